Source: an optimization exercise on an open RTL-to-GDS flow (aim: small area and a short achievable clock period). Production flows keep margins and buffers that such runs may drop.
Where RTL was checked, it was by simulation tests only, not by an equivalence proof against the original.
Order is by start time. A run may have started before the one above it ended, and the first run may already hold edits.
Not every run is shown, and edits may drop behaviour that the tests do not exercise.
Function not checked in runs 2 to 7, 10 and 21: the RTL went through the layout flow alone.
Power and IR drop assume default switching activity.

[flow/config.mk]
export PLATFORM = sky130hd
export DESIGN_NAME = timer
export DESIGN_NICKNAME = timer
export VERILOG_FILES = /design/flow/design.v
export SDC_FILE = /design/flow/constraint.sdc
export NUM_CORES = 4
export LEC_CHECK = 0
export CAP_MARGIN = 20
export CORE_MARGIN = 2
export CORE_UTILIZATION = 40
export SLEW_MARGIN = 20
[flow/design.v]
module timer
#(
    parameter ADDR_WIDTH    = 32   ,
    parameter DATA_WIDTH    = 32   
)
(
    input                    clk               ,
    input                    rstn              ,
    output logic             slave_rdy         ,
    output logic  [3:0]      timer_int         ,
    input [ADDR_WIDTH-1:0]   raddr             ,
    input                    re                ,
    output logic  [DATA_WIDTH-1:0]   rdata             ,
    input [DATA_WIDTH/8-1:0] rsel              ,
    input [ADDR_WIDTH-1:0]   waddr             ,
    input                    we                ,
    input [DATA_WIDTH-1:0]   wdata             ,
    input [DATA_WIDTH/8-1:0] wsel   
);
logic    [2 :0]  timer_1_control_reg;   
logic    [31:0]  timer_1_load_count;    
logic            timer_1_raw_int_status; 
logic    [2 :0]  timer_2_control_reg;   
logic    [31:0]  timer_2_load_count;    
logic            timer_2_raw_int_status; 
logic    [2 :0]  timer_3_control_reg;   
logic    [31:0]  timer_3_load_count;    
logic            timer_3_raw_int_status; 
logic    [2 :0]  timer_4_control_reg;   
logic    [31:0]  timer_4_load_count;    
logic            timer_4_raw_int_status; 
logic    [31:0]  timer_1_current_value; 
logic            timer_1_int_clear;     
logic            timer_1_int_status;    
logic            timer_1_interrupt;     
logic    [31:0]  timer_2_current_value; 
logic            timer_2_int_clear;     
logic            timer_2_int_status;    
logic            timer_2_interrupt;     
logic    [31:0]  timer_3_current_value; 
logic            timer_3_int_clear;     
logic            timer_3_int_status;    
logic            timer_3_interrupt;     
logic    [31:0]  timer_4_current_value; 
logic            timer_4_int_clear;     
logic            timer_4_int_status;    
logic            timer_4_interrupt;     
logic            timers_int_clear;  
logic first_trans;
logic re_d1;
logic we_d1;
logic re_pos;
logic we_pos;
counter  timer_1 (
  .interrupt              (timer_1_interrupt     ),
  .clk                    (clk                   ),
  .rstn                   (rstn                  ),
  .timer_current_value    (timer_1_current_value ),
  .timer_enable           (timer_1_control_reg[0]),
  .timer_load_count       (timer_1_load_count    ),
  .timer_mode             (timer_1_control_reg[1])
);
counter  timer_2 (
  .interrupt              (timer_2_interrupt     ),
  .clk                    (clk                   ),
  .rstn                   (rstn                  ),
  .timer_current_value    (timer_2_current_value ),
  .timer_enable           (timer_2_control_reg[0]),
  .timer_load_count       (timer_2_load_count    ),
  .timer_mode             (timer_2_control_reg[1])
);
counter  timer_3 (
  .interrupt              (timer_3_interrupt     ),
  .clk                    (clk                   ),
  .rstn                   (rstn                  ),
  .timer_current_value    (timer_3_current_value ),
  .timer_enable           (timer_3_control_reg[0]),
  .timer_load_count       (timer_3_load_count    ),
  .timer_mode             (timer_3_control_reg[1])
);
counter  timer_4 (
  .interrupt              (timer_4_interrupt     ),
  .clk                    (clk                   ),
  .rstn                   (rstn                  ),
  .timer_current_value    (timer_4_current_value ),
  .timer_enable           (timer_4_control_reg[0]),
  .timer_load_count       (timer_4_load_count    ),
  .timer_mode             (timer_4_control_reg[1])
);
always @(posedge clk or negedge rstn)
begin
  if(!rstn)
  begin
    timer_1_load_count <= 32'b0;
    timer_1_control_reg <= 3'b0;
    timer_2_load_count <= 32'b0;
    timer_2_control_reg <= 3'b0;
    timer_3_load_count <= 32'b0;
    timer_3_control_reg <= 3'b0;
    timer_4_load_count <= 32'b0;
    timer_4_control_reg <= 3'b0;
  end
  else
  begin  
    if(we)
    begin
      case(waddr[7:2])
        6'b000000:
        begin
          timer_1_load_count <= wdata;
        end
        6'b000010:
        begin
          timer_1_control_reg <= wdata[2:0];
        end
        6'b000101:
        begin
          timer_2_load_count <= wdata;
        end
        6'b000111:
        begin
          timer_2_control_reg <= wdata[2:0];
        end
        6'b001010:
        begin
          timer_3_load_count <= wdata;
        end
        6'b001100:
        begin
          timer_3_control_reg <= wdata[2:0];
        end
        6'b001111:
        begin
          timer_4_load_count <= wdata;
        end
        6'b010001:
        begin
          timer_4_control_reg <= wdata[2:0];
        end
      endcase
    end
  end
end
always @(posedge clk)
begin
  if(re)  begin
    case(raddr[7:2])
    6'b000000:
    begin
      rdata <= timer_1_load_count;
    end
    6'b000001:
    begin
      rdata <= timer_1_current_value;
    end
    6'b000010:
    begin
      rdata <= {29'b0, timer_1_control_reg};
    end
    6'b000011:
    begin
      rdata <= 32'b0;
    end
    6'b000100:
    begin
      rdata <= {31'b0, timer_1_int_status};
    end
    6'b000101:
    begin
      rdata <= timer_2_load_count;
    end
    6'b000110:
    begin
      rdata <= timer_2_current_value;
    end
    6'b000111:
    begin
      rdata <= {29'b0, timer_2_control_reg};
    end
    6'b001000:
    begin
      rdata <= 32'b0;
    end
    6'b001001:
    begin
      rdata <= {31'b0, timer_2_int_status};
    end
    6'b001010:
    begin
      rdata <= timer_3_load_count;
    end
    6'b001011:
    begin
      rdata <= timer_3_current_value;
    end
    6'b001100:
    begin
      rdata <= {29'b0, timer_3_control_reg};
    end
    6'b001101:
    begin
      rdata <= 32'b0;
    end
    6'b001110:
    begin
      rdata <= {31'b0, timer_3_int_status};
    end
    6'b001111:
    begin
      rdata <= timer_4_load_count;
    end
    6'b010000:
    begin
      rdata <= timer_4_current_value;
    end
    6'b010001:
    begin
      rdata <= {29'b0, timer_4_control_reg};
    end
    6'b010010:
    begin
      rdata <= 32'b0;
    end
    6'b010011:
    begin
      rdata <= {31'b0, timer_4_int_status};
    end
    6'b101000:
    begin
      rdata <= {28'b0, timer_int};
    end
    6'b101001:
    begin
      rdata <= 32'b0;
    end
    6'b101010:
    begin
      rdata <= {28'b0, timer_4_raw_int_status, timer_3_raw_int_status, timer_2_raw_int_status, timer_1_raw_int_status};
    end
    default:
    begin
      rdata <= 32'bx;
    end
    endcase
  end
  else
	begin
	  rdata <= 32'bx;
	end
end
assign timer_int = {timer_4_int_status, timer_3_int_status, timer_2_int_status, timer_1_int_status};
assign first_trans = re_pos || we_pos;
assign re_pos = re && ~re_d1;
assign we_pos = we && ~we_d1;
always @(posedge clk or negedge rstn) begin
    if(!rstn)
        re_d1 <= 1'b0;
    else
        re_d1 <= re;
end
always @(posedge clk or negedge rstn) begin
    if(!rstn)
        we_d1 <= 1'b0;
    else
        we_d1 <= we;
end
assign slave_rdy = ~first_trans;
assign timer_1_int_clear = (raddr[7:2] == 6'b000011) && re;
assign timer_2_int_clear = (raddr[7:2] == 6'b001000) && re;
assign timer_3_int_clear = (raddr[7:2] == 6'b001101) && re;
assign timer_4_int_clear = (raddr[7:2] == 6'b010010) && re;
assign timers_int_clear =  (raddr[7:2] == 6'b101001) && re;
assign timer_1_int_status = timer_1_raw_int_status && !timer_1_control_reg[2];
always @(posedge clk or negedge rstn)
begin
  if(!rstn)
  begin
    timer_1_raw_int_status <= 1'b0;
  end
  else
  begin
    if(timer_1_control_reg[0])
    begin
      if(timer_1_interrupt)
      begin
        timer_1_raw_int_status <= 1'b1;
      end
      else
      begin
        if(timer_1_int_clear || timers_int_clear)
        begin
          timer_1_raw_int_status <= 1'b0;
        end
      end
    end
    else
    begin
      timer_1_raw_int_status <= 1'b0;
    end
  end
end
assign timer_2_int_status = timer_2_raw_int_status && !timer_2_control_reg[2];
always @(posedge clk or negedge rstn)
begin
  if(!rstn)
  begin
    timer_2_raw_int_status <= 1'b0;
  end
  else
  begin
    if(timer_2_control_reg[0])
    begin
      if(timer_2_interrupt)
      begin
        timer_2_raw_int_status <= 1'b1;
      end
      else
      begin
        if(timer_2_int_clear || timers_int_clear)
        begin
          timer_2_raw_int_status <= 1'b0;
        end
      end
    end
    else
    begin
      timer_2_raw_int_status <= 1'b0;
    end
  end
end
assign timer_3_int_status = timer_3_raw_int_status && !timer_3_control_reg[2];
always @(posedge clk or negedge rstn)
begin
  if(!rstn)
  begin
    timer_3_raw_int_status <= 1'b0;
  end
  else
  begin
    if(timer_3_control_reg[0])
    begin
      if(timer_3_interrupt)
      begin
        timer_3_raw_int_status <= 1'b1;
      end
      else
      begin
        if(timer_3_int_clear || timers_int_clear)
        begin
          timer_3_raw_int_status <= 1'b0;
        end
      end
    end
    else
    begin
      timer_3_raw_int_status <= 1'b0;
    end
  end
end
assign timer_4_int_status = timer_4_raw_int_status && !timer_4_control_reg[2];
always @(posedge clk or negedge rstn)
begin
  if(!rstn)
  begin
    timer_4_raw_int_status <= 1'b0;
  end
  else
  begin
    if(timer_4_control_reg[0])
    begin
      if(timer_4_interrupt)
      begin
        timer_4_raw_int_status <= 1'b1;
      end
      else
      begin
        if(timer_4_int_clear || timers_int_clear)
        begin
          timer_4_raw_int_status <= 1'b0;
        end
      end
    end
    else
    begin
      timer_4_raw_int_status <= 1'b0;
    end
  end
end
endmodule
module counter(
  input                 clk                 ,
  input                 rstn                ,
  input                 timer_enable        ,
  input                 timer_mode          ,
  input        [31:0]   timer_load_count    ,
  output logic [31:0]   timer_current_value ,
  output logic          interrupt           
);
logic     [31:0]  counter;            
logic             timer_enable_flop;  
logic            load_cnt_en;        
always @(posedge clk or negedge rstn)
begin
  if(!rstn)
  begin
      timer_enable_flop <=0;
  end
  else
  begin
      timer_enable_flop <=timer_enable ;
  end
end
assign load_cnt_en= (timer_enable && !timer_enable_flop)
                    || !(|counter[31:0]);
always @(posedge clk or negedge rstn)
begin
  if(!rstn)
  begin
      counter[31:0] <=32'hffffffff;
  end
  else if(load_cnt_en)
  begin
    if(timer_mode)
    begin
      counter[31:0]<=timer_load_count[31:0];
    end
    else 
    begin
      counter[31:0]<=32'hffffffff;
    end
  end
  else if (timer_enable)
  begin
    counter[31:0]<=counter[31:0]-1'b1;
  end
  else
  begin
    counter[31:0]<=counter[31:0];
  end
end
assign timer_current_value[31:0]=counter[31:0];
always @(posedge clk or negedge rstn)
begin
  if(!rstn)
  begin
    interrupt <=1'b0;
  end
  else if(!{|counter[31:0]})
  begin
    interrupt <=1'b1;
  end
  else
  begin
    interrupt<=1'b0 ;
  end
end
endmodule
[flow/run.sh]
#!/bin/bash
# synth_recipe.tcl (not shown) runs the flow's synth.tcl, then flattens the netlist and writes it again
# the make line also repeats each setting of config.mk as NAME=value (left out here)
make -C /OpenROAD-flow-scripts/flow DESIGN_CONFIG=/design/flow/config.mk WORK_HOME=/design/flow/orfs CLKGATE_MAP_FILE= SYNTH_SCRIPT=/design/flow/synth_recipe.tcl finish
[flow/constraint.sdc]
create_clock -name core_clock -period 4.0 [get_ports {clk}]
set_input_delay 0.8000 -clock core_clock [delete_from_list [all_inputs] [get_ports {clk}]]
set_output_delay 0.8000 -clock core_clock [all_outputs]
set_load 0.01 [all_outputs]
==> results.txt, run 1 <==
Setup Viol. Count Final 0; clock period minus worst slack 3220 ps; Async SR Flop Fraction 89.8%; Reg power frac 48.2%; cell leakage power 7.89 nW; multi-input logic area 0.00904 mm^2; global-route wire length before repair 102000 um; yosys warns 2; P&R area growth vs syn 16.6%; register bit total from synthesis 314; top cell type's share of synthesized area 21.8%; dpl ws 640 ps; share of the clock period used by the worst path 80.4%; num rows 77; Setup TNS Final 0 ps; die height 214 um; Post-synth EDFFs 0; share of post-route cells with drive strength above 1 23.6%; initial antenna violation count 0; Via Count 16300; Critical Path Start Type flop; CP cell instances nor4_1 > nand4_1 > or3_4 > inv_2 > nor4_1 > or3_1; ranking of synthesized cells by area dfrtp_1 (22%), dfstp_2 (19%), mux2_2 (9.1%); vias in the first global route 15700; Routed WL 67800 um; CTS sink cnt 314; Net Count, Synth 1923; I/O Buffers 84; Post-CTS Setup Inserts 0; FILL cells 4204; Fin. Hold Viols 0; Synth Cell Area 0.0177 mm^2; Finished Layout Cells 2486; slowest CP cell nor4_1; area leader, netlist dfrtp_1; placed cells 2415; Crit Path Category reg2reg; crit-path most repeated cell nor4_1; DRC 0; CTS clk-pin slew, worst paths 60 ps; initial core utilization 40.2%; total congestion overflow 0; run status complete, no violations; clk root buf clkbuf_16; Slew headroom 23.3%; Int Power 7.65 mW; CTS H-tree depth 2; Fmax 311 MHz; combinational fraction of design power 19.9%; Final Worst Setup Slack 784 ps; Die W 214 um; Vias/cell 6.55; IO Pins 145; clk_skew 20.0 ps; Inserted Clock Buffers 38; Pwr per Cell Area 560 mW/mm^2; WP buf/inv 1; CP delay by family, top simple AND/OR/NAND/NOR gates; drt initial violations 1845; Worst Path Max Fanout 20; Arr. time, crit path 3690 ps; Skew-Pair Late Insertion Delay 560 ps; fin nets 1979; max-slew violations 0; GPL Wtd Cong 0.982; wire per inst 27.3 um; pin count of the biggest net entering global routing 97; CTS tree yes; Final ANT Viol Nets 0; Finished Cell Area 0.0206 mm^2; Synth Instances 1807; sequential cell area 0.00786 mm^2; Initial DRT Pass Iterations 6; Core Area 0.0439 mm^2; hold_buf cts 0; switching part of the total 33.8%; Synth Flop Type dfrtp_1; Crit. End Element flop; unrepaired setup endpoints after global routing no; max incr delay on CP 680 ps; synthesized area per cell 9.78 um^2; hold crit path type in2async; full die area 0.0459 mm^2; max_cap viols 0; WHS 221 ps; hpwl dp 49300 um; CTS resizes 0; CTS Buffer Depth 3; power share of the clock group 31.9%; Seq/Total Area, Yosys 44.5%; IR drop worst, VDD 0.000319 V; All-Layer GR Usage 29.2%; worst-margin pin slew 1150 ps; DP Area 0.0193 mm^2; P_sw 3.90 mW; CP required 4480 ps; Netlist cell types 90
-- cell usage after synthesis, drive strengths merged, types with 27 or more instances --
cell / number
a21oi: 76
a222oi: 28
a22o: 27
a22oi: 33
a31oi: 31
buf: 36
clkbuf: 106
dfrtp: 154
dfstp: 128
dfxtp: 32
inv: 48
mux2: 143
nand2: 110
nand3: 70
nor2: 117
nor3: 69
nor4: 53
o21ai: 65
or3: 27
or4: 38
-- routing by layer --
layer / vias up / routed length (um) / global-route usage [%]
li1: 7145 / - / -
met1: 8172 / 28700 / 40.3
met2: 819 / 30700 / 45.9
met3: 142 / 5970 / 5.46
met4: 0 / 2400 / 10.5
met5: - / 0 / 0
-- cell families after synthesis --
family	Yosys count	share of synthesized area, %
buffers and inverters	192	4.55
and+or+nand+nor	605	18.2
DFF	314	44.5
AOI/OAI and AO/OA	532	22.4
muxes	147	9.34
adders and majority gates	8	0.566
xor gates and xnor gates	9	0.446
-- cells in the final DEF (no fill, tap or decap), types with 24 or more instances in the layout --
cell / count
a21oi_1: 76
dfrtp_1: 154
a222oi_1: 28
nand3_1: 69
buf_4: 69
nor2_1: 113
o31ai_1: 24
o21ai_0: 62
nor3_1: 68
a31oi_1: 31
nand2_1: 110
clkbuf_16: 39
dfstp_2: 128
or4_1: 33
inv_1: 46
mux2_2: 143
a22oi_1: 33
or3_1: 26
clkdlybuf4s50_1: 83
dfxtp_1: 32
a22o_1: 27
nand4_1: 26
nor4_1: 50
-- power groups by stage --
stage | logic, mW | registers, mW | clock network, mW
final | 2.30 | 5.56 | 3.68
after global routing | 2.54 | 5.66 | 3.85
after CTS | 2.28 | 5.48 | 3.73
after detailed placement | 2.27 | 5.53 | 0
after global placement | 2.22 | 5.51 | 0
after floorplan | 1.70 | 4.92 | 0
-- worst reg2reg max path: cells and delay by family, from the launching register on --
family | cells | cell delay [ps]
buffers and inverters | 1 | 390
and+or+nand+nor | 5 | 2320
DFF | 1 | 440
-- metrics by stage --
stage	util [%]	total power, mW
after floorplan	-	6.62
after global placement	43.9	7.73
after detailed placement	43.9	7.80
after CTS	46.9	11.5
after global routing	46.9	12.0
final	46.9	11.5
-- path summary, 6_finish.rpt --
path                                                 start  slack [ps]  cells past startpoint                                  end
setup / recovery           timer_3.counter[20]$_DFFE_PN1P_         780                      6      timer_3.counter[28]$_DFFE_PN1P_
hold / removal                                        rstn         220                      1  timer_3.timer_enable_flop$_DFF_PN0_
setup reg to reg           timer_3.counter[20]$_DFFE_PN1P_         780                      6      timer_3.counter[28]$_DFFE_PN1P_
hold reg to reg                timer_2.interrupt$_DFF_PN0_         470                      2   timer_2_raw_int_status$_DFFE_PN0P_
max in group asynchronous                             rstn        2760                      2      timer_1.counter[27]$_DFFE_PN1P_
min in group core_clock        timer_2.interrupt$_DFF_PN0_         470                      2   timer_2_raw_int_status$_DFFE_PN0P_
-- cell type report --
type	instances	share of cell area [%]
Antenna cell	2	0.0243
Clock buffer	55	5.32
Clock inverter	14	0.984
Inverter	50	0.935
Multi-Input combinational cell	1301	43.9
Sequential cell	314	38.1
Tap cell	592	3.60
Timing Repair Buffer	158	7.11
==> run 2: changes to the inputs <==
==> flow/design.v (replaced) <==
module timer
#(
    parameter ADDR_WIDTH    = 32   ,
    parameter DATA_WIDTH    = 32
)
(
    input                    clk               ,
    input                    rstn              ,
    output logic             slave_rdy         ,
    output logic  [3:0]      timer_int         ,
    input [ADDR_WIDTH-1:0]   raddr             ,
    input                    re                ,
    output logic  [DATA_WIDTH-1:0]   rdata             ,
    input [DATA_WIDTH/8-1:0] rsel              ,
    input [ADDR_WIDTH-1:0]   waddr             ,
    input                    we                ,
    input [DATA_WIDTH-1:0]   wdata             ,
    input [DATA_WIDTH/8-1:0] wsel
);
logic [3:0][31:0] lc;
logic [3:0][31:0] cnt;
logic [3:0]       lcv;
logic [3:0]       cv;
logic [3:0][2:0]  ctrl;
logic [3:0]       en_d;
logic [3:0]       expf;
logic [3:0]       raw;
logic             re_d1;
logic             we_d1;
wire [5:0] widx = waddr[7:2];
wire [5:0] ridx = raddr[7:2];
logic [3:0] wr_lc, wr_ctrl;
assign wr_lc[0]   = we & (widx == 6'd0);
assign wr_ctrl[0] = we & (widx == 6'd2);
assign wr_lc[1]   = we & (widx == 6'd5);
assign wr_ctrl[1] = we & (widx == 6'd7);
assign wr_lc[2]   = we & (widx == 6'd10);
assign wr_ctrl[2] = we & (widx == 6'd12);
assign wr_lc[3]   = we & (widx == 6'd15);
assign wr_ctrl[3] = we & (widx == 6'd17);
logic [3:0] clr;
wire clr_all = re & (ridx == 6'd41);
assign clr[0] = re & (ridx == 6'd3);
assign clr[1] = re & (ridx == 6'd8);
assign clr[2] = re & (ridx == 6'd13);
assign clr[3] = re & (ridx == 6'd18);
logic [3:0] ist;
assign ist[0] = raw[0] & ~ctrl[0][2];
assign ist[1] = raw[1] & ~ctrl[1][2];
assign ist[2] = raw[2] & ~ctrl[2][2];
assign ist[3] = raw[3] & ~ctrl[3][2];
assign timer_int = ist;
genvar n;
generate
for (n = 0; n < 4; n = n + 1) begin : tm
  wire en   = ctrl[n][0];
  wire mode = ctrl[n][1];
  wire zero = cv[n] & (cnt[n] == 32'd0);
  wire load = (en & ~en_d[n]) | zero;
  wire [31:0] lval = mode ? (lc[n] & {32{lcv[n]}}) : 32'hffffffff;
  always @(posedge clk) begin
    if (wr_lc[n]) lc[n] <= wdata;
    cnt[n] <= load ? lval : cnt[n] - {31'd0, en};
    en_d[n] <= en;
    expf[n] <= zero;
  end
  always @(posedge clk or negedge rstn) begin
    if (!rstn) begin
      lcv[n]  <= 1'b0;
      cv[n]   <= 1'b0;
      ctrl[n] <= 3'b0;
      raw[n]  <= 1'b0;
    end else begin
      if (wr_lc[n]) lcv[n] <= 1'b1;
      if (load) cv[n] <= 1'b1;
      if (wr_ctrl[n]) ctrl[n] <= wdata[2:0];
      if (!en) raw[n] <= 1'b0;
      else if (expf[n]) raw[n] <= 1'b1;
      else if (clr[n] | clr_all) raw[n] <= 1'b0;
    end
  end
end
endgenerate
logic [31:0] rd_next;
always @(*) begin
  case (ridx)
    6'd0:  rd_next = lc[0] & {32{lcv[0]}};
    6'd1:  rd_next = cnt[0] | {32{~cv[0]}};
    6'd2:  rd_next = {29'b0, ctrl[0]};
    6'd4:  rd_next = {31'b0, ist[0]};
    6'd5:  rd_next = lc[1] & {32{lcv[1]}};
    6'd6:  rd_next = cnt[1] | {32{~cv[1]}};
    6'd7:  rd_next = {29'b0, ctrl[1]};
    6'd9:  rd_next = {31'b0, ist[1]};
    6'd10: rd_next = lc[2] & {32{lcv[2]}};
    6'd11: rd_next = cnt[2] | {32{~cv[2]}};
    6'd12: rd_next = {29'b0, ctrl[2]};
    6'd14: rd_next = {31'b0, ist[2]};
    6'd15: rd_next = lc[3] & {32{lcv[3]}};
    6'd16: rd_next = cnt[3] | {32{~cv[3]}};
    6'd17: rd_next = {29'b0, ctrl[3]};
    6'd19: rd_next = {31'b0, ist[3]};
    6'd40: rd_next = {28'b0, ist};
    6'd42: rd_next = {28'b0, raw};
    default: rd_next = 32'b0;
  endcase
end
always @(posedge clk) rdata <= rd_next;
always @(posedge clk or negedge rstn) begin
  if (!rstn) begin
    re_d1 <= 1'b0;
    we_d1 <= 1'b0;
  end else begin
    re_d1 <= re;
    we_d1 <= we;
  end
end
assign slave_rdy = ~((re & ~re_d1) | (we & ~we_d1));
endmodule
==> results.txt, run 2 <==
run status complete, no violations; CTS H-tree depth 2; Post-CTS Setup Inserts 0; hpwl dp 37900 um; Crit. End Element flop; Commonest cells post-synth dfxtp_1 (168), nand2_1 (129), edfxtp_1 (128), a21oi_1 (104), nand3_1 (96); Critical Path Start Type flop; Fin. Hold Viols 0; WP buf/inv 1; DRC 0; yosys warns 1; CP required 4440 ps; Slew headroom 23.8%; CTS tree yes; max incr delay on CP 680 ps; CTS sink cnt 322; top layer in use met4; IR drop worst, VDD 0.000247 V; initial antenna violation count 0; num rows 72; All-Layer GR Usage 26.9%; share of post-route cells with drive strength above 1 10.1%; Pwr per Cell Area 545 mW/mm^2; max_cap viols 0; Final ANT Viol Nets 0; Synth Cell Area 0.0158 mm^2; clk_skew 29.4 ps; Finished Cell Area 0.0188 mm^2; Synth Instances 1639; area leader, netlist edfxtp_1; top-count cell post-synth dfxtp_1; Via Count 13600; Net Count, Synth 1755; CP delay by family, top simple AND/OR/NAND/NOR gates; CTS clk-pin slew, worst paths 60 ps; Arr. time, crit path 3720 ps; Initial DRT Pass Iterations 6; Seq/Total Area, Yosys 49.7%; Fmax 304 MHz; Routed WL 55800 um; full die area 0.0411 mm^2; unrepaired setup endpoints after global routing no; vias in the first global route 12900; Worst Path Max Fanout 15; total congestion overflow 0; FILL cells 3537; die height 203 um; met2 wire length 23900 um; worst-margin pin slew 1140 ps; Setup Viol. Count Final 0; multi-input logic area 0.00722 mm^2; DP Area 0.0175 mm^2; IO Pins 145; top cell type's share of synthesized area 24.3%; clk root buf clkbuf_16; n_diodes 0; Vias/cell 6.00; Crit Path Category reg2reg; met3 WL 6160 um; clock period minus worst slack 3280 ps; CP cell instances nor4_1 > nand2_1 > nor4_1 > a31oi_4 > buf_4 > mux2_2; global-route wire length before repair 82500 um; synthesized area per cell 9.64 um^2; crit-path most repeated cell nor4_1; Die W 203 um; P&R area growth vs syn 18.7%; wire per inst 24.6 um; I/O Buffers 84; pin count of the biggest net entering global routing 49; Inserted Clock Buffers 36; hold_buf cts 0; Synth Flop Type dfxtp_1; Async SR Flop Fraction 8.07%; Core Area 0.0388 mm^2; most common cell after layout, fill and taps aside dfxtp_1; fin nets 1833; CTS Buffer Depth 3; initial core utilization 40.7%; cell leakage power 7.21 nW; Skew-Pair Late Insertion Delay 560 ps; Setup TNS Final 0 ps; max-slew violations 0; Post-synth EDFFs 128; sequential cell area 0.00786 mm^2; CTS resizes 0; Netlist cell types 64; M1 wire length 23900 um; register bit total from synthesis 322; biggest regs cnt (128), lc (128), rdata (32); WHS 231 ps; hold crit path type in2async; most frequent cells in the layout dfxtp_1 (168), nand2_1 (129), edfxtp_1 (128); drt initial violations 1728; share of the clock period used by the worst path 82.1%; slowest CP cell nor4_1; GPL Wtd Cong 0.936; ranking of synthesized cells by area edfxtp_1 (24%), dfxtp_1 (21%), xnor2_1 (5.1%)
run 2: cell types whose count changed after synthesis, sizes merged, moves of 85 or more:
cell,change
dfxtp,+136
dfrtp,-128
dfstp,-128
edfxtp,+128
mux2,-118
xnor2,+85
run 2: final timing paths:
kind / start / to / slack, ps / cells after the start
max: cnt[8]$_DFF_P_ / cnt[20]$_DFF_P_ / 720 / 6
min: rstn / ctrl[0]$_DFFE_PN0P_ / 230 / 1
min in group core_clock: expf[1]$_DFF_P_ / raw[1]$_DFFE_PN0P_ / 490 / 2
max in group asynchronous: rstn / raw[1]$_DFFE_PN0P_ / 3240 / 2
max reg2reg: cnt[8]$_DFF_P_ / cnt[20]$_DFF_P_ / 720 / 6
min reg2reg: expf[1]$_DFF_P_ / raw[1]$_DFFE_PN0P_ / 490 / 2
run 2: kinds of logic after synthesis:
family                     share of synthesized area [%]
AOI/OAI and AO/OA                                   12.9
xor gates and xnor gates                            6.04
adders and majority gates                          0.634
buffers and inverters                               4.97
DFF                                                 49.7
muxes                                               4.95
and+or+nand+nor                                     20.8
run 2: power breakdown:
group	leakage, nW	internal [mW]	switching, mW	total [mW]
registers	2.85	3.95	0.727	4.67
logic	3.72	0.849	1.03	1.88
clock network	0.636	2.27	1.40	3.67
total	7.21	7.07	3.15	10.2
run 2: worst register-to-register path: stages (launching register included):
cell and delay [ps]:
dfxtp_1 330, nor4_1 680, nand2_1 380, nor4_1 660
a31oi_4 460, buf_4 360, mux2_2 300
run 2: layout make-up:
class	count	area share, %
Tap cell	518	3.46
Sequential cell	322	41.9
Inverter	90	1.80
Multi-Input combinational cell	1119	38.5
Timing Repair Buffer	148	7.42
Clock inverter	21	1.67
Clock buffer	45	5.26
run 2: routing by layer:
layer / vias to the layer above / GRT usage (%)
li1: 6102 / -
met1: 6609 / 38.1
met2: 763 / 40.3
met3: 113 / 6.57
met4: 0 / 8.65
met5: - / 0
run 2: stage by stage:
| stage | utilization [%] | cells | total power [mW] | worst slack [ps] |
|---|---|---|---|---|
| floorplan | - | 1639 | 5.81 | 779 |
| global placement | 45.0 | 2197 | 6.49 | 571 |
| detailed placement | 45.0 | 2197 | 6.54 | 536 |
| CTS | 48.3 | 2263 | 10.2 | 827 |
| global route | 48.3 | 2263 | 10.6 | 666 |
| finish | 48.3 | 2263 | 10.2 | 716 |
==> run 3: changes to the inputs <==
--- a/flow/config.mk
+++ b/flow/config.mk
@@ -5,7 +5,9 @@
 export SDC_FILE = /design/flow/constraint.sdc
 export NUM_CORES = 4
 export LEC_CHECK = 0
+export ABC_CLOCK_PERIOD_IN_PS = 2000
 export CAP_MARGIN = 20
 export CORE_MARGIN = 2
-export CORE_UTILIZATION = 40
+export CORE_UTILIZATION = 55
+export SETUP_SLACK_MARGIN = 1.6
 export SLEW_MARGIN = 20
==> results.txt, run 3 <==
run status complete, no violations; fin util 67.5%; All-Layer GR Usage 37.2%; Routed WL 57900 um; Post-Synth Simple-Gate Area 20.8%; worst-margin pin slew 1070 ps; hold_buf cts 0; WP buf/inv 2; I/O Buffers 84; Synth Cell Area 0.0158 mm^2; Fin. Hold Viols 0; Pwr per Cell Area 520 mW/mm^2; Setup crit start raddr[2]; total congestion overflow 0; wire per inst 26.8 um; Post-synth EDFFs 128; Fmax 415 MHz; Via Count 14000; Commonest cells post-synth dfxtp_1 (168), nand2_1 (129), edfxtp_1 (128), a21oi_1 (104), nand3_1 (96); drt initial violations 1723; Synth Flop Type dfxtp_1; share of the clock period used by the worst path 60.2%; share of post-route cells with drive strength above 1 14.7%; hpwl dp 37000 um; Setup TNS Final 0 ps; Initial DRT Pass Iterations 6; vias in the first global route 13100; most common cell after layout, fill and taps aside dfxtp_1; P_sw 3.20 mW; register-to-register setup slack 1640 ps; Int Power 6.79 mW; initial antenna violation count 0; CTS Buffer Depth 3; synthesized area per cell 9.64 um^2; die height 173 um; DRC 0; CP delay by family, top simple AND/OR/NAND/NOR gates; GPL Wtd Cong 0.955; Arr. time, crit path 2670 ps; max_cap viols 0; fin nets 1866; CP required 4260 ps; IR drop worst, VDD 0.000536 V; power share of the clock group 33.1%; CTS clk-pin slew, worst paths 60 ps; clock period minus worst slack 2410 ps; main combinational cell family by area after synthesis simple AND/OR/NAND/NOR gates; xor/xnor share of the synthesized area 6.04%; Async SR Flop Fraction 8.07%; max incr delay on CP 460 ps; Inserted Clock Buffers 36; Skew-Pair Late Insertion Delay 520 ps; CTS H-tree depth 2; initial core utilization 55.5%; Critical Path Start Type primary input; IO Pins 145; Slew headroom 28.8%; full die area 0.0301 mm^2; complex-gate fraction of the synthesized area 12.9%; Net Count, Synth 1755; top cell type's share of synthesized area 24.3%; Netlist cell types 64; Final ANT Viol Nets 0; Worst Path Max Fanout 31; switching part of the total 32.0%; unrepaired setup endpoints after global routing no; CTS sink cnt 322; CP cell instances clkdlybuf4s50_1 > nor2b_2 > nand2_1 > buf_12 > o22ai_1 > a311oi_2 > nand4_1; combinational fraction of design power 19.2%; Crit. End Element flop; Crit Path Category in2reg; cell leakage power 7.56 nW; Crit Reg-Reg Startpoint cnt[15]$_DFF_P_; register bit total from synthesis 322; multiplexer share of the synthesized area 4.95%; pin count of the biggest net entering global routing 49; Die W 173 um; clk_skew 17.5 ps; Synth Instances 1639; max-slew violations 0; Seq/Total Area, Yosys 49.7%; Reg power frac 47.7%; Core Area 0.0285 mm^2; top-count cell post-synth dfxtp_1; P&R area growth vs syn 21.7%; Vias/cell 6.48; num rows 62; clk root buf clkbuf_16; adder-cell area share of the yosys netlist 0.634%; Setup Viol. Count Final 0; FILL cells 2316; hold crit path type in2async; global-route wire length before repair 82800 um; most frequent cells in the layout dfxtp_1 (168), edfxtp_1 (128), nand2_1 (126); Power, Total 9.99 mW; biggest regs cnt (128), lc (128), rdata (32); area leader, netlist edfxtp_1; ranking of synthesized cells by area edfxtp_1 (24%), dfxtp_1 (21%), xnor2_1 (5.1%); slowest CP cell clkdlybuf4s50_1; CTS tree yes; yosys warns 1
[run 3: cell counts after synthesis]
No cell type changed its count.
[run 3: per-stage QoR]
step / instances / instance area [um^2] / setup slack (ps) / hold slack [ps]
after floorplan: 1639 / 15900 / 1350 / 417
after global placement: 2056 / 17300 / 581 / 467
after detailed placement: 2056 / 17300 / 525 / 470
after CTS: 2142 / 18900 / 1590 / 473
after global routing: 2160 / 19200 / 1590 / 293
final: 2162 / 19200 / 1590 / 263
[run 3: power by group through the flow]
| stage | registers [mW] | logic [mW] | clock network, mW |
|---|---|---|---|
| 6_report | 4.77 | 1.92 | 3.31 |
| 5_1_grt | 4.82 | 2.08 | 3.45 |
| 4_1_cts | 4.70 | 1.82 | 3.31 |
| 3_5_place_dp | 4.72 | 1.78 | 0 |
| 3_3_place_gp | 4.70 | 1.75 | 0 |
| 2_1_floorplan | 4.43 | 1.38 | 0 |
[run 3: per-layer routing]
metal | up-vias | global-route usage [%] | wire length [um]
li1 | 6180 | - | -
met1 | 6720 | 53.5 | 24200
met2 | 925 | 52.7 | 23700
met4 | 0 | 16.2 | 2760
met5 | - | 0 | 0
met3 | 183 | 10.3 | 7280
[run 3: what timing repair did]
action | in CTS | in global routing
setup buffers | 21 | 16
gates cloned | 1 | 2
setup endpoints to repair | 226 | 122
pin swaps | 12 | 9
resized for setup | 73 | 33
[run 3: layout make-up]
class | instances | area [um^2] | share of cell area [%]
Multi-Input combinational cell | 1119 | 7580 | 39.4
Timing Repair Buffer | 181 | 1790 | 9.31
Inverter | 90 | 338 | 1.76
Clock buffer | 52 | 1020 | 5.32
Tap cell | 384 | 480 | 2.50
Antenna cell | 2 | 5.00 | 0.0260
Sequential cell | 322 | 7870 | 40.9
Clock inverter | 12 | 136 | 0.709
[run 3: worst paths after layout]
| check | end | cells after the start |
|---|---|---|
| setup / recovery | rdata[7]$_DFF_P_ | 7 |
| hold / removal | ctrl[7]$_DFFE_PN0P_ | 1 |
| setup reg to reg | cnt[31]$_DFF_P_ | 7 |
| hold reg to reg | en_d[2]$_DFF_P_ | 0 |
| max in group asynchronous | ctrl[0]$_DFFE_PN0P_ | 2 |
| min in group core_clock | en_d[2]$_DFF_P_ | 0 |
[run 3: logic make-up (layout without fill, tap and decap cells)]
group                    count (synthesis)  count (layout)
AND/OR/NAND/NOR                        612             612
flip-flops                             322             322
AO/OA/AOI/OAI                          315             315
buffers and inverters                  198             335
XOR/XNOR                               109             109
multiplexers                            75              75
adder cells (fa/ha/maj)                  8               8
other                                    0               2
==> run 4: changes to the inputs <==
==> flow/config.mk (replaced) <==
export PLATFORM = sky130hd
export DESIGN_NAME = timer
export DESIGN_NICKNAME = timer
export VERILOG_FILES = /design/flow/design.v
export SDC_FILE = /design/flow/constraint.sdc
export NUM_CORES = 4
export LEC_CHECK = 0
export ABC_CLOCK_PERIOD_IN_PS = 1800
export CAP_MARGIN = 20
export CORE_MARGIN = 2
export CORE_UTILIZATION = 55
export SETUP_SLACK_MARGIN = 2.0
export SLEW_MARGIN = 20
==> results.txt, run 4 <==
run status complete, no violations; slowest CP cell or4_4; Critical Path Start Type flop; CTS clk-pin slew, worst paths 60 ps; power share of the clock group 31.6%; CP cell instances or3_4 > or4_4 > o31ai_4 > buf_12 > buf_16 > nand3_1 > o21a_1; Final ANT Viol Nets 0; Worst Path Max Fanout 8; Vias/cell 6.69; Skew-Pair Late Insertion Delay 530 ps; full die area 0.0301 mm^2; Commonest cells post-synth dfxtp_1 (168), nand2_1 (129), edfxtp_1 (128), a21oi_1 (104), nand3_1 (96); Synth Flop Type dfxtp_1; drt initial violations 2088; Post-synth EDFFs 128; Via Count 15100; combinational fraction of design power 23.7%; Arr. time, crit path 2800 ps; Setup crit start cnt[85]$_DFF_P_; P_sw 3.58 mW; top-count cell post-synth dfxtp_1; Fin. Hold Viols 0; top cell type's share of synthesized area 24.3%; CP required 4420 ps; P&R area growth vs syn 37.1%; switching part of the total 33.4%; DRC 0; hold crit path type in2async; Int Power 7.15 mW; hold_buf cts 0; Inserted Clock Buffers 36; Fmax 420 MHz; worst-margin pin slew 1000 ps; CTS sink cnt 322; yosys warns 1; Net Count, Synth 1755; CTS Buffer Depth 3; Crit. End Element flop; clk root buf clkbuf_16; clock period minus worst slack 2380 ps; Die W 173 um; Reg power frac 44.7%; total congestion overflow 0; Power, Total 10.7 mW; synthesized area per cell 9.64 um^2; IO Pins 145; share of post-route cells with drive strength above 1 28.1%; share of the clock period used by the worst path 59.5%; Initial DRT Pass Iterations 6; IR drop worst, VDD 0.000472 V; vias in the first global route 14700; Setup Viol. Count Final 0; clk_skew 14.2 ps; Pwr per Cell Area 496 mW/mm^2; num rows 62; Crit Path Category reg2reg; Routed WL 67100 um; global-route wire length before repair 93900 um; Seq/Total Area, Yosys 49.7%; Core Area 0.0285 mm^2; All-Layer GR Usage 42.6%; Crit Reg-Reg Startpoint cnt[85]$_DFF_P_; wire per inst 29.8 um; biggest regs cnt (128), lc (128), rdata (32); CTS H-tree depth 2; initial antenna violation count 1; unrepaired setup endpoints after global routing yes; area leader, netlist edfxtp_1; initial core utilization 55.5%; Slew headroom 33.4%; most common cell after layout, fill and taps aside dfxtp_1; GPL Wtd Cong 0.918; CTS tree yes; max-slew violations 0; most frequent cells in the layout dfxtp_1 (149), edfxtp_1 (128), nand2_1 (124); Synth Cell Area 0.0158 mm^2; max incr delay on CP 600 ps; Synth Instances 1639; register bit total from synthesis 322; die height 173 um; pin count of the biggest net entering global routing 52; Netlist cell types 64; Async SR Flop Fraction 8.07%; max_cap viols 0; fin nets 1957; I/O Buffers 84; Setup TNS Final 0 ps; cell leakage power 8.65 nW; ranking of synthesized cells by area edfxtp_1 (24%), dfxtp_1 (21%), xnor2_1 (5.1%); hpwl dp 37300 um
## run 4: cell counts after synthesis
No cell type changed its count.
## run 4: what timing repair did
action	4_1_cts	5_1_grt
setup buffers	82	23
resized for setup	274	139
endpoints found under the hold margin	0	0
cloned	22	6
pin swaps	40	38
setup endpoints to repair	339	274
## run 4: critical path, delay by kind of cell, from the launching register on
kind	cells	cell delay (ps)
AO/OA/AOI/OAI	2	460
buffers and inverters	2	360
flip-flops	1	340
AND/OR/NAND/NOR	3	1100
## run 4: worst paths after layout
check                                           end  slack [ps]  cells past startpoint
worst max-delay path                cnt[94]$_DFF_P_        1620                      7
worst min-delay path                re_d1$_DFF_PN0_         260                      1
worst max register to register      cnt[94]$_DFF_P_        1620                      7
worst min register to register   raw[3]$_DFFE_PN0P_         450                      1
max in group asynchronous       ctrl[8]$_DFFE_PN0P_        3200                      2
min in group core_clock             we_d1$_DFF_PN0_         410                      1
## run 4: per-layer routing
layer / global-route usage, % / share of wire, % / up-vias
li1: - / - / 6382
met1: 52.2 / 35 / 7169
met2: 65.4 / 43 / 1154
met3: 11.8 / 13 / 368
met4: 29.5 / 8.4 / 2
met5: 0 / 0.019 / -
## run 4: layout make-up
cell class                 count  area (um^2)
multi-input combinational   1122         8550
sequential                   322         7900
fill                        1959         6810
timing repair buffer         269         3190
clock buffer                  44          982
tap                          384          480
inverter                      90          340
clock inverter                20          200
antenna                        1         2.50
## run 4: power groups by stage
stage	registers, mW	logic, mW	clock network (mW)
floorplan	4.46	1.45	0
global placement	4.71	1.80	0
detailed placement	4.74	1.83	0
CTS	4.72	2.22	3.38
global route	4.87	2.69	3.52
finish	4.80	2.54	3.39
## run 4: cell families (layout without fill, tap and decap cells)
group                    count (synthesis)  in the layout  share of synthesized area (%)
XOR/XNOR                               109            109                           6.04
flip-flops                             322            322                           49.7
multiplexers                            75             75                           4.95
buffers and inverters                  198            423                           4.97
AND/OR/NAND/NOR                        612            615                           20.8
other                                    0              1                              0
AO/OA/AOI/OAI                          315            315                           12.9
adder cells (fa/ha/maj)                  8              8                          0.634
## run 4: through the flow
stage | util (%) | area (um^2) | hold slack (ps) | cells | setup WS (ps)
5_1_grt | 76.1 | 21700 | 290 | 2251 | 1580
3_3_place_gp | 61.7 | 17600 | 430 | 2054 | 731
3_5_place_dp | 61.7 | 17600 | 439 | 2054 | 728
2_1_floorplan | - | 16400 | 417 | 1639 | 1350
4_1_cts | 72.7 | 20700 | 407 | 2222 | 1680
6_report | 76.1 | 21700 | 259 | 2252 | 1620
==> run 5: changes to the inputs <==
==> flow/config.mk (replaced) <==
export PLATFORM = sky130hd
export DESIGN_NAME = timer
export DESIGN_NICKNAME = timer
export VERILOG_FILES = /design/flow/design.v
export SDC_FILE = /design/flow/constraint.sdc
export NUM_CORES = 4
export LEC_CHECK = 0
export ABC_CLOCK_PERIOD_IN_PS = 2000
export CAP_MARGIN = 20
export CORE_MARGIN = 2
export CORE_UTILIZATION = 65
export SETUP_SLACK_MARGIN = 1.8
export SLEW_MARGIN = 20
==> results.txt, run 5 <==
CTS clk-pin slew, worst paths 60 ps; num rows 57; Async SR Flop Fraction 8.07%; most frequent cells in the layout dfxtp_1 (160), edfxtp_1 (128), nand2_1 (126); Int Power 6.88 mW; CTS sink cnt 322; DRC 0; ranking of synthesized cells by area edfxtp_1 (24%), dfxtp_1 (21%), xnor2_1 (5.1%); Routed WL 59800 um; global-route wire length before repair 85200 um; Arr. time, crit path 2730 ps; Setup Viol. Count Final 0; grt peak-use layer met2; Setup TNS Final 0 ps; Fin. Hold Viols 0; yosys warns 1; CTS Buffer Depth 3; Critical Path Start Type flop; Synth Instances 1639; Crit Reg-Reg Startpoint cnt[92]$_DFF_P_; wire per inst 28.2 um; top cell type's share of synthesized area 24.3%; worst-margin pin slew 1140 ps; Final Worst Setup Slack 1590 ps; unrepaired setup endpoints after global routing yes; P_sw 3.28 mW; power share of the clock group 32.6%; drt initial violations 2255; biggest regs cnt (128), lc (128), rdata (32); Post-synth EDFFs 128; clk_skew 21.0 ps; I/O Buffers 84; CTS H-tree depth 2; Inserted Clock Buffers 34; run status complete, no violations; die height 160 um; IR drop worst, VDD 0.000401 V; register bit total from synthesis 322; clk root buf clkbuf_16; Slew headroom 23.9%; Vias/cell 6.94; fin nets 1882; GPL Wtd Cong 0.984; share of post-route cells with drive strength above 1 18.9%; Critical Path Sink cnt[68]$_DFF_P_; CP required 4320 ps; Core Area 0.0241 mm^2; Crit. End Element flop; initial core utilization 65.5%; P&R area growth vs syn 25.2%; cell leakage power 7.97 nW; share of the clock period used by the worst path 60.3%; Register-to-Register Path Depth 7; Reg2Reg Capture Point cnt[68]$_DFF_P_; Seq/Total Area, Yosys 49.7%; Fmax 414 MHz; vias in the first global route 14300; max-slew violations 0; hold crit path type in2reg; top-count cell post-synth dfxtp_1; global routing usage on met1 54.0%; Net Count, Synth 1755; Synth Cell Area 0.0158 mm^2; initial antenna violation count 2; All-Layer GR Usage 44.9%; clock period minus worst slack 2410 ps; total congestion overflow 0; synthesized area per cell 9.64 um^2; hpwl dp 35900 um; WHS 467 ps; Initial DRT Pass Iterations 6; Die W 160 um; GR met3 Demand/Resource 12.3%; Pwr per Cell Area 514 mW/mm^2; Synth Flop Type dfxtp_1; Commonest cells post-synth dfxtp_1 (168), nand2_1 (129), edfxtp_1 (128), a21oi_1 (104), nand3_1 (96); full die area 0.0256 mm^2; max_cap viols 0; Power, Total 10.2 mW; Crit Path Category reg2reg; switching part of the total 32.3%; pin count of the biggest net entering global routing 52; register-to-register setup slack 1590 ps; Reg power frac 47.3%; dpl ws 627 ps; IO Pins 145; most common cell after layout, fill and taps aside dfxtp_1; combinational fraction of design power 20.1%; area leader, netlist edfxtp_1; CTS tree yes; Setup crit start cnt[92]$_DFF_P_; fin util 82.0%; met2 usage 69.3%; Final ANT Viol Nets 0; Skew-Pair Late Insertion Delay 520 ps; Worst Path Max Fanout 8; Via Count 14700; Netlist cell types 64
==> run 5: cell counts after synthesis <==
No cell type changed its count.
==> run 5: power by group through the flow <==
stage	logic (mW)	registers, mW	clock network [mW]
final	2.05	4.80	3.31
after detailed placement	1.80	4.73	0
after global placement	1.75	4.70	0
after floorplan	1.42	4.44	0
after CTS	1.87	4.69	3.29
after global routing	2.19	4.85	3.41
==> run 5: worst max-delay path: stages, from the launching register on <==
cell,delay (ps)
dfxtp_2,330
or4_4,540
or4_4,510
o31ai_4,260
buf_12,180
buf_8,130
clkbuf_16,150
a31oi_1,100
==> run 5: area by class of cell <==
cell class	instances	area [um^2]
clock buffers	47	951
clock inverters	14	198
diodes	3	7.51
inverters	90	339
flip-flops and latches	322	7880
repair buffers	196	2110
multi-input cells	1122	7880
well taps	324	405
fillers	1526	4330
==> run 5: logic make-up after synthesis <==
kind of cell               share of synthesized area (%)
DFF                                                 49.7
adders and majority gates                          0.634
muxes                                               4.95
buffers and inverters                               4.97
AOI/OAI and AO/OA                                   12.9
xor gates and xnor gates                            6.04
and+or+nand+nor                                     20.8
==> run 5: how the worst min path moves through the flow <==
stage,startpoint,to,slack (ps),cells after the start
floorplan,ctrl[9]$_DFFE_PN0P_,en_d[3]$_DFF_P_,420,0
global placement,expf[3]$_DFF_P_,raw[3]$_DFFE_PN0P_,430,1
detailed placement,expf[3]$_DFF_P_,raw[3]$_DFFE_PN0P_,450,1
CTS,expf[3]$_DFF_P_,raw[3]$_DFFE_PN0P_,460,1
global route,re,re_d1$_DFF_PN0_,470,1
finish,re,re_d1$_DFF_PN0_,470,1
==> run 5: repair_timing <==
| action | in CTS | in global routing |
|---|---|---|
| pin swaps | 18 | 16 |
| setup endpoints to repair | 316 | 207 |
| resized for setup | 116 | 92 |
| setup buffers | 26 | 18 |
| gates cloned | 8 | 4 |
| hold buffers | 0 | 0 |
==> run 5: metal layers <==
layer / part of all wire [%] / routed length, um / up-vias
met2: 44 / 26400 / 1192
li1: - / - / 6227
met3: 14 / 8170 / 335
met5: 0.022 / 13 / -
met4: 7.9 / 4750 / 2
met1: 34 / 20500 / 6949
==> run 5: per-stage QoR <==
| step | area, um^2 | cells |
|---|---|---|
| floorplan | 16100 | 1639 |
| global placement | 17400 | 1998 |
| detailed placement | 17400 | 1998 |
| CTS | 19100 | 2093 |
| global route | 19800 | 2115 |
| finish | 19800 | 2118 |
==> run 6: changes to the inputs <==
--- a/flow/design.v
+++ b/flow/design.v
@@ -24,6 +24,8 @@
 logic [3:0][2:0]  ctrl;
 logic [3:0]       en_d;
 logic [3:0]       expf;
+logic [3:0]       zq;     
+logic [3:0]       lcz;    
 logic [3:0]       raw;
 logic             re_d1;
 logic             we_d1;
@@ -50,19 +52,50 @@
 assign ist[2] = raw[2] & ~ctrl[2][2];
 assign ist[3] = raw[3] & ~ctrl[3][2];
 assign timer_int = ist;
+wire wz = (wdata == 32'd0);
 genvar n;
 generate
 for (n = 0; n < 4; n = n + 1) begin : tm
   wire en   = ctrl[n][0];
   wire mode = ctrl[n][1];
-  wire zero = cv[n] & (cnt[n] == 32'd0);
-  wire load = (en & ~en_d[n]) | zero;
-  wire [31:0] lval = mode ? (lc[n] & {32{lcv[n]}}) : 32'hffffffff;
+  wire load = (en & ~en_d[n]) | zq[n];
+  wire zq_next = load ? (mode & (~lcv[n] | lcz[n]))
+                      : (en & cv[n] & (cnt[n] == 32'd1));
+  wire [31:0] c = cnt[n];
+  wire [7:0] g;
+  for (genvar j = 0; j < 8; j = j + 1) begin : grp
+    assign g[j] = ~|c[4*j+3:4*j];
+  end
+  wire [7:0] ge;
+  assign ge[0] = en;
+  assign ge[1] = en & g[0];
+  assign ge[2] = en & g[0] & g[1];
+  assign ge[3] = ge[2] & g[2];
+  assign ge[4] = ge[2] & g[2] & g[3];
+  assign ge[5] = ge[4] & g[4];
+  assign ge[6] = ge[4] & g[4] & g[5];
+  assign ge[7] = ge[6] & g[6];
+  wire [31:0] b;
+  for (genvar j = 0; j < 8; j = j + 1) begin : bor
+    assign b[4*j]   = ge[j];
+    assign b[4*j+1] = ge[j] & ~c[4*j];
+    assign b[4*j+2] = ge[j] & ~c[4*j] & ~c[4*j+1];
+    assign b[4*j+3] = ge[j] & ~c[4*j] & ~c[4*j+1] & ~c[4*j+2];
+  end
+  wire sel_lc = load & mode & lcv[n];
+  wire one    = load & ~mode;
   always @(posedge clk) begin
-    if (wr_lc[n]) lc[n] <= wdata;
-    cnt[n] <= load ? lval : cnt[n] - {31'd0, en};
+    if (wr_lc[n]) begin
+      lc[n]  <= wdata;
+      lcz[n] <= wz;
+    end
+    cnt[n] <= (lc[n] & {32{sel_lc}}) | {32{one}} | ({32{~load}} & (c ^ b));
     en_d[n] <= en;
-    expf[n] <= zero;
+    expf[n] <= zq[n];
+  end
+  always @(posedge clk or negedge rstn) begin
+    if (!rstn) zq[n] <= 1'b0;
+    else       zq[n] <= zq_next;
   end
   always @(posedge clk or negedge rstn) begin
     if (!rstn) begin
@@ -81,29 +114,36 @@
   end
 end
 endgenerate
+wire [5:0] i = ridx;
+wire [3:0] s_lc, s_cnt, s_ctrl, s_is;
+assign s_lc[0]   = ~i[4] & ~i[3] & ~i[2] & ~i[1] & ~i[0];    
+assign s_cnt[0]  = ~i[4] & ~i[3] & ~i[2] & ~i[1] &  i[0];    
+assign s_ctrl[0] = ~i[4] & ~i[3] & ~i[2] &  i[1] & ~i[0];    
+assign s_is[0]   = ~i[3] &  i[2] & ~i[1] & ~i[0];            
+assign s_lc[1]   = ~i[3] &  i[2] & ~i[1] &  i[0];            
+assign s_cnt[1]  = ~i[3] &  i[2] &  i[1] & ~i[0];            
+assign s_ctrl[1] = ~i[3] &  i[2] &  i[1] &  i[0];            
+assign s_is[1]   = ~i[5] &  i[3] & ~i[2] & ~i[1] &  i[0];    
+assign s_lc[2]   = ~i[5] &  i[3] & ~i[2] &  i[1] & ~i[0];    
+assign s_cnt[2]  =  i[3] & ~i[2] &  i[1] &  i[0];            
+assign s_ctrl[2] =  i[3] &  i[2] & ~i[1] & ~i[0];            
+assign s_is[2]   =  i[3] &  i[2] &  i[1] & ~i[0];            
+assign s_lc[3]   =  i[3] &  i[2] &  i[1] &  i[0];            
+assign s_cnt[3]  =  i[4] & ~i[1] & ~i[0];                    
+assign s_ctrl[3] =  i[4] & ~i[1] &  i[0];                    
+assign s_is[3]   =  i[4] &  i[1] &  i[0];                    
+wire   s_ti      =  i[5] & ~i[1] & ~i[0];                    
+wire   s_raw     =  i[5] &  i[1];                            
+wire [3:0] g_lc  = s_lc & lcv;
+wire [3:0] g_cnt = s_cnt & cv;
+wire       ones  = |(s_cnt & ~cv);
 logic [31:0] rd_next;
 always @(*) begin
-  case (ridx)
-    6'd0:  rd_next = lc[0] & {32{lcv[0]}};
-    6'd1:  rd_next = cnt[0] | {32{~cv[0]}};
-    6'd2:  rd_next = {29'b0, ctrl[0]};
-    6'd4:  rd_next = {31'b0, ist[0]};
-    6'd5:  rd_next = lc[1] & {32{lcv[1]}};
-    6'd6:  rd_next = cnt[1] | {32{~cv[1]}};
-    6'd7:  rd_next = {29'b0, ctrl[1]};
-    6'd9:  rd_next = {31'b0, ist[1]};
-    6'd10: rd_next = lc[2] & {32{lcv[2]}};
-    6'd11: rd_next = cnt[2] | {32{~cv[2]}};
-    6'd12: rd_next = {29'b0, ctrl[2]};
-    6'd14: rd_next = {31'b0, ist[2]};
-    6'd15: rd_next = lc[3] & {32{lcv[3]}};
-    6'd16: rd_next = cnt[3] | {32{~cv[3]}};
-    6'd17: rd_next = {29'b0, ctrl[3]};
-    6'd19: rd_next = {31'b0, ist[3]};
-    6'd40: rd_next = {28'b0, ist};
-    6'd42: rd_next = {28'b0, raw};
-    default: rd_next = 32'b0;
-  endcase
+  rd_next = {32{ones}};
+  for (int k = 0; k < 4; k = k + 1)
+    rd_next = rd_next | (lc[k] & {32{g_lc[k]}}) | (cnt[k] & {32{g_cnt[k]}})
+            | {29'b0, ctrl[k] & {3{s_ctrl[k]}}} | {31'b0, ist[k] & s_is[k]};
+  rd_next[3:0] = rd_next[3:0] | (ist & {4{s_ti}}) | (raw & {4{s_raw}});
 end
 always @(posedge clk) rdata <= rd_next;
 always @(posedge clk or negedge rstn) begin
--- a/flow/config.mk
+++ b/flow/config.mk
@@ -8,6 +8,6 @@
 export ABC_CLOCK_PERIOD_IN_PS = 2000
 export CAP_MARGIN = 20
 export CORE_MARGIN = 2
-export CORE_UTILIZATION = 65
-export SETUP_SLACK_MARGIN = 1.8
+export CORE_UTILIZATION = 55
+export SETUP_SLACK_MARGIN = 1.7
 export SLEW_MARGIN = 20
==> results.txt, run 6 <==
IR drop worst, VDD 0.000366 V; Seq/Total Area, Yosys 53.8%; Synth Cell Area 0.0150 mm^2; yosys warns 1; CTS sink cnt 330; All-Layer GR Usage 33.7%; drt initial violations 1662; placed cells 1807; most frequent cells in the layout dfxtp_1 (156), nand2_1 (144), edfxtp_1 (132); clk_skew 14.1 ps; max_cap viols 0; P&R area growth vs syn 24.5%; die height 169 um; share of the clock period used by the worst path 61.7%; Critical Path Start Type flop; synthesized area per cell 10.5 um^2; clock period minus worst slack 2470 ps; Core Area 0.0269 mm^2; wire per inst 25.8 um; GPL Wtd Cong 0.897; num rows 60; Routed WL 49400 um; CP required 4450 ps; register bit total from synthesis 330; IO Pins 145; Fin. Hold Viols 0; Initial DRT Pass Iterations 9; Via Count 12300; initial antenna violation count 1; total congestion overflow 0; hold_buf cts 0; initial core utilization 55.9%; Arr. time, crit path 2920 ps; global-route wire length before repair 72000 um; worst-margin pin slew 1050 ps; ranking of synthesized cells by area edfxtp_1 (26%), dfxtp_1 (22%), ha_1 (8.0%); Setup Viol. Count Final 0; Worst Path Max Fanout 3; top cell type's share of synthesized area 26.4%; full die area 0.0286 mm^2; CTS H-tree depth 2; share of post-route cells with drive strength above 1 18.1%; cell leakage power 8.31 nW; Pwr per Cell Area 539 mW/mm^2; Inserted Clock Buffers 37; Slew headroom 30.2%; unrepaired setup endpoints after global routing yes; Net Count, Synth 1636; clk root buf clkbuf_16; I/O Buffers 84; Die W 169 um; Fmax 405 MHz; CTS tree yes; Finished Layout Cells 1914; hold crit path type in2async; Commonest cells post-synth dfxtp_1 (168), nand2_1 (149), edfxtp_1 (132), inv_1 (112); Skew-Pair Late Insertion Delay 520 ps; pin count of the biggest net entering global routing 43; Post-synth EDFFs 132; FILL cells 2072; biggest regs cnt (128), lc (128), rdata (32); DRC 0; Crit Path Category reg2reg; vias in the first global route 11700; run status complete, no violations; Final ANT Viol Nets 0; CTS clk-pin slew, worst paths 60 ps; Vias/cell 6.44; most common cell after layout, fill and taps aside dfxtp_1; Synth Flop Type dfxtp_1; hpwl dp 31600 um; CTS Buffer Depth 3; area leader, netlist edfxtp_1; Crit. End Element flop; Netlist cell types 62; max-slew violations 0; Synth Instances 1432; Power, Total 10.1 mW; Async SR Flop Fraction 9.09%; top-count cell post-synth dfxtp_1; fin nets 1746; Setup TNS Final 0 ps
## run 6: cell types whose count changed in the layout (fill, tap and decap cells not counted), sizes merged, moves of 26 or more
cell,delta
a21boi,-51
a222oi,+31
a22oi,+26
a32o,+31
and3,+80
buf,-29
ha,+88
mux2i,-49
nand3,-86
nor2b,-44
nor3,-58
nor4,-27
o22ai,-38
xnor2,-91
## run 6: worst paths after layout
kind                            startpoint                  end  slack (ps)  cells after the start
max                        cnt[67]$_DFF_P_      cnt[91]$_DFF_P_        1530                     11
min                                   rstn   lcv[0]$_DFFE_PN0P_         360                      1
max reg2reg                cnt[67]$_DFF_P_      cnt[91]$_DFF_P_        1530                     11
min reg2reg                zq[0]$_DFF_PN0_      expf[0]$_DFF_P_         430                      0
max in group asynchronous             rstn  ctrl[9]$_DFFE_PN0P_        3050                      1
min in group core_clock    zq[0]$_DFF_PN0_      expf[0]$_DFF_P_         430                      0
## run 6: layer usage
layer	vias to the layer above	global-route usage [%]	routed length [um]
met5	-	0	0
met4	0	10.3	1530
met3	85	7.79	5620
met2	686	51.9	22000
met1	6028	47.7	20200
li1	5526	-	-
## run 6: timing repair
item	in CTS	in global routing
pin swaps	16	33
endpoints found under the setup margin	193	180
resized for setup	90	100
gates cloned	2	1
buffers inserted	18	16
## run 6: cells by family (layout without fill, tap and decap cells)
| kind of cell | Yosys count | in the layout | synth area share [%] |
|---|---|---|---|
| simple gates | 466 | 468 | 16.6 |
| xor+xnor | 33 | 33 | 1.92 |
| fa+ha+maj | 96 | 96 | 8.00 |
| buf+inv | 206 | 343 | 5.46 |
| other cells | 0 | 2 | 0 |
| compound gates | 288 | 288 | 13.3 |
| mux | 13 | 13 | 0.966 |
| flops | 330 | 330 | 53.8 |
## run 6: worst max-delay path, cell delays in order (launching register included)
cell,delay (ps)
dfxtp_4,360
nor4b_4,320
nand2_2,170
nor3_4,310
nand2_2,150
nor3_4,280
ha_2,230
ha_4,130
ha_4,110
xor2_1,140
nor2_1,70
a31oi_1,120
## run 6: layout make-up
cell class / instances / area, um^2 / share of cell area (%)
sequential: 330 / 8100 / 43.3
multi-input combinational: 898 / 6920 / 37.0
timing repair buffer: 163 / 1540 / 8.21
clock buffer: 51 / 1070 / 5.73
inverter: 112 / 427 / 2.28
tap: 341 / 427 / 2.28
clock inverter: 17 / 219 / 1.17
antenna: 2 / 5.00 / 0.0268
## run 6: power by group
part	internal (mW)	leakage [nW]	switching, mW
Clock	2.20	0.627	1.38
Sequential	4.07	2.94	0.566
Combinational	0.756	4.74	1.09
Total	7.03	8.31	3.04
## run 6: metrics by stage
| step | utilization, % | area (um^2) | setup slack (ps) | hold WS (ps) |
|---|---|---|---|---|
| 3_3_place_gp | 60.9 | 16400 | 666 | 402 |
| 4_1_cts | 67.4 | 18100 | 1550 | 367 |
| 2_1_floorplan | - | 15100 | 1430 | 370 |
| 3_5_place_dp | 60.9 | 16400 | 665 | 406 |
| 6_report | 69.6 | 18700 | 1530 | 361 |
| 5_1_grt | 69.6 | 18700 | 1480 | 406 |
==> run 7: changes to the inputs <==
--- a/flow/config.mk
+++ b/flow/config.mk
@@ -8,6 +8,8 @@
 export ABC_CLOCK_PERIOD_IN_PS = 2000
 export CAP_MARGIN = 20
 export CORE_MARGIN = 2
-export CORE_UTILIZATION = 55
+export CORE_UTILIZATION = 65
+export CTS_BUF_LIST = sky130_fd_sc_hd__clkbuf_4 sky130_fd_sc_hd__clkbuf_8
+export CTS_CLUSTER_SIZE = 30
 export SETUP_SLACK_MARGIN = 1.7
 export SLEW_MARGIN = 20
==> results.txt, run 7 <==
fin nets 1754; Synth Instances 1432; Setup TNS Final 0 ps; ranking of synthesized cells by area edfxtp_1 (26%), dfxtp_1 (22%), ha_1 (8.0%); wire per inst 24.4 um; share of post-route cells with drive strength above 1 19.6%; Die W 156 um; num rows 55; yosys warns 1; Via Count 12500; Fin. Hold Viols 0; CTS clk-pin slew, worst paths 70 ps; worst-margin pin slew 1010 ps; IR drop worst, VDD 0.000415 V; CTS H-tree depth 2; xor/xnor share of the synthesized area 1.92%; Vias/cell 6.66; unrepaired setup endpoints after global routing yes; total congestion overflow 0; CP required 4510 ps; max-slew violations 0; power share of the clock group 30.3%; Synth Cell Area 0.0150 mm^2; cell leakage power 8.18 nW; Seq/Total Area, Yosys 53.8%; global-route wire length before repair 68500 um; Int Power 6.32 mW; hpwl dp 28900 um; Netlist cell types 62; initial antenna violation count 2; Routed WL 45900 um; most frequent cells in the layout dfxtp_1 (154), nand2_1 (144), edfxtp_1 (132); Post-synth EDFFs 132; initial core utilization 66.3%; placed cells 1746; Synth Flop Type dfxtp_1; Post-Synth Simple-Gate Area 16.6%; clk root buf clkbuf_8; hold crit path type in2async; CTS Buffer Depth 3; Final ANT Viol Nets 0; vias in the first global route 11900; GPL Wtd Cong 0.924; run status complete, no violations; IO Pins 145; Critical Path Start Type flop; multiplexer share of the synthesized area 0.966%; main combinational cell family by area after synthesis simple AND/OR/NAND/NOR gates; P_sw 2.98 mW; Crit Path Category reg2reg; Pwr per Cell Area 507 mW/mm^2; pin count of the biggest net entering global routing 59; area leader, netlist edfxtp_1; full die area 0.0243 mm^2; WHS 218 ps; Register-to-Register Path Depth 12; Initial DRT Pass Iterations 10; top cell type's share of synthesized area 26.4%; Skew-Pair Late Insertion Delay 590 ps; Slew headroom 32.7%; combinational fraction of design power 19.5%; Crit. End Element flop; Net Count, Synth 1636; switching part of the total 32.0%; All-Layer GR Usage 37.1%; Worst Path Max Fanout 3; Async SR Flop Fraction 9.09%; Power, Total 9.29 mW; adder-cell area share of the yosys netlist 8.00%; die height 156 um; Inserted Clock Buffers 51; I/O Buffers 84; synthesized area per cell 10.5 um^2; CTS tree yes; register bit total from synthesis 330; top-count cell post-synth dfxtp_1; Fmax 415 MHz; clk_skew 21.8 ps; Core Area 0.0226 mm^2; clock period minus worst slack 2410 ps; drt initial violations 1730; Finished Layout Cells 1879; biggest regs cnt (128), lc (128), rdata (32); P&R area growth vs syn 22.0%; max_cap viols 0; most common cell after layout, fill and taps aside dfxtp_1; Setup Viol. Count Final 0; share of the clock period used by the worst path 60.2%; Reg power frac 50.2%; DRC 0; CTS sink cnt 330; complex-gate fraction of the synthesized area 13.3%; Arr. time, crit path 2920 ps; Commonest cells post-synth dfxtp_1 (168), nand2_1 (149), edfxtp_1 (132), inv_1 (112)
==> run 7: kinds of logic after synthesis <==
logic type,after synthesis
simple gates,466
xor+xnor,33
compound gates,288
flops,330
buf+inv,206
fa+ha+maj,96
mux,13
==> run 7: path summary, 6_finish.rpt <==
path / from / end / slack [ps]
min reg2reg: zq[2]$_DFF_PN0_ / expf[2]$_DFF_P_ / 430
min in group core_clock: zq[2]$_DFF_PN0_ / expf[2]$_DFF_P_ / 430
max in group asynchronous: rstn / ctrl[6]$_DFFE_PN0P_ / 3230
max reg2reg: cnt[73]$_DFF_P_ / cnt[83]$_DFF_P_ / 1590
max: cnt[73]$_DFF_P_ / cnt[83]$_DFF_P_ / 1590
min: rstn / ctrl[7]$_DFFE_PN0P_ / 220
==> run 7: final cells by class <==
type	count	area (um^2)
diodes	1	2.50
repair buffers	158	1420
inverters	112	423
clock buffers	67	866
flip-flops and latches	330	8110
well taps	285	357
fillers	1412	4320
multi-input cells	897	6980
clock inverters	29	153
==> run 7: power groups by stage <==
stage	Clock, mW	Combinational (mW)	Sequential, mW
after CTS	2.80	1.70	4.59
after detailed placement	0	1.61	4.62
after floorplan	0	1.04	4.45
after global placement	0	1.55	4.60
after global routing	2.96	2.00	4.71
final	2.82	1.82	4.66
==> run 7: repair_timing <==
item | 4_1_cts | 5_1_grt
hold buffers | 0 | 0
endpoints found under the setup margin | 177 | 128
gates cloned | 1 | 0
setup buffers | 19 | 16
pin swaps | 25 | 37
gates resized for setup | 105 | 94
==> run 7: critical path: stages (launching register included) <==
cell,delay [ps]
dfxtp_2,330
or4_4,550
nor3_4,240
nand2_2,130
buf_4,180
buf_6,110
inv_4,40
ha_4,130
ha_4,130
ha_4,120
xor2_1,160
nor2_1,50
a31oi_1,150
==> run 7: metal layers <==
| layer | vias to the layer above | global-route usage (%) | part of all wire (%) |
|---|---|---|---|
| li1 | 5539 | - | - |
| met1 | 6009 | 51.6 | 38 |
| met2 | 846 | 58.7 | 46 |
| met3 | 116 | 7.89 | 13 |
| met4 | 0 | 12.0 | 3.1 |
| met5 | - | 0 | 0 |
==> run 7: metrics by stage <==
step	setup WS, ps	util, %	cell area [um^2]
floorplan	1430	-	15100
global placement	725	71.8	16200
detailed placement	771	71.7	16200
CTS	1550	78.5	17800
global route	1530	80.9	18300
finish	1590	80.9	18300
==> run 8: changes to the inputs <==
--- a/flow/design.v
+++ b/flow/design.v
@@ -66,22 +66,23 @@
   for (genvar j = 0; j < 8; j = j + 1) begin : grp
     assign g[j] = ~|c[4*j+3:4*j];
   end
-  wire [7:0] ge;
-  assign ge[0] = en;
-  assign ge[1] = en & g[0];
-  assign ge[2] = en & g[0] & g[1];
-  assign ge[3] = ge[2] & g[2];
-  assign ge[4] = ge[2] & g[2] & g[3];
-  assign ge[5] = ge[4] & g[4];
-  assign ge[6] = ge[4] & g[4] & g[5];
-  assign ge[7] = ge[6] & g[6];
-  wire [31:0] b;
+  wire [7:0] gz;
+  assign gz[0] = 1'b1;
+  assign gz[1] = g[0];
+  assign gz[2] = g[0] & g[1];
+  assign gz[3] = gz[2] & g[2];
+  assign gz[4] = gz[2] & g[2] & g[3];
+  assign gz[5] = gz[4] & g[4];
+  assign gz[6] = gz[4] & g[4] & g[5];
+  assign gz[7] = gz[6] & g[6];
+  wire [31:0] z;
   for (genvar j = 0; j < 8; j = j + 1) begin : bor
-    assign b[4*j]   = ge[j];
-    assign b[4*j+1] = ge[j] & ~c[4*j];
-    assign b[4*j+2] = ge[j] & ~c[4*j] & ~c[4*j+1];
-    assign b[4*j+3] = ge[j] & ~c[4*j] & ~c[4*j+1] & ~c[4*j+2];
+    assign z[4*j]   = gz[j];
+    assign z[4*j+1] = gz[j] & ~c[4*j];
+    assign z[4*j+2] = gz[j] & ~c[4*j] & ~c[4*j+1];
+    assign z[4*j+3] = gz[j] & ~c[4*j] & ~c[4*j+1] & ~c[4*j+2];
   end
+  wire [31:0] b = z & {32{en}};
   wire sel_lc = load & mode & lcv[n];
   wire one    = load & ~mode;
   always @(posedge clk) begin
==> results.txt, run 8 <==
Arr. time, crit path 2740 ps; All-Layer GR Usage 36.5%; run status complete, no violations; share of post-route cells with drive strength above 1 14.3%; Via Count 12800; die height 156 um; clk root buf clkbuf_8; Inserted Clock Buffers 53; num rows 55; Synth Cell Area 0.0151 mm^2; Synth Flop Type dfxtp_1; hpwl dp 31100 um; max incr delay on CP 630 ps; IO Pins 145; area leader, netlist edfxtp_1; hold crit path type reg2reg; most frequent cells in the layout nand2_1 (187), dfxtp_1 (166), edfxtp_1 (132); Pwr per Cell Area 528 mW/mm^2; Hold Path Stages 0; Setup TNS Final 0 ps; Worst Path Max Fanout 8; CTS clk-pin slew, worst paths 60 ps; most common cell after layout, fill and taps aside nand2_1; Initial DRT Pass Iterations 5; Synth Instances 1479; initial core utilization 66.4%; Seq/Total Area, Yosys 53.6%; CP cell instances or4_4 > or3_2 > o31a_1 > nor3_1 > a31oi_1; Core Area 0.0227 mm^2; register bit total from synthesis 330; clk_skew 14.6 ps; dpl ws 765 ps; Routed WL 45000 um; Netlist cell types 64; worst-margin pin slew 1140 ps; yosys warns 1; vias in the first global route 11700; full die area 0.0244 mm^2; CTS Buffer Depth 3; WHS 416 ps; GPL Wtd Cong 0.975; Critical Path Start Type flop; Slew headroom 23.9%; Commonest cells post-synth nand2_1 (187), dfxtp_1 (168), edfxtp_1 (132), a21oi_1 (109), clkbuf_1 (95); Finished Cell Area 0.0176 mm^2; initial antenna violation count 0; ranking of synthesized cells by area edfxtp_1 (26%), dfxtp_1 (22%), dfrtp_1 (5.0%); Vias/cell 6.75; fin util 77.4%; wire per inst 23.8 um; CTS H-tree depth 2; drt initial violations 1811; Die W 156 um; Net Count, Synth 1591; I/O Buffers 84; slowest CP cell or4_4; clock period minus worst slack 2330 ps; Power, Total 9.28 mW; Crit. End Element flop; synthesized area per cell 10.2 um^2; IR drop worst, VDD 0.000496 V; total congestion overflow 0; unrepaired setup endpoints after global routing yes; global-route wire length before repair 67700 um; top-count cell post-synth nand2_1; Post-synth EDFFs 132; P&R area growth vs syn 16.7%; Register-to-Register Path Depth 5; Fmax 429 MHz; pin count of the biggest net entering global routing 67; Final Worst Setup Slack 1670 ps; placed cells 1774; top cell type's share of synthesized area 26.3%; hold_buf cts 0; Finished Layout Cells 1894; Final ANT Viol Nets 0; biggest regs cnt (128), lc (128), rdata (32); cell leakage power 6.64 nW; CTS sink cnt 330; Setup Viol. Count Final 0; CP required 4410 ps; Fin. Hold Viols 0; share of the clock period used by the worst path 58.2%; CTS tree yes; DP Area 0.0162 mm^2; Crit Path Category reg2reg; DRC 0; Skew-Pair Late Insertion Delay 590 ps; max-slew violations 0; fin nets 1674; max_cap viols 0; Async SR Flop Fraction 9.09%
-- run 8: path summary, 6_finish.rpt --
check,from,end,slack (ps)
max,cnt[101]$_DFF_P_,cnt[126]$_DFF_P_,1670
min,zq[2]$_DFF_PN0_,expf[2]$_DFF_P_,420
max reg2reg,cnt[101]$_DFF_P_,cnt[126]$_DFF_P_,1670
min reg2reg,zq[2]$_DFF_PN0_,expf[2]$_DFF_P_,420
max in group asynchronous,rstn,ctrl[6]$_DFFE_PN0P_,2540
min in group asynchronous,rstn,cv[1]$_DFFE_PN0N_,680
-- run 8: worst max-delay path, delay by kind of cell, from the launching register on --
kind | cells | cell delay, ps
flip-flops | 1 | 370
AO/OA/AOI/OAI | 2 | 390
AND/OR/NAND/NOR | 3 | 1390
-- run 8: repair_timing --
action / 4_1_cts / 5_1_grt
gates cloned: 0 / 1
pin swaps: 3 / 4
setup endpoints to repair: 125 / 91
setup buffers: 8 / 9
gates resized for setup: 37 / 23
-- run 8: layer usage --
| metal | GRT usage [%] | wire (um) | up-vias |
|---|---|---|---|
| met3 | 11.3 | 6170 | 84 |
| met2 | 50.4 | 18700 | 766 |
| li1 | - | - | 5810 |
| met4 | 9.61 | 1170 | 0 |
| met5 | 0 | 0 | - |
| met1 | 55.5 | 19000 | 6125 |
-- run 8: cell families after synthesis --
| kind of cell | count (synthesis) | synth area share [%] |
|---|---|---|
| buffers and inverters | 125 | 3.23 |
| AO/OA/AOI/OAI | 323 | 14.4 |
| AND/OR/NAND/NOR | 604 | 22.8 |
| adder cells (fa/ha/maj) | 4 | 0.332 |
| flip-flops | 330 | 53.6 |
| multiplexers | 12 | 0.897 |
| XOR/XNOR | 81 | 4.71 |
-- run 8: final cells by class --
class	instances	area, um^2
Inverter	20	75.1
Clock inverter	19	81.3
Timing Repair Buffer	132	1210
Multi-Input combinational cell	1025	6780
Tap cell	285	357
Sequential cell	330	8090
Fill cell	1587	5120
Antenna cell	2	5.00
Clock buffer	81	990
-- run 8: power by group --
part,internal [mW],leakage [nW],switching [mW],total [mW]
Clock,1.57,0.571,1.32,2.89
Sequential,4.05,2.94,0.806,4.86
Combinational,0.748,3.13,0.780,1.53
Total,6.37,6.64,2.91,9.28
==> run 9: changes to the inputs <==
--- a/flow/config.mk
+++ b/flow/config.mk
@@ -11,5 +11,5 @@
 export CORE_UTILIZATION = 65
 export CTS_BUF_LIST = sky130_fd_sc_hd__clkbuf_4 sky130_fd_sc_hd__clkbuf_8
 export CTS_CLUSTER_SIZE = 30
-export SETUP_SLACK_MARGIN = 1.7
+export SETUP_SLACK_MARGIN = 1.9
 export SLEW_MARGIN = 20
==> results.txt, run 9 <==
WP buf/inv 1; Setup Viol. Count Final 0; DRC 0; clk root buf clkbuf_8; n_diodes 0; unrepaired setup endpoints after global routing yes; worst-margin pin slew 1140 ps; Routed WL 49800 um; Crit. End Element flop; Reg power frac 50.4%; most frequent cells in the layout nand2_1 (181), dfxtp_1 (155), edfxtp_1 (132); biggest regs cnt (128), lc (128), rdata (32); Power, Total 9.74 mW; Synth Cell Area 0.0151 mm^2; vias in the first global route 12200; hpwl dp 31200 um; drt initial violations 2021; M1 wire length 19300 um; wire per inst 25.5 um; I/O Buffers 84; Seq/Total Area, Yosys 53.6%; Async SR Flop Fraction 9.09%; Critical Path Start Type flop; P&R area growth vs syn 24.3%; cell leakage power 7.40 nW; CTS H-tree depth 2; CP cell instances or4_4 > or3_4 > buf_16 > nor4_4 > xnor2_1 > a21oi_1; FILL cells 1379; met2 wire length 21600 um; Die W 156 um; Core Area 0.0227 mm^2; CP required 4460 ps; max_cap viols 0; top-count cell post-synth nand2_1; slowest CP cell or4_4; CTS sink cnt 330; Crit Path Category reg2reg; Vias/cell 6.98; max incr delay on CP 550 ps; Net Count, Synth 1591; full die area 0.0244 mm^2; IO Pins 145; total congestion overflow 0; CTS clk-pin slew, worst paths 60 ps; Synth Instances 1479; switching part of the total 31.8%; Initial DRT Pass Iterations 7; met3 WL 7310 um; WHS 433 ps; Int Power 6.65 mW; Commonest cells post-synth nand2_1 (187), dfxtp_1 (168), edfxtp_1 (132), a21oi_1 (109), clkbuf_1 (95); top cell type's share of synthesized area 26.3%; synthesized area per cell 10.2 um^2; Final ANT Viol Nets 0; top layer in use met4; global-route wire length before repair 72200 um; GPL Wtd Cong 0.962; most common cell after layout, fill and taps aside nand2_1; Slew headroom 23.8%; share of the clock period used by the worst path 53.8%; Netlist cell types 64; Via Count 13600; yosys warns 1; Skew-Pair Late Insertion Delay 590 ps; clk_skew 21.7 ps; Post-synth EDFFs 132; Pwr per Cell Area 520 mW/mm^2; die height 156 um; CTS tree yes; num rows 55; combinational fraction of design power 16.7%; pin count of the biggest net entering global routing 67; Synth Flop Type dfxtp_1; Worst Path Max Fanout 5; P_sw 3.10 mW; CTS Buffer Depth 3; Fmax 464 MHz; All-Layer GR Usage 38.9%; initial core utilization 66.4%; register bit total from synthesis 330; ranking of synthesized cells by area edfxtp_1 (26%), dfxtp_1 (22%), dfrtp_1 (5.0%); area leader, netlist edfxtp_1; hold crit path type reg2reg; Inserted Clock Buffers 54; share of post-route cells with drive strength above 1 21.3%; fin nets 1729; Setup TNS Final 0 ps; clock period minus worst slack 2150 ps; run status complete, no violations; power share of the clock group 32.9%; Arr. time, crit path 2610 ps; initial antenna violation count 1; CP delay by family, top simple AND/OR/NAND/NOR gates; IR drop worst, VDD 0.000590 V; Fin. Hold Viols 0; max-slew violations 0
run 9: cell type report:
type / instances / area (um^2) / area share, %
Inverter: 20 / 75.1 / 0.401
Clock inverter: 14 / 116 / 0.621
Clock buffer: 88 / 1070 / 5.73
Tap cell: 285 / 357 / 1.90
Sequential cell: 330 / 8110 / 43.3
Multi-Input combinational cell: 1024 / 7110 / 38.0
Timing Repair Buffer: 187 / 1890 / 10.1
run 9: power by group through the flow:
stage	sequential [mW]	clock (mW)	combinational, mW
floorplan	4.58	0	0.996
global placement	4.83	0	1.42
detailed placement	4.85	0	1.47
CTS	4.81	3.20	1.54
global route	4.96	3.35	1.75
finish	4.91	3.21	1.62
run 9: what timing repair did:
action | CTS | global route
hold buffers | 0 | 0
resized for setup | 149 | 68
endpoints found under the setup margin | 285 | 194
pin swaps | 31 | 32
cloned | 5 | 3
buffers inserted | 44 | 20
run 9: worst register-to-register path, cell delays in order, from the launching register on:
cell and delay [ps]:
dfxtp_4 360, or4_4 550, or3_4 460, buf_16 180, nor4_4 230, xnor2_1 170, a21oi_1 90
run 9: final timing paths:
| check | from | end | slack [ps] | cells after the start |
|---|---|---|---|---|
| max | cnt[100]$_DFF_P_ | cnt[127]$_DFF_P_ | 1850 | 6 |
| min in group asynchronous | rstn | raw[2]$_DFFE_PN0P_ | 720 | 1 |
| min reg2reg | zq[3]$_DFF_PN0_ | expf[3]$_DFF_P_ | 430 | 0 |
| max reg2reg | cnt[100]$_DFF_P_ | cnt[127]$_DFF_P_ | 1850 | 6 |
| min | zq[3]$_DFF_PN0_ | expf[3]$_DFF_P_ | 430 | 0 |
| max in group asynchronous | rstn | ctrl[9]$_DFFE_PN0P_ | 2510 | 2 |
run 9: stage by stage:
| step | cell area, um^2 | setup WS [ps] | utilization, % | cells |
|---|---|---|---|---|
| global route | 18700 | 1780 | 82.5 | 1948 |
| detailed placement | 16200 | 741 | 71.5 | 1774 |
| CTS | 18300 | 1620 | 80.4 | 1925 |
| global placement | 16200 | 770 | 71.5 | 1774 |
| finish | 18700 | 1850 | 82.5 | 1948 |
| floorplan | 15200 | 1430 | - | 1479 |
run 9: logic make-up after synthesis:
kind of cell	count (synthesis)	synth area share, %
AND/OR/NAND/NOR	604	22.8
multiplexers	12	0.897
buffers and inverters	125	3.23
adder cells (fa/ha/maj)	4	0.332
XOR/XNOR	81	4.71
AO/OA/AOI/OAI	323	14.4
flip-flops	330	53.6
run 9: per-layer routing:
metal  GRT usage (%)  vias to the layer above
met5               0                        -
met4            10.8                        0
met3            8.56                      144
met2            56.9                     1068
met1            58.7                     6497
li1                -                     5897
==> run 10: changes to the inputs <==
--- a/flow/design.v
+++ b/flow/design.v
@@ -17,8 +17,8 @@
     input [DATA_WIDTH-1:0]   wdata             ,
     input [DATA_WIDTH/8-1:0] wsel
 );
-logic [3:0][31:0] lc;
-logic [3:0][31:0] cnt;
+logic [3:0][31:0] nlc;
+logic [3:0][31:0] ncnt;
 logic [3:0]       lcv;
 logic [3:0]       cv;
 logic [3:0][2:0]  ctrl;
@@ -40,6 +40,8 @@
 assign wr_ctrl[2] = we & (widx == 6'd12);
 assign wr_lc[3]   = we & (widx == 6'd15);
 assign wr_ctrl[3] = we & (widx == 6'd17);
+wire [31:0] nwdata = ~wdata;
+wire        wz     = (wdata == 32'd0);
 logic [3:0] clr;
 wire clr_all = re & (ridx == 6'd41);
 assign clr[0] = re & (ridx == 6'd3);
@@ -52,19 +54,18 @@
 assign ist[2] = raw[2] & ~ctrl[2][2];
 assign ist[3] = raw[3] & ~ctrl[3][2];
 assign timer_int = ist;
-wire wz = (wdata == 32'd0);
 genvar n;
 generate
 for (n = 0; n < 4; n = n + 1) begin : tm
   wire en   = ctrl[n][0];
   wire mode = ctrl[n][1];
   wire load = (en & ~en_d[n]) | zq[n];
+  wire [31:0] q = ncnt[n];
   wire zq_next = load ? (mode & (~lcv[n] | lcz[n]))
-                      : (en & cv[n] & (cnt[n] == 32'd1));
-  wire [31:0] c = cnt[n];
+                      : (en & cv[n] & (q == 32'hfffffffe));
   wire [7:0] g;
   for (genvar j = 0; j < 8; j = j + 1) begin : grp
-    assign g[j] = ~|c[4*j+3:4*j];
+    assign g[j] = &q[4*j+3:4*j];
   end
   wire [7:0] gz;
   assign gz[0] = 1'b1;
@@ -76,27 +77,23 @@
   assign gz[6] = gz[4] & g[4] & g[5];
   assign gz[7] = gz[6] & g[6];
   wire [31:0] z;
-  for (genvar j = 0; j < 8; j = j + 1) begin : bor
+  for (genvar j = 0; j < 8; j = j + 1) begin : tog
     assign z[4*j]   = gz[j];
-    assign z[4*j+1] = gz[j] & ~c[4*j];
-    assign z[4*j+2] = gz[j] & ~c[4*j] & ~c[4*j+1];
-    assign z[4*j+3] = gz[j] & ~c[4*j] & ~c[4*j+1] & ~c[4*j+2];
+    assign z[4*j+1] = gz[j] & q[4*j];
+    assign z[4*j+2] = gz[j] & q[4*j] & q[4*j+1];
+    assign z[4*j+3] = gz[j] & q[4*j] & q[4*j+1] & q[4*j+2];
   end
-  wire [31:0] b = z & {32{en}};
+  wire [31:0] t = z & {32{en}};
   wire sel_lc = load & mode & lcv[n];
-  wire one    = load & ~mode;
+  wire one    = load & mode & ~lcv[n];
   always @(posedge clk) begin
     if (wr_lc[n]) begin
-      lc[n]  <= wdata;
+      nlc[n] <= nwdata;
       lcz[n] <= wz;
     end
-    cnt[n] <= (lc[n] & {32{sel_lc}}) | {32{one}} | ({32{~load}} & (c ^ b));
+    ncnt[n] <= (nlc[n] & {32{sel_lc}}) | {32{one}} | ({32{~load}} & (q ^ t));
     en_d[n] <= en;
     expf[n] <= zq[n];
-  end
-  always @(posedge clk or negedge rstn) begin
-    if (!rstn) zq[n] <= 1'b0;
-    else       zq[n] <= zq_next;
   end
   always @(posedge clk or negedge rstn) begin
     if (!rstn) begin
@@ -104,6 +101,7 @@
       cv[n]   <= 1'b0;
       ctrl[n] <= 3'b0;
       raw[n]  <= 1'b0;
+      zq[n]   <= 1'b0;
     end else begin
       if (wr_lc[n]) lcv[n] <= 1'b1;
       if (load) cv[n] <= 1'b1;
@@ -111,6 +109,7 @@
       if (!en) raw[n] <= 1'b0;
       else if (expf[n]) raw[n] <= 1'b1;
       else if (clr[n] | clr_all) raw[n] <= 1'b0;
+      zq[n] <= zq_next;
     end
   end
 end
@@ -142,7 +141,7 @@
 always @(*) begin
   rd_next = {32{ones}};
   for (int k = 0; k < 4; k = k + 1)
-    rd_next = rd_next | (lc[k] & {32{g_lc[k]}}) | (cnt[k] & {32{g_cnt[k]}})
+    rd_next = rd_next | (~nlc[k] & {32{g_lc[k]}}) | (~ncnt[k] & {32{g_cnt[k]}})
             | {29'b0, ctrl[k] & {3{s_ctrl[k]}}} | {31'b0, ist[k] & s_is[k]};
   rd_next[3:0] = rd_next[3:0] | (ist & {4{s_ti}}) | (raw & {4{s_raw}});
 end
--- a/flow/config.mk
+++ b/flow/config.mk
@@ -11,5 +11,5 @@
 export CORE_UTILIZATION = 65
 export CTS_BUF_LIST = sky130_fd_sc_hd__clkbuf_4 sky130_fd_sc_hd__clkbuf_8
 export CTS_CLUSTER_SIZE = 30
-export SETUP_SLACK_MARGIN = 1.9
+export SETUP_SLACK_MARGIN = 1.7
 export SLEW_MARGIN = 20
==> results.txt, run 10 <==
run status complete, no violations; max incr delay on CP 350 ps; Setup TNS Final 0 ps; Routed WL 46800 um; Net Count, Synth 1627; Via Count 12900; Final Worst Setup Slack 1690 ps; Synth Flop Type dfxtp_1; Fmax 434 MHz; sequential cell area 0.00808 mm^2; IR drop worst, VDD 0.000343 V; initial core utilization 65.7%; top-count cell post-synth dfxtp_1; Skew-Pair Late Insertion Delay 600 ps; CTS clk-pin slew, worst paths 60 ps; Critical Path Start Type primary input; Core Area 0.0233 mm^2; combinational fraction of design power 19.4%; most common cell after layout, fill and taps aside dfxtp_1; ranking of synthesized cells by area edfxtp_1 (26%), dfxtp_1 (22%), dfrtp_1 (4.9%); unrepaired setup endpoints after global routing no; total congestion overflow 0; GPL Wtd Cong 0.971; share of the clock period used by the worst path 57.6%; area leader, netlist edfxtp_1; most frequent cells in the layout dfxtp_1 (168), nand3_1 (135), edfxtp_1 (132); Setup Viol. Count Final 0; pin count of the biggest net entering global routing 68; Crit Path Category in2reg; Worst Path Max Fanout 16; CP delay by family, top buffers and inverters; Crit. End Element flop; worst-margin pin slew 1040 ps; hpwl dp 30600 um; biggest regs ncnt (128), nlc (128), rdata (32); Initial DRT Pass Iterations 8; Finished Layout Cells 1979; Die W 157 um; Synth Cell Area 0.0153 mm^2; I/O Buffers 84; power share of the clock group 30.9%; initial antenna violation count 2; CP cell instances clkbuf_2 > buf_4 > and2_1 > nand4_1 > buf_6 > o221ai_1 > nor4_1 > buf_4 > o211ai_1; share of post-route cells with drive strength above 1 14.3%; num rows 56; FILL cells 1635; dpl ws 531 ps; P&R area growth vs syn 18.6%; All-Layer GR Usage 37.3%; Async SR Flop Fraction 9.09%; crit-path most repeated cell buf_4; CTS H-tree depth 2; max_cap viols 0; full die area 0.0247 mm^2; fin util 77.9%; Vias/cell 6.51; Synth Instances 1515; CTS tree yes; Pwr per Cell Area 548 mW/mm^2; clock period minus worst slack 2310 ps; register bit total from synthesis 330; hold crit path type reg2reg; WP buf/inv 4; Seq/Total Area, Yosys 52.9%; drt initial violations 1705; CTS Buffer Depth 3; clk_skew 33.4 ps; Fin. Hold Viols 0; wire per inst 23.7 um; Slew headroom 29.8%; Inserted Clock Buffers 52; Reg power frac 49.7%; top cell type's share of synthesized area 26.0%; fin nets 1727; die height 157 um; switching part of the total 32.0%; clk root buf clkbuf_8; CTS sink cnt 330; global-route wire length before repair 68800 um; CP required 4440 ps; yosys warns 1; multi-input logic area 0.00689 mm^2; IO Pins 145; cell leakage power 6.45 nW; Commonest cells post-synth dfxtp_1 (168), nand3_1 (135), edfxtp_1 (132), nand2b_1 (100), o21ai_0 (87); placed cells 1863; vias in the first global route 11700; Netlist cell types 64; Int Power 6.75 mW; max-slew violations 0; slowest CP cell nor4_1; DRC 0; P_sw 3.18 mW; synthesized area per cell 10.1 um^2; Final ANT Viol Nets 0; Post-synth EDFFs 132; Arr. time, crit path 2750 ps
## run 10: changes by cell type after synthesis, moves of 44 or more
cell	delta
xor2_1	+44
o22ai_1	+70
nand2_1	-130
o21ai_0	+72
a22oi_1	-55
and3_1	-78
nand3_1	+91
a21oi_1	-105
nand2b_1	+95
## run 10: worst register-to-register path: stages, from the launching register on
cell,delay [ps]
dfxtp_1,550
nand4_1,210
or3_1,620
or4_1,570
o21ai_0,160
## run 10: layer usage
| metal | GRT usage [%] | part of all wire [%] |
|---|---|---|
| met1 | 55.1 | 41 |
| met2 | 51.3 | 41 |
| met3 | 13.5 | 15 |
| met4 | 11.1 | 3.0 |
| met5 | 0 | 0 |
## run 10: cell type report
| class | instances | share of cell area [%] |
|---|---|---|
| Sequential cell | 330 | 44.6 |
| Multi-Input combinational cell | 1033 | 38.0 |
| Timing Repair Buffer | 144 | 7.75 |
| Clock buffer | 83 | 5.58 |
| Tap cell | 319 | 2.20 |
| Inverter | 54 | 1.12 |
| Clock inverter | 15 | 0.670 |
| Antenna cell | 1 | 0.0138 |
## run 10: power by group through the flow
stage / Clock (mW) / Combinational [mW] / Sequential (mW)
after floorplan: 0 / 1.25 / 4.74
final: 3.07 / 1.92 / 4.94
after global routing: 3.23 / 2.09 / 5.00
after CTS: 3.08 / 1.86 / 4.89
after detailed placement: 0 / 1.82 / 4.95
after global placement: 0 / 1.77 / 4.93
## run 10: timing repair
item,in CTS,in global routing
endpoints found under the setup margin,107,140
gates resized for setup,44,30
buffers inserted,10,4
hold endpoints to repair,0,0
gates cloned,2,1
pin swaps,4,2
hold buffers,0,0
## run 10: cell families (layout without fill, tap and decap cells)
| kind of cell | count (synthesis) | count (layout) | synth area share [%] |
|---|---|---|---|
| buffers and inverters | 153 | 296 | 3.84 |
| xor gates and xnor gates | 121 | 121 | 6.94 |
| AOI/OAI and AO/OA | 281 | 281 | 12.1 |
| adders and majority gates | 4 | 4 | 0.328 |
| and+or+nand+nor | 608 | 609 | 22.6 |
| DFF | 330 | 330 | 52.9 |
| muxes | 18 | 18 | 1.28 |
| other | 0 | 1 | 0 |
## run 10: final timing paths
check	endpoint	slack (ps)	cells past startpoint	from
setup / recovery	rdata[23]$_DFF_P_	1690	9	raddr[5]
hold / removal	expf[0]$_DFF_P_	370	0	zq[0]$_DFF_PN0_
setup reg to reg	zq[3]$_DFF_PN0_	1780	4	ncnt[108]$_DFF_P_
hold reg to reg	expf[0]$_DFF_P_	370	0	zq[0]$_DFF_PN0_
max in group asynchronous	ctrl[1]$_DFFE_PN0P_	3030	2	rstn
min in group asynchronous	ctrl[11]$_DFFE_PN0P_	610	2	rstn
## run 10: per-stage QoR
| stage | hold slack [ps] | power [mW] | area [um^2] |
|---|---|---|---|
| floorplan | 349 | 5.98 | 15300 |
| global placement | 353 | 6.70 | 16600 |
| detailed placement | 358 | 6.77 | 16600 |
| CTS | 373 | 9.82 | 18000 |
| global route | 376 | 10.3 | 18100 |
| finish | 371 | 9.93 | 18100 |
==> run 11: changes to the inputs <==
==> flow/design.v: back to that of run 8 <==
==> flow/flow/run.sh (new file) <==
#!/bin/bash
# Standard ORFS layout with two extra settings:
#  - port buffers start as buf_1 (repair_timing upsizes the critical ones)
#  - power recovery after global routing downsizes non-critical gates
bash standard.sh "BUFFER_PORTS_ARGS=-buffer_cell sky130_fd_sc_hd__buf_1" RECOVER_POWER=100 finish > standard.log 2>&1
==> flow/standard.sh (new file) <==
#!/bin/bash
# synth_recipe.tcl (not shown) runs the flow's synth.tcl, then flattens the netlist and writes it again
# the make line also repeats each setting of config.mk as NAME=value (left out here)
make -C /OpenROAD-flow-scripts/flow DESIGN_CONFIG=/design/flow/config.mk WORK_HOME=/design/flow/orfs CLKGATE_MAP_FILE= SYNTH_SCRIPT=/design/flow/synth_recipe.tcl "${@:-finish}"
removed: flow/run.sh
==> results.txt, run 11 <==
full die area 0.0244 mm^2; register bit total from synthesis 330; Core Area 0.0227 mm^2; Crit Path Category in2reg; max_cap viols 5; CTS clk-pin slew, worst paths 60 ps; share of the clock period used by the worst path 74.9%; worst-margin pin slew 2070 ps; Worst Hold Path EP expf[2]$_DFF_P_; area leader, netlist edfxtp_1; fin nets 1672; clock period minus worst slack 3000 ps; most common cell after layout, fill and taps aside nand2_1; Finished Cell Area 0.0169 mm^2; CTS Buffer Depth 3; vias in the first global route 11400; Synth Flop Type dfxtp_1; initial core utilization 66.4%; Seq/Total Area, Yosys 53.6%; Vias/cell 6.63; Routed WL 44400 um; CTS tree yes; Synth Instances 1479; CP required 4160 ps; top-count cell post-synth nand2_1; Commonest cells post-synth nand2_1 (187), dfxtp_1 (168), edfxtp_1 (132), a21oi_1 (109), clkbuf_1 (95); wire per inst 23.5 um; die height 156 um; Crit. End Element flop; CTS H-tree depth 2; Post-synth EDFFs 132; synthesized area per cell 10.2 um^2; Synth Cell Area 0.0151 mm^2; GPL Wtd Cong 0.961; CTS sink cnt 330; Reg2Reg Capture Point cnt[25]$_DFF_P_; max incr delay on CP 1430 ps; DP Area 0.0157 mm^2; placed cells 1774; violated checks capacitance limit, slew limit; Netlist cell types 64; Slew headroom -38.0%; Critical Path Start Type primary input; Setup Viol. Count Final 0; slowest CP cell and3_1; Worst Path Max Fanout 34; initial antenna violation count 0; P&R area growth vs syn 11.9%; Skew-Pair Late Insertion Delay 590 ps; run status finished with violations; Fin. Hold Viols 0; Initial DRT Pass Iterations 6; drt initial violations 1644; clk_skew 19.5 ps; num rows 55; hold crit path type reg2reg; register-to-register setup slack 1130 ps; share of post-route cells with drive strength above 1 10.9%; pin count of the biggest net entering global routing 67; IO Pins 145; hpwl dp 30800 um; Crit Reg-Reg Startpoint ctrl[0]$_DFFE_PN0P_; Register-to-Register Path Depth 5; Fmax 334 MHz; Hold Path Stages 0; DRC 0; top cell type's share of synthesized area 26.3%; I/O Buffers 84; Finished Layout Cells 1891; Net Count, Synth 1591; max-slew violations 160; CP cell instances buf_1 > nor3b_1 > nor3b_1 > and3_1; Power, Total 9.40 mW; crit-path most repeated cell nor3b_1; yosys warns 1; Inserted Clock Buffers 54; unrepaired setup endpoints after global routing yes; All-Layer GR Usage 36.3%; Arr. time, crit path 3160 ps; cell leakage power 6.28 nW; biggest regs cnt (128), lc (128), rdata (32); total congestion overflow 0; Die W 156 um; global-route wire length before repair 67000 um; Pwr per Cell Area 558 mW/mm^2; Final ANT Viol Nets 0; Setup TNS Final 0 ps; HP Start zq[2]$_DFF_PN0_; Via Count 12500; Async SR Flop Fraction 9.09%; WHS 396 ps; IR drop worst, VDD 0.000510 V; ranking of synthesized cells by area edfxtp_1 (26%), dfxtp_1 (22%), dfrtp_1 (5.0%); n_diodes 0; most frequent cells in the layout nand2_1 (187), dfxtp_1 (167), edfxtp_1 (132); clk root buf clkbuf_8
-- run 11: cell types whose count changed in the layout (fill, tap and decap cells not counted), moves of 56 or more --
cell / change
nand2_1: +132
o21ai_0: -71
nand3_1: -91
nand2b_1: -94
clkdlybuf4s50_1: -71
a22oi_1: +56
o22ai_1: -70
a21oi_1: +106
and3_1: +78
-- run 11: layout make-up --
type                    count  area (um^2)
fillers                  1679         5850
flip-flops and latches    330         8080
clock inverters            20          194
clock buffers              82         1010
well taps                 285          357
repair buffers            130          604
multi-input cells        1024         6540
inverters                  20         75.1
-- run 11: critical path, delay by kind of cell --
kind                   cells  cell delay [ps]
AND/OR/NAND/NOR            3             2190
buffers and inverters      1              140
-- run 11: logic make-up (layout without fill, tap and decap cells) --
family,after synthesis,in the layout,synth area share [%]
and+or+nand+nor,604,604,22.8
DFF,330,330,53.6
buffers and inverters,125,252,3.23
AOI/OAI and AO/OA,323,323,14.4
xor gates and xnor gates,81,81,4.71
adders and majority gates,4,4,0.332
muxes,12,12,0.897
-- run 11: per-stage QoR --
stage	util [%]	setup slack (ps)
finish	74.2	1000
global route	74.2	830
CTS	74.9	1670
detailed placement	69.0	931
global placement	69.0	925
floorplan	-	1430
-- run 11: layer usage --
| metal | vias up | track usage (%) | wire [um] |
|---|---|---|---|
| met5 | - | 0 | 0 |
| met4 | 0 | 9.79 | 1050 |
| met3 | 68 | 10.0 | 5700 |
| met2 | 726 | 50.5 | 18400 |
| met1 | 5961 | 55.8 | 19200 |
| li1 | 5791 | - | - |
-- run 11: timing repair --
action,in CTS,in global routing
buffers inserted,7,8
gates resized for setup,12,14
pin swaps,2,1
hold buffers,0,0
setup endpoints to repair,88,57
-- run 11: report_power, final --
group | internal, mW | switching, mW
Clock | 1.87 | 1.34
Combinational | 0.617 | 0.751
Sequential | 4.05 | 0.774
Total | 6.54 | 2.87
-- run 11: worst max path at each step --
stage,slack (ps),start,end,cells past startpoint
after floorplan,1430,waddr[6],lc[0]$_DFFE_PP_,3
after CTS,1670,ctrl[9]$_DFFE_PN0P_,cnt[124]$_DFF_P_,5
final,1000,we,lc[75]$_DFFE_PP_,4
after global routing,830,we,lc[69]$_DFFE_PP_,4
after global placement,930,raddr[2],rdata[3]$_DFF_P_,6
after detailed placement,930,raddr[2],rdata[17]$_DFF_P_,7
==> run 12: changes to the inputs <==
==> flow/flow/run.sh (replaced) <==
#!/bin/bash
# Standard ORFS layout, except that port buffers start as buf_1
# (repair_timing upsizes the critical ones).
bash standard.sh "BUFFER_PORTS_ARGS=-buffer_cell sky130_fd_sc_hd__buf_1" finish > standard.log 2>&1
==> results.txt, run 12 <==
run status complete, no violations; hold_buf cts 0; full die area 0.0244 mm^2; Seq/Total Area, Yosys 53.6%; total congestion overflow 0; CTS Buffer Depth 3; CTS H-tree depth 2; fin nets 1672; global-route wire length before repair 67000 um; wire per inst 23.4 um; Netlist cell types 64; GPL Wtd Cong 0.961; max-slew violations 0; pin count of the biggest net entering global routing 67; met3 WL 5770 um; unrepaired setup endpoints after global routing yes; Worst Path Max Fanout 17; DRC 0; clk root buf clkbuf_8; synthesized area per cell 10.2 um^2; Initial DRT Pass Iterations 6; Core Area 0.0227 mm^2; die height 156 um; Synth Cell Area 0.0151 mm^2; Skew-Pair Late Insertion Delay 590 ps; top cell type's share of synthesized area 26.3%; share of post-route cells with drive strength above 1 13.9%; vias in the first global route 11400; Final Worst Setup Slack 1700 ps; top-count cell post-synth nand2_1; max_cap viols 0; CTS clk-pin slew, worst paths 60 ps; top layer in use met4; All-Layer GR Usage 36.3%; dpl ws 931 ps; Setup Viol. Count Final 0; Via Count 12500; cell leakage power 6.45 nW; clock period minus worst slack 2300 ps; register bit total from synthesis 330; Slew headroom 23.7%; Arr. time, crit path 2720 ps; num rows 55; Fin. Hold Viols 0; Crit Path Category reg2reg; drt initial violations 1639; Crit Reg-Reg Startpoint cnt[101]$_DFF_P_; IR drop worst, VDD 0.000512 V; I/O Buffers 84; Die W 156 um; P&R area growth vs syn 13.8%; Async SR Flop Fraction 9.09%; M1 wire length 19100 um; most common cell after layout, fill and taps aside nand2_1; clk_skew 24.5 ps; Setup TNS Final 0 ps; Setup crit start cnt[101]$_DFF_P_; Routed WL 44300 um; Pwr per Cell Area 551 mW/mm^2; most frequent cells in the layout nand2_1 (187), dfxtp_1 (167), edfxtp_1 (132); Vias/cell 6.62; Inserted Clock Buffers 54; Synth Flop Type dfxtp_1; yosys warns 1; Final ANT Viol Nets 0; initial core utilization 66.4%; share of the clock period used by the worst path 57.4%; Synth Instances 1479; Critical Path Start Type flop; Register-to-Register Path Depth 6; worst-margin pin slew 1140 ps; CTS tree yes; met2 wire length 18500 um; IO Pins 145; Net Count, Synth 1591; CP required 4430 ps; fin util 75.5%; biggest regs cnt (128), lc (128), rdata (32); hold crit path type in2async; Crit. End Element flop; area leader, netlist edfxtp_1; Commonest cells post-synth nand2_1 (187), dfxtp_1 (168), edfxtp_1 (132), a21oi_1 (109), clkbuf_1 (95); CTS sink cnt 330; Fmax 436 MHz; Post-synth EDFFs 132; initial antenna violation count 0; ranking of synthesized cells by area edfxtp_1 (26%), dfxtp_1 (22%), dfrtp_1 (5.0%); hpwl dp 30800 um
==> run 12: cell counts after synthesis <==
Identical to the previous run, type by type.
==> run 12: per-stage QoR <==
step	cell area [um^2]	std cells	hold WS [ps]	total power, mW
2_1_floorplan	15100	1479	370	5.58
3_3_place_gp	15700	1774	396	6.12
3_5_place_dp	15700	1774	401	6.18
4_1_cts	17000	1883	308	9.38
5_1_grt	17100	1891	375	9.83
6_report	17100	1892	315	9.45
==> run 12: area by class of cell <==
| type | instances | area, um^2 |
|---|---|---|
| Tap cell | 285 | 357 |
| Inverter | 20 | 75.1 |
| Clock buffer | 82 | 1010 |
| Antenna cell | 1 | 2.50 |
| Fill cell | 1618 | 5570 |
| Multi-Input combinational cell | 1024 | 6740 |
| Clock inverter | 20 | 194 |
| Timing Repair Buffer | 130 | 678 |
| Sequential cell | 330 | 8080 |
==> run 12: routing by layer <==
metal,global-route usage [%],up-vias
met2,50.5,705
met4,9.79,0
met1,55.8,5968
met3,10.0,65
met5,0,-
li1,-,5785
==> run 12: worst max-delay path: stages (launching register included) <==
cell and delay [ps]:
dfxtp_1 380, or4_4 600, or3_4 520, buf_4 190, nor4_2 220, xnor2_1 160, a21oi_1 80
==> run 12: logic make-up (layout without fill, tap and decap cells) <==
logic type	count (synthesis)	after routing	synth area share, %
adders and majority gates	4	4	0.332
and+or+nand+nor	604	604	22.8
DFF	330	330	53.6
muxes	12	12	0.897
AOI/OAI and AO/OA	323	323	14.4
other	0	1	0
xor gates and xnor gates	81	81	4.71
buffers and inverters	125	252	3.23
==> run 12: where the power goes <==
part / total, mW / switching, mW / internal [mW]
clock: 3.22 / 1.35 / 1.87
sequential: 4.85 / 0.798 / 4.05
combinational: 1.39 / 0.756 / 0.632
total: 9.45 / 2.90 / 6.55
==> run 12: worst paths after layout <==
path	end	slack [ps]
max in group asynchronous	ctrl[9]$_DFFE_PN0P_	3120
max reg2reg	cnt[107]$_DFF_P_	1700
min reg2reg	expf[2]$_DFF_P_	410
max	cnt[107]$_DFF_P_	1700
min	ctrl[2]$_DFFE_PN0P_	320
min in group core_clock	we_d1$_DFF_PN0_	410
==> run 12: timing repair <==
item / 4_1_cts / 5_1_grt
pin swaps: 2 / 1
gates resized for setup: 12 / 14
setup buffers: 7 / 8
setup endpoints to repair: 88 / 57
hold endpoints to repair: 0 / 0
==> run 13: changes to the inputs <==
==> flow/flow/run.sh (replaced) <==
#!/bin/bash
# Standard ORFS layout (standard.sh) with these changes:
#  - port buffers start as buf_1 (repair_timing upsizes the critical ones);
#  - DONT_USE_CELLS is the platform's list plus the slow wide OR/NOR/AND/NAND
#    gates and the delay cells (flow/dont_use.txt), so synthesis maps to
#    faster gates and the resizer does not size port buffers into delay cells.
HERE=$(pwd)
DU=$(tr '\n' ' ' < "$HERE/flow/dont_use.txt")
bash standard.sh "BUFFER_PORTS_ARGS=-buffer_cell sky130_fd_sc_hd__buf_1" \
  "DONT_USE_CELLS=$DU" finish > standard.log 2>&1
==> flow/flow/dont_use.txt (new file) <==
sky130_fd_sc_hd__probe_p_8
sky130_fd_sc_hd__probec_p_8
sky130_fd_sc_hd__lpflow_bleeder_1
sky130_fd_sc_hd__lpflow_clkbufkapwr_1
sky130_fd_sc_hd__lpflow_clkbufkapwr_16
sky130_fd_sc_hd__lpflow_clkbufkapwr_2
sky130_fd_sc_hd__lpflow_clkbufkapwr_4
sky130_fd_sc_hd__lpflow_clkbufkapwr_8
sky130_fd_sc_hd__lpflow_clkinvkapwr_1
sky130_fd_sc_hd__lpflow_clkinvkapwr_16
sky130_fd_sc_hd__lpflow_clkinvkapwr_2
sky130_fd_sc_hd__lpflow_clkinvkapwr_4
sky130_fd_sc_hd__lpflow_clkinvkapwr_8
sky130_fd_sc_hd__lpflow_decapkapwr_12
sky130_fd_sc_hd__lpflow_decapkapwr_3
sky130_fd_sc_hd__lpflow_decapkapwr_4
sky130_fd_sc_hd__lpflow_decapkapwr_6
sky130_fd_sc_hd__lpflow_decapkapwr_8
sky130_fd_sc_hd__lpflow_inputiso0n_1
sky130_fd_sc_hd__lpflow_inputiso0p_1
sky130_fd_sc_hd__lpflow_inputiso1n_1
sky130_fd_sc_hd__lpflow_inputiso1p_1
sky130_fd_sc_hd__lpflow_inputisolatch_1
sky130_fd_sc_hd__lpflow_isobufsrc_1
sky130_fd_sc_hd__lpflow_isobufsrc_16
sky130_fd_sc_hd__lpflow_isobufsrc_2
sky130_fd_sc_hd__lpflow_isobufsrc_4
sky130_fd_sc_hd__lpflow_isobufsrc_8
sky130_fd_sc_hd__lpflow_isobufsrckapwr_16
sky130_fd_sc_hd__lpflow_lsbuf_lh_hl_isowell_tap_1
sky130_fd_sc_hd__lpflow_lsbuf_lh_hl_isowell_tap_2
sky130_fd_sc_hd__lpflow_lsbuf_lh_hl_isowell_tap_4
sky130_fd_sc_hd__lpflow_lsbuf_lh_isowell_4
sky130_fd_sc_hd__lpflow_lsbuf_lh_isowell_tap_1
sky130_fd_sc_hd__lpflow_lsbuf_lh_isowell_tap_2
sky130_fd_sc_hd__lpflow_lsbuf_lh_isowell_tap_4
sky130_fd_sc_hd__and4_1
sky130_fd_sc_hd__and4_2
sky130_fd_sc_hd__and4_4
sky130_fd_sc_hd__and4b_1
sky130_fd_sc_hd__and4b_2
sky130_fd_sc_hd__and4b_4
sky130_fd_sc_hd__and4bb_1
sky130_fd_sc_hd__and4bb_2
sky130_fd_sc_hd__and4bb_4
sky130_fd_sc_hd__clkdlybuf4s15_1
sky130_fd_sc_hd__clkdlybuf4s15_2
sky130_fd_sc_hd__clkdlybuf4s18_1
sky130_fd_sc_hd__clkdlybuf4s18_2
sky130_fd_sc_hd__clkdlybuf4s25_1
sky130_fd_sc_hd__clkdlybuf4s25_2
sky130_fd_sc_hd__clkdlybuf4s50_1
sky130_fd_sc_hd__clkdlybuf4s50_2
sky130_fd_sc_hd__dlygate4sd1_1
sky130_fd_sc_hd__dlygate4sd2_1
sky130_fd_sc_hd__dlygate4sd3_1
sky130_fd_sc_hd__dlymetal6s2s_1
sky130_fd_sc_hd__dlymetal6s4s_1
sky130_fd_sc_hd__dlymetal6s6s_1
sky130_fd_sc_hd__nand4_1
sky130_fd_sc_hd__nand4_2
sky130_fd_sc_hd__nand4_4
sky130_fd_sc_hd__nand4b_1
sky130_fd_sc_hd__nand4b_2
sky130_fd_sc_hd__nand4b_4
sky130_fd_sc_hd__nand4bb_1
sky130_fd_sc_hd__nand4bb_2
sky130_fd_sc_hd__nand4bb_4
sky130_fd_sc_hd__nor3_1
sky130_fd_sc_hd__nor3_2
sky130_fd_sc_hd__nor3_4
sky130_fd_sc_hd__nor3b_1
sky130_fd_sc_hd__nor3b_2
sky130_fd_sc_hd__nor3b_4
sky130_fd_sc_hd__nor4_1
sky130_fd_sc_hd__nor4_2
sky130_fd_sc_hd__nor4_4
sky130_fd_sc_hd__nor4b_1
sky130_fd_sc_hd__nor4b_2
sky130_fd_sc_hd__nor4b_4
sky130_fd_sc_hd__nor4bb_1
sky130_fd_sc_hd__nor4bb_2
sky130_fd_sc_hd__nor4bb_4
sky130_fd_sc_hd__or3_1
sky130_fd_sc_hd__or3_2
sky130_fd_sc_hd__or3_4
sky130_fd_sc_hd__or3b_1
sky130_fd_sc_hd__or3b_2
sky130_fd_sc_hd__or3b_4
sky130_fd_sc_hd__or4_1
sky130_fd_sc_hd__or4_2
sky130_fd_sc_hd__or4_4
sky130_fd_sc_hd__or4b_1
sky130_fd_sc_hd__or4b_2
sky130_fd_sc_hd__or4b_4
sky130_fd_sc_hd__or4bb_1
sky130_fd_sc_hd__or4bb_2
sky130_fd_sc_hd__or4bb_4
--- a/flow/config.mk
+++ b/flow/config.mk
@@ -9,7 +9,8 @@
 export CAP_MARGIN = 20
 export CORE_MARGIN = 2
 export CORE_UTILIZATION = 65
-export CTS_BUF_LIST = sky130_fd_sc_hd__clkbuf_4 sky130_fd_sc_hd__clkbuf_8
-export CTS_CLUSTER_SIZE = 30
+export CTS_BUF_LIST = sky130_fd_sc_hd__clkbuf_16
+export CTS_CLUSTER_DIAMETER = 80
+export CTS_CLUSTER_SIZE = 24
 export SETUP_SLACK_MARGIN = 1.7
 export SLEW_MARGIN = 20
==> results.txt, run 13 <==
run status complete, no violations; Core Area 0.0233 mm^2; CP required 4330 ps; Register-to-Register Path Depth 6; yosys warns 1; clock period minus worst slack 2260 ps; num rows 56; slowest CP cell a221oi_1; wire per inst 24.3 um; placed cells 1929; Net Count, Synth 1715; clk root buf clkbuf_16; Fmax 443 MHz; Critical Path Start Type primary input; hold crit path type in2async; Pwr per Cell Area 493 mW/mm^2; dpl ws 870 ps; synthesized area per cell 9.60 um^2; Initial DRT Pass Iterations 6; Crit. End Element flop; pin count of the biggest net entering global routing 43; Final Worst Setup Slack 1740 ps; Arr. time, crit path 2590 ps; worst-margin pin slew 1080 ps; initial core utilization 66.0%; Vias/cell 6.60; register bit total from synthesis 330; hold_buf cts 0; hpwl dp 32800 um; IO Pins 145; clk_skew 23.7 ps; CTS H-tree depth 1; P&R area growth vs syn 6.50%; die height 158 um; Post-synth EDFFs 132; Final ANT Viol Nets 0; power share of the clock group 23.1%; share of the clock period used by the worst path 56.5%; Die W 158 um; Reg power frac 57.6%; Fin. Hold Viols 0; biggest regs cnt (128), lc (128), rdata (32); Commonest cells post-synth nand2_1 (206), dfxtp_1 (168), nor2_1 (151), edfxtp_1 (132), and3_1 (117); ranking of synthesized cells by area edfxtp_1 (26%), dfxtp_1 (22%), nand2_1 (5.0%); Finished Layout Cells 1960; max incr delay on CP 360 ps; Synth Flop Type dfxtp_1; CTS clk-pin slew, worst paths 90 ps; cell leakage power 6.37 nW; GPL Wtd Cong 0.939; Slew headroom 28.2%; full die area 0.0249 mm^2; FILL cells 1842; most frequent cells in the layout nand2_1 (206), dfxtp_1 (168), nor2_1 (146); vias in the first global route 12100; total congestion overflow 0; DP Area 0.0159 mm^2; CP cell instances buf_2 > buf_2 > nor2b_1 > nand3b_1 > buf_4 > o21ai_0 > a221oi_1 > nand3_1; Skew-Pair Late Insertion Delay 520 ps; Setup TNS Final 0 ps; Async SR Flop Fraction 9.09%; CTS Buffer Depth 3; DRC 0; share of post-route cells with drive strength above 1 6.83%; switching part of the total 32.3%; top cell type's share of synthesized area 25.8%; max_cap viols 0; global-route wire length before repair 71100 um; n_diodes 0; crit-path most repeated cell buf_2; Synth Cell Area 0.0154 mm^2; max-slew violations 0; combinational fraction of design power 19.4%; initial antenna violation count 0; Synth Instances 1603; Worst Path Max Fanout 29; Crit Path Category in2reg; most common cell after layout, fill and taps aside nand2_1; Via Count 12900; Routed WL 47700 um; drt initial violations 1924; top-count cell post-synth nand2_1; IR drop worst, VDD 0.000446 V; area leader, netlist edfxtp_1; fin nets 1743; CTS tree yes; CTS sink cnt 330; WHS 364 ps; Inserted Clock Buffers 17; Int Power 5.47 mW; unrepaired setup endpoints after global routing yes; All-Layer GR Usage 38.2%; P_sw 2.61 mW; Seq/Total Area, Yosys 52.5%; Setup Viol. Count Final 0; Finished Cell Area 0.0164 mm^2; I/O Buffers 84; Netlist cell types 59
## run 13: cell types whose count changed after synthesis, sizes merged, moves of 30 or more
cell | previous run | this run
a21oi | 109 | 71
nand3 | 44 | 84
o21ai | 16 | 53
nor3 | 30 | 0
nor4 | 53 | 0
nor2 | 45 | 151
nand4 | 48 | 0
## run 13: critical path, delay by kind of cell
family / cells / cell delay (ps)
buf+inv: 3 / 750
compound gates: 2 / 510
simple gates: 3 / 510
## run 13: metal layers
layer | vias up | routed length (um) | GRT usage, %
met5 | - | 0 | 0
met1 | 6176 | 19400 | 54.8
met2 | 811 | 20800 | 57.6
met3 | 123 | 6020 | 9.06
li1 | 5820 | - | -
met4 | 0 | 1430 | 12.2
## run 13: repair_timing
action                     in CTS  in global routing
buffers inserted                0                  2
pin swaps                       0                  4
resized for setup              18                 11
setup endpoints to repair      81                 72
## run 13: path summary, 6_finish.rpt
kind | from | endpoint | slack, ps
hold reg to reg | zq[1]$_DFF_PN0_ | expf[1]$_DFF_P_ | 460
hold / removal | rstn | lcv[2]$_DFFE_PN0P_ | 360
setup / recovery | raddr[3] | rdata[31]$_DFF_P_ | 1740
max in group asynchronous | rstn | ctrl[0]$_DFFE_PN0P_ | 3030
min in group core_clock | we | we_d1$_DFF_PN0_ | 420
setup reg to reg | cnt[104]$_DFF_P_ | cnt[116]$_DFF_P_ | 1750
## run 13: cells by family after synthesis
logic type / synth area share (%)
and+or+nand+nor: 21.8
AOI/OAI and AO/OA: 15.8
DFF: 52.5
buffers and inverters: 3.89
xor gates and xnor gates: 4.84
muxes: 0.870
adders and majority gates: 0.325
## run 13: metrics by stage
stage / util [%] / total power, mW
2_1_floorplan: - / 5.61
3_3_place_gp: 68.0 / 6.15
3_5_place_dp: 68.0 / 6.21
4_1_cts: 70.1 / 8.01
5_1_grt: 70.2 / 8.41
6_report: 70.2 / 8.08
## run 13: power groups by stage
stage	Combinational [mW]	Clock, mW	Sequential (mW)
6_report	1.57	1.86	4.65
5_1_grt	1.72	1.98	4.71
4_1_cts	1.53	1.86	4.62
3_5_place_dp	1.52	0	4.69
3_3_place_gp	1.47	0	4.68
2_1_floorplan	1.10	0	4.51
## run 13: area by class of cell
class	instances	area, um^2	area share (%)
Sequential cell	330	8080	49.3
Clock buffer	17	425	2.60
Timing Repair Buffer	118	537	3.27
Tap cell	319	399	2.44
Inverter	27	101	0.618
Clock inverter	12	45.0	0.275
Multi-Input combinational cell	1137	6800	41.5
==> run 14: changes to the inputs <==
==> flow/flow/run.sh (replaced) <==
#!/bin/bash
# Standard ORFS layout, except that port buffers start as buf_1
# (repair_timing upsizes the critical ones).
bash standard.sh "BUFFER_PORTS_ARGS=-buffer_cell sky130_fd_sc_hd__buf_1" finish > standard.log 2>&1
removed: flow/flow/dont_use.txt
==> results.txt, run 14 <==
Register-to-Register Path Depth 5; P&R area growth vs syn 9.13%; full die area 0.0244 mm^2; CP delay by family, top simple AND/OR/NAND/NOR gates; synthesized area per cell 10.2 um^2; yosys warns 1; CTS tree yes; biggest regs cnt (128), lc (128), rdata (32); grt peak-use layer met1; critical path depth 5; CP required 4400 ps; Setup TNS Final 0 ps; hold_buf cts 0; CTS Buffer Depth 3; clk_skew 12.3 ps; I/O Buffers 84; Routed WL 43700 um; global-route wire length before repair 65600 um; cell leakage power 6.10 nW; CTS sink cnt 330; Pwr per Cell Area 494 mW/mm^2; vias in the first global route 10900; top cell type's share of synthesized area 26.3%; total congestion overflow 0; drt initial violations 1537; CTS H-tree depth 1; Crit Path Category reg2reg; All-Layer GR Usage 35.4%; Vias/cell 6.76; wire per inst 24.0 um; GPL Wtd Cong 0.961; area leader, netlist edfxtp_1; Initial DRT Pass Iterations 6; Commonest cells post-synth nand2_1 (187), dfxtp_1 (168), edfxtp_1 (132), a21oi_1 (109), clkbuf_1 (95); IO Pins 145; DP Area 0.0157 mm^2; register bit total from synthesis 330; clock period minus worst slack 2310 ps; GR met3 Demand/Resource 7.67%; Die W 156 um; share of post-route cells with drive strength above 1 9.58%; Synth Instances 1479; FILL cells 1703; IR drop worst, VDD 0.000420 V; unrepaired setup endpoints after global routing yes; Skew-Pair Late Insertion Delay 510 ps; num rows 55; top-count cell post-synth nand2_1; max incr delay on CP 710 ps; initial core utilization 66.4%; initial antenna violation count 0; CTS clk-pin slew, worst paths 100 ps; global routing usage on met1 56.5%; Crit. End Element flop; ranking of synthesized cells by area edfxtp_1 (26%), dfxtp_1 (22%), dfrtp_1 (5.0%); DRC 0; Fin. Hold Viols 0; Seq/Total Area, Yosys 53.6%; run status complete, no violations; Setup Viol. Count Final 0; max_cap viols 0; Synth Flop Type dfxtp_1; Crit Reg-Reg Startpoint cnt[104]$_DFF_P_; Core Area 0.0227 mm^2; Setup crit start cnt[104]$_DFF_P_; clk root buf clkbuf_16; Netlist cell types 64; fin nets 1636; slowest CP cell or4_1; WP buf/inv 0; Finished Cell Area 0.0164 mm^2; Worst Path Max Fanout 7; n_diodes 0; pin count of the biggest net entering global routing 67; Post-synth EDFFs 132; Arr. time, crit path 2710 ps; Slew headroom 21.2%; Via Count 12300; Critical Path Start Type flop; Async SR Flop Fraction 9.09%; most common cell after layout, fill and taps aside nand2_1; Fmax 434 MHz; met2 usage 49.9%; Synth Cell Area 0.0151 mm^2; Final ANT Viol Nets 0; share of the clock period used by the worst path 57.7%; CP cell instances or4_1 > nor4_4 > nand4b_1 > o21a_1 > o31a_1; most frequent cells in the layout nand2_1 (187), dfxtp_1 (166), edfxtp_1 (132); max-slew violations 0; die height 156 um; Net Count, Synth 1591; worst-margin pin slew 1180 ps; Inserted Clock Buffers 17; hpwl dp 30800 um; hold crit path type in2async
==> run 14: cell count changes after synthesis, moves of 20 or more <==
cell,delta
a21oi_1,+38
and2_1,-25
and3_1,-23
buf_2,-20
clkbuf_1,+24
nand3_1,-40
nand4_1,+47
nor2_1,-106
nor3_1,+25
nor4_1,+40
o21ai_0,-38
==> run 14: worst paths after layout <==
| kind | to | slack, ps |
|---|---|---|
| worst max-delay path | cnt[116]$_DFF_P_ | 1690 |
| worst min-delay path | re_d1$_DFF_PN0_ | 380 |
| worst max register to register | cnt[116]$_DFF_P_ | 1690 |
| worst min register to register | expf[2]$_DFF_P_ | 420 |
| max in group asynchronous | ctrl[6]$_DFFE_PN0P_ | 3050 |
| min in group core_clock | expf[2]$_DFF_P_ | 420 |
==> run 14: kinds of logic after synthesis <==
kind of cell	share of synthesized area (%)
multiplexers	0.897
XOR/XNOR	4.71
AO/OA/AOI/OAI	14.4
flip-flops	53.6
buffers and inverters	3.23
adder cells (fa/ha/maj)	0.332
AND/OR/NAND/NOR	22.8
==> run 14: area by class of cell <==
cell class / count / area, um^2 / area share, %
multi-input cells: 1024 / 6730 / 40.9
flip-flops and latches: 330 / 8090 / 49.2
inverters: 20 / 75.1 / 0.457
repair buffers: 131 / 697 / 4.24
clock buffers: 17 / 425 / 2.59
well taps: 285 / 357 / 2.17
clock inverters: 12 / 71.3 / 0.434
==> run 14: worst register-to-register path, cell delays in order, from the launching register on <==
cell and delay [ps]:
dfxtp_1 400, or4_1 720, nor4_4 320, nand4b_1 280
o21a_1 260, o31a_1 230
==> run 14: report_power, final <==
| part | internal, mW | switching (mW) | total (mW) |
|---|---|---|---|
| logic | 0.629 | 0.755 | 1.38 |
| clock network | 0.847 | 1.05 | 1.90 |
| registers | 4.04 | 0.794 | 4.84 |
| total | 5.52 | 2.60 | 8.12 |
==> run 14: what timing repair did <==
action,CTS,global route
pin swaps,2,2
setup endpoints to repair,95,56
buffers inserted,9,7
resized for setup,13,12
==> run 14: through the flow <==
step / setup WS [ps] / util (%) / cells / total power, mW / hold WS, ps
2_1_floorplan: 1430 / - / 1479 / 5.58 / 370
3_3_place_gp: 925 / 69.0 / 1774 / 6.12 / 396
3_5_place_dp: 931 / 69.0 / 1774 / 6.18 / 401
4_1_cts: 1680 / 71.9 / 1812 / 8.04 / 385
5_1_grt: 1590 / 72.4 / 1819 / 8.45 / 426
6_report: 1690 / 72.4 / 1819 / 8.12 / 375
==> run 14: per-layer routing <==
metal / wire length (um) / part of all wire (%)
met5: 0 / 0
met4: 795 / 1.8
met3: 5410 / 12
met2: 18200 / 42
met1: 19200 / 44
==> run 15: changes to the inputs <==
==> flow/flow/run.sh (replaced) <==
#!/bin/bash
# Standard ORFS layout (standard.sh) with these changes:
#  - port buffers start as buf_1 (repair_timing upsizes the critical ones);
#  - DONT_USE_CELLS is the platform's list plus the slow wide OR/NOR/AND/NAND
#    gates and the delay cells (flow/dont_use.txt), so synthesis maps to
#    faster gates and the resizer does not size port buffers into delay cells.
HERE=$(pwd)
DU=$(tr '\n' ' ' < "$HERE/flow/dont_use.txt")
bash standard.sh "BUFFER_PORTS_ARGS=-buffer_cell sky130_fd_sc_hd__buf_1" \
  "DONT_USE_CELLS=$DU" finish > standard.log 2>&1
==> flow/flow/dont_use.txt: back to that of run 13 <==
--- a/flow/config.mk
+++ b/flow/config.mk
@@ -12,5 +12,5 @@
 export CTS_BUF_LIST = sky130_fd_sc_hd__clkbuf_16
 export CTS_CLUSTER_DIAMETER = 80
 export CTS_CLUSTER_SIZE = 24
-export SETUP_SLACK_MARGIN = 1.7
+export SETUP_SLACK_MARGIN = 1.9
 export SLEW_MARGIN = 20
==> results.txt, run 15 <==
Core Area 0.0233 mm^2; CP required 4370 ps; All-Layer GR Usage 39.2%; Worst Path Max Fanout 16; share of the clock period used by the worst path 54.0%; Synth Flop Type dfxtp_1; P_sw 2.62 mW; area leader, netlist edfxtp_1; Fin. Hold Viols 0; Net Count, Synth 1715; switching part of the total 32.3%; CP delay by family, top compound AO/OA/AOI/OAI gates; slowest CP cell a2111o_1; Crit. End Element flop; Vias/cell 6.70; register bit total from synthesis 330; initial antenna violation count 2; global-route wire length before repair 72700 um; wire per inst 25.0 um; Fmax 463 MHz; Netlist cell types 59; multi-input logic area 0.00694 mm^2; CTS H-tree depth 1; pin count of the biggest net entering global routing 54; unrepaired setup endpoints after global routing yes; Synth Instances 1603; fin nets 1770; GPL Wtd Cong 0.935; Inserted Clock Buffers 17; Reg power frac 56.9%; Async SR Flop Fraction 9.09%; Setup TNS Final 0 ps; run status complete, no violations; Post-synth EDFFs 132; top cell type's share of synthesized area 25.8%; CTS Buffer Depth 3; Final Worst Setup Slack 1840 ps; Reg2Reg Capture Point cnt[122]$_DFF_P_; max_cap viols 0; Int Power 5.49 mW; WP buf/inv 3; clk_skew 20.0 ps; num rows 56; P&R area growth vs syn 8.81%; register-to-register setup slack 1970 ps; sequential cell area 0.00809 mm^2; biggest regs cnt (128), lc (128), rdata (32); top-count cell post-synth nand2_1; Pwr per Cell Area 485 mW/mm^2; CP cell instances buf_2 > buf_6 > nor2b_2 > and3_4 > buf_1 > a22oi_2 > nand2_1 > a2111o_1; Critical Path Start Type primary input; CTS sink cnt 330; Initial DRT Pass Iterations 9; Routed WL 49700 um; full die area 0.0249 mm^2; initial core utilization 66.0%; IR drop worst, VDD 0.000525 V; Arr. time, crit path 2530 ps; Setup Viol. Count Final 0; drt initial violations 1880; die height 158 um; max-slew violations 0; Register-to-Register Path Depth 6; ranking of synthesized cells by area edfxtp_1 (26%), dfxtp_1 (22%), nand2_1 (5.0%); combinational fraction of design power 20.3%; Via Count 13300; synthesized area per cell 9.60 um^2; most frequent cells in the layout nand2_1 (205), dfxtp_1 (168), nor2_1 (145); CTS tree yes; share of post-route cells with drive strength above 1 9.71%; hold crit path type in2async; power share of the clock group 22.8%; vias in the first global route 12200; hpwl dp 33000 um; Seq/Total Area, Yosys 52.5%; Commonest cells post-synth nand2_1 (206), dfxtp_1 (168), nor2_1 (151), edfxtp_1 (132), and3_1 (117); IO Pins 145; Crit Reg-Reg Startpoint cnt[104]$_DFF_P_; CTS clk-pin slew, worst paths 100 ps; DRC 0; worst-margin pin slew 1090 ps; total congestion overflow 0; clk root buf clkbuf_16; Slew headroom 27.6%; I/O Buffers 84; most common cell after layout, fill and taps aside nand2_1; cell leakage power 6.52 nW; max incr delay on CP 430 ps; FILL cells 1794; Skew-Pair Late Insertion Delay 520 ps; clock period minus worst slack 2160 ps; dpl ws 871 ps; Die W 158 um; Crit Path Category in2reg; Final ANT Viol Nets 0; hold_buf cts 0; yosys warns 1; Synth Cell Area 0.0154 mm^2
run 15: how the worst max path moves through the flow:
stage	from	endpoint	slack, ps	cells past startpoint
after CTS	raddr[3]	rdata[0]$_DFF_P_	1870	8
after global placement	raddr[2]	rdata[20]$_DFF_P_	880	8
after floorplan	waddr[7]	lc[0]$_DFFE_PP_	1870	4
after global routing	raddr[3]	rdata[0]$_DFF_P_	1860	8
final	raddr[3]	rdata[12]$_DFF_P_	1840	8
after detailed placement	raddr[2]	rdata[28]$_DFF_P_	870	7
run 15: power by group through the flow:
stage          clock network (mW)  registers, mW  logic (mW)
6_report                     1.85           4.62        1.65
5_1_grt                      1.96           4.67        1.80
4_1_cts                      1.86           4.59        1.58
3_5_place_dp                    0           4.66        1.56
3_3_place_gp                    0           4.64        1.52
2_1_floorplan                   0           4.51        1.11
run 15: cells by family (layout without fill, tap and decap cells):
logic type	after synthesis	in the layout	share of synthesized area, %
AND/OR/NAND/NOR	684	686	21.8
adder cells (fa/ha/maj)	4	4	0.325
XOR/XNOR	85	85	4.84
AO/OA/AOI/OAI	352	352	15.8
buffers and inverters	136	199	3.89
multiplexers	12	12	0.870
flip-flops	330	330	52.5
other	0	1	0
run 15: cell type report:
| type | instances | share of cell area [%] |
|---|---|---|
| inverter | 27 | 0.605 |
| timing repair buffer | 143 | 4.47 |
| clock buffer | 17 | 2.54 |
| tap | 319 | 2.38 |
| antenna | 1 | 0.0149 |
| clock inverter | 12 | 0.269 |
| sequential | 330 | 48.3 |
| multi-input combinational | 1139 | 41.4 |
run 15: layer usage:
metal	share of wire, %	GRT usage [%]	routed length, um
met1	39	54.2	19300
met2	44	59.4	21900
met3	13	10.6	6650
met4	3.8	13.9	1910
met5	0	1.45	0
run 15: per-stage QoR:
step | total power [mW] | utilization, % | std cells | hold slack, ps | area [um^2]
global placement | 6.16 | 68.2 | 1933 | 399 | 15900
global route | 8.44 | 71.8 | 1987 | 443 | 16700
CTS | 8.03 | 70.7 | 1967 | 395 | 16500
floorplan | 5.62 | - | 1603 | 370 | 15500
detailed placement | 6.22 | 68.2 | 1933 | 421 | 15900
finish | 8.11 | 71.8 | 1988 | 390 | 16700
run 15: what timing repair did:
action / 4_1_cts / 5_1_grt
pin swaps: 5 / 7
resized for setup: 39 / 38
endpoints found under the setup margin: 132 / 159
gates cloned: 1 / 2
setup buffers: 4 / 17
==> run 16: changes to the inputs <==
--- a/flow/config.mk
+++ b/flow/config.mk
@@ -12,5 +12,5 @@
 export CTS_BUF_LIST = sky130_fd_sc_hd__clkbuf_16
 export CTS_CLUSTER_DIAMETER = 80
 export CTS_CLUSTER_SIZE = 24
-export SETUP_SLACK_MARGIN = 1.9
+export SETUP_SLACK_MARGIN = 2.1
 export SLEW_MARGIN = 20
==> results.txt, run 16 <==
run status complete, no violations; fin nets 1842; area leader, netlist edfxtp_1; Vias/cell 6.56; Critical Path Sink timer_int[0]; Slew headroom 40.7%; multi-input logic area 0.00744 mm^2; CP required 3200 ps; Routed WL 51200 um; die height 158 um; most frequent cells in the layout nand2_1 (200), dfxtp_1 (168), nor2_1 (140); Initial DRT Pass Iterations 6; ranking of synthesized cells by area edfxtp_1 (26%), dfxtp_1 (22%), nand2_1 (5.0%); Inserted Clock Buffers 18; Post-Synth Simple-Gate Area 21.8%; placed cells 1930; register bit total from synthesis 330; Die W 158 um; complex-gate fraction of the synthesized area 15.8%; clk root buf clkbuf_16; Seq/Total Area, Yosys 52.5%; unrepaired setup endpoints after global routing yes; register-to-register setup slack 2070 ps; Crit Reg-Reg Startpoint lcv[2]$_DFFE_PN0P_; global-route wire length before repair 73100 um; Reg2Reg Capture Point rdata[8]$_DFF_P_; IO Pins 145; initial core utilization 66.0%; Setup crit start raw[0]$_DFFE_PN0P_; initial antenna violation count 1; CP cell instances nor2b_4 > buf_6; Synth Flop Type dfxtp_1; Crit Path Category reg2out; yosys warns 1; Critical Path Start Type flop; Power, Total 8.40 mW; Pwr per Cell Area 470 mW/mm^2; Commonest cells post-synth nand2_1 (206), dfxtp_1 (168), nor2_1 (151), edfxtp_1 (132), and3_1 (117); vias in the first global route 12000; Skew-Pair Late Insertion Delay 530 ps; cell leakage power 6.94 nW; biggest regs cnt (128), lc (128), rdata (32); CTS tree yes; Fmax 485 MHz; Fin. Hold Viols 0; sequential cell area 0.00809 mm^2; P&R area growth vs syn 16.1%; Finished Layout Cells 2061; share of the clock period used by the worst path 51.5%; slowest CP cell dfrtp_1; Net Count, Synth 1715; top-count cell post-synth nand2_1; CP delay by family, top flip-flops; synthesized area per cell 9.60 um^2; CTS Buffer Depth 3; Netlist cell types 59; Async SR Flop Fraction 9.09%; Synth Instances 1603; hold crit path type in2async; full die area 0.0249 mm^2; Setup TNS Final 0 ps; All-Layer GR Usage 39.5%; Core Area 0.0233 mm^2; Final ANT Viol Nets 0; clk_skew 21.0 ps; CTS sink cnt 330; total congestion overflow 0; critical path depth 2; max_cap viols 0; n_diodes 0; DRC 0; GPL Wtd Cong 1.01; drt initial violations 1949; clock period minus worst slack 2060 ps; CTS H-tree depth 1; wire per inst 24.9 um; adder-cell area share of the yosys netlist 0.325%; max-slew violations 0; WHS 374 ps; max incr delay on CP 410 ps; I/O Buffers 84; hpwl dp 33400 um; Post-synth EDFFs 132; Setup Viol. Count Final 0; num rows 56; Via Count 13500; xor/xnor share of the synthesized area 4.84%; worst-margin pin slew 890 ps; most common cell after layout, fill and taps aside nand2_1; multiplexer share of the synthesized area 0.870%; Worst Path Max Fanout 3; pin count of the biggest net entering global routing 45; Synth Cell Area 0.0154 mm^2; top cell type's share of synthesized area 25.8%; share of post-route cells with drive strength above 1 16.0%; CTS clk-pin slew, worst paths 90 ps; Arr. time, crit path 1260 ps; FILL cells 1644; main combinational cell family by area after synthesis simple AND/OR/NAND/NOR gates; Register-to-Register Path Depth 6; IR drop worst, VDD 0.000464 V; Crit. End Element output port; WP buf/inv 1
-- run 16: cell counts after synthesis --
Identical to the previous run, type by type.
-- run 16: stage by stage --
stage	setup WS, ps	util [%]	instance area (um^2)
2_1_floorplan	1870	-	15900
3_3_place_gp	982	69.0	16100
3_5_place_dp	988	69.0	16100
4_1_cts	1950	73.9	17300
5_1_grt	1900	76.6	17900
6_report	1940	76.6	17900
-- run 16: cells by family after synthesis --
kind of cell               after synthesis
DFF                                    330
buffers and inverters                  136
muxes                                   12
AOI/OAI and AO/OA                      352
xor gates and xnor gates                85
adders and majority gates                4
and+or+nand+nor                        684
-- run 16: power breakdown --
part / internal (mW) / switching, mW / leakage, nW
clock network: 0.885 / 1.13 / 0.298
logic: 0.731 / 0.975 / 3.71
registers: 4.04 / 0.640 / 2.93
total: 5.66 / 2.74 / 6.94
-- run 16: worst min-delay path by stage --
stage,end
2_1_floorplan,expf[0]$_DFF_P_
3_3_place_gp,expf[2]$_DFF_P_
3_5_place_dp,expf[0]$_DFF_P_
4_1_cts,ctrl[8]$_DFFE_PN0P_
5_1_grt,re_d1$_DFF_PN0_
6_report,ctrl[8]$_DFFE_PN0P_
-- run 16: routing by layer --
metal / vias up / GRT usage (%) / wire length, um
li1: 6040 / - / -
met1: 6405 / 60.8 / 20700
met2: 933 / 56.2 / 21400
met3: 132 / 8.87 / 7310
met4: 0 / 10.1 / 1750
met5: - / 0 / 0
-- run 16: worst register-to-register path: stages, from the launching register on --
cell      delay [ps]
dfrtp_2          470
nor2b_1          150
and3b_2          250
buf_12           180
a22o_1           250
a221oi_2         270
nand3_1          210
-- run 16: cell type report --
| class | count | share of cell area, % |
|---|---|---|
| tap | 319 | 2.23 |
| sequential | 330 | 45.3 |
| clock inverter | 13 | 0.399 |
| multi-input combinational | 1141 | 41.7 |
| clock buffer | 19 | 2.66 |
| inverter | 27 | 0.567 |
| timing repair buffer | 212 | 7.17 |
-- run 16: what timing repair did --
| action | in CTS | in global routing |
|---|---|---|
| pin swaps | 36 | 31 |
| gates cloned | 6 | 4 |
| setup buffers | 45 | 44 |
| gates resized for setup | 98 | 75 |
| hold buffers | 0 | 0 |
| endpoints found under the setup margin | 245 | 104 |
==> run 17: changes to the inputs <==
--- a/flow/design.v
+++ b/flow/design.v
@@ -47,10 +47,6 @@
 assign clr[2] = re & (ridx == 6'd13);
 assign clr[3] = re & (ridx == 6'd18);
 logic [3:0] ist;
-assign ist[0] = raw[0] & ~ctrl[0][2];
-assign ist[1] = raw[1] & ~ctrl[1][2];
-assign ist[2] = raw[2] & ~ctrl[2][2];
-assign ist[3] = raw[3] & ~ctrl[3][2];
 assign timer_int = ist;
 wire wz = (wdata == 32'd0);
 genvar n;
@@ -83,6 +79,8 @@
     assign z[4*j+3] = gz[j] & ~c[4*j] & ~c[4*j+1] & ~c[4*j+2];
   end
   wire [31:0] b = z & {32{en}};
+  wire raw_next  = en & (expf[n] | (raw[n] & ~(clr[n] | clr_all)));
+  wire mask_next = wr_ctrl[n] ? wdata[2] : ctrl[n][2];
   wire sel_lc = load & mode & lcv[n];
   wire one    = load & ~mode;
   always @(posedge clk) begin
@@ -104,13 +102,13 @@
       cv[n]   <= 1'b0;
       ctrl[n] <= 3'b0;
       raw[n]  <= 1'b0;
+      ist[n]  <= 1'b0;
     end else begin
       if (wr_lc[n]) lcv[n] <= 1'b1;
       if (load) cv[n] <= 1'b1;
       if (wr_ctrl[n]) ctrl[n] <= wdata[2:0];
-      if (!en) raw[n] <= 1'b0;
-      else if (expf[n]) raw[n] <= 1'b1;
-      else if (clr[n] | clr_all) raw[n] <= 1'b0;
+      raw[n] <= raw_next;
+      ist[n] <= raw_next & ~mask_next;
     end
   end
 end
--- a/flow/flow/dont_use.txt
+++ b/flow/flow/dont_use.txt
@@ -96,3 +96,9 @@
 sky130_fd_sc_hd__or4bb_1
 sky130_fd_sc_hd__or4bb_2
 sky130_fd_sc_hd__or4bb_4
+sky130_fd_sc_hd__fa_1
+sky130_fd_sc_hd__fa_2
+sky130_fd_sc_hd__fa_4
+sky130_fd_sc_hd__ha_1
+sky130_fd_sc_hd__ha_2
+sky130_fd_sc_hd__ha_4
--- a/flow/config.mk
+++ b/flow/config.mk
@@ -12,5 +12,5 @@
 export CTS_BUF_LIST = sky130_fd_sc_hd__clkbuf_16
 export CTS_CLUSTER_DIAMETER = 80
 export CTS_CLUSTER_SIZE = 24
-export SETUP_SLACK_MARGIN = 2.1
+export SETUP_SLACK_MARGIN = 1.9
 export SLEW_MARGIN = 20
==> results.txt, run 17 <==
run status complete, no violations; CTS sink cnt 334; CTS Buffer Depth 3; die height 159 um; Skew-Pair Late Insertion Delay 540 ps; Crit Path Category in2reg; fin nets 1767; Synth Instances 1618; multi-input logic area 0.00715 mm^2; top cell type's share of synthesized area 25.3%; initial antenna violation count 1; Slew headroom 27.1%; CP required 4370 ps; max-slew violations 0; Die W 159 um; Net Count, Synth 1726; slowest CP cell a221oi_2; total congestion overflow 0; All-Layer GR Usage 40.2%; cell leakage power 6.64 nW; Inserted Clock Buffers 18; Seq/Total Area, Yosys 52.2%; hpwl dp 35400 um; DP Area 0.0161 mm^2; full die area 0.0254 mm^2; hold crit path type in2async; yosys warns 1; num rows 56; sequential cell area 0.00818 mm^2; CTS tree yes; Initial DRT Pass Iterations 9; FILL cells 1851; clk_skew 23.5 ps; I/O Buffers 84; register bit total from synthesis 334; GPL Wtd Cong 0.966; Finished Cell Area 0.0171 mm^2; Fmax 470 MHz; share of post-route cells with drive strength above 1 10.4%; IO Pins 145; max_cap viols 0; Synth Cell Area 0.0157 mm^2; most common cell after layout, fill and taps aside nand2_1; clk root buf clkbuf_16; Worst Path Max Fanout 32; hold_buf cts 0; Setup Viol. Count Final 0; share of the clock period used by the worst path 53.2%; Async SR Flop Fraction 10.2%; Setup TNS Final 0 ps; Pwr per Cell Area 503 mW/mm^2; P&R area growth vs syn 8.87%; CTS clk-pin slew, worst paths 90 ps; DRC 0; Via Count 13500; max incr delay on CP 310 ps; register-to-register setup slack 1950 ps; CP cell instances buf_1 > buf_2 > nor2_1 > and3_1 > buf_6 > a22o_1 > a221oi_2 > nand3_2; synthesized area per cell 9.68 um^2; n_diodes 0; global-route wire length before repair 77200 um; IR drop worst, VDD 0.000462 V; Routed WL 51900 um; clock period minus worst slack 2130 ps; Crit. End Element flop; Synth Flop Type dfxtp_1; top-count cell post-synth nand2_1; biggest regs cnt (128), lc (128), rdata (32); drt initial violations 2068; Vias/cell 6.77; CTS H-tree depth 1; Netlist cell types 66; initial core utilization 66.5%; wire per inst 26.1 um; Fin. Hold Viols 0; vias in the first global route 12400; Core Area 0.0235 mm^2; Arr. time, crit path 2500 ps; Post-synth EDFFs 132; area leader, netlist edfxtp_1; ranking of synthesized cells by area edfxtp_1 (25%), dfxtp_1 (21%), dfrtp_1 (5.4%); Commonest cells post-synth nand2_1 (200), dfxtp_1 (168), nor2_1 (145), edfxtp_1 (132), and3_1 (116); Final ANT Viol Nets 0; worst-margin pin slew 1090 ps; unrepaired setup endpoints after global routing no; pin count of the biggest net entering global routing 46; most frequent cells in the layout nand2_1 (200), dfxtp_1 (168), nor2_1 (141); Critical Path Start Type primary input
## run 17: area by class of cell
cell class | instances | area share [%]
Sequential cell | 334 | 48.0
Multi-Input combinational cell | 1143 | 41.9
Timing Repair Buffer | 132 | 3.79
Clock buffer | 20 | 2.93
Tap cell | 319 | 2.34
Inverter | 30 | 0.660
Clock inverter | 12 | 0.352
## run 17: critical path, delay by kind of cell
family          cells  cell delay [ps]
compound gates      2              550
simple gates        3              460
buf+inv             3              670
## run 17: power by group
part	switching (mW)	internal, mW	total [mW]
clock	1.13	0.920	2.05
combinational	0.985	0.696	1.68
sequential	0.723	4.12	4.84
## run 17: kinds of logic after synthesis
family          count (synthesis)  share of synthesized area, %
flops                         334                          52.2
buf+inv                       143                          4.19
simple gates                  709                          23.1
xor+xnor                       78                          4.36
mux                            13                         0.935
compound gates                341                          15.2
## run 17: path summary, 6_finish.rpt
| check | from | endpoint | cells after the start |
|---|---|---|---|
| setup / recovery | raddr[4] | rdata[13]$_DFF_P_ | 8 |
| max in group asynchronous | rstn | ctrl[0]$_DFFE_PN0P_ | 2 |
| hold reg to reg | zq[3]$_DFF_PN0_ | expf[3]$_DFF_P_ | 0 |
| hold / removal | rstn | ctrl[10]$_DFFE_PN0P_ | 1 |
| min in group core_clock | we | we_d1$_DFF_PN0_ | 1 |
| setup reg to reg | ctrl[10]$_DFFE_PN0P_ | cnt[99]$_DFF_P_ | 3 |
## run 17: per-layer routing
| layer | vias up | part of all wire (%) | global-route usage [%] |
|---|---|---|---|
| met5 | - | 0.021 | 0 |
| met4 | 2 | 3.3 | 13.2 |
| met3 | 115 | 15 | 11.9 |
| met2 | 981 | 41 | 56.9 |
| met1 | 6443 | 40 | 59.5 |
| li1 | 5939 | - | - |
## run 17: through the flow
step | hold slack, ps | util [%] | cells | worst slack (ps) | total power [mW]
floorplan | 342 | - | 1618 | 1830 | 5.78
global placement | 420 | 68.3 | 1945 | 926 | 6.38
CTS | 378 | 71.6 | 1982 | 1880 | 8.45
finish | 347 | 72.4 | 1990 | 1870 | 8.57
detailed placement | 421 | 68.3 | 1945 | 935 | 6.44
global route | 415 | 72.4 | 1990 | 1910 | 8.90
## run 17: timing repair
item | in CTS | in global routing
endpoints found under the setup margin | 199 | 170
pin swaps | 2 | 3
resized for setup | 46 | 37
setup buffers | 3 | 8
cloned | 2 | 0
==> run 18: changes to the inputs <==
--- a/flow/config.mk
+++ b/flow/config.mk
@@ -12,5 +12,5 @@
 export CTS_BUF_LIST = sky130_fd_sc_hd__clkbuf_16
 export CTS_CLUSTER_DIAMETER = 80
 export CTS_CLUSTER_SIZE = 24
-export SETUP_SLACK_MARGIN = 1.9
+export SETUP_SLACK_MARGIN = 2.0
 export SLEW_MARGIN = 20
==> results.txt, run 18 <==
Critical Path Start Type primary input; top-count cell post-synth nand2_1; total congestion overflow 0; full die area 0.0254 mm^2; max_cap viols 0; adder-cell area share of the yosys netlist 0%; yosys warns 1; Die W 159 um; area leader, netlist edfxtp_1; Skew-Pair Late Insertion Delay 520 ps; initial core utilization 66.5%; GPL Wtd Cong 0.912; max-slew violations 0; fin nets 1783; share of the clock period used by the worst path 51.1%; initial antenna violation count 4; Fin. Hold Viols 0; P&R area growth vs syn 10.0%; top cell type's share of synthesized area 25.3%; Async SR Flop Fraction 10.2%; Post-synth EDFFs 132; Int Power 5.76 mW; DRC 0; Setup TNS Final 0 ps; CTS Buffer Depth 3; combinational fraction of design power 20.2%; synthesized area per cell 9.68 um^2; Netlist cell types 66; Net Count, Synth 1726; CTS clk-pin slew, worst paths 90 ps; clk_skew 23.5 ps; share of post-route cells with drive strength above 1 11.6%; Synth Cell Area 0.0157 mm^2; Initial DRT Pass Iterations 7; clock period minus worst slack 2040 ps; Inserted Clock Buffers 18; sequential cell area 0.00818 mm^2; Synth Instances 1618; pin count of the biggest net entering global routing 46; n_diodes 0; Commonest cells post-synth nand2_1 (200), dfxtp_1 (168), nor2_1 (145), edfxtp_1 (132), and3_1 (116); Finished Cell Area 0.0172 mm^2; Post-Synth Simple-Gate Area 23.1%; Seq/Total Area, Yosys 52.2%; Synth Flop Type dfxtp_1; dpl ws 810 ps; ranking of synthesized cells by area edfxtp_1 (25%), dfxtp_1 (21%), dfrtp_1 (5.4%); num rows 56; Fmax 490 MHz; Final ANT Viol Nets 0; worst-margin pin slew 1010 ps; DP Area 0.0161 mm^2; most frequent cells in the layout nand2_1 (200), dfxtp_1 (168), nor2_1 (141); xor/xnor share of the synthesized area 4.36%; vias in the first global route 12400; hold crit path type in2async; register-to-register setup slack 2010 ps; drt initial violations 2140; register bit total from synthesis 334; CTS tree yes; Vias/cell 6.75; WHS 429 ps; CTS sink cnt 334; Final Worst Setup Slack 1960 ps; Routed WL 52300 um; power share of the clock group 24.1%; wire per inst 26.1 um; Slew headroom 33.0%; Reg power frac 55.7%; hpwl dp 34000 um; main combinational cell family by area after synthesis simple AND/OR/NAND/NOR gates; complex-gate fraction of the synthesized area 15.2%; IO Pins 145; P_sw 2.82 mW; CP required 4320 ps; All-Layer GR Usage 39.9%; Worst Path Max Fanout 31; Arr. time, crit path 2360 ps; Crit. End Element flop; IR drop worst, VDD 0.000482 V; CTS H-tree depth 1; multi-input logic area 0.00718 mm^2; cell leakage power 6.73 nW; Via Count 13500; die height 159 um; switching part of the total 32.9%; Crit Path Category in2reg; multiplexer share of the synthesized area 0.935%; clk root buf clkbuf_16; global-route wire length before repair 76400 um; unrepaired setup endpoints after global routing yes; Core Area 0.0235 mm^2; run status complete, no violations; I/O Buffers 84; fin util 73.2%; biggest regs cnt (128), lc (128), rdata (32); Pwr per Cell Area 498 mW/mm^2; FILL cells 1807; most common cell after layout, fill and taps aside nand2_1; Setup Viol. Count Final 0
[run 18: changes by cell type in the layout (fill, tap and decap cells not counted), sizes merged]
| cell | change |
|---|---|
| buf | +12 |
| clkbuf | +2 |
| and2 | +1 |
| bufinv | +1 |
[run 18: final cells by class]
class                           count  share of cell area (%)
Clock inverter                     13                   0.523
Sequential cell                   334                    47.5
Timing Repair Buffer              147                    4.63
Tap cell                          319                    2.32
Clock buffer                       19                    2.76
Inverter                           30                   0.653
Multi-Input combinational cell   1144                    41.6
[run 18: worst max-delay path: stages]
cell      delay [ps]
buf_4            180
buf_6            160
and3b_4          390
a32o_1           290
a221oi_1         240
nand3_1          280
[run 18: kinds of logic (layout without fill, tap and decap cells)]
kind of cell	count (synthesis)	in the layout
AOI/OAI and AO/OA	341	341
buffers and inverters	143	209
xor gates and xnor gates	78	78
DFF	334	334
muxes	13	13
and+or+nand+nor	709	712
[run 18: metrics by stage]
stage	total power [mW]	std cells
6_report	8.59	2006
3_5_place_dp	6.45	1938
2_1_floorplan	5.80	1618
5_1_grt	8.90	2006
3_3_place_gp	6.39	1938
4_1_cts	8.49	1980
[run 18: worst paths after layout]
check / startpoint / endpoint / cells after the start
max: raddr[3] / rdata[9]$_DFF_P_ / 6
min: rstn / ctrl[1]$_DFFE_PN0P_ / 1
max reg2reg: ctrl[9]$_DFFE_PN0P_ / cnt[105]$_DFF_P_ / 6
min reg2reg: zq[1]$_DFF_PN0_ / expf[1]$_DFF_P_ / 0
max in group asynchronous: rstn / ctrl[3]$_DFFE_PN0P_ / 1
min in group core_clock: we / we_d1$_DFF_PN0_ / 1
[run 18: power groups by stage]
stage          Combinational (mW)  Sequential, mW  Clock (mW)
2_1_floorplan                1.17            4.63           0
3_3_place_gp                 1.59            4.80           0
3_5_place_dp                 1.63            4.82           0
4_1_cts                      1.67            4.74        2.08
5_1_grt                      1.88            4.84        2.18
6_report                     1.74            4.78        2.07
[run 18: per-layer routing]
metal / track usage [%] / up-vias / part of all wire, %
li1: - / 5970 / -
met1: 55.2 / 6419 / 38
met2: 60.2 / 996 / 43
met3: 11.9 / 150 / 15
met4: 13.8 / 4 / 3.6
met5: 0 / - / 0.046
[run 18: timing repair]
action,CTS,global route
hold buffers,0,0
pin swaps,4,12
buffers inserted,8,25
cloned,2,1
hold endpoints to repair,0,0
setup endpoints to repair,225,128
resized for setup,56,35
==> run 19: changes to the inputs <==
--- a/flow/config.mk
+++ b/flow/config.mk
@@ -8,7 +8,7 @@
 export ABC_CLOCK_PERIOD_IN_PS = 2000
 export CAP_MARGIN = 20
 export CORE_MARGIN = 2
-export CORE_UTILIZATION = 65
+export CORE_UTILIZATION = 80
 export CTS_BUF_LIST = sky130_fd_sc_hd__clkbuf_16
 export CTS_CLUSTER_DIAMETER = 80
 export CTS_CLUSTER_SIZE = 24
==> results.txt, run 19 <==
hpwl dp 33300 um; clock period minus worst slack 2090 ps; multi-input logic area 0.00718 mm^2; Slew headroom 32.1%; yosys warns 1; Crit Path Category in2reg; Inserted Clock Buffers 17; IO Pins 145; global-route wire length before repair 79000 um; Via Count 14800; initial antenna violation count 7; Core Area 0.0193 mm^2; top-count cell post-synth nand2_1; CTS Buffer Depth 3; most frequent cells in the layout nand2_1 (200), dfxtp_1 (168), nor2_1 (138); Vias/cell 7.58; Die W 144 um; Synth Instances 1618; run status complete, no violations; Skew-Pair Late Insertion Delay 530 ps; hold_buf cts 0; share of post-route cells with drive strength above 1 11.3%; Setup crit start raddr[5]; I/O Buffers 84; Arr. time, crit path 2390 ps; Setup TNS Final 0 ps; vias in the first global route 14000; cell leakage power 6.64 nW; placed cells 1885; dpl ws 961 ps; M1 wire length 17400 um; drt initial violations 2885; worst-margin pin slew 1020 ps; share of the clock period used by the worst path 52.2%; area leader, netlist edfxtp_1; hold crit path type in2async; total congestion overflow 0; FILL cells 974; Synth Cell Area 0.0157 mm^2; pin count of the biggest net entering global routing 46; Critical Path Start Type primary input; GPL Wtd Cong 0.962; CTS H-tree depth 1; CTS tree yes; Crit. End Element flop; max_cap viols 0; ranking of synthesized cells by area edfxtp_1 (25%), dfxtp_1 (21%), dfrtp_1 (5.4%); max-slew violations 0; Net Count, Synth 1726; Netlist cell types 66; synthesized area per cell 9.68 um^2; fin nets 1780; Crit Reg-Reg Startpoint lcv[1]$_DFFE_PN0P_; Commonest cells post-synth nand2_1 (200), dfxtp_1 (168), nor2_1 (145), edfxtp_1 (132), and3_1 (116); CP required 4300 ps; Finished Layout Cells 1952; Final ANT Viol Nets 0; wire per inst 28.5 um; CTS sink cnt 334; All-Layer GR Usage 51.5%; Seq/Total Area, Yosys 52.2%; biggest regs cnt (128), lc (128), rdata (32); IR drop worst, VDD 0.000495 V; fin util 88.2%; unrepaired setup endpoints after global routing yes; top cell type's share of synthesized area 25.3%; full die area 0.0207 mm^2; DRC 0; Routed WL 55500 um; sequential cell area 0.00819 mm^2; register bit total from synthesis 334; clk root buf clkbuf_16; Async SR Flop Fraction 10.2%; Worst Path Max Fanout 10; die height 144 um; Fin. Hold Viols 0; most common cell after layout, fill and taps aside nand2_1; Fmax 479 MHz; initial core utilization 81.0%; met2 wire length 23700 um; Post-synth EDFFs 132; top layer in use met4; num rows 51; P&R area growth vs syn 8.90%; CTS clk-pin slew, worst paths 100 ps; Pwr per Cell Area 500 mW/mm^2; clk_skew 20.3 ps; Initial DRT Pass Iterations 8; Setup Viol. Count Final 0; met3 WL 9680 um; Final Worst Setup Slack 1910 ps; Synth Flop Type dfxtp_1
==> run 19: cell counts after synthesis <==
No cell type changed its count.
==> run 19: metal layers <==
metal	global-route usage [%]	vias up
met3	17.9	511
met5	0	-
met2	77.2	1542
met1	62.9	6781
met4	35.1	0
li1	-	5961
==> run 19: cells by family (layout without fill, tap and decap cells) <==
logic type             after synthesis  count (layout)  synth area share [%]
AND/OR/NAND/NOR                    709             713                  23.1
AO/OA/AOI/OAI                      341             341                  15.2
flip-flops                         334             334                  52.2
buffers and inverters              143             203                  4.19
XOR/XNOR                            78              78                  4.36
multiplexers                        13              13                 0.935
other                                0               5                     0
==> run 19: worst paths after layout <==
path / to / slack (ps) / depth (start not counted)
max: rdata[13]$_DFF_P_ / 1910 / 7
min: ctrl[7]$_DFFE_PN0P_ / 390 / 1
max reg2reg: rdata[3]$_DFF_P_ / 1970 / 5
min reg2reg: expf[0]$_DFF_P_ / 450 / 0
max in group asynchronous: ctrl[9]$_DFFE_PN0P_ / 2970 / 1
min in group core_clock: we_d1$_DFF_PN0_ / 440 / 1
==> run 19: timing repair <==
item | 4_1_cts | 5_1_grt
pin swaps | 4 | 9
resized for setup | 53 | 36
gates cloned | 1 | 3
setup endpoints to repair | 248 | 123
setup buffers | 11 | 18
==> run 19: cell type report <==
class | instances | area share, %
Antenna cell | 5 | 0.0734
Clock buffer | 17 | 2.49
Clock inverter | 12 | 0.264
Inverter | 30 | 0.660
Multi-Input combinational cell | 1145 | 42.1
Sequential cell | 334 | 48.0
Tap cell | 265 | 1.94
Timing Repair Buffer | 144 | 4.49
==> run 19: critical path, stage by stage <==
cell and delay, ps:
clkbuf_4 200, nor2_1 100, and3_4 260, clkbuf_2 190
a22o_1 260, a221oi_2 260, nand3_1 320
==> run 19: power by group <==
part	switching [mW]	total (mW)	internal, mW
registers	0.714	4.83	4.12
logic	1.11	1.81	0.704
clock network	1.10	1.88	0.783
==> run 19: per-stage QoR <==
| step | hold WS, ps | cell area [um^2] | total power, mW |
|---|---|---|---|
| 2_1_floorplan | 342 | 15900 | 5.80 |
| 3_3_place_gp | 400 | 16100 | 6.33 |
| 3_5_place_dp | 406 | 16100 | 6.43 |
| 4_1_cts | 429 | 16800 | 8.26 |
| 5_1_grt | 453 | 17000 | 8.72 |
| 6_report | 392 | 17100 | 8.52 |
==> run 20: changes to the inputs <==
--- a/flow/config.mk
+++ b/flow/config.mk
@@ -8,9 +8,10 @@
 export ABC_CLOCK_PERIOD_IN_PS = 2000
 export CAP_MARGIN = 20
 export CORE_MARGIN = 2
-export CORE_UTILIZATION = 80
+export CORE_UTILIZATION = 65
 export CTS_BUF_LIST = sky130_fd_sc_hd__clkbuf_16
 export CTS_CLUSTER_DIAMETER = 80
 export CTS_CLUSTER_SIZE = 24
 export SETUP_SLACK_MARGIN = 2.0
 export SLEW_MARGIN = 20
+export TNS_END_PERCENT = 5
==> results.txt, run 20 <==
Final ANT Viol Nets 0; total congestion overflow 0; num rows 56; I/O Buffers 84; Core Area 0.0235 mm^2; n_diodes 0; P&R area growth vs syn 7.34%; Crit Reg-Reg Startpoint cnt[68]$_DFF_P_; Synth Flop Type dfxtp_1; CTS Buffer Depth 3; Die W 159 um; placed cells 1945; Routed WL 49800 um; most frequent cells in the layout nand2_1 (200), dfxtp_1 (168), nor2_1 (141); Netlist cell types 66; CTS H-tree depth 1; Inserted Clock Buffers 17; yosys warns 1; register bit total from synthesis 334; max incr delay on CP 410 ps; drt initial violations 1935; initial antenna violation count 0; clk_skew 21.6 ps; hpwl dp 33900 um; Fin. Hold Viols 0; hold_buf cts 0; power share of the clock group 22.4%; Slew headroom 22.7%; max-slew violations 0; area leader, netlist edfxtp_1; DRC 0; All-Layer GR Usage 38.5%; Commonest cells post-synth nand2_1 (200), dfxtp_1 (168), nor2_1 (145), edfxtp_1 (132), and3_1 (116); share of the clock period used by the worst path 53.5%; Setup Viol. Count Final 0; switching part of the total 32.8%; Synth Instances 1618; CP required 4320 ps; full die area 0.0254 mm^2; IR drop worst, VDD 0.000482 V; Net Count, Synth 1726; critical path depth 7; worst-margin pin slew 1160 ps; clock period minus worst slack 2140 ps; Seq/Total Area, Yosys 52.2%; hold crit path type in2async; Fmax 467 MHz; top cell type's share of synthesized area 25.3%; clk root buf clkbuf_16; dpl ws 767 ps; Initial DRT Pass Iterations 8; most common cell after layout, fill and taps aside nand2_1; P_sw 2.73 mW; Critical Path Start Type primary input; Register-to-Register Path Depth 6; synthesized area per cell 9.68 um^2; Finished Layout Cells 2000; Arr. time, crit path 2460 ps; slowest CP cell a221oi_1; crit-path most repeated cell buf_4; IO Pins 145; wire per inst 24.9 um; die height 159 um; global-route wire length before repair 74900 um; Synth Cell Area 0.0157 mm^2; fin nets 1779; Crit. End Element flop; unrepaired setup endpoints after global routing yes; Worst Path Max Fanout 14; run status complete, no violations; CP cell instances buf_2 > buf_4 > and2_1 > and3_1 > buf_4 > a221oi_1 > nand3_1; Async SR Flop Fraction 10.2%; Reg power frac 57.4%; ranking of synthesized cells by area edfxtp_1 (25%), dfxtp_1 (21%), dfrtp_1 (5.4%); Skew-Pair Late Insertion Delay 520 ps; biggest regs cnt (128), lc (128), rdata (32); Vias/cell 6.71; CTS sink cnt 334; Setup TNS Final 0 ps; Post-synth EDFFs 132; GPL Wtd Cong 0.961; Via Count 13400; register-to-register setup slack 1880 ps; Int Power 5.59 mW; top-count cell post-synth nand2_1; Reg2Reg Capture Point cnt[88]$_DFF_P_; Final Worst Setup Slack 1860 ps; CTS tree yes; CP delay by family, top simple AND/OR/NAND/NOR gates; CTS clk-pin slew, worst paths 100 ps; WP buf/inv 3; combinational fraction of design power 20.2%; pin count of the biggest net entering global routing 46; Pwr per Cell Area 495 mW/mm^2; vias in the first global route 12600; max_cap viols 0; initial core utilization 66.5%; share of post-route cells with drive strength above 1 9.04%; Crit Path Category in2reg; cell leakage power 6.56 nW
## run 20: cell counts after synthesis
Identical to the previous run, type by type.
## run 20: logic make-up after synthesis
family          count (synthesis)  synth area share (%)
compound gates                341                  15.2
flops                         334                  52.2
simple gates                  709                  23.1
buf+inv                       143                  4.19
xor+xnor                       78                  4.36
mux                            13                 0.935
## run 20: cell type report
class	count	area (um^2)
tap	319	399
inverter	30	113
multi-input combinational	1141	6960
timing repair buffer	147	683
clock buffer	17	425
sequential	334	8190
clock inverter	12	45.0
fill	1895	6730
## run 20: metal layers
| layer | up-vias | share of wire, % | track usage, % |
|---|---|---|---|
| met5 | - | 0 | 0 |
| met2 | 826 | 44 | 58.6 |
| met3 | 161 | 12 | 7.74 |
| met4 | 0 | 4.4 | 15.4 |
| met1 | 6474 | 40 | 54.7 |
| li1 | 5954 | - | - |
## run 20: repair_timing
item	CTS	global route
pin swaps	2	3
buffers inserted	3	23
gates resized for setup	32	22
endpoints found under the setup margin	212	215
## run 20: worst max-delay path by stage
stage | slack, ps | to | from
global placement | 760 | rdata[18]$_DFF_P_ | raddr[5]
floorplan | 1810 | rdata[1]$_DFF_P_ | raddr[5]
global route | 1850 | cnt[88]$_DFF_P_ | cnt[68]$_DFF_P_
detailed placement | 770 | rdata[18]$_DFF_P_ | raddr[5]
CTS | 1710 | lc[0]$_DFFE_PP_ | we
finish | 1860 | rdata[13]$_DFF_P_ | raddr[3]
## run 20: power by group through the flow
stage / combinational (mW) / sequential (mW) / clock, mW
after floorplan: 1.16 / 4.62 / 0
after global placement: 1.55 / 4.80 / 0
after detailed placement: 1.60 / 4.82 / 0
after CTS: 1.62 / 4.74 / 1.87
after global routing: 1.82 / 4.84 / 1.99
final: 1.68 / 4.78 / 1.87
## run 20: per-stage QoR
step | area [um^2] | utilization, % | hold WS [ps] | total power [mW]
CTS | 16600 | 70.7 | 405 | 8.23
global placement | 16100 | 68.2 | 402 | 6.35
floorplan | 15700 | - | 342 | 5.78
finish | 16800 | 71.4 | 392 | 8.32
detailed placement | 16100 | 68.3 | 408 | 6.42
global route | 16800 | 71.4 | 425 | 8.65
==> run 21: changes to the inputs <==
--- a/flow/design.v
+++ b/flow/design.v
@@ -24,8 +24,6 @@
 logic [3:0][2:0]  ctrl;
 logic [3:0]       en_d;
 logic [3:0]       expf;
-logic [3:0]       zq;     
-logic [3:0]       lcz;    
 logic [3:0]       raw;
 logic             re_d1;
 logic             we_d1;
@@ -48,15 +46,13 @@
 assign clr[3] = re & (ridx == 6'd18);
 logic [3:0] ist;
 assign timer_int = ist;
-wire wz = (wdata == 32'd0);
 genvar n;
 generate
 for (n = 0; n < 4; n = n + 1) begin : tm
   wire en   = ctrl[n][0];
   wire mode = ctrl[n][1];
-  wire load = (en & ~en_d[n]) | zq[n];
-  wire zq_next = load ? (mode & (~lcv[n] | lcz[n]))
-                      : (en & cv[n] & (cnt[n] == 32'd1));
+  wire zero = cv[n] & (cnt[n] == 32'd0);
+  wire load = (en & ~en_d[n]) | zero;
   wire [31:0] c = cnt[n];
   wire [7:0] g;
   for (genvar j = 0; j < 8; j = j + 1) begin : grp
@@ -84,17 +80,10 @@
   wire sel_lc = load & mode & lcv[n];
   wire one    = load & ~mode;
   always @(posedge clk) begin
-    if (wr_lc[n]) begin
-      lc[n]  <= wdata;
-      lcz[n] <= wz;
-    end
+    if (wr_lc[n]) lc[n] <= wdata;
     cnt[n] <= (lc[n] & {32{sel_lc}}) | {32{one}} | ({32{~load}} & (c ^ b));
     en_d[n] <= en;
-    expf[n] <= zq[n];
-  end
-  always @(posedge clk or negedge rstn) begin
-    if (!rstn) zq[n] <= 1'b0;
-    else       zq[n] <= zq_next;
+    expf[n] <= zero;
   end
   always @(posedge clk or negedge rstn) begin
     if (!rstn) begin
--- a/flow/config.mk
+++ b/flow/config.mk
@@ -14,4 +14,3 @@
 export CTS_CLUSTER_SIZE = 24
 export SETUP_SLACK_MARGIN = 2.0
 export SLEW_MARGIN = 20
-export TNS_END_PERCENT = 5
==> results.txt, run 21 <==
Power, Total 8.17 mW; CTS clk-pin slew, worst paths 90 ps; cell leakage power 6.49 nW; hold_buf cts 0; Async SR Flop Fraction 9.20%; die height 156 um; Die W 156 um; share of the clock period used by the worst path 50.3%; fin nets 1745; Pwr per Cell Area 487 mW/mm^2; share of post-route cells with drive strength above 1 13.5%; Skew-Pair Late Insertion Delay 520 ps; I/O Buffers 84; Core Area 0.0226 mm^2; Crit Reg-Reg Startpoint cnt[92]$_DFF_P_; Netlist cell types 57; CP cell instances clkbuf_4 > buf_6 > and2_4 > and3_4 > buf_1 > a22oi_1 > and3_1 > nand3_2; most common cell after layout, fill and taps aside nand2_1; run status complete, no violations; Vias/cell 6.62; Routed WL 46600 um; IR drop worst, VDD 0.000362 V; top-count cell post-synth nand2_1; vias in the first global route 12000; top cell type's share of synthesized area 25.6%; num rows 55; Synth Flop Type dfxtp_1; Finished Layout Cells 1933; dpl ws 932 ps; CTS H-tree depth 1; CP required 4330 ps; pin count of the biggest net entering global routing 34; drt initial violations 1750; CTS Buffer Depth 3; placed cells 1854; Seq/Total Area, Yosys 53.1%; unrepaired setup endpoints after global routing yes; Setup Viol. Count Final 0; biggest regs cnt (128), lc (128), rdata (32); ranking of synthesized cells by area edfxtp_1 (26%), dfxtp_1 (22%), and3_1 (6.4%); IO Pins 145; All-Layer GR Usage 37.9%; GPL Wtd Cong 0.941; Fin. Hold Viols 0; Setup crit start raddr[2]; area leader, netlist edfxtp_1; Initial DRT Pass Iterations 8; max_cap viols 0; Crit. End Element flop; CTS tree yes; Slew headroom 25.7%; Post-synth EDFFs 128; Critical Path Start Type primary input; Worst Path Max Fanout 11; Via Count 12800; max-slew violations 0; Crit Path Category in2reg; CTS sink cnt 326; Finished Cell Area 0.0168 mm^2; worst-margin pin slew 1110 ps; synthesized area per cell 9.69 um^2; Inserted Clock Buffers 17; wire per inst 24.1 um; DRC 0; Synth Instances 1548; Fmax 497 MHz; Final Worst Setup Slack 1990 ps; full die area 0.0243 mm^2; Net Count, Synth 1656; total congestion overflow 0; Synth Cell Area 0.0150 mm^2; clk_skew 19.6 ps; initial core utilization 66.2%; DP Area 0.0155 mm^2; global-route wire length before repair 69600 um; clock period minus worst slack 2010 ps; hpwl dp 31900 um; Arr. time, crit path 2340 ps; hold crit path type in2async; Setup TNS Final 0 ps; most frequent cells in the layout nand2_1 (211), dfxtp_1 (160), and3_1 (135); Register-to-Register Path Depth 7; register-to-register setup slack 2000 ps; Reg2Reg Capture Point cnt[74]$_DFF_P_; initial antenna violation count 0; register bit total from synthesis 326; yosys warns 1; FILL cells 1689; max incr delay on CP 230 ps; clk root buf clkbuf_16; Commonest cells post-synth nand2_1 (213), dfxtp_1 (168), and3_1 (154), edfxtp_1 (128), nor2_1 (126); slowest CP cell and3_1; P&R area growth vs syn 11.9%; Final ANT Viol Nets 0
## run 21: changes by cell type after synthesis, moves of 18 or more
cell / delta
nor2_1: -19
a21oi_1: -18
a22oi_1: +37
nand3_1: -25
and3_1: +38
a221oi_1: -22
clkbuf_1: -19
## run 21: logic make-up after synthesis
group	count (synthesis)	share of synthesized area, %
AOI/OAI and AO/OA	297	13.8
xor gates and xnor gates	83	4.85
buffers and inverters	134	4.06
DFF	326	53.1
muxes	16	1.18
and+or+nand+nor	692	23.0
## run 21: timing repair
item,in CTS,in global routing
gates cloned,2,1
buffers inserted,21,25
gates resized for setup,98,58
endpoints found under the setup margin,191,153
pin swaps,15,15
hold endpoints to repair,0,0
## run 21: cell type report
| type | instances | area, um^2 | area share [%] |
|---|---|---|---|
| tap | 285 | 357 | 2.13 |
| clock buffer | 18 | 450 | 2.68 |
| multi-input combinational | 1089 | 6820 | 40.6 |
| sequential | 326 | 7980 | 47.5 |
| timing repair buffer | 176 | 1020 | 6.11 |
| inverter | 27 | 101 | 0.604 |
| clock inverter | 11 | 46.3 | 0.276 |
| antenna | 1 | 2.50 | 0.0149 |
## run 21: worst max-delay path, delay by kind of cell
family                 cells  cell delay, ps
and+or+nand+nor            4             750
buffers and inverters      3             560
AOI/OAI and AO/OA          1             220
## run 21: worst max-delay path by stage
stage	to	cells past startpoint
2_1_floorplan	rdata[30]$_DFF_P_	9
3_3_place_gp	rdata[6]$_DFF_P_	7
3_5_place_dp	rdata[4]$_DFF_P_	8
4_1_cts	cnt[115]$_DFF_P_	7
5_1_grt	cnt[74]$_DFF_P_	7
6_report	rdata[30]$_DFF_P_	8
## run 21: report_power, final
part	switching [mW]	internal, mW	total, mW
Combinational	0.874	0.709	1.58
Clock	1.07	0.825	1.90
Sequential	0.671	4.02	4.69
## run 21: layer usage
metal	up-vias	track usage [%]	share of wire [%]
met5	-	0	0
met4	0	14.9	4.3
met3	126	5.00	10
met2	735	59.7	45
met1	6170	53.6	40
li1	5758	-	-
## run 21: through the flow
| step | hold slack [ps] | utilization (%) |
|---|---|---|
| CTS | 363 | 72.6 |
| global placement | 475 | 68.5 |
| detailed placement | 474 | 68.5 |
| global route | 401 | 74.1 |
| finish | 351 | 74.1 |
| floorplan | 342 | - |

-- what the ideal ports hide --
The results above use ideal ports. As a check the final layouts listed here were re-extracted and re-timed, cells and wires unchanged. Step 1 assumes that a clkbuf_16 drives the clock port and a buf_2 every other input. Step 2, shift: input delay + t, output delay - t, t = (earliest + latest rising clock arrival at the registers) / 2. This alone moves slack from input paths to output paths. Three values: ideal ports, drivers, drivers and shift; two values: the first two.
run	t (ns)	slack for setup (ns)	hold slack, ns	worst data-port slew with drivers (ns)
run 1	0.612	0.784 / 0.784 / 0.544	0.221 / 0.216 / 0.466	0.05
run 2	0.600	0.716 / 0.716 / 0.432	0.231 / 0.198 / 0.491	0.05
run 3	0.570	1.592 / 1.627 / 1.058	0.263 / 0.228 / 0.474	0.08
run 4	0.577	1.621 / 1.621 / 1.312	0.259 / 0.223 / 0.452	0.10
run 5	0.563	1.587 / 1.587 / 1.265	0.467 / 0.437 / 0.476	0.06
run 6	0.566	1.531 / 1.531 / 1.184	0.361 / 0.334 / 0.426	0.07
run 7	0.619	1.591 / 1.591 / 1.076	0.218 / 0.206 / 0.428	0.04
run 8	0.621	1.671 / 1.635 / 1.096	0.416 / 0.416 / 0.416	0.05
run 9	0.625	1.846 / 1.829 / 1.260	0.433 / 0.427 / 0.433	0.04
run 10	0.629	1.695 / 1.693 / 1.090	0.371 / 0.371 / 0.371	0.05
run 11	0.622	1.003 / 1.023 / 0.401	0.396 / 0.376 / 0.396	0.06
run 12	0.621	1.704 / 1.704 / 1.215	0.315 / 0.293 / 0.409	0.06
run 13	0.562	1.740 / 1.747 / 1.208	0.364 / 0.333 / 0.455	0.04
run 14	0.554	1.694 / 1.694 / 1.247	0.375 / 0.351 / 0.416	0.06
run 15	0.565	1.840 / 1.868 / 1.306	0.390 / 0.371 / 0.450	0.06
run 16	0.569	1.939 / 1.888 / 1.387	0.374 / 0.345 / 0.401	0.07
run 17	0.581	1.870 / 1.880 / 1.300	0.347 / 0.325 / 0.445	0.04
run 18	0.563	1.957 / 1.956 / 1.400	0.429 / 0.405 / 0.469	0.05
run 19	0.565	1.912 / 1.911 / 1.347	0.392 / 0.373 / 0.447	0.09
run 20	0.566	1.859 / 1.867 / 1.321	0.392 / 0.363 / 0.440	0.07
run 21	0.558	1.987 / 1.966 / 1.458	0.351 / 0.325 / 0.492	0.08
For run 10, which loses most, drivers alone change the setup slack by -0.002 ns; drivers and shift together by -0.605 ns.
